Background: an optimization exercise with open tools, aiming at small area and a short achievable clock period. Do not read the settings as production practice.
RTL that was checked went through simulation tests only; none was proved equivalent to the original.
The runs stand in the order in which they began. Some may have run side by side, so a run need not build on the results above it, and the first need not be the original design.
The series may have gaps, and a smaller design here may also do less where the tests do not look.
The RTL of runs 3 to 7, 10, 12, 15, 17 and 20 to 22 was laid out without a check of its function.
Power figures rest on the tool's default switching activity, not on a simulated workload.

==> design/flow/design.v <==
module rec_calc(
    input [16:0] valA,
    input [3:0] op,
    input clk,
    input reset,
    output [16:0] result
);
    logic [16:0] valB;
    logic [16:0] out;
    always @(posedge clk) begin
        if (reset) begin
            valB <= 'b0;
            out <= 'b0;
        end
        else begin
            valB <= out;
            out <= op == 3 ? (valB == 17'b0 ? 17'h1ffff : valA / valB) : op == 2 ? valA * valB : op == 1 ? valA - valB : valA + valB;
        end
    end
    assign result = out;
endmodule
==> design/flow/run.sh <==
#!/bin/bash
# synth_recipe.tcl (not shown) runs the flow's synth.tcl, then flattens the netlist and writes it again
# the make line also repeats each setting of config.mk as NAME=value (left out here)
make -C /OpenROAD-flow-scripts/flow DESIGN_CONFIG=/design/flow/config.mk WORK_HOME=/design/flow/orfs CLKGATE_MAP_FILE= SYNTH_SCRIPT=/design/flow/synth_recipe.tcl finish
==> design/flow/config.mk <==
export PLATFORM = sky130hd
export DESIGN_NAME = rec_calc
export DESIGN_NICKNAME = rec_calc
export VERILOG_FILES = /design/flow/design.v
export SDC_FILE = /design/flow/constraint.sdc
export NUM_CORES = 4
export LEC_CHECK = 0
export CAP_MARGIN = 20
export CORE_MARGIN = 2
export CORE_UTILIZATION = 40
export SLEW_MARGIN = 20
==> design/flow/constraint.sdc <==
create_clock -name core_clock -period 33.0 [get_ports {clk}]
set_input_delay 6.6000 -clock core_clock [delete_from_list [all_inputs] [get_ports {clk}]]
set_output_delay 6.6000 -clock core_clock [all_outputs]
set_load 0.01 [all_outputs]
==> results.sh, run 1 <==
export IMPL_achievable_frequency_mhz=30.9
export IMPL_clock_sink_count=34
export IMPL_share_of_final_layout_standard_cells_stronger_than_drive_strength_1_pct=33.5
export IMPL_insertion_delay_ps=280
export IMPL_syn_inst=1923
export IMPL_worst_endpoint_required_ps=33170
export IMPL_globalRoute_totalOverflow=0
export IMPL_syn_to_final_growth_pct=46.6
export IMPL_yosys_top_cells_count="ha_1, nand2_1, inv_1"
export IMPL_cts_inserted_buffers=5
export IMPL_timing_worst_slew_pin_value_ps=1030
export IMPL_global_route_usage_total_pct=29.1
export IMPL_worst_setup_sp="valA[16]"
export IMPL_place_port_buffers=39
export IMPL_worstSetupEndpointType="register"
export IMPL_boundaryPins=40
export IMPL_post_synth_num_cell_types=80
export IMPL_dp_hpwl_um=42600
export IMPL_drt_iter0_drc=1213
export IMPL_worstRegToRegCells=138
export IMPL_r2r_slack_ps=5740
export IMPL_post_synth_instance_area_um2=14300
export IMPL_hold_violations=0
export IMPL_hold_path_end="valB[11]$_SDFF_PP0_"
export IMPL_totalWireLength_um=56300
export IMPL_dieArea_um2=37200
export IMPL_synth_enable_flop_cells=0
export IMPL_post_synth_main_area_contributors="ha_1, fa_1, xnor2_1, nand2_1, inv_1"
export IMPL_drc=0
export IMPL_pin_count_of_the_biggest_net_entering_global_routing=35
export IMPL_route_vias_total=16500
export IMPL_timing_worst_setup_path_type="primary input to register"
export IMPL_num_nets_final=2771
export IMPL_drv_cap=0
export IMPL_worstReg2RegEnd="out[0]$_SDFF_PP0_"
export IMPL_postSynth_asyncResetShare_pct=0
export IMPL_slew_violations=0
export IMPL_critPathMaxStageDelay_ps=460
export IMPL_fin_skew_ps=6.31
export IMPL_critPathBufInv=22
export IMPL_yosysWarnings=1
export IMPL_final_antenna_net_count=0
export IMPL_critical_path_startpoint_type="primary input"
export IMPL_fp_dieW_um=193
export IMPL_max_slew_margin_pct=30.9
export IMPL_setup_viol=0
export IMPL_worst_hold_path_num_cells=1
export IMPL_holdCritPathClass="register to register"
export IMPL_die_h_um=193
export IMPL_fin_crit_share_pct=98.2
export IMPL_min_from="out[11]$_SDFF_PP0_"
export IMPL_grt_setup_unrepaired="true"
export IMPL_synth_most_common_cell="ha_1"
export IMPL_outcome="no timing/DRC/antenna violations"
export IMPL_placement_cell_area_um2=18500
export IMPL_largest_area_contributor_in_the_netlist="ha_1"
export IMPL_path_delay_family="compound AO/OA/AOI/OAI gates"
export IMPL_grt_antenna_before_repair=1
export IMPL_placement_rows=69
export IMPL_synth_top_cell_area_share_pct=19.9
export IMPL_crit_slowest_cell="or4_1"
export IMPL_worst_endpoint_arrival_ps=32570
export IMPL_routabilityCongestion=0.952
export IMPL_worst_r2r_startpoint="valB[7]$_SDFF_PP0_"
export IMPL_clock_tree_root_cell="clkbuf_16"
export IMPL_cp_max_fo=8
export IMPL_wl_per_cell_um=19.5
export IMPL_synth_seq_area_share_pct=4.78
export IMPL_first_global_vias=15900
export IMPL_yosys_register_bits=34
export IMPL_period_minus_slack_ps=32390
export IMPL_grt_first_pass_wirelength_um=84600
export IMPL_tritoncts="yes"
export IMPL_cts_htree_levels=2
export IMPL_final_util_pct=59.2
export IMPL_ctsLongestPathBuffers=2
export IMPL_synth_flop_cell="dfxtp_1"
export IMPL_clkSlewWorstSetupHoldPaths_ps=50
export IMPL_initial_util_pct=40.4
export IMPL_postSynthAreaPerCell_um2=7.41
export IMPL_core_region_area_um2=35300
export IMPL_first_pass_iters=5
export IMPL_post_route_cell_area_um2=20900
export IMPL_post_drt_via_cell_ratio=5.71
final cells by class:
cell class              count  area [µm²]
inverters                 190         713
fillers                  3137       14400
diodes                      1        2.50
repair buffers            569        4480
multi-input cells        1626       14300
flip-flops and latches     34         681
clock buffers               7         143
well taps                 461         577
clock inverters             1        5.00
layer usage:
layer | global-route usage (%) | vias up | share of wire, %
li1 | - | 7770 | -
met1 | 38.6 | 7954 | 43
met2 | 48.9 | 622 | 47
met3 | 3.00 | 162 | 6.8
met4 | 10.2 | 0 | 4.1
met5 | 0 | - | 0
stage by stage:
stage | setup slack [ps] | cells | hold WS, ps | setup TNS [ps]
floorplan | 38.9 | 1923 | 492 | 0
global placement | -1260 | 2802 | 487 | -1500
detailed placement | -1850 | 2802 | 489 | -2600
CTS | 11.3 | 2832 | 501 | 0
global route | -620 | 2889 | 502 | -620
finish | 607 | 2889 | 498 | 0
cell families after synthesis:
family / count (synthesis) / synth area share, %
AND/OR/NAND/NOR: 672 / 22.2
AO/OA/AOI/OAI: 464 / 21.9
adder cells (fa/ha/maj): 322 / 33.3
buffers and inverters: 263 / 7.08
XOR/XNOR: 137 / 8.42
flip-flops: 34 / 4.78
multiplexers: 31 / 2.36
worst max path at each step:
| stage | slack (ps) | end | depth (start not counted) |
|---|---|---|---|
| 5_1_grt | -620 | out[0]$_SDFF_PP0_ | 141 |
| 4_1_cts | 10 | out[0]$_SDFF_PP0_ | 137 |
| 6_report | 610 | out[0]$_SDFF_PP0_ | 139 |
| 3_5_place_dp | -1850 | out[0]$_SDFF_PP0_ | 127 |
| 2_1_floorplan | 40 | out[0]$_SDFF_PP0_ | 137 |
| 3_3_place_gp | -1260 | out[0]$_SDFF_PP0_ | 129 |
worst register-to-register path: cells and delay by family (launching register included):
| family | cells | cell delay [ps] |
|---|---|---|
| adders and majority gates | 16 | 4390 |
| muxes | 3 | 1060 |
| DFF | 1 | 580 |
| AOI/OAI and AO/OA | 64 | 12080 |
| and+or+nand+nor | 34 | 6070 |
| buffers and inverters | 21 | 2970 |
state kept, by name, indices dropped and copies added, names as in the netlist:
register	count
out	17
valB	17
placed cells by master (no fill, tap or decap), drive strengths merged, types with 18 or more instances in the layout:
master and instances:
mux2 21, nor2 164, or2 19, ha 227
dfxtp 34, fa 95, xor2 36, a21o 37
o211ai 21, o21a 42, o21ai 78, nand2 220
a21oi 111, xnor2 101, o31ai 18, a31oi 25
and2 36, nor3 65, buf 531, inv 189
clkdlybuf4s50 38, nand3 47, nand2b 21, a211oi 23
or3 19, nor2b 28
what timing repair did:
action,CTS,global route
setup endpoints to repair,2,2
hold buffers,0,0
buffers inserted,22,57
pin swaps,31,139
gates resized for setup,63,266
Power of run 1 is left out: the tool's default activity adds up to more than one toggle a clock period on the data nets, which glitch-free logic cannot reach.
==> run 2, diff against run 1 <==
==> design/flow/design.v (replaced) <==
module rec_calc(
    input [16:0] valA,
    input [3:0] op,
    input clk,
    input reset,
    output [16:0] result
);
    logic [16:0] valB;
    logic [16:0] out;
    logic [16:0] quot;
    logic [16:0] x;
    logic [16:0] nxt;
    logic [18:0] m [1:3];
    logic isdiv, ismul, issub, inv;
    assign isdiv = (op == 4'd3);
    assign ismul = (op == 4'd2);
    assign issub = (op == 4'd1);
    assign inv = isdiv | issub;
    assign m[1] = {2'b0, valB};
    assign m[2] = {1'b0, valB, 1'b0};
    assign m[3] = {2'b0, valB} + {1'b0, valB, 1'b0};
    always_comb begin
        x = ismul ? 17'd0 : valA;
        quot = 17'd0;
        if (isdiv) quot[16] = (valB[16:1] == 16'd0) & (x[16] >= valB[0]);
        else quot[16] = ismul & valA[16];
        if (quot[16]) x[16] = x[16] ^ valB[0];
        for (int j = 7; j >= 0; j--) begin
            logic [17:0] t [1:3];
            logic g [1:3];
            logic [3:0] s;
            logic [16:0] mk;
            for (int k = 1; k <= 3; k++) begin
                mk = m[k][16:0] & ((17'h1 << (17 - 2*j)) - 17'h1);
                t[k] = {1'b0, x >> (2*j)} + {1'b0, inv ? ~mk & ((17'h1 << (17 - 2*j)) - 17'h1) : mk} + inv;
                g[k] = ((m[k] >> (17 - 2*j)) == 19'd0) & t[k][17 - 2*j];
            end
            if (isdiv) begin
                s[3] = g[3];
                s[2] = g[2] & ~g[3];
                s[1] = g[1] & ~g[2];
            end else if (ismul) begin
                s[3] = valA[2*j+1] & valA[2*j];
                s[2] = valA[2*j+1] & ~valA[2*j];
                s[1] = ~valA[2*j+1] & valA[2*j];
            end else begin
                s[3] = 1'b0;
                s[2] = 1'b0;
                s[1] = (j == 0);
            end
            quot[2*j+1] = s[3] | s[2];
            quot[2*j] = s[3] | s[1];
            for (int k = 1; k <= 3; k++)
                if (s[k]) x = (x & ((17'h1 << (2*j)) - 17'h1)) | (t[k][16:0] << (2*j));
        end
    end
    assign nxt = isdiv ? quot : x;
    always @(posedge clk) begin
        if (reset) begin
            valB <= 'b0;
            out <= 'b0;
        end else begin
            valB <= out;
            out <= nxt;
        end
    end
    assign result = out;
endmodule
--- a/design/flow/config.mk
+++ b/design/flow/config.mk
@@ -6,4 +6,5 @@
 export NUM_CORES = 4
 export LEC_CHECK = 0
+export ABC_AREA = 1
 export CAP_MARGIN = 20
 export CORE_MARGIN = 2
==> run 2 against run 1 <==
Compared with the run above: maximum frequency up 6.9%; sequential share of layout area rose by 1.0 points; die area increased by 3.3%; worst hold slack got worse by 73 ps; area after synthesis grew 3.4%; register-to-register slack improved by 2600 ps; clock skew grew 0.87 ps; cell count fell by 0.35%; routed wire length rose by 2.9%; first-iteration DRC count rose by 25%; utilization shrank 16 points; largest cell class unchanged.
==> results.sh, run 2 <==
export IMPL_clock_sink_count=34
export IMPL_clockPowerShare_pct=4.2
export IMPL_power_density_cell_area_nw_per_um2=81.4
export IMPL_setup_viol=0
export IMPL_finalWorstSetupSlack_ps=2700
export IMPL_cts_inserted_buffers=5
export IMPL_final_tns_setup_ps=0
export IMPL_period_minus_slack_ps=30300
export IMPL_timing_worst_setup_path_type="primary input to register"
export IMPL_critPathBufInv=15
export IMPL_global_route_usage_total_pct=29.8
export IMPL_postCtsResizedCells=0
export IMPL_postSynthAreaPerCell_um2=6.19
export IMPL_initial_util_pct=40.4
export IMPL_post_synth_main_area_contributors="ha_1, nand2_1, a21oi_1, inv_1, xor2_1"
export IMPL_fillCellCount=3935
export IMPL_core_region_area_um2=36400
export IMPL_dieArea_um2=38400
export IMPL_grt_setup_unrepaired="false"
export IMPL_grt_first_pass_wirelength_um=89000
export IMPL_worst_endpoint_arrival_ps=30480
export IMPL_timing_worst_slew_pin_value_ps=1060
export IMPL_sw_frac_of_total_pct=59.4
export IMPL_insertion_delay_ps=280
export IMPL_critical_path_top_cell_by_count="nand2_1"
export IMPL_drt_iter0_drc=1518
export IMPL_post_drt_via_cell_ratio=5.65
export IMPL_post_synth_instance_area_um2=14700
export IMPL_post_cts_hold_buffer_count=0
export IMPL_yosys_top_cells_count="nand2_1, inv_1, ha_1"
export IMPL_postSynth_asyncResetShare_pct=0
export IMPL_placement_rows=70
export IMPL_syn_inst=2382
export IMPL_hold_violations=0
export IMPL_p_comb_share_pct=90.8
export IMPL_worstSetupEndpointType="register"
export IMPL_boundaryPins=40
export IMPL_slew_violations=0
export IMPL_syn_to_final_growth_pct=7.62
export IMPL_achievable_frequency_mhz=33.0
export IMPL_holdCritPathClass="register to register"
export IMPL_die_h_um=196
export IMPL_clkSlewWorstSetupHoldPaths_ps=60
export IMPL_largest_area_contributor_in_the_netlist="ha_1"
export IMPL_yosys_register_bits=34
export IMPL_route_vias_total=16300
export IMPL_drv_cap=0
export IMPL_layout_common_cells="nand2_1, inv_1, ha_1"
export IMPL_share_of_final_layout_standard_cells_stronger_than_drive_strength_1_pct=8.13
export IMPL_pin_count_of_the_biggest_net_entering_global_routing=41
export IMPL_fin_skew_ps=7.19
export IMPL_worst_hold_path_num_cells=2
export IMPL_clock_tree_root_cell="clkbuf_16"
export IMPL_crit_slowest_cell="clkdlybuf4s50_1"
export IMPL_cp_max_fo=27
export IMPL_outcome="no timing/DRC/antenna violations"
export IMPL_ctsLongestPathBuffers=2
export IMPL_grt_antenna_before_repair=0
export IMPL_power_frac_seq_pct=4.9
export IMPL_totalWireLength_um=57900
export IMPL_synth_most_common_cell="nand2_1"
export IMPL_placed_cells_incl_taps=2871
export IMPL_synth_seq_area_share_pct=4.62
export IMPL_yosysWarnings=18
export IMPL_place_port_buffers=39
export IMPL_cts_htree_levels=2
export IMPL_routabilityCongestion=1.00
export IMPL_fin_crit_share_pct=91.8
export IMPL_intPower_uw=523
export IMPL_final_cells=2879
export IMPL_wl_per_cell_um=20.1
export IMPL_critPathMaxStageDelay_ps=560
export IMPL_drc=0
export IMPL_irDropWorstVdd_mv=0.0251
export IMPL_first_global_vias=15500
export IMPL_final_antenna_net_count=0
export IMPL_worstRegToRegCells=136
export IMPL_first_pass_iters=6
export IMPL_fp_dieW_um=196
export IMPL_worst_endpoint_required_ps=33170
export IMPL_post_synth_num_cell_types=62
export IMPL_synth_top_cell_area_share_pct=21.2
export IMPL_critical_path_startpoint_type="primary input"
export IMPL_worst_path_stages=130
export IMPL_globalRoute_totalOverflow=0
export IMPL_path_delay_family="compound AO/OA/AOI/OAI gates"
export IMPL_layout_commonest_cell="nand2_1"
export IMPL_num_nets_final=2700
export IMPL_power_leakage_uw=0.00842
export IMPL_synth_enable_flop_cells=0
export IMPL_power_net_switching_uw=767
export IMPL_biggestRegsByFlops="out: 17 flops, valB: 17 flops"
export IMPL_synth_flop_cell="dfxtp_1"
export IMPL_dp_hpwl_um=46000
export IMPL_max_slew_margin_pct=29.5
export IMPL_post_cts_setup_buffers=0
export IMPL_tritoncts="yes"
export IMPL_place_ws_ps=3190
-- run 2: area by class of cell --
type | instances | area (µm²) | share of cell area [%]
diodes | 1 | 2.50 | 0.0158
clock buffers | 6 | 139 | 0.876
clock inverters | 1 | 30.0 | 0.189
inverters | 309 | 1160 | 7.33
multi-input cells | 1999 | 12700 | 80.1
flip-flops and latches | 34 | 681 | 4.29
well taps | 468 | 586 | 3.69
repair buffers | 61 | 556 | 3.50
-- run 2: logic make-up after synthesis --
| logic type | synth area share, % |
|---|---|
| AOI/OAI and AO/OA | 20.8 |
| xor gates and xnor gates | 10.8 |
| adders and majority gates | 23.5 |
| buffers and inverters | 9.48 |
| DFF | 4.62 |
| and+or+nand+nor | 30.8 |
-- run 2: through the flow --
step	utilization (%)	hold WS (ps)	total power, µW	area, µm²
after floorplan	-	447	896	14700
after global placement	43.1	411	1200	15700
after detailed placement	43.1	423	1210	15700
after CTS	43.5	433	1270	15900
after global routing	43.5	444	1420	15900
final	43.5	425	1290	15900
-- run 2: final timing paths --
check / start / slack, ps / endpoint
setup / recovery: op[0] / 2700 / out[2]$_SDFF_PP0_
hold / removal: out[12]$_SDFF_PP0_ / 430 / valB[12]$_SDFF_PP0_
setup reg to reg: valB[16]$_SDFF_PP0_ / 8330 / out[2]$_SDFF_PP0_
hold reg to reg: out[12]$_SDFF_PP0_ / 430 / valB[12]$_SDFF_PP0_
-- run 2: routing by layer --
layer / GRT usage [%] / vias up / wire (µm)
met5: 0 / - / 0
met2: 48.1 / 678 / 24900
met3: 5.02 / 131 / 4830
li1: - / 8007 / -
met1: 39.8 / 7450 / 25800
met4: 10.9 / 0 / 2420
-- run 2: power groups by stage --
stage / clock network (µW) / registers (µW) / logic, µW
after detailed placement: 0 / 64.6 / 1140
after global placement: 0 / 64.5 / 1140
after CTS: 54.6 / 64.0 / 1150
after global routing: 56.0 / 65.2 / 1300
final: 54.8 / 63.6 / 1170
after floorplan: 0 / 64.7 / 831
-- run 2: worst reg2reg max path: cells and delay by family (launching register included) --
kind                       cells  cell delay (ps)
AOI/OAI and AO/OA             52             9680
and+or+nand+nor               62             8360
adders and majority gates      9             3390
buffers and inverters         13             2770
DFF                            1              360
==> run 3, diff against run 2 <==
==> design/flow/design.v (replaced) <==
module rec_calc(
    input [16:0] valA,
    input [3:0] op,
    input clk,
    input reset,
    output [16:0] result
);
    logic [16:0] valB;
    logic [16:0] out;
    logic [16:0] quot;
    logic [16:0] x;
    logic [16:0] nxt;
    logic [18:0] m [1:3];
    logic isdiv, ismul, issub, isadd;
    assign isdiv = (op == 4'd3);
    assign ismul = (op == 4'd2);
    assign issub = (op == 4'd1);
    assign isadd = ~isdiv & ~ismul & ~issub;
    assign m[1] = {2'b0, valB};
    assign m[2] = {1'b0, valB, 1'b0};
    assign m[3] = {2'b0, valB} + {1'b0, valB, 1'b0};
    always_comb begin
        x = (isdiv | issub) ? valA : ismul ? 17'h1ffff : ~valA;
        quot = 17'd0;
        quot[16] = (isdiv & (valB[16:1] == 16'd0) & (x[16] | ~valB[0])) | (ismul & valA[16]);
        if (quot[16]) x[16] = x[16] ^ valB[0];
        for (int j = 7; j >= 0; j--) begin
            logic [17:0] t [1:3];
            logic g [1:4];
            logic [3:0] s;
            logic [16:0] mk;
            g[4] = 1'b0;
            for (int k = 1; k <= 3; k++) begin
                mk = m[k][16:0] & ((17'h1 << (17 - 2*j)) - 17'h1);
                t[k] = {1'b0, x >> (2*j)} + {1'b0, ~mk & ((17'h1 << (17 - 2*j)) - 17'h1)} + 18'd1;
                g[k] = (isdiv & ((m[k] >> (17 - 2*j)) == 19'd0) & t[k][17 - 2*j])
                     | (ismul & ({valA[2*j+1], valA[2*j]} >= k))
                     | ((issub | isadd) & (j == 0) & (k == 1));
            end
            for (int k = 1; k <= 3; k++) s[k] = g[k] & ~g[k+1];
            quot[2*j+1] = g[2];
            quot[2*j] = s[3] | s[1];
            for (int k = 1; k <= 3; k++)
                if (s[k]) x = (x & ((17'h1 << (2*j)) - 17'h1)) | (t[k][16:0] << (2*j));
        end
    end
    assign nxt = isdiv ? quot : issub ? x : ~x;
    always @(posedge clk) begin
        if (reset) begin
            valB <= 'b0;
            out <= 'b0;
        end else begin
            valB <= out;
            out <= nxt;
        end
    end
    assign result = out;
endmodule
--- a/design/flow/config.mk
+++ b/design/flow/config.mk
@@ -9,4 +9,5 @@
 export CAP_MARGIN = 20
 export CORE_MARGIN = 2
-export CORE_UTILIZATION = 40
+export CORE_UTILIZATION = 65
+export SETUP_SLACK_MARGIN = 5
 export SLEW_MARGIN = 20
==> run 3 against run 2 <==
Compared with the run above: utilization increased by 33 points; die area shrank 39%; sequential share of layout area down 0.23 points; worst hold slack worse by 5.0 ps; sequential cell count stayed put; non-clock buffer count is 96 higher; still clean.
==> results.sh, run 3 <==
export IMPL_max_slew_margin_pct=4.01
export IMPL_drc=0
export IMPL_fin_crit_share_pct=81.7
export IMPL_worst_hold_path_num_cells=2
export IMPL_grt_antenna_before_repair=0
export IMPL_core_region_area_um2=21800
export IMPL_n_antenna_cell=0
export IMPL_worstRegToRegCells=139
export IMPL_crit_slowest_cell="clkdlybuf4s50_1"
export IMPL_boundaryPins=40
export IMPL_cts_inserted_buffers=5
export IMPL_final_tns_setup_ps=0
export IMPL_achievable_frequency_mhz=37.1
export IMPL_die_h_um=152
export IMPL_fp_dieW_um=152
export IMPL_final_antenna_net_count=0
export IMPL_cts_htree_levels=2
export IMPL_postSynth_asyncResetShare_pct=0
export IMPL_globalRoute_totalOverflow=0
export IMPL_grt_setup_unrepaired="false"
export IMPL_setup_viol=0
export IMPL_biggestRegsByFlops="out: 17 flops, valB: 17 flops"
export IMPL_hold_violations=0
export IMPL_layout_commonest_cell="nand2_1"
export IMPL_largest_area_contributor_in_the_netlist="ha_1"
export IMPL_insertion_delay_ps=290
export IMPL_yosys_top_cells_count="nand2_1, inv_1, ha_1"
export IMPL_slew_violations=0
export IMPL_dp_hpwl_um=37800
export IMPL_holdCritPathClass="register to register"
export IMPL_cp_max_fo=32
export IMPL_first_pass_iters=6
export IMPL_post_synth_instance_area_um2=14300
export IMPL_route_vias_total=16600
export IMPL_fillCellCount=1785
export IMPL_outcome="no timing/DRC/antenna violations"
export IMPL_synth_most_common_cell="nand2_1"
export IMPL_syn_inst=2307
export IMPL_routabilityCongestion=1.04
export IMPL_drt_iter0_drc=1614
export IMPL_worst_endpoint_required_ps=33150
export IMPL_drv_cap=0
export IMPL_clock_tree_root_cell="clkbuf_16"
export IMPL_post_synth_num_cell_types=54
export IMPL_placement_cell_area_um2=14900
export IMPL_dieArea_um2=23200
export IMPL_critical_path_startpoint_type="primary input"
export IMPL_synth_enable_flop_cells=0
export IMPL_placed_cells_incl_taps=2615
export IMPL_clock_sink_count=34
export IMPL_share_of_final_layout_standard_cells_stronger_than_drive_strength_1_pct=15.5
export IMPL_timing_worst_slew_pin_value_ps=1440
export IMPL_num_nets_final=2748
export IMPL_grt_first_pass_wirelength_um=77300
export IMPL_tritoncts="yes"
export IMPL_synth_seq_area_share_pct=4.75
export IMPL_placement_rows=54
export IMPL_period_minus_slack_ps=26960
export IMPL_synth_flop_cell="dfxtp_1"
export IMPL_critical_path_top_cell_by_count="nand2_1"
export IMPL_totalWireLength_um=51600
export IMPL_postSynthAreaPerCell_um2=6.21
export IMPL_critPathMaxStageDelay_ps=470
export IMPL_final_cells=2724
export IMPL_post_route_cell_area_um2=16800
export IMPL_worst_endpoint_arrival_ps=27110
export IMPL_fin_skew_ps=4.27
export IMPL_layout_area_seq_um2=681
export IMPL_multiInputGateArea_um2=12800
export IMPL_pin_count_of_the_biggest_net_entering_global_routing=33
export IMPL_post_synth_main_area_contributors="ha_1, nand2_1, inv_1, a21oi_1, xor2_1"
export IMPL_ctsLongestPathBuffers=2
export IMPL_timing_worst_setup_path_type="primary input to register"
export IMPL_post_cts_hold_buffer_count=0
export IMPL_layout_common_cells="nand2_1, inv_1, ha_1"
export IMPL_first_global_vias=15200
export IMPL_initial_util_pct=65.8
export IMPL_worstSetupEndpointType="register"
export IMPL_place_port_buffers=39
export IMPL_clkSlewWorstSetupHoldPaths_ps=60
export IMPL_syn_to_final_growth_pct=17.0
export IMPL_synth_top_cell_area_share_pct=22.5
export IMPL_yosys_register_bits=34
export IMPL_wl_per_cell_um=19.0
export IMPL_yosysWarnings=18
export IMPL_post_drt_via_cell_ratio=6.09
export IMPL_global_route_usage_total_pct=40.9
-- run 3: cell types whose count changed in the layout (fill, tap and decap cells not counted), moves of 18 or more --
cell / delta
nand3_1: -19
a21oi_1: -19
buf_4: +90
o21bai_1: +22
xor2_1: -32
o21ai_0: +20
a21oi_2: +18
ha_4: +22
inv_1: +64
o21ai_1: -21
nand2_1: -85
-- run 3: per-stage QoR --
stage	hold WS, ps	utilization [%]	worst slack (ps)
after detailed placement	410	68.5	890
after global placement	408	68.5	1200
after global routing	436	77.0	4460
after floorplan	447	-	8070
after CTS	421	71.3	5010
final	420	77.0	6040
-- run 3: worst paths after layout --
path,start,endpoint,slack (ps)
max,op[2],out[3]$_SDFF_PP0_,6040
min reg2reg,out[15]$_SDFF_PP0_,valB[15]$_SDFF_PP0_,420
max reg2reg,valB[2]$_SDFF_PP0_,out[3]$_SDFF_PP0_,11680
min,out[15]$_SDFF_PP0_,valB[15]$_SDFF_PP0_,420
-- run 3: per-layer routing --
layer	vias up	global-route usage, %	wire [µm]
li1	7881	-	-
met1	7492	53.7	19700
met2	970	65.9	22400
met3	246	5.29	5910
met4	0	21.0	3570
met5	-	0	0
-- run 3: what timing repair did --
item / 4_1_cts / 5_1_grt
setup endpoints to repair: 17 / 17
buffers inserted: 26 / 71
pin swaps: 6 / 53
resized for setup: 63 / 142
gates cloned: 1 / 3
-- run 3: cell families (layout without fill, tap and decap cells) --
| kind of cell | count (synthesis) | count (layout) | synth area share (%) |
|---|---|---|---|
| adder cells (fa/ha/maj) | 282 | 282 | 26.0 |
| AND/OR/NAND/NOR | 936 | 939 | 28.7 |
| buffers and inverters | 401 | 535 | 11.9 |
| AO/OA/AOI/OAI | 515 | 515 | 20.2 |
| flip-flops | 34 | 34 | 4.75 |
| multiplexers | 2 | 2 | 0.140 |
| XOR/XNOR | 137 | 137 | 8.38 |
-- run 3: cell type report --
| class | count | share of cell area (%) |
|---|---|---|
| Inverter | 370 | 8.48 |
| Clock inverter | 2 | 0.224 |
| Sequential cell | 34 | 4.06 |
| Clock buffer | 6 | 0.769 |
| Tap cell | 280 | 2.09 |
| Multi-Input combinational cell | 1875 | 76.4 |
| Timing Repair Buffer | 157 | 7.94 |
-- run 3: worst max-delay path, delay by kind of cell --
kind	cells	cell delay, ps
buf+inv	21	3150
simple gates	48	4370
compound gates	70	10210
fa+ha+maj	9	2650
Power of run 3 is not shown: the default activity estimate is doubtful for this run.
==> run 4, diff against run 3 <==
--- a/design/flow/config.mk
+++ b/design/flow/config.mk
@@ -9,5 +9,4 @@
 export CAP_MARGIN = 20
 export CORE_MARGIN = 2
-export CORE_UTILIZATION = 65
-export SETUP_SLACK_MARGIN = 5
+export CORE_UTILIZATION = 40
 export SLEW_MARGIN = 20
==> run 4 against run 3 <==
Compared with the run above: non-clock buffer count is 92 lower; clock skew up 11 ps; routed wire length down 1.4%; setup slack worse by 3700 ps; die area grew 61%; global-route usage down 14 points; critical endpoint is now out[9]$_SDFF_PP0_.
==> results.sh, run 4 <==
export IMPL_boundaryPins=40
export IMPL_final_tns_setup_ps=0
export IMPL_drt_iter0_drc=1197
export IMPL_timing_worst_slew_pin_value_ps=845
export IMPL_hold_violations=0
export IMPL_synth_top_cell_area_share_pct=22.5
export IMPL_r2r_slack_ps=8320
export IMPL_critical_path_startpoint_type="primary input"
export IMPL_post_drt_via_cell_ratio=5.48
export IMPL_clock_sink_count=34
export IMPL_synth_enable_flop_cells=0
export IMPL_fp_dieW_um=193
export IMPL_first_global_vias=14800
export IMPL_post_synth_instance_area_um2=14300
export IMPL_period_minus_slack_ps=30640
export IMPL_grt_first_pass_wirelength_um=80100
export IMPL_num_nets_final=2653
export IMPL_synth_seq_area_share_pct=4.75
export IMPL_wl_per_cell_um=18.1
export IMPL_clock_tree_root_cell="clkbuf_16"
export IMPL_cp_max_fo=26
export IMPL_outcome="no timing/DRC/antenna violations"
export IMPL_place_port_buffers=39
export IMPL_slew_violations=0
export IMPL_critPathCapture="out[9]$_SDFF_PP0_"
export IMPL_worstRegToRegCells=156
export IMPL_final_hold_worst_slack_ps=421
export IMPL_route_vias_total=15400
export IMPL_routabilityCongestion=0.977
export IMPL_biggestRegsByFlops="out: 17 flops, valB: 17 flops"
export IMPL_share_of_final_layout_standard_cells_stronger_than_drive_strength_1_pct=6.98
export IMPL_crit_slowest_cell="ha_1"
export IMPL_globalRoute_totalOverflow=0
export IMPL_synth_most_common_cell="nand2_1"
export IMPL_holdCritPathClass="register to register"
export IMPL_initial_util_pct=40.5
export IMPL_worst_r2r_startpoint="valB[11]$_SDFF_PP0_"
export IMPL_syn_to_final_growth_pct=7.58
export IMPL_cts_inserted_buffers=5
export IMPL_post_synth_main_area_contributors="ha_1, nand2_1, inv_1, a21oi_1, xor2_1"
export IMPL_n_antenna_cell=0
export IMPL_tritoncts="yes"
export IMPL_clkSlewWorstSetupHoldPaths_ps=70
export IMPL_core_region_area_um2=35400
export IMPL_yosys_top_cells_count="nand2_1, inv_1, ha_1"
export IMPL_worst_endpoint_arrival_ps=30800
export IMPL_achievable_frequency_mhz=32.6
export IMPL_fin_skew_ps=15.3
export IMPL_worst_hold_path_num_cells=2
export IMPL_synth_flop_cell="dfxtp_1"
export IMPL_critPathMaxStageDelay_ps=410
export IMPL_final_cells=2810
export IMPL_post_synth_num_cell_types=54
export IMPL_die_h_um=193
export IMPL_fillCellCount=3728
export IMPL_layout_commonest_cell="nand2_1"
export IMPL_ctsLongestPathBuffers=2
export IMPL_final_util_pct=43.5
export IMPL_max_slew_margin_pct=43.1
export IMPL_first_pass_iters=6
export IMPL_dieArea_um2=37300
export IMPL_worstSetupEndpointType="register"
export IMPL_yosys_register_bits=34
export IMPL_syn_inst=2307
export IMPL_totalWireLength_um=50900
export IMPL_fin_crit_share_pct=92.8
export IMPL_grt_antenna_before_repair=0
export IMPL_worst_endpoint_required_ps=33170
export IMPL_drc=0
export IMPL_placement_rows=69
export IMPL_dp_hpwl_um=39800
export IMPL_placed_cells_incl_taps=2800
export IMPL_worst_setup_sp="op[3]"
export IMPL_pin_count_of_the_biggest_net_entering_global_routing=35
export IMPL_drv_cap=0
export IMPL_postSynthAreaPerCell_um2=6.21
export IMPL_critical_path_top_cell_by_count="nand2_1"
export IMPL_setup_viol=0
export IMPL_final_antenna_net_count=0
export IMPL_insertion_delay_ps=290
export IMPL_worstReg2RegEnd="out[9]$_SDFF_PP0_"
export IMPL_global_route_usage_total_pct=26.7
export IMPL_layout_common_cells="nand2_1, inv_1, ha_1"
export IMPL_cts_htree_levels=2
export IMPL_grt_setup_unrepaired="false"
export IMPL_postSynth_asyncResetShare_pct=0
export IMPL_timing_worst_setup_path_type="primary input to register"
export IMPL_largest_area_contributor_in_the_netlist="ha_1"
export IMPL_yosysWarnings=18
-- run 4: cell type report --
| type | count | area [µm²] | area share, % |
|---|---|---|---|
| Inverter | 370 | 1390 | 9.02 |
| Clock buffer | 7 | 143 | 0.926 |
| Tap cell | 461 | 577 | 3.74 |
| Clock inverter | 1 | 5.00 | 0.0325 |
| Timing Repair Buffer | 65 | 586 | 3.80 |
| Multi-Input combinational cell | 1872 | 12000 | 78.1 |
| Sequential cell | 34 | 681 | 4.42 |
-- run 4: cell families (layout without fill, tap and decap cells) --
logic type | Yosys count | after routing | synth area share [%]
and+or+nand+nor | 936 | 936 | 28.7
AOI/OAI and AO/OA | 515 | 515 | 20.2
buffers and inverters | 401 | 443 | 11.9
adders and majority gates | 282 | 282 | 26.0
xor gates and xnor gates | 137 | 137 | 8.38
DFF | 34 | 34 | 4.75
muxes | 2 | 2 | 0.140
-- run 4: layer usage --
metal,wire (µm),up-vias,global-route usage [%]
met4,2530,0,11.4
met3,3560,130,2.48
met1,22500,7009,35.7
met5,0,-,0
met2,22300,584,43.9
li1,-,7664,-
-- run 4: worst min-delay path by stage --
stage	start	end	slack, ps
after global placement	out[14]$_SDFF_PP0_	valB[14]$_SDFF_PP0_	420
after CTS	out[13]$_SDFF_PP0_	valB[13]$_SDFF_PP0_	430
after global routing	out[14]$_SDFF_PP0_	valB[14]$_SDFF_PP0_	450
final	out[14]$_SDFF_PP0_	valB[14]$_SDFF_PP0_	420
after detailed placement	out[14]$_SDFF_PP0_	valB[14]$_SDFF_PP0_	420
after floorplan	out[0]$_SDFF_PP0_	valB[0]$_SDFF_PP0_	450
-- run 4: per-stage QoR --
stage | instance area (µm²) | setup slack, ps
3_5_place_dp | 15200 | 764
4_1_cts | 15300 | 994
5_1_grt | 15400 | 49.7
6_report | 15400 | 2360
3_3_place_gp | 15200 | 1180
2_1_floorplan | 14300 | 8070
-- run 4: critical path: cells and delay by family --
kind | cells | cell delay (ps)
AOI/OAI and AO/OA | 59 | 10000
and+or+nand+nor | 69 | 7570
buffers and inverters | 23 | 3510
adders and majority gates | 9 | 3090
-- run 4: timing repair --
item	in CTS	in global routing
setup endpoints to repair	0	17
resized for setup	0	20
endpoints found under the hold margin	0	0
hold buffers	0	0
buffers inserted	0	2
Power of run 4 is not shown: the default activity estimate is doubtful for this run.
==> run 5, diff against run 4 <==
==> design/flow/flow/run.sh (new file) <==
#!/bin/bash
# Standard synthesis and layout; the layout's timing repair aims for a setup
# slack of SETUP_MARGIN ns at the design's clock period, so that it sizes and
# buffers the critical paths harder than the default margin of 0 would.
set -euo pipefail
SETUP_MARGIN=$(cat flow/setup_margin.txt)
bash standard.sh synth > synth.log 2>&1
bash standard.sh SETUP_SLACK_MARGIN=$SETUP_MARGIN finish > layout.log 2>&1
==> design/flow/flow/setup_margin.txt (new file) <==
12
==> design/flow/standard.sh (new file) <==
#!/bin/bash
# synth_recipe.tcl (not shown) runs the flow's synth.tcl, then flattens the netlist and writes it again
# the make line also repeats each setting of config.mk as NAME=value (left out here)
make -C /OpenROAD-flow-scripts/flow DESIGN_CONFIG=/design/flow/config.mk WORK_HOME=/design/flow/orfs CLKGATE_MAP_FILE= SYNTH_SCRIPT=/design/flow/synth_recipe.tcl "${@:-finish}"
removed: design/flow/run.sh
==> run 5 against run 4 <==
Compared with the run above: global-route usage up 2.4 points; die area did not move; design area up 29%; largest cell class unchanged; area after synthesis stayed put; maximum frequency is 22% higher; worst hold slack lost 1.8 ps; setup slack better by 5500 ps; sequential cell count unchanged; first-iteration DRC count increased by 1.1%; count of clock-buffer cells in the layout down 2; via count up 11%; cell count up 9.8%; critical endpoint unchanged.
==> results.sh, run 5 <==
export IMPL_clkSlewWorstSetupHoldPaths_ps=70
export IMPL_grt_setup_unrepaired="true"
export IMPL_worstRegToRegCells=151
export IMPL_slew_violations=0
export IMPL_synth_flop_cell="dfxtp_1"
export IMPL_synth_area_mux_share_pct=0.140
export IMPL_outcome="no timing/DRC/antenna violations"
export IMPL_yosysWarnings=18
export IMPL_fin_crit_share_pct=76.2
export IMPL_worst_endpoint_required_ps=33150
export IMPL_timing_worst_setup_path_type="primary input to register"
export IMPL_die_h_um=193
export IMPL_drv_cap=0
export IMPL_synth_enable_flop_cells=0
export IMPL_met1_demand_to_capacity_share_in_global_routing_pct=37.9
export IMPL_final_tns_setup_ps=0
export IMPL_drt_iter0_drc=1210
export IMPL_clock_sink_count=34
export IMPL_grt_util_met2_pct=48.2
export IMPL_routabilityCongestion=0.980
export IMPL_grt_first_pass_wirelength_um=87100
export IMPL_post_synth_num_cell_types=54
export IMPL_cts_inserted_buffers=5
export IMPL_post_synth_instance_area_um2=14300
export IMPL_drc=0
export IMPL_syn_to_final_growth_pct=39.0
export IMPL_critical_path_startpoint_type="primary input"
export IMPL_initial_util_pct=40.5
export IMPL_critical_path_top_cell_by_count="nand2_2"
export IMPL_final_antenna_net_count=0
export IMPL_hold_violations=0
export IMPL_achievable_frequency_mhz=39.8
export IMPL_fin_skew_ps=12.5
export IMPL_first_pass_iters=5
export IMPL_clock_tree_root_cell="clkbuf_16"
export IMPL_boundaryPins=40
export IMPL_post_cts_hold_buffer_count=0
export IMPL_place_port_buffers=39
export IMPL_crit_slowest_cell="o211ai_1"
export IMPL_insertion_delay_ps=300
export IMPL_yosys_area_share_adder_pct=26.0
export IMPL_worst_hold_path_num_cells=2
export IMPL_biggestRegsByFlops="out: 17 flops, valB: 17 flops"
export IMPL_totalWireLength_um=58200
export IMPL_post_drt_via_cell_ratio=5.52
export IMPL_yosys_register_bits=34
export IMPL_worst_endpoint_arrival_ps=25280
export IMPL_postSynth_asyncResetShare_pct=0
export IMPL_synth_seq_area_share_pct=4.75
export IMPL_layout_common_cells="nand2_1, inv_1, buf_4"
export IMPL_n_antenna_cell=0
export IMPL_first_global_vias=16500
export IMPL_synth_xor_xnor_area_share_pct=8.38
export IMPL_syn_inst=2307
export IMPL_gr_max_usage_layer="met2"
export IMPL_largest_area_contributor_in_the_netlist="ha_1"
export IMPL_num_nets_final=2928
export IMPL_timing_worst_slew_pin_value_ps=939
export IMPL_critPathMaxStageDelay_ps=370
export IMPL_dp_hpwl_um=40500
export IMPL_synth_top_cell_area_share_pct=22.5
export IMPL_pin_count_of_the_biggest_net_entering_global_routing=33
export IMPL_wl_per_cell_um=18.9
export IMPL_synth_simple_gate_area_share_pct=28.7
export IMPL_share_of_final_layout_standard_cells_stronger_than_drive_strength_1_pct=28.9
export IMPL_grt_antenna_before_repair=0
export IMPL_post_synth_main_area_contributors="ha_1, nand2_1, inv_1, a21oi_1, xor2_1"
export IMPL_period_minus_slack_ps=25130
export IMPL_largest_family_of_logic_cells_by_synthesized_area="simple AND/OR/NAND/NOR gates"
export IMPL_globalRoute_totalOverflow=0
export IMPL_worstSetupEndpointType="register"
export IMPL_holdCritPathClass="register to register"
export IMPL_route_vias_total=17000
export IMPL_dieArea_um2=37300
export IMPL_layout_commonest_cell="nand2_1"
export IMPL_yosys_top_cells_count="nand2_1, inv_1, ha_1"
export IMPL_max_slew_margin_pct=37.4
export IMPL_global_route_usage_total_pct=29.1
export IMPL_postSynthAreaPerCell_um2=6.21
export IMPL_setup_viol=0
export IMPL_tritoncts="yes"
export IMPL_core_region_area_um2=35400
export IMPL_synth_compound_area_share_pct=20.2
export IMPL_ctsLongestPathBuffers=2
export IMPL_cp_max_fo=13
export IMPL_grt_use_met3_pct=2.42
export IMPL_placement_rows=69
export IMPL_cts_htree_levels=2
export IMPL_fp_dieW_um=193
export IMPL_synth_most_common_cell="nand2_1"
-- run 5: path summary, 6_finish.rpt --
check / startpoint / end / slack [ps]
setup / recovery: op[3] / out[9]$_SDFF_PP0_ / 7870
hold / removal: out[4]$_SDFF_PP0_ / valB[4]$_SDFF_PP0_ / 420
setup reg to reg: valB[11]$_SDFF_PP0_ / out[9]$_SDFF_PP0_ / 13210
hold reg to reg: out[4]$_SDFF_PP0_ / valB[4]$_SDFF_PP0_ / 420
-- run 5: what timing repair did --
item                                    CTS  global route
gates resized for setup                 209           214
endpoints found under the setup margin   17            17
pin swaps                               134           197
cloned                                    6             1
buffers inserted                        196            79
-- run 5: worst max-delay path: cells and delay by family --
kind | cells | cell delay [ps]
AO/OA/AOI/OAI | 50 | 6810
XOR/XNOR | 1 | 110
adder cells (fa/ha/maj) | 9 | 2300
buffers and inverters | 33 | 3540
AND/OR/NAND/NOR | 61 | 5830
-- run 5: cell type report --
cell class / count / area, µm²
Tap cell: 461 / 577
Multi-Input combinational cell: 1879 / 14200
Inverter: 370 / 1470
Sequential cell: 34 / 681
Timing Repair Buffer: 333 / 2810
Clock buffer: 5 / 125
Fill cell: 3352 / 15500
Clock inverter: 3 / 45.0
-- run 5: layer usage --
layer / share of wire, % / routed length (µm)
met5: 0 / 0
met4: 5.7 / 3330
met3: 6.8 / 3970
met2: 45 / 26400
met1: 42 / 24600
-- run 5: cells by family after synthesis --
family,Yosys count
AOI/OAI and AO/OA,515
xor gates and xnor gates,137
adders and majority gates,282
buffers and inverters,401
DFF,34
muxes,2
and+or+nand+nor,936
-- run 5: through the flow --
step | instance area [µm²] | std cells | hold slack [ps] | utilization, % | worst slack, ps
after global routing | 19900 | 3085 | 439 | 56.2 | 6760
final | 19900 | 3085 | 420 | 56.2 | 7870
after detailed placement | 15700 | 2795 | 413 | 44.3 | 3090
after global placement | 15700 | 2795 | 410 | 44.3 | 3480
after floorplan | 14900 | 2307 | 447 | - | 9730
after CTS | 18400 | 3005 | 423 | 51.9 | 8000
Power of run 5 is not shown: the default activity estimate is doubtful for this run.
==> run 6, diff against run 5 <==
==> design/flow/run.sh (new file) <==
#!/bin/bash
# synth_recipe.tcl (not shown) runs the flow's synth.tcl, then flattens the netlist and writes it again
# the make line also repeats each setting of config.mk as NAME=value (left out here)
make -C /OpenROAD-flow-scripts/flow DESIGN_CONFIG=/design/flow/config.mk WORK_HOME=/design/flow/orfs CLKGATE_MAP_FILE= SYNTH_SCRIPT=/design/flow/synth_recipe.tcl finish
--- a/design/flow/config.mk
+++ b/design/flow/config.mk
@@ -6,7 +6,8 @@
 export NUM_CORES = 4
 export LEC_CHECK = 0
-export ABC_AREA = 1
+export ABC_AREA = 0
 export CAP_MARGIN = 20
 export CORE_MARGIN = 2
-export CORE_UTILIZATION = 40
+export CORE_UTILIZATION = 65
+export SETUP_SLACK_MARGIN = 5
 export SLEW_MARGIN = 20
removed: design/flow/flow/run.sh
removed: design/flow/flow/setup_margin.txt
removed: design/flow/standard.sh
==> run 6 against run 5 <==
Compared with the run above: sequential cell count did not move; via count rose by 3.0%; routed wire length rose by 4.3%; non-clock buffer count fell by 199; critical path type unchanged; highest routed layer unchanged.
==> results.sh, run 6 <==
export IMPL_outcome="no timing/DRC/antenna violations"
export IMPL_synth_enable_flop_cells=0
export IMPL_place_port_buffers=39
export IMPL_worstSetupEndpointType="register"
export IMPL_yosys_top_cells_count="ha_1, a21oi_1, nor2_1"
export IMPL_top_signal_layer_used="met4"
export IMPL_worst_endpoint_arrival_ps=27960
export IMPL_synth_most_common_cell="ha_1"
export IMPL_drt_iter0_drc=2309
export IMPL_route_layer_met1_wl_um=22700
export IMPL_post_synth_main_area_contributors="ha_1, xnor2_1, a21oi_1, nor2_1, dfxtp_1"
export IMPL_met3RoutedLength_um=8020
export IMPL_core_region_area_um2=22700
export IMPL_final_tns_setup_ps=0
export IMPL_period_minus_slack_ps=27790
export IMPL_hold_violations=0
export IMPL_drv_cap=0
export IMPL_syn_inst=2075
export IMPL_place_ws_ps=1230
export IMPL_post_cts_hold_buffer_count=0
export IMPL_placement_cell_area_um2=15800
export IMPL_route_vias_total=17500
export IMPL_fin_crit_share_pct=84.2
export IMPL_wl_per_cell_um=24.8
export IMPL_achievable_frequency_mhz=36.0
export IMPL_num_nets_final=2470
export IMPL_timing_worst_setup_path_type="primary input to register"
export IMPL_worst_endpoint_required_ps=33170
export IMPL_drc=0
export IMPL_post_synth_num_cell_types=101
export IMPL_critPathCapture="out[7]$_SDFF_PP0_"
export IMPL_share_of_final_layout_standard_cells_stronger_than_drive_strength_1_pct=13.6
export IMPL_cp_max_fo=18
export IMPL_synth_top_cell_area_share_pct=21.3
export IMPL_critical_path_startpoint_type="primary input"
export IMPL_critical_path_top_cell_by_count="buf_4"
export IMPL_syn_to_final_growth_pct=15.4
export IMPL_yosys_register_bits=34
export IMPL_critPathMaxStageDelay_ps=580
export IMPL_tritoncts="yes"
export IMPL_placement_rows=55
export IMPL_largest_area_contributor_in_the_netlist="ha_1"
export IMPL_fin_skew_ps=4.97
export IMPL_layout_commonest_cell="ha_1"
export IMPL_worst_r2r_startpoint="valB[6]$_SDFF_PP0_"
export IMPL_clock_tree_root_cell="clkbuf_16"
export IMPL_post_route_cell_area_um2=17400
export IMPL_postSynth_asyncResetShare_pct=0
export IMPL_slew_violations=0
export IMPL_grt_antenna_before_repair=1
export IMPL_r2r_slack_ps=10380
export IMPL_worstReg2RegEnd="out[7]$_SDFF_PP0_"
export IMPL_worstRegToRegCells=93
export IMPL_biggestRegsByFlops="out: 17 flops, valB: 17 flops"
export IMPL_first_pass_iters=9
export IMPL_holdCritPathClass="register to register"
export IMPL_route_met2_wl_um=25300
export IMPL_max_slew_margin_pct=20.2
export IMPL_post_synth_instance_area_um2=15100
export IMPL_worst_setup_sp="op[2]"
export IMPL_final_antenna_net_count=0
export IMPL_first_global_vias=16100
export IMPL_initial_util_pct=66.4
export IMPL_synth_seq_area_share_pct=4.51
export IMPL_setup_viol=0
export IMPL_clock_sink_count=34
export IMPL_globalRoute_totalOverflow=0
export IMPL_timing_worst_slew_pin_value_ps=1200
export IMPL_post_drt_via_cell_ratio=7.15
export IMPL_crit_slowest_cell="or4_4"
export IMPL_ctsLongestPathBuffers=2
export IMPL_global_route_usage_total_pct=46.5
export IMPL_grt_first_pass_wirelength_um=88300
export IMPL_insertion_delay_ps=280
export IMPL_die_h_um=156
export IMPL_layout_common_cells="ha_1, nor2_1, a21oi_1"
export IMPL_dp_hpwl_um=44700
export IMPL_dieArea_um2=24400
export IMPL_cts_htree_levels=2
export IMPL_finalWorstSetupSlack_ps=5210
export IMPL_synth_flop_cell="dfxtp_1"
export IMPL_boundaryPins=40
export IMPL_clkSlewWorstSetupHoldPaths_ps=60
export IMPL_totalWireLength_um=60700
export IMPL_pin_count_of_the_biggest_net_entering_global_routing=39
export IMPL_fp_dieW_um=156
export IMPL_grt_setup_unrepaired="true"
export IMPL_postSynthAreaPerCell_um2=7.27
export IMPL_yosysWarnings=18
export IMPL_cts_inserted_buffers=5
export IMPL_routabilityCongestion=1.10
run 6: final cells by class:
class / instances / area (µm²)
multi-input combinational: 1898 / 14700
fill: 1769 / 5310
timing repair buffer: 134 / 1200
sequential: 34 / 681
tap: 285 / 357
inverter: 92 / 345
clock buffer: 7 / 143
clock inverter: 1 / 5.00
antenna: 1 / 2.50
run 6: kinds of logic (layout without fill, tap and decap cells):
logic type,after synthesis,count (layout),share of synthesized area [%]
simple gates,713,713,23.6
compound gates,694,695,30.6
fa+ha+maj,282,282,24.6
xor+xnor,169,169,9.91
buf+inv,144,234,3.94
mux,39,39,2.79
flops,34,34,4.51
other cells,0,1,0
run 6: per-layer routing:
| layer | vias up | global-route usage, % |
|---|---|---|
| met3 | 335 | 10.5 |
| met2 | 1246 | 70.9 |
| met1 | 8067 | 58.4 |
| met5 | - | 0 |
| met4 | 0 | 31.4 |
| li1 | 7884 | - |
run 6: timing repair:
action | CTS | global route
setup buffers | 13 | 54
endpoints found under the setup margin | 17 | 17
gates resized for setup | 75 | 121
cloned | 0 | 3
pin swaps | 10 | 34
run 6: how the worst min path moves through the flow:
| stage | from | endpoint | slack, ps | depth (start not counted) |
|---|---|---|---|---|
| after floorplan | out[0]$_SDFF_PP0_ | valB[0]$_SDFF_PP0_ | 490 | 1 |
| after global placement | out[8]$_SDFF_PP0_ | valB[8]$_SDFF_PP0_ | 440 | 1 |
| after detailed placement | out[0]$_SDFF_PP0_ | valB[0]$_SDFF_PP0_ | 450 | 1 |
| after CTS | out[8]$_SDFF_PP0_ | valB[8]$_SDFF_PP0_ | 460 | 1 |
| after global routing | out[1]$_SDFF_PP0_ | valB[1]$_SDFF_PP0_ | 470 | 1 |
| final | out[8]$_SDFF_PP0_ | valB[8]$_SDFF_PP0_ | 460 | 1 |
run 6: through the flow:
stage                     hold slack (ps)  util [%]  std cells
final                                 460      76.6       2452
after global routing                  474      76.6       2451
after global placement                444      69.6       2373
after floorplan                       492         -       2075
after CTS                             461      72.1       2394
after detailed placement              455      69.6       2373
run 6: worst max-delay path: cells and delay by family:
family / cells / cell delay, ps
AOI/OAI and AO/OA: 44 / 8550
adders and majority gates: 9 / 2690
buffers and inverters: 14 / 2740
muxes: 4 / 960
and+or+nand+nor: 26 / 6400
Power of run 6 is not shown: the default activity estimate is doubtful for this run.
==> run 7, diff against run 6 <==
--- a/design/flow/config.mk
+++ b/design/flow/config.mk
@@ -6,8 +6,7 @@
 export NUM_CORES = 4
 export LEC_CHECK = 0
-export ABC_AREA = 0
+export ABC_AREA = 1
 export CAP_MARGIN = 20
 export CORE_MARGIN = 2
 export CORE_UTILIZATION = 65
-export SETUP_SLACK_MARGIN = 5
 export SLEW_MARGIN = 20
==> run 7 against run 6 <==
Compared with the run above: first-iteration DRC count fell by 36%; cell count grew 7.1%; setup slack got worse by 3100 ps; design area shrank 13%; non-clock buffer count down 74; via count fell by 9.5%; area after synthesis is 5.1% lower; critical path type unchanged; largest cell class unchanged.
==> results.sh, run 7 <==
export IMPL_outcome="no timing/DRC/antenna violations"
export IMPL_synth_seq_area_share_pct=4.75
export IMPL_num_nets_final=2648
export IMPL_synth_top_cell_area_share_pct=22.5
export IMPL_drt_iter0_drc=1477
export IMPL_tritoncts="yes"
export IMPL_ctsLongestPathBuffers=2
export IMPL_final_tns_setup_ps=0
export IMPL_clock_sink_count=34
export IMPL_grt_setup_unrepaired="false"
export IMPL_holdCritPathClass="register to register"
export IMPL_setup_viol=0
export IMPL_core_region_area_um2=21800
export IMPL_worst_setup_sp="op[3]"
export IMPL_routabilityCongestion=1.04
export IMPL_fin_skew_ps=3.73
export IMPL_pin_count_of_the_biggest_net_entering_global_routing=33
export IMPL_post_synth_instance_area_um2=14300
export IMPL_first_global_vias=14900
export IMPL_drc=0
export IMPL_post_drt_via_cell_ratio=6.04
export IMPL_largest_area_contributor_in_the_netlist="ha_1"
export IMPL_grt_antenna_before_repair=2
export IMPL_post_synth_main_area_contributors="ha_1, nand2_1, inv_1, a21oi_1, xor2_1"
export IMPL_synth_most_common_cell="nand2_1"
export IMPL_post_synth_num_cell_types=54
export IMPL_yosys_top_cells_count="nand2_1, inv_1, ha_1"
export IMPL_postSynth_asyncResetShare_pct=0
export IMPL_critical_path_top_cell_by_count="nand2_1"
export IMPL_dp_hpwl_um=37800
export IMPL_final_antenna_net_count=0
export IMPL_worst_endpoint_arrival_ps=31070
export IMPL_fp_dieW_um=152
export IMPL_max_slew_margin_pct=27.2
export IMPL_yosys_register_bits=34
export IMPL_fillCellCount=2055
export IMPL_syn_to_final_growth_pct=5.69
export IMPL_critical_path_startpoint_type="primary input"
export IMPL_die_h_um=152
export IMPL_yosysWarnings=18
export IMPL_grt_first_pass_wirelength_um=76200
export IMPL_drv_cap=0
export IMPL_timing_worst_slew_pin_value_ps=1090
export IMPL_synth_flop_cell="dfxtp_1"
export IMPL_initial_util_pct=65.8
export IMPL_cp_max_fo=32
export IMPL_layout_commonest_cell="nand2_1"
export IMPL_globalRoute_totalOverflow=0
export IMPL_critPathMaxStageDelay_ps=460
export IMPL_timing_worst_setup_path_type="primary input to register"
export IMPL_dieArea_um2=23200
export IMPL_biggestRegsByFlops="out: 17 flops, valB: 17 flops"
export IMPL_boundaryPins=40
export IMPL_worst_r2r_startpoint="valB[9]$_SDFF_PP0_"
export IMPL_placement_rows=54
export IMPL_crit_slowest_cell="ha_1"
export IMPL_insertion_delay_ps=280
export IMPL_place_port_buffers=39
export IMPL_achievable_frequency_mhz=32.3
export IMPL_period_minus_slack_ps=30910
export IMPL_worstSetupEndpointType="register"
export IMPL_slew_violations=0
export IMPL_route_vias_total=15900
export IMPL_share_of_final_layout_standard_cells_stronger_than_drive_strength_1_pct=6.66
export IMPL_layout_common_cells="nand2_1, inv_1, ha_1"
export IMPL_worst_endpoint_required_ps=33150
export IMPL_min_from="out[15]$_SDFF_PP0_"
export IMPL_clkSlewWorstSetupHoldPaths_ps=60
export IMPL_cts_htree_levels=2
export IMPL_wl_per_cell_um=18.4
export IMPL_cts_inserted_buffers=5
export IMPL_syn_inst=2307
export IMPL_global_route_usage_total_pct=40.3
export IMPL_fin_crit_share_pct=93.7
export IMPL_synth_enable_flop_cells=0
export IMPL_post_cts_hold_buffer_count=0
export IMPL_totalWireLength_um=48300
export IMPL_first_pass_iters=6
export IMPL_postSynthAreaPerCell_um2=6.21
export IMPL_clock_tree_root_cell="clkbuf_16"
export IMPL_hold_violations=0
-- run 7: cell count changes in the layout (fill, tap and decap cells not counted), sizes merged, moves of 54 or more --
cell / before / now
buf: 93 / 21
xnor2: 109 / 53
nor2b: 64 / 0
inv: 92 / 368
nand3: 61 / 134
nor2: 187 / 130
nand2: 165 / 581
a21o: 60 / 5
a21oi: 196 / 250
nor3: 61 / 4
-- run 7: path summary, 6_finish.rpt --
kind,slack [ps],depth (start not counted),end
setup reg to reg,8050,146,out[3]$_SDFF_PP0_
hold reg to reg,420,2,valB[15]$_SDFF_PP0_
setup / recovery,2090,146,out[3]$_SDFF_PP0_
hold / removal,420,2,valB[15]$_SDFF_PP0_
-- run 7: kinds of logic (layout without fill, tap and decap cells) --
group	after synthesis	after routing	share of synthesized area, %
AOI/OAI and AO/OA	515	515	20.2
xor gates and xnor gates	137	137	8.38
adders and majority gates	282	282	26.0
buffers and inverters	401	438	11.9
DFF	34	34	4.75
muxes	2	2	0.140
other	0	2	0
and+or+nand+nor	936	936	28.7
-- run 7: cell type report --
type                            count  area (µm²)  share of cell area (%)
Tap cell                          280         350                    2.31
Multi-Input combinational cell   1872       12000                    79.2
Inverter                          370        1390                    9.18
Clock buffer                        6         129                   0.852
Timing Repair Buffer               60         548                    3.62
Clock inverter                      2        37.5                   0.248
Antenna cell                        2        5.00                  0.0331
Sequential cell                    34         681                    4.50
-- run 7: through the flow --
stage / cells / area (µm²) / hold WS (ps) / setup WS, ps / utilization, %
floorplan: 2307 / 14300 / 447 / 8070 / -
global placement: 2615 / 14900 / 408 / 1200 / 68.5
detailed placement: 2615 / 14900 / 410 / 890 / 68.5
CTS: 2623 / 15100 / 421 / 1080 / 69.3
global route: 2624 / 15100 / 436 / 41.8 / 69.5
finish: 2626 / 15100 / 420 / 2090 / 69.6
-- run 7: repair_timing --
item / in CTS / in global routing
setup buffers: 0 / 1
hold endpoints to repair: 0 / 0
setup endpoints to repair: 0 / 17
resized for setup: 0 / 14
-- run 7: metal layers --
metal  wire length [µm]  part of all wire, %  global-route usage [%]
met4               2750                  5.7                    19.4
met1              19900                   41                    53.5
met3               4890                   10                    5.09
met2              20800                   43                    65.0
met5                  0                    0                       0
-- run 7: worst max-delay path, delay by kind of cell --
family          cells  cell delay [ps]
compound gates     59            10970
simple gates       59             7310
fa+ha+maj           9             3130
buf+inv            19             2990
Power of run 7 is not shown: the default activity estimate is doubtful for this run.
==> run 8, diff against run 7 <==
==> design/flow/design.v (replaced) <==
module calc_row #(parameter int W = 17, parameter int K = 3) (
    input  logic [W-1:0]   x,
    input  logic [K*W-1:0] mk,      
    input  logic [K-1:0]   hz,      
    input  logic [K-1:0]   en,      
    output logic [W-1:0]   xn,
    output logic [K-1:0]   g
);
    logic [W:0] t [1:K];
    always_comb begin
        for (int k = 1; k <= K; k++) begin
            t[k] = {1'b0, x} - {1'b0, mk[(k-1)*W +: W]};
            g[k-1] = (hz[k-1] & ~t[k][W]) | en[k-1];
        end
        xn = x & {W{~g[0]}};
        for (int k = 1; k <= K; k++)
            xn = xn | (t[k][W-1:0] & {W{g[k-1] & (k == K || !g[k])}});
    end
endmodule
module rec_calc(
    input [16:0] valA,
    input [3:0] op,
    input clk,
    input reset,
    output [16:0] result
);
    logic [16:0] valB;
    logic [16:0] out;
    logic [16:0] quot;
    logic [16:0] nxt;
    logic [18:0] m [1:3];
    logic isdiv, ismul, issub, isadd;
    logic [16:0] x [0:7];
    assign isdiv = (op == 4'd3);
    assign ismul = (op == 4'd2);
    assign issub = (op == 4'd1);
    assign isadd = ~isdiv & ~ismul & ~issub;
    always_comb
        for (int k = 1; k <= 3; k++) m[k] = valB * k;
    logic [16:0] x0;
    assign x0 = (isdiv | issub) ? valA : ismul ? 17'h1ffff : ~valA;
    logic [20:0] mk0;
    logic [6:0] hz0, en0, g0;
    always_comb
        for (int k = 1; k <= 7; k++) begin
            logic [2:0] lo;
            lo = valB[2:0] * k;
            mk0[(k-1)*3 +: 3] = lo;
            hz0[k-1] = isdiv & (valB <= 17'd7 / k);
            en0[k-1] = ismul & (valA[16:14] >= k);
        end
    calc_row #(.W(3), .K(7)) row_top (.x(x0[16:14]), .mk(mk0), .hz(hz0), .en(en0), .xn(x[7][16:14]), .g(g0));
    assign x[7][13:0] = x0[13:0];
    assign quot[16] = g0[3];
    assign quot[15] = (g0[1] & ~g0[3]) | g0[5];
    assign quot[14] = (g0[0] & ~g0[1]) | (g0[2] & ~g0[3]) | (g0[4] & ~g0[5]) | g0[6];
    for (genvar j = 6; j >= 0; j--) begin : rows
        localparam int W = 17 - 2 * j;
        logic [3*W-1:0] mk;
        logic [2:0] hz, en, g;
        always_comb
            for (int k = 1; k <= 3; k++) begin
                mk[(k-1)*W +: W] = m[k][W-1:0];
                hz[k-1] = isdiv & ((m[k] >> W) == 19'd0);
                en[k-1] = (ismul & ({valA[2*j+1], valA[2*j]} >= k))
                        | ((issub | isadd) & (j == 0) & (k == 1));
            end
        calc_row #(.W(W), .K(3)) row (.x(x[j+1][16:2*j]), .mk(mk), .hz(hz), .en(en), .xn(x[j][16:2*j]), .g(g));
        if (j > 0) begin : low
            assign x[j][2*j-1:0] = x[j+1][2*j-1:0];
        end
        assign quot[2*j+1] = g[1];
        assign quot[2*j] = (g[0] & ~g[1]) | g[2];
    end
    assign nxt = isdiv ? quot : issub ? x[0] : ~x[0];
    always @(posedge clk) begin
        if (reset) begin
            valB <= 'b0;
            out <= 'b0;
        end else begin
            valB <= out;
            out <= nxt;
        end
    end
    assign result = out;
endmodule
--- a/design/flow/config.mk
+++ b/design/flow/config.mk
@@ -10,3 +10,6 @@
 export CORE_MARGIN = 2
 export CORE_UTILIZATION = 65
+export SETUP_SLACK_MARGIN = 5
 export SLEW_MARGIN = 20
+export SYNTH_HIERARCHICAL = 1
+export SYNTH_MINIMUM_KEEP_SIZE = 0
==> run 8 against run 7 <==
Compared with the run above: register-to-register slack better by 8200 ps; utilization is 1.1 points lower; setup slack better by 8300 ps.
==> results.sh, run 8 <==
export IMPL_grt_setup_unrepaired="false"
export IMPL_share_of_final_layout_standard_cells_stronger_than_drive_strength_1_pct=6.39
export IMPL_drc=0
export IMPL_post_synth_instance_area_um2=20600
export IMPL_syn_to_final_growth_pct=4.48
export IMPL_post_cts_hold_buffer_count=0
export IMPL_crit_slowest_cell="fa_1"
export IMPL_slew_violations=0
export IMPL_period_minus_slack_ps=22600
export IMPL_pin_count_of_the_biggest_net_entering_global_routing=41
export IMPL_initial_util_pct=65.6
export IMPL_yosys_register_bits=34
export IMPL_layout_common_cells="nand2_1, inv_1, nand3_1"
export IMPL_clock_tree_root_cell="clkbuf_16"
export IMPL_post_cts_setup_buffers=0
export IMPL_min_from="out[5]$_SDFF_PP0_"
export IMPL_synth_seq_area_share_pct=3.31
export IMPL_placement_cell_area_um2=21400
export IMPL_cts_inserted_buffers=5
export IMPL_synth_top_cell_area_share_pct=20.3
export IMPL_cts_htree_levels=2
export IMPL_post_synth_main_area_contributors="nand2_1, ha_1, inv_1, nand3_1, a21oi_1"
export IMPL_worstReg2RegEnd="out[15]$_SDFF_PP0_"
export IMPL_dieArea_um2=33100
export IMPL_clkSlewWorstSetupHoldPaths_ps=50
export IMPL_timing_worst_slew_pin_value_ps=1020
export IMPL_yosys_top_cells_count="nand2_1, inv_1, nand3_1"
export IMPL_n_antenna_cell=0
export IMPL_layout_commonest_cell="nand2_1"
export IMPL_achievable_frequency_mhz=44.3
export IMPL_largest_area_contributor_in_the_netlist="nand2_1"
export IMPL_worstRegToRegCells=87
export IMPL_critical_path_startpoint_type="primary input"
export IMPL_syn_inst=3684
export IMPL_place_port_buffers=39
export IMPL_postSynthAreaPerCell_um2=5.59
export IMPL_insertion_delay_ps=280
export IMPL_yosysWarnings=35
export IMPL_clock_sink_count=34
export IMPL_route_vias_total=23900
export IMPL_totalWireLength_um=70800
export IMPL_fin_skew_ps=4.21
export IMPL_synth_flop_cell="dfxtp_1"
export IMPL_hold_path_end="valB[5]$_SDFF_PP0_"
export IMPL_global_route_usage_total_pct=42.3
export IMPL_worstSetupEndpointType="register"
export IMPL_cp_max_fo=33
export IMPL_boundaryPins=40
export IMPL_worst_endpoint_arrival_ps=22720
export IMPL_max_slew_margin_pct=31.2
export IMPL_worst_r2r_startpoint="valB[10]$_SDFF_PP0_"
export IMPL_routabilityCongestion=1.06
export IMPL_worst_endpoint_required_ps=33120
export IMPL_final_antenna_net_count=0
export IMPL_post_drt_via_cell_ratio=5.78
export IMPL_biggestRegsByFlops="out: 17 flops, valB: 17 flops"
export IMPL_core_region_area_um2=31400
export IMPL_postCtsResizedCells=0
export IMPL_grt_antenna_before_repair=2
export IMPL_critPathMaxStageDelay_ps=620
export IMPL_setup_viol=0
export IMPL_final_tns_setup_ps=0
export IMPL_wl_per_cell_um=17.2
export IMPL_die_h_um=182
export IMPL_synth_most_common_cell="nand2_1"
export IMPL_fp_dieW_um=182
export IMPL_worst_hold_path_num_cells=2
export IMPL_fin_crit_share_pct=68.5
export IMPL_placement_rows=65
export IMPL_outcome="no timing/DRC/antenna violations"
export IMPL_first_pass_iters=8
export IMPL_drv_cap=0
export IMPL_num_nets_final=4070
export IMPL_post_route_cell_area_um2=21500
export IMPL_ctsLongestPathBuffers=2
export IMPL_r2r_slack_ps=16270
export IMPL_synth_enable_flop_cells=0
export IMPL_tritoncts="yes"
export IMPL_globalRoute_totalOverflow=0
export IMPL_first_global_vias=22400
export IMPL_grt_first_pass_wirelength_um=113000
export IMPL_postSynth_asyncResetShare_pct=0
export IMPL_timing_worst_setup_path_type="primary input to register"
export IMPL_critical_path_top_cell_by_count="nand2_1"
export IMPL_drt_iter0_drc=2513
export IMPL_post_synth_num_cell_types=49
export IMPL_hold_violations=0
export IMPL_dp_hpwl_um=57100
export IMPL_holdCritPathClass="register to register"
run 8: cell types whose count changed after synthesis, sizes merged, moves of 61 or more:
cell,change
nand2,+610
nand4,+61
inv,+433
o21ai,-101
nand3,+253
nor2,+109
run 8: how the worst max path moves through the flow:
| stage | from | to | slack (ps) |
|---|---|---|---|
| 4_1_cts | op[0] | out[15]$_SDFF_PP0_ | 10850 |
| 3_3_place_gp | op[3] | out[10]$_SDFF_PP0_ | 10650 |
| 6_report | op[0] | out[15]$_SDFF_PP0_ | 10400 |
| 2_1_floorplan | op[3] | out[2]$_SDFF_PP0_ | 14810 |
| 5_1_grt | op[3] | out[10]$_SDFF_PP0_ | 9390 |
| 3_5_place_dp | op[0] | out[15]$_SDFF_PP0_ | 10650 |
run 8: cell type report:
type                            count  area, µm²
Sequential cell                    34        682
Multi-Input combinational cell   2819      16600
Inverter                          804       3020
Timing Repair Buffer               60        543
Clock buffer                        6        139
Fill cell                        2976       9890
Clock inverter                      2       12.5
Tap cell                          402        503
run 8: routing by layer:
metal,global-route usage [%],vias up,wire length (µm)
li1,-,11700,-
met3,7.70,270,7950
met1,54.1,10700,28500
met4,21.1,4,4370
met5,0,-,29
met2,68.2,1215,30000
run 8: kinds of logic after synthesis:
family / after synthesis / share of synthesized area [%]
AND/OR/NAND/NOR: 2026 / 44.8
buffers and inverters: 842 / 16.2
AO/OA/AOI/OAI: 332 / 9.67
adder cells (fa/ha/maj): 323 / 20.7
XOR/XNOR: 126 / 5.36
flip-flops: 34 / 3.31
other: 1 / 0.0182
run 8: stage by stage:
step	utilization [%]	hold WS, ps	setup slack [ps]	cells
after global routing	68.5	461	9390	4127
after CTS	68.5	432	10850	4127
after floorplan	-	447	14810	3695
after detailed placement	68.0	419	10650	4119
final	68.5	429	10400	4127
after global placement	68.0	410	10650	4119
run 8: critical path, delay by kind of cell:
| kind | cells | cell delay [ps] |
|---|---|---|
| AO/OA/AOI/OAI | 13 | 3010 |
| AND/OR/NAND/NOR | 56 | 6950 |
| adder cells (fa/ha/maj) | 8 | 3910 |
| buffers and inverters | 12 | 2190 |
Power of run 8 is not shown: the default activity estimate is doubtful for this run.
==> run 9, diff against run 8 <==
--- a/design/flow/config.mk
+++ b/design/flow/config.mk
@@ -12,4 +12,2 @@
 export SETUP_SLACK_MARGIN = 5
 export SLEW_MARGIN = 20
-export SYNTH_HIERARCHICAL = 1
-export SYNTH_MINIMUM_KEEP_SIZE = 0
==> run 9 against run 8 <==
Compared with the run above: still clean; utilization grew 2.2 points; register-to-register slack lost 3900 ps; synthesized cell count shrank 32%; global-route usage increased by 0.79 points; sequential share of layout area is 1.1 points higher; clock skew fell by 1.8 ps; critical path depth grew 34; sequential cell count unchanged; area after synthesis decreased by 27%; design area down 25%; critical path type unchanged; critical endpoint is now out[16]$_SDFF_PP0_.
==> results.sh, run 9 <==
export IMPL_num_nets_final=2846
export IMPL_dp_hpwl_um=41800
export IMPL_finalWorstSetupSlack_ps=6780
export IMPL_largest_area_contributor_in_the_netlist="ha_1"
export IMPL_initial_util_pct=66.5
export IMPL_final_antenna_net_count=0
export IMPL_achievable_frequency_mhz=38.1
export IMPL_layout_common_cells="nand2_1, inv_1, ha_1"
export IMPL_routabilityCongestion=1.08
export IMPL_first_pass_iters=8
export IMPL_insertion_delay_ps=280
export IMPL_route_vias_total=17700
export IMPL_post_synth_instance_area_um2=15100
export IMPL_timing_worst_slew_pin_value_ps=1140
export IMPL_synth_flop_cell="dfxtp_1"
export IMPL_setup_viol=0
export IMPL_dieArea_um2=24500
export IMPL_critical_path_startpoint_type="primary input"
export IMPL_worstSetupEndpointType="register"
export IMPL_postSynth_asyncResetShare_pct=0
export IMPL_boundaryPins=40
export IMPL_drv_cap=0
export IMPL_drc=0
export IMPL_slew_violations=0
export IMPL_synth_seq_area_share_pct=4.51
export IMPL_tritoncts="yes"
export IMPL_clkSlewWorstSetupHoldPaths_ps=50
export IMPL_globalRoute_totalOverflow=0
export IMPL_holdCritPathClass="register to register"
export IMPL_outcome="no timing/DRC/antenna violations"
export IMPL_final_cells=2816
export IMPL_cts_htree_levels=2
export IMPL_hold_violations=0
export IMPL_path_delay_family="simple AND/OR/NAND/NOR gates"
export IMPL_layout_commonest_cell="nand2_1"
export IMPL_worst_path_stages=123
export IMPL_max_slew_margin_pct=24.2
export IMPL_worst_hold_path_num_cells=2
export IMPL_yosys_top_cells_count="nand2_1, inv_1, ha_1"
export IMPL_ctsLongestPathBuffers=2
export IMPL_critPathBufInv=16
export IMPL_clock_sink_count=34
export IMPL_drt_iter0_drc=2037
export IMPL_pin_count_of_the_biggest_net_entering_global_routing=38
export IMPL_worst_endpoint_arrival_ps=26370
export IMPL_cts_inserted_buffers=5
export IMPL_first_global_vias=16600
export IMPL_grt_first_pass_wirelength_um=83800
export IMPL_post_synth_num_cell_types=66
export IMPL_clock_tree_root_cell="clkbuf_16"
export IMPL_worstRegToRegCells=118
export IMPL_postSynthAreaPerCell_um2=6.07
export IMPL_final_tns_setup_ps=0
export IMPL_post_synth_main_area_contributors="ha_1, nand2_1, inv_1, a21oi_1, nor2_1"
export IMPL_synth_most_common_cell="nand2_1"
export IMPL_synth_enable_flop_cells=0
export IMPL_grt_setup_unrepaired="false"
export IMPL_place_ws_ps=5700
export IMPL_share_of_final_layout_standard_cells_stronger_than_drive_strength_1_pct=5.97
export IMPL_placed_cells_incl_taps=2807
export IMPL_fin_skew_ps=2.44
export IMPL_fp_dieW_um=156
export IMPL_worst_endpoint_required_ps=33150
export IMPL_wl_per_cell_um=19.1
export IMPL_fin_crit_share_pct=79.5
export IMPL_period_minus_slack_ps=26220
export IMPL_die_h_um=156
export IMPL_core_region_area_um2=22700
export IMPL_totalWireLength_um=53700
export IMPL_post_cts_hold_buffer_count=0
export IMPL_yosysWarnings=29
export IMPL_biggestRegsByFlops="out: 17 flops, valB: 17 flops"
export IMPL_global_route_usage_total_pct=43.1
export IMPL_timing_worst_setup_path_type="primary input to register"
export IMPL_placement_rows=55
export IMPL_syn_inst=2488
export IMPL_place_port_buffers=39
export IMPL_syn_to_final_growth_pct=6.34
export IMPL_yosys_register_bits=34
export IMPL_post_drt_via_cell_ratio=6.27
export IMPL_crit_slowest_cell="o221ai_1"
export IMPL_synth_top_cell_area_share_pct=22.2
export IMPL_critPathMaxStageDelay_ps=500
export IMPL_grt_antenna_before_repair=1
export IMPL_critical_path_top_cell_by_count="nand2_1"
export IMPL_cp_max_fo=37
-- run 9: changes by cell type after synthesis, moves of 22 or more --
cell and delta:
o21ai_0 +77, nand4_1 -55, ha_1 -27, inv_2 -22
o22ai_1 +36, nand3b_1 -55, inv_1 -391, a21oi_1 +49
nand2_1 -574, nand3_1 -220, nand3_2 -28
-- run 9: layout make-up --
| cell class | instances | area (µm²) |
|---|---|---|
| Sequential cell | 34 | 682 |
| Fill cell | 2055 | 6650 |
| Timing Repair Buffer | 55 | 514 |
| Clock inverter | 1 | 5.00 |
| Tap cell | 285 | 357 |
| Clock buffer | 7 | 143 |
| Antenna cell | 1 | 2.50 |
| Multi-Input combinational cell | 2043 | 12900 |
| Inverter | 390 | 1470 |
-- run 9: worst paths after layout --
kind	startpoint	to	slack [ps]
setup / recovery	op[3]	out[16]$_SDFF_PP0_	6780
hold / removal	out[14]$_SDFF_PP0_	valB[14]$_SDFF_PP0_	420
setup reg to reg	valB[1]$_SDFF_PP0_	out[16]$_SDFF_PP0_	12380
hold reg to reg	out[14]$_SDFF_PP0_	valB[14]$_SDFF_PP0_	420
-- run 9: logic make-up after synthesis --
logic type / synth area share [%]
adder cells (fa/ha/maj): 25.6
buffers and inverters: 10.4
AO/OA/AOI/OAI: 20.4
AND/OR/NAND/NOR: 31.8
XOR/XNOR: 7.24
flip-flops: 4.51
-- run 9: worst register-to-register path, delay by kind of cell, from the launching register on --
family / cells / cell delay (ps)
adders and majority gates: 10 / 4450
AOI/OAI and AO/OA: 37 / 6750
DFF: 1 / 310
and+or+nand+nor: 57 / 7100
xor gates and xnor gates: 1 / 160
buffers and inverters: 13 / 1730
-- run 9: routing by layer --
metal	routed length (µm)	vias up	global-route usage, %	part of all wire, %
li1	-	8416	-	-
met2	22500	1101	67.9	42
met3	6460	266	8.36	12
met4	3790	0	25.3	7.1
met1	21000	7881	54.6	39
met5	0	-	0	0
-- run 9: repair_timing --
item	CTS	global route
gates resized for setup	0	16
buffers inserted	0	0
setup endpoints to repair	0	17
-- run 9: stage by stage --
| stage | area, µm² | hold slack [ps] | utilization [%] |
|---|---|---|---|
| CTS | 16000 | 423 | 70.5 |
| floorplan | 15100 | 447 | - |
| detailed placement | 15900 | 409 | 69.9 |
| finish | 16100 | 422 | 70.7 |
| global placement | 15900 | 409 | 69.9 |
| global route | 16100 | 446 | 70.7 |
Power of run 9 is not shown: the default activity estimate is doubtful for this run.
==> run 10, diff against run 9 <==
--- a/design/flow/design.v
+++ b/design/flow/design.v
@@ -41,5 +41,6 @@
     assign x0 = (isdiv | issub) ? valA : ismul ? 17'h1ffff : ~valA;
     logic [20:0] mk0;
-    logic [6:0] hz0, en0, g0;
+    logic [6:0] hz0, g0;
+    logic [2:0] xt, xm;
     always_comb
         for (int k = 1; k <= 7; k++) begin
@@ -47,8 +48,9 @@
             lo = valB[2:0] * k;
             mk0[(k-1)*3 +: 3] = lo;
-            hz0[k-1] = isdiv & (valB <= 17'd7 / k);
-            en0[k-1] = ismul & (valA[16:14] >= k);
+            hz0[k-1] = (valB <= 17'd7 / k);
         end
-    calc_row #(.W(3), .K(7)) row_top (.x(x0[16:14]), .mk(mk0), .hz(hz0), .en(en0), .xn(x[7][16:14]), .g(g0));
+    calc_row #(.W(3), .K(7)) row_top (.x(valA[16:14]), .mk(mk0), .hz(hz0), .en(7'd0), .xn(xt), .g(g0));
+    assign xm = ~(valA[16:14] * valB[2:0]);
+    assign x[7][16:14] = (isdiv | issub) ? (isdiv ? xt : valA[16:14]) : ismul ? xm : ~valA[16:14];
     assign x[7][13:0] = x0[13:0];
     assign quot[16] = g0[3];
==> run 10 against run 9 <==
Compared with the run above: register-to-register slack got worse by 1100 ps; critical path depth is 8 lower; area after synthesis is 0.71% higher; via count is 2.3% higher; utilization increased by 0.59 points; setup slack worse by 310 ps; die area grew 0.69%; non-clock buffer count up 5; cell count is 2.5% higher; global-route usage increased by 0.78 points; design area rose by 1.1%; worst hold slack improved by 5.2 ps; still clean on timing, DRC and antenna.
==> results.sh, run 10 <==
export IMPL_cts_inserted_buffers=5
export IMPL_dp_hpwl_um=43600
export IMPL_dieArea_um2=24600
export IMPL_synth_simple_gate_area_share_pct=33.3
export IMPL_power_leakage_uw=0.00822
export IMPL_holdCritPathClass="register to register"
export IMPL_sw_frac_of_total_pct=61.4
export IMPL_fp_dieW_um=157
export IMPL_post_synth_main_area_contributors="ha_1, nand2_1, inv_1, a21oi_1, nor2_1"
export IMPL_post_cts_hold_buffer_count=0
export IMPL_power_frac_seq_pct=4.2
export IMPL_clkSlewWorstSetupHoldPaths_ps=50
export IMPL_grt_setup_unrepaired="false"
export IMPL_grt_first_pass_wirelength_um=85100
export IMPL_drv_cap=0
export IMPL_setup_viol=0
export IMPL_share_of_final_layout_standard_cells_stronger_than_drive_strength_1_pct=6.49
export IMPL_synth_enable_flop_cells=0
export IMPL_num_nets_final=2894
export IMPL_global_route_usage_total_pct=43.8
export IMPL_route_vias_total=18100
export IMPL_slew_violations=0
export IMPL_cts_htree_levels=2
export IMPL_post_synth_num_cell_types=56
export IMPL_biggestRegsByFlops="out: 17 flops, valB: 17 flops"
export IMPL_yosysWarnings=29
export IMPL_postSynth_asyncResetShare_pct=0
export IMPL_grt_antenna_before_repair=1
export IMPL_placement_rows=55
export IMPL_largest_family_of_logic_cells_by_synthesized_area="simple AND/OR/NAND/NOR gates"
export IMPL_achievable_frequency_mhz=37.7
export IMPL_post_synth_instance_area_um2=15200
export IMPL_ctsLongestPathBuffers=2
export IMPL_place_port_buffers=39
export IMPL_yosys_area_share_adder_pct=25.9
export IMPL_tritoncts="yes"
export IMPL_n_antenna_cell=0
export IMPL_max_slew_margin_pct=32.8
export IMPL_drc=0
export IMPL_layout_commonest_cell="nand2_1"
export IMPL_cp_max_fo=13
export IMPL_hold_violations=0
export IMPL_critical_path_startpoint_type="primary input"
export IMPL_worstSetupEndpointType="register"
export IMPL_post_drt_via_cell_ratio=6.26
export IMPL_totalWireLength_um=55100
export IMPL_p_comb_share_pct=91.8
export IMPL_irDropWorstVdd_mv=0.0900
export IMPL_die_h_um=157
export IMPL_worst_endpoint_arrival_ps=26690
export IMPL_synth_flop_cell="dfxtp_1"
export IMPL_period_minus_slack_ps=26530
export IMPL_globalRoute_totalOverflow=0
export IMPL_critical_path_top_cell_by_count="nand2_1"
export IMPL_drt_iter0_drc=2315
export IMPL_fin_skew_ps=2.35
export IMPL_multiInputGateArea_um2=13000
export IMPL_critPathMaxStageDelay_ps=670
export IMPL_outcome="no timing/DRC/antenna violations"
export IMPL_boundaryPins=40
export IMPL_initial_util_pct=66.8
export IMPL_fin_crit_share_pct=80.4
export IMPL_intPower_uw=598
export IMPL_clock_sink_count=34
export IMPL_synth_seq_area_share_pct=4.47
export IMPL_layout_common_cells="nand2_1, inv_1, ha_1"
export IMPL_post_route_cell_area_um2=16200
export IMPL_final_antenna_net_count=0
export IMPL_timing_worst_slew_pin_value_ps=1010
export IMPL_first_global_vias=16600
export IMPL_synth_xor_xnor_area_share_pct=5.35
export IMPL_clock_tree_root_cell="clkbuf_16"
export IMPL_synth_top_cell_area_share_pct=22.5
export IMPL_syn_to_final_growth_pct=6.79
export IMPL_insertion_delay_ps=280
export IMPL_power_net_switching_uw=953
export IMPL_power_density_cell_area_nw_per_um2=95.5
export IMPL_fillCellCount=1975
export IMPL_worst_endpoint_required_ps=33160
export IMPL_placement_cell_area_um2=16000
export IMPL_core_region_area_um2=22800
export IMPL_crit_slowest_cell="o21ai_0"
export IMPL_final_tns_setup_ps=0
export IMPL_layout_area_seq_um2=682
export IMPL_wl_per_cell_um=19.1
export IMPL_routabilityCongestion=1.06
export IMPL_synth_most_common_cell="nand2_1"
export IMPL_clockPowerShare_pct=4.0
export IMPL_postSynthAreaPerCell_um2=6.02
export IMPL_timing_worst_setup_path_type="primary input to register"
export IMPL_syn_inst=2527
export IMPL_yosys_top_cells_count="nand2_1, inv_1, ha_1"
export IMPL_synth_compound_area_share_pct=20.8
export IMPL_first_pass_iters=8
export IMPL_largest_area_contributor_in_the_netlist="ha_1"
export IMPL_yosys_register_bits=34
export IMPL_pin_count_of_the_biggest_net_entering_global_routing=32
export IMPL_synth_area_mux_share_pct=0
## run 10: cell type report
type	instances	area share, %
inverter	386	8.95
tap	313	2.41
clock inverter	3	0.424
clock buffer	5	0.770
multi-input combinational	2085	79.9
sequential	34	4.20
timing repair buffer	60	3.37
## run 10: worst max-delay path: cells and delay by family
family                     cells  cell delay, ps
and+or+nand+nor               60            7860
adders and majority gates      9            3230
AOI/OAI and AO/OA             36            6410
buffers and inverters         10            2610
## run 10: timing repair
item | 4_1_cts | 5_1_grt
setup endpoints to repair | 0 | 14
resized for setup | 0 | 3
setup buffers | 0 | 0
## run 10: cell families after synthesis
kind of cell             Yosys count
AO/OA/AOI/OAI                    561
adder cells (fa/ha/maj)          299
flip-flops                        34
buffers and inverters            408
XOR/XNOR                          93
AND/OR/NAND/NOR                 1132
## run 10: metrics by stage
stage	hold WS [ps]	setup slack [ps]	util [%]	std cells	power [µW]
3_3_place_gp	409	6940	70.4	2878	1400
5_1_grt	442	5030	71.3	2886	1690
4_1_cts	426	6900	71.3	2886	1500
2_1_floorplan	447	12270	-	2527	1080
6_report	427	6470	71.3	2886	1550
3_5_place_dp	415	6670	70.4	2878	1430
## run 10: power by group through the flow
stage	clock, µW	combinational [µW]	sequential [µW]
after global placement	0	1330	65.5
after detailed placement	0	1360	65.6
final	61.7	1420	65.7
after global routing	63.3	1560	66.4
after floorplan	0	1010	67.3
after CTS	61.5	1370	65.2
## run 10: path summary, 6_finish.rpt
check        cells after the start  slack [ps]                  to          startpoint
max reg2reg                    117       11300   out[4]$_SDFF_PP0_  valB[1]$_SDFF_PP0_
min reg2reg                      2         430  valB[1]$_SDFF_PP0_   out[1]$_SDFF_PP0_
max                            115        6470   out[4]$_SDFF_PP0_            valA[15]
min                              2         430  valB[1]$_SDFF_PP0_   out[1]$_SDFF_PP0_
## run 10: layer usage
metal	wire length [µm]	part of all wire, %	track usage, %
met1	21900	40	57.5
met2	22500	41	67.0
met3	7200	13	9.22
met4	3590	6.5	23.8
met5	17	0.031	0
==> run 11, diff against run 10 <==
--- a/design/flow/design.v
+++ b/design/flow/design.v
@@ -41,6 +41,5 @@
     assign x0 = (isdiv | issub) ? valA : ismul ? 17'h1ffff : ~valA;
     logic [20:0] mk0;
-    logic [6:0] hz0, g0;
-    logic [2:0] xt, xm;
+    logic [6:0] hz0, en0, g0;
     always_comb
         for (int k = 1; k <= 7; k++) begin
@@ -48,9 +47,8 @@
             lo = valB[2:0] * k;
             mk0[(k-1)*3 +: 3] = lo;
-            hz0[k-1] = (valB <= 17'd7 / k);
+            hz0[k-1] = isdiv & (valB <= 17'd7 / k);
+            en0[k-1] = ismul & (valA[16:14] >= k);
         end
-    calc_row #(.W(3), .K(7)) row_top (.x(valA[16:14]), .mk(mk0), .hz(hz0), .en(7'd0), .xn(xt), .g(g0));
-    assign xm = ~(valA[16:14] * valB[2:0]);
-    assign x[7][16:14] = (isdiv | issub) ? (isdiv ? xt : valA[16:14]) : ismul ? xm : ~valA[16:14];
+    calc_row #(.W(3), .K(7)) row_top (.x(x0[16:14]), .mk(mk0), .hz(hz0), .en(en0), .xn(x[7][16:14]), .g(g0));
     assign x[7][13:0] = x0[13:0];
     assign quot[16] = g0[3];
==> design/flow/flow/run.sh (new file) <==
#!/bin/bash
# Standard synthesis and layout; the layout's timing repair aims for a setup
# slack of SETUP_MARGIN ns at the design's clock period.
set -euo pipefail
SETUP_MARGIN=$(cat flow/setup_margin.txt)
bash standard.sh synth > synth.log 2>&1
bash standard.sh SETUP_SLACK_MARGIN=$SETUP_MARGIN finish > layout.log 2>&1
==> design/flow/flow/setup_margin.txt (new file) <==
8
==> design/flow/standard.sh (new file) <==
#!/bin/bash
# synth_recipe.tcl (not shown) runs the flow's synth.tcl, then flattens the netlist and writes it again
# the make line also repeats each setting of config.mk as NAME=value (left out here)
make -C /OpenROAD-flow-scripts/flow DESIGN_CONFIG=/design/flow/config.mk WORK_HOME=/design/flow/orfs CLKGATE_MAP_FILE= SYNTH_SCRIPT=/design/flow/synth_recipe.tcl "${@:-finish}"
--- a/design/flow/config.mk
+++ b/design/flow/config.mk
@@ -10,4 +10,3 @@
 export CORE_MARGIN = 2
 export CORE_UTILIZATION = 65
-export SETUP_SLACK_MARGIN = 5
 export SLEW_MARGIN = 20
removed: design/flow/run.sh
==> run 11 against run 10 <==
Compared with the run above: still clean; critical endpoint is now out[16]$_SDFF_PP0_; via count down 1.3%; highest routed layer unchanged; critical path depth increased by 8; routed wire length increased by 0.32%; count of clock-buffer cells in the layout is 2 higher.
==> results.sh, run 11 <==
export IMPL_largest_area_contributor_in_the_netlist="ha_1"
export IMPL_fin_skew_ps=3.52
export IMPL_post_drt_via_cell_ratio=6.25
export IMPL_timing_worst_slew_pin_value_ps=1180
export IMPL_layout_common_cells="nand2_1, inv_1, ha_1"
export IMPL_drt_iter0_drc=2218
export IMPL_die_h_um=156
export IMPL_min_from="out[14]$_SDFF_PP0_"
export IMPL_worst_r2r_startpoint="valB[1]$_SDFF_PP0_"
export IMPL_critical_path_top_cell_by_count="nand2_1"
export IMPL_worst_endpoint_arrival_ps=24210
export IMPL_cp_max_fo=19
export IMPL_post_synth_main_area_contributors="ha_1, nand2_1, inv_1, a21oi_1, nor2_1"
export IMPL_pin_count_of_the_biggest_net_entering_global_routing=38
export IMPL_first_pass_iters=13
export IMPL_wl_per_cell_um=19.4
export IMPL_worstReg2RegEnd="out[16]$_SDFF_PP0_"
export IMPL_global_route_usage_total_pct=43.3
export IMPL_initial_util_pct=66.5
export IMPL_cts_htree_levels=2
export IMPL_postSynthAreaPerCell_um2=6.07
export IMPL_syn_inst=2488
export IMPL_synth_top_cell_area_share_pct=22.2
export IMPL_outcome="no timing/DRC/antenna violations"
export IMPL_clock_sink_count=34
export IMPL_place_port_buffers=39
export IMPL_setup_viol=0
export IMPL_post_synth_num_cell_types=66
export IMPL_tritoncts="yes"
export IMPL_fin_crit_share_pct=72.9
export IMPL_max_slew_margin_pct=21.2
export IMPL_worstSetupEndpointType="register"
export IMPL_layout_commonest_cell="nand2_1"
export IMPL_num_nets_final=2884
export IMPL_totalWireLength_um=55300
export IMPL_yosys_top_cells_count="nand2_1, inv_1, ha_1"
export IMPL_drc=0
export IMPL_ctsLongestPathBuffers=2
export IMPL_worstRegToRegCells=116
export IMPL_boundaryPins=40
export IMPL_grt_setup_unrepaired="false"
export IMPL_grt_antenna_before_repair=2
export IMPL_yosys_register_bits=34
export IMPL_timing_worst_setup_path_type="primary input to register"
export IMPL_biggestRegsByFlops="out: 17 flops, valB: 17 flops"
export IMPL_hold_violations=0
export IMPL_placement_rows=55
export IMPL_fp_dieW_um=156
export IMPL_synth_most_common_cell="nand2_1"
export IMPL_routabilityCongestion=1.08
export IMPL_first_global_vias=16600
export IMPL_share_of_final_layout_standard_cells_stronger_than_drive_strength_1_pct=10.4
export IMPL_final_tns_setup_ps=0
export IMPL_r2r_slack_ps=14220
export IMPL_worst_hold_path_num_cells=2
export IMPL_synth_seq_area_share_pct=4.51
export IMPL_critPathMaxStageDelay_ps=500
export IMPL_final_antenna_net_count=0
export IMPL_grt_first_pass_wirelength_um=84200
export IMPL_route_vias_total=17900
export IMPL_postSynth_asyncResetShare_pct=0
export IMPL_dp_hpwl_um=41800
export IMPL_insertion_delay_ps=280
export IMPL_clock_tree_root_cell="clkbuf_16"
export IMPL_syn_to_final_growth_pct=11.8
export IMPL_globalRoute_totalOverflow=0
export IMPL_period_minus_slack_ps=24060
export IMPL_synth_flop_cell="dfxtp_1"
export IMPL_holdCritPathClass="register to register"
export IMPL_dieArea_um2=24500
export IMPL_core_region_area_um2=22700
export IMPL_worst_endpoint_required_ps=33150
export IMPL_post_cts_hold_buffer_count=0
export IMPL_post_synth_instance_area_um2=15100
export IMPL_achievable_frequency_mhz=41.6
export IMPL_slew_violations=0
export IMPL_yosysWarnings=29
export IMPL_cts_inserted_buffers=5
export IMPL_clkSlewWorstSetupHoldPaths_ps=50
export IMPL_critical_path_startpoint_type="primary input"
export IMPL_crit_slowest_cell="ha_1"
export IMPL_hold_path_end="valB[14]$_SDFF_PP0_"
export IMPL_synth_enable_flop_cells=0
export IMPL_drv_cap=0
run 11: cell count changes after synthesis, sizes merged, moves of 6 or more:
| cell | delta |
|---|---|
| nor3 | -6 |
| nand2 | -6 |
| o22ai | +7 |
| o221ai | -6 |
| nand3 | +6 |
| o31ai | +8 |
| nor2 | -23 |
| a31oi | +10 |
| o21bai | -7 |
| xor2 | +34 |
| o21ai | -24 |
| a21oi | -27 |
| nand4 | -11 |
run 11: per-layer routing:
metal | vias to the layer above | part of all wire [%] | global-route usage [%]
met5 | - | 0.090 | 0
met4 | 2 | 6.9 | 25.0
met3 | 286 | 12 | 8.67
met2 | 1128 | 43 | 68.6
met1 | 7938 | 39 | 54.5
li1 | 8496 | - | -
run 11: cells by family after synthesis:
| logic type | after synthesis | synth area share (%) |
|---|---|---|
| flops | 34 | 4.51 |
| simple gates | 1088 | 31.8 |
| compound gates | 537 | 20.4 |
| fa+ha+maj | 294 | 25.6 |
| buf+inv | 411 | 10.4 |
| xor+xnor | 124 | 7.24 |
run 11: worst max-delay path by stage:
stage                      from                  to  depth (start not counted)
after global placement    op[0]   out[6]$_SDFF_PP0_                        119
after global routing      op[3]  out[16]$_SDFF_PP0_                        122
after floorplan           op[3]   out[2]$_SDFF_PP0_                        120
after CTS                 op[2]  out[12]$_SDFF_PP0_                        123
after detailed placement  op[0]   out[6]$_SDFF_PP0_                        119
final                     op[3]  out[16]$_SDFF_PP0_                        123
run 11: what timing repair did:
action                                  4_1_cts  5_1_grt
resized for setup                            25      111
hold endpoints to repair                      0        0
pin swaps                                     4       23
cloned                                        0        1
endpoints found under the setup margin       17       17
buffers inserted                              6       31
run 11: final cells by class:
| class | count | area [µm²] |
|---|---|---|
| multi-input combinational | 2043 | 13400 |
| fill | 1934 | 5830 |
| inverter | 390 | 1490 |
| timing repair buffer | 93 | 838 |
| sequential | 34 | 682 |
| tap | 285 | 357 |
| clock buffer | 7 | 143 |
| clock inverter | 1 | 5.00 |
| antenna | 1 | 2.50 |
run 11: critical path, delay by kind of cell:
family          cells  cell delay, ps
compound gates     37            5700
buf+inv            19            2430
xor+xnor            1             200
simple gates       58            6510
fa+ha+maj           8            2670
run 11: through the flow:
stage / util (%) / worst slack, ps / std cells / hold slack (ps) / instance area [µm²]
2_1_floorplan: - / 10800 / 2488 / 447 / 15100
3_3_place_gp: 69.9 / 6440 / 2807 / 409 / 15900
3_5_place_dp: 69.9 / 5700 / 2807 / 409 / 15900
4_1_cts: 71.1 / 8020 / 2821 / 423 / 16100
5_1_grt: 74.3 / 7810 / 2853 / 446 / 16900
6_report: 74.3 / 8940 / 2854 / 422 / 16900
Power of run 11 is not shown: the default activity estimate is doubtful for this run.
==> run 12, diff against run 11 <==
==> design/flow/design.v (replaced) <==
module calc_row #(parameter int W = 17, parameter int K = 3) (
    input  logic [W-1:0]   x,
    input  logic [K*W-1:0] mk,      
    input  logic [K-1:0]   hz,      
    input  logic [K-1:0]   en,      
    output logic [W-1:0]   xn,
    output logic [K-1:0]   g
);
    logic [W:0] t [1:K];
    always_comb begin
        for (int k = 1; k <= K; k++) begin
            t[k] = {1'b0, x} - {1'b0, mk[(k-1)*W +: W]};
            g[k-1] = (hz[k-1] & ~t[k][W]) | en[k-1];
        end
        xn = x & {W{~g[0]}};
        for (int k = 1; k <= K; k++)
            xn = xn | (t[k][W-1:0] & {W{g[k-1] & (k == K || !g[k])}});
    end
endmodule
module calc_row4 #(parameter int J = 0) (
    input  logic [16:0] x,
    input  logic [16:0] b,
    input  logic [18:0] b3,         
    input  logic        div,
    input  logic [2:0]  en,
    output logic [16:0] xn,
    output logic [1:0]  q
);
    localparam int W = 17 - 2 * J;
    logic [18:0] m [1:3];
    logic [3*W-1:0] mk;
    logic [2:0] hz, g;
    assign m[1] = {2'b0, b};
    assign m[2] = {1'b0, b, 1'b0};
    assign m[3] = b3;
    always_comb
        for (int k = 1; k <= 3; k++) begin
            mk[(k-1)*W +: W] = m[k][W-1:0];
            hz[k-1] = div & ((m[k] >> W) == 19'd0);
        end
    calc_row #(.W(W), .K(3)) row (.x(x[16:2*J]), .mk(mk), .hz(hz), .en(en), .xn(xn[16:2*J]), .g(g));
    if (J > 0) begin : low
        assign xn[2*J-1:0] = x[2*J-1:0];
    end
    assign q[1] = g[1];
    assign q[0] = (g[0] & ~g[1]) | g[2];
endmodule
module rec_calc(
    input [16:0] valA,
    input [3:0] op,
    input clk,
    input reset,
    output [16:0] result
);
    localparam int JS = 4;           
    logic [16:0] valB;               
    logic [16:0] sx;                 
    logic [16:2*JS] sq;              
    logic [16:0] sb;                 
    logic [2*JS-1:0] sa;             
    logic sdiv, ssub, smul;
    logic isdiv, ismul, issub, isadd;
    assign isdiv = (op == 4'd3);
    assign ismul = (op == 4'd2);
    assign issub = (op == 4'd1);
    assign isadd = ~isdiv & ~ismul & ~issub;
    logic [18:0] b3a;
    assign b3a = {2'b0, valB} + {1'b0, valB, 1'b0};
    logic [16:0] xa [JS:7];
    logic [16:0] qa;
    assign xa[7][13:0] = (isdiv | issub) ? valA[13:0] : ismul ? 14'h3fff : ~valA[13:0];
    logic [20:0] mk0;
    logic [6:0] hz0, en0, g0;
    always_comb
        for (int k = 1; k <= 7; k++) begin
            logic [2:0] lo;
            lo = valB[2:0] * k;
            mk0[(k-1)*3 +: 3] = lo;
            hz0[k-1] = isdiv & (valB <= 17'd7 / k);
            en0[k-1] = ismul & (valA[16:14] >= k);
        end
    calc_row #(.W(3), .K(7)) row_top (
        .x((isdiv | issub) ? valA[16:14] : ismul ? 3'h7 : ~valA[16:14]),
        .mk(mk0), .hz(hz0), .en(en0), .xn(xa[7][16:14]), .g(g0));
    assign qa[16] = g0[3];
    assign qa[15] = (g0[1] & ~g0[3]) | g0[5];
    assign qa[14] = (g0[0] & ~g0[1]) | (g0[2] & ~g0[3]) | (g0[4] & ~g0[5]) | g0[6];
    for (genvar j = 6; j >= JS; j--) begin : rows_a
        logic [2:0] en;
        always_comb
            for (int k = 1; k <= 3; k++)
                en[k-1] = ismul & ({valA[2*j+1], valA[2*j]} >= k);
        calc_row4 #(.J(j)) row (.x(xa[j+1]), .b(valB), .b3(b3a), .div(isdiv), .en(en),
                                .xn(xa[j]), .q(qa[2*j+1:2*j]));
    end
    always @(posedge clk) begin
        if (reset) begin
            sx <= 17'h1ffff;
            sq <= '0;
            sb <= '0;
            sa <= '0;
            sdiv <= 1'b0;
            ssub <= 1'b0;
            smul <= 1'b1;
            valB <= 17'd0;
        end else begin
            sx <= xa[JS];
            sq <= qa[16:2*JS];
            sb <= valB;
            sa <= valA[2*JS-1:0];
            sdiv <= isdiv;
            ssub <= issub;
            smul <= ismul;
            valB <= result;
        end
    end
    logic [18:0] b3b;
    assign b3b = {2'b0, sb} + {1'b0, sb, 1'b0};
    logic [16:0] xb [0:JS];
    logic [2*JS-1:0] qb;
    assign xb[JS] = sx;
    for (genvar j = JS - 1; j >= 0; j--) begin : rows_b
        logic [2:0] en;
        always_comb
            for (int k = 1; k <= 3; k++)
                en[k-1] = (smul & ({sa[2*j+1], sa[2*j]} >= k))
                        | (~sdiv & ~smul & (j == 0) & (k == 1));
        calc_row4 #(.J(j)) row (.x(xb[j+1]), .b(sb), .b3(b3b), .div(sdiv), .en(en),
                                .xn(xb[j]), .q(qb[2*j+1:2*j]));
    end
    assign result = sdiv ? {sq, qb} : ssub ? xb[0] : ~xb[0];
endmodule
==> design/flow/run.sh (new file) <==
#!/bin/bash
# synth_recipe.tcl (not shown) runs the flow's synth.tcl, then flattens the netlist and writes it again
# the make line also repeats each setting of config.mk as NAME=value (left out here)
make -C /OpenROAD-flow-scripts/flow DESIGN_CONFIG=/design/flow/config.mk WORK_HOME=/design/flow/orfs CLKGATE_MAP_FILE= SYNTH_SCRIPT=/design/flow/synth_recipe.tcl finish
removed: design/flow/flow/run.sh
removed: design/flow/flow/setup_margin.txt
removed: design/flow/standard.sh
==> run 12 against run 11 <==
Compared with the run above: sequential share of layout area up 3.9 points; maximum frequency up 19%; clock skew up 2.8 ps; cell count up 7.4%; critical path depth down 60; utilization down 5.0 points; count of clock-buffer cells in the layout up 3; first-iteration DRC count down 12%; design area up 6.2%; critical path type is now register to output port; critical endpoint is now result[1]; largest cell class unchanged; highest routed layer is now met4.
==> results.sh, run 12 <==
export IMPL_outcome="no timing/DRC/antenna violations"
export IMPL_tritoncts="yes"
export IMPL_synth_flop_cell="dfxtp_1"
export IMPL_worstReg2RegEnd="valB[1]$_SDFF_PP0_"
export IMPL_worst_endpoint_required_ps=26400
export IMPL_dieArea_um2=27400
export IMPL_dp_hpwl_um=47400
export IMPL_post_drt_via_cell_ratio=6.14
export IMPL_synth_enable_flop_cells=0
export IMPL_globalRoute_totalOverflow=0
export IMPL_grt_antenna_before_repair=0
export IMPL_worst_hold_path_num_cells=2
export IMPL_critical_path_top_cell_by_count="nand2_1"
export IMPL_holdCritPathClass="register to register"
export IMPL_clock_tree_root_cell="clkbuf_16"
export IMPL_syn_to_final_growth_pct=5.84
export IMPL_n_antenna_cell=0
export IMPL_placement_rows=59
export IMPL_postSynth_asyncResetShare_pct=0
export IMPL_synth_most_common_cell="nand2_1"
export IMPL_syn_inst=2700
export IMPL_grt_first_pass_wirelength_um=90400
export IMPL_timing_worst_slew_pin_value_ps=1080
export IMPL_drt_iter0_drc=1941
export IMPL_yosys_top_cells_count="nand2_1, inv_1, ha_1"
export IMPL_worst_path_stages=63
export IMPL_irDropWorstVdd_mv=0.0791
export IMPL_synth_seq_area_share_pct=8.39
export IMPL_layout_common_cells="nand2_1, inv_1, ha_1"
export IMPL_place_ws_ps=13640
export IMPL_clkSlewWorstSetupHoldPaths_ps=60
export IMPL_critical_path_startpoint_type="register"
export IMPL_power_leakage_uw=0.00899
export IMPL_timing_worst_setup_path_type="register to output port"
export IMPL_first_global_vias=17600
export IMPL_boundaryPins=40
export IMPL_grt_setup_unrepaired="false"
export IMPL_achievable_frequency_mhz=49.6
export IMPL_power_density_cell_area_nw_per_um2=94.4
export IMPL_cts_htree_levels=3
export IMPL_route_vias_total=18800
export IMPL_r2r_slack_ps=20120
export IMPL_period_minus_slack_ps=20160
export IMPL_synth_top_cell_area_share_pct=21.4
export IMPL_hold_violations=0
export IMPL_post_synth_instance_area_um2=16900
export IMPL_hold_path_end="sb[12]$_SDFF_PP0_"
export IMPL_worst_r2r_startpoint="sb[0]$_SDFF_PP0_"
export IMPL_fin_skew_ps=6.29
export IMPL_fin_crit_share_pct=61.1
export IMPL_worst_endpoint_arrival_ps=13560
export IMPL_post_synth_num_cell_types=58
export IMPL_post_cts_hold_buffer_count=0
export IMPL_max_slew_margin_pct=27.5
export IMPL_critPathMaxStageDelay_ps=850
export IMPL_postSynthAreaPerCell_um2=6.27
export IMPL_path_delay_family="simple AND/OR/NAND/NOR gates"
export IMPL_die_h_um=165
export IMPL_crit_slowest_cell="xnor2_1"
export IMPL_critPathBufInv=8
export IMPL_setup_viol=0
export IMPL_routabilityCongestion=1.06
export IMPL_postCtsResizedCells=0
export IMPL_final_tns_setup_ps=0
export IMPL_post_synth_main_area_contributors="ha_1, nand2_1, dfxtp_1, inv_1, a21oi_1"
export IMPL_clock_sink_count=71
export IMPL_place_port_buffers=39
export IMPL_share_of_final_layout_standard_cells_stronger_than_drive_strength_1_pct=5.31
export IMPL_drc=0
export IMPL_yosysWarnings=43
export IMPL_final_antenna_net_count=0
export IMPL_wl_per_cell_um=19.2
export IMPL_worstRegToRegCells=62
export IMPL_cp_max_fo=17
export IMPL_finalWorstSetupSlack_ps=12840
export IMPL_post_cts_setup_buffers=0
export IMPL_core_region_area_um2=25800
export IMPL_pin_count_of_the_biggest_net_entering_global_routing=60
export IMPL_biggestRegsByFlops="sb: 17 flops, sx: 17 flops, valB: 17 flops"
export IMPL_min_from="valB[12]$_SDFF_PP0_"
export IMPL_global_route_usage_total_pct=42.7
export IMPL_design_power_total_uw=1690
export IMPL_totalWireLength_um=58900
export IMPL_initial_util_pct=65.6
export IMPL_cts_inserted_buffers=9
export IMPL_drv_cap=0
export IMPL_insertion_delay_ps=350
export IMPL_num_nets_final=3066
export IMPL_fp_dieW_um=165
export IMPL_largest_area_contributor_in_the_netlist="ha_1"
export IMPL_ctsLongestPathBuffers=2
export IMPL_worstSetupEndpointType="output port"
export IMPL_layout_commonest_cell="nand2_1"
export IMPL_yosys_register_bits=71
export IMPL_first_pass_iters=6
export IMPL_slew_violations=0
==> run 12: changes by cell type after synthesis, sizes merged, moves of 26 or more <==
cell / delta
nand3: +38
xnor2: +33
nor2: +38
or2: +26
a21oi: +28
dfxtp: +37
==> run 12: report_power, final <==
group          leakage [µW]  internal [µW]  switching, µW
Clock              0.000135           58.9           41.0
Sequential         0.000587            101           19.0
Combinational       0.00827            543            930
==> run 12: worst reg2reg max path, delay by kind of cell (launching register included) <==
kind / cells / cell delay, ps
adder cells (fa/ha/maj): 6 / 2310
XOR/XNOR: 1 / 850
flip-flops: 1 / 480
buffers and inverters: 7 / 1190
AO/OA/AOI/OAI: 17 / 3660
AND/OR/NAND/NOR: 31 / 4260
==> run 12: stage by stage <==
stage               hold slack, ps  cell area, µm²  util, %  cells
global route                   579           17900     69.4   3066
finish                         551           17900     69.4   3066
global placement               519           17600     68.2   3050
detailed placement             534           17600     68.2   3050
CTS                            542           17900     69.4   3066
floorplan                      473           16900        -   2700
==> run 12: layout make-up <==
class	count	area, µm²
Clock inverter	6	70.1
Sequential cell	71	1420
Tap cell	335	419
Fill cell	2316	7910
Clock buffer	10	229
Inverter	387	1450
Timing Repair Buffer	49	460
Multi-Input combinational cell	2208	13900
==> run 12: worst max path at each step <==
stage,slack [ps],start,end
2_1_floorplan,17910,sb[1]$_SDFF_PP0_,result[16]
3_3_place_gp,14170,sb[0]$_SDFF_PP0_,result[1]
3_5_place_dp,13640,sb[0]$_SDFF_PP0_,result[1]
4_1_cts,13220,sb[0]$_SDFF_PP0_,result[1]
5_1_grt,11950,sb[1]$_SDFF_PP0_,result[1]
6_report,12840,sb[0]$_SDFF_PP0_,result[1]
==> run 12: cells by family (layout without fill, tap and decap cells) <==
| family | Yosys count | in the layout | share of synthesized area [%] |
|---|---|---|---|
| fa+ha+maj | 317 | 317 | 24.6 |
| buf+inv | 421 | 452 | 9.69 |
| compound gates | 544 | 544 | 18.1 |
| flops | 71 | 71 | 8.39 |
| xor+xnor | 163 | 163 | 8.43 |
| simple gates | 1184 | 1184 | 30.8 |
==> run 12: layer usage <==
layer	track usage, %	up-vias	routed length, µm	part of all wire, %
met5	0	-	0	0
met4	28.9	0	4350	7.4
met3	9.24	251	5860	9.9
met2	68.6	1029	25700	44
met1	51.1	8530	23000	39
li1	-	9014	-	-
==> run 13, diff against run 12 <==
--- a/design/flow/design.v
+++ b/design/flow/design.v
@@ -58,4 +58,5 @@
     logic [16:2*JS] sq;              
     logic [16:0] sb;                 
+    logic [18:0] sb3;                
     logic [2*JS-1:0] sa;             
     logic sdiv, ssub, smul;
@@ -99,4 +100,5 @@
             sq <= '0;
             sb <= '0;
+            sb3 <= '0;
             sa <= '0;
             sdiv <= 1'b0;
@@ -108,4 +110,5 @@
             sq <= qa[16:2*JS];
             sb <= valB;
+            sb3 <= b3a;
             sa <= valA[2*JS-1:0];
             sdiv <= isdiv;
@@ -115,6 +118,4 @@
         end
     end
-    logic [18:0] b3b;
-    assign b3b = {2'b0, sb} + {1'b0, sb, 1'b0};
     logic [16:0] xb [0:JS];
     logic [2*JS-1:0] qb;
@@ -126,5 +127,5 @@
                 en[k-1] = (smul & ({sa[2*j+1], sa[2*j]} >= k))
                         | (~sdiv & ~smul & (j == 0) & (k == 1));
-        calc_row4 #(.J(j)) row (.x(xb[j+1]), .b(sb), .b3(b3b), .div(sdiv), .en(en),
+        calc_row4 #(.J(j)) row (.x(xb[j+1]), .b(sb), .b3(sb3), .div(sdiv), .en(en),
                                 .xn(xb[j]), .q(qb[2*j+1:2*j]));
     end
==> design/flow/flow/run.sh (new file) <==
#!/bin/bash
# Standard synthesis and layout; the layout's timing repair aims for a setup
# slack of SETUP_MARGIN ns at the design's clock period.
set -euo pipefail
SETUP_MARGIN=$(cat flow/setup_margin.txt)
bash standard.sh synth > synth.log 2>&1
bash standard.sh SETUP_SLACK_MARGIN=$SETUP_MARGIN finish > layout.log 2>&1
==> design/flow/flow/setup_margin.txt (new file) <==
15
==> design/flow/standard.sh (new file) <==
#!/bin/bash
# synth_recipe.tcl (not shown) runs the flow's synth.tcl, then flattens the netlist and writes it again
# the make line also repeats each setting of config.mk as NAME=value (left out here)
make -C /OpenROAD-flow-scripts/flow DESIGN_CONFIG=/design/flow/config.mk WORK_HOME=/design/flow/orfs CLKGATE_MAP_FILE= SYNTH_SCRIPT=/design/flow/synth_recipe.tcl "${@:-finish}"
removed: design/flow/run.sh
==> run 13 against run 12 <==
Compared with the run above: sequential share of layout area up 1.9 points; clock power up 6%; area after synthesis up 0.81%; sequential cell count up 18; global-route usage down 1.0 points; via count up 2.5%; critical endpoint is now result[2]; design area up 0.94%; still clean on timing, DRC and antenna; total power about the same.
==> results.sh, run 13 <==
export IMPL_cp_max_fo=17
export IMPL_grt_antenna_before_repair=1
export IMPL_share_of_final_layout_standard_cells_stronger_than_drive_strength_1_pct=4.77
export IMPL_postSynthAreaPerCell_um2=6.15
export IMPL_cts_inserted_buffers=9
export IMPL_yosys_register_bits=89
export IMPL_layout_commonest_cell="nand2_1"
export IMPL_routabilityCongestion=1.05
export IMPL_power_density_cell_area_nw_per_um2=93.5
export IMPL_global_route_usage_total_pct=41.7
export IMPL_place_port_buffers=39
export IMPL_drv_cap=0
export IMPL_max_slew_margin_pct=35.4
export IMPL_post_route_cell_area_um2=18100
export IMPL_fp_dieW_um=166
export IMPL_grt_setup_unrepaired="false"
export IMPL_post_cts_hold_buffer_count=0
export IMPL_wl_per_cell_um=18.9
export IMPL_boundaryPins=40
export IMPL_place_ws_ps=16340
export IMPL_synth_flop_cell="dfxtp_1"
export IMPL_period_minus_slack_ps=17270
export IMPL_worstRegToRegCells=59
export IMPL_timing_worst_setup_path_type="register to output port"
export IMPL_dp_hpwl_um=47900
export IMPL_totalWireLength_um=59500
export IMPL_worstSetupEndpointType="output port"
export IMPL_final_util_pct=69.8
export IMPL_clkSlewWorstSetupHoldPaths_ps=70
export IMPL_outcome="no timing/DRC/antenna violations"
export IMPL_first_global_vias=18200
export IMPL_ctsLongestPathBuffers=2
export IMPL_critPathMaxStageDelay_ps=610
export IMPL_insertion_delay_ps=350
export IMPL_postSynth_asyncResetShare_pct=0
export IMPL_syn_to_final_growth_pct=5.98
export IMPL_synth_most_common_cell="nand2_1"
export IMPL_worst_endpoint_required_ps=26400
export IMPL_achievable_frequency_mhz=57.9
export IMPL_n_antenna_cell=0
export IMPL_route_vias_total=19300
export IMPL_largest_area_contributor_in_the_netlist="ha_1"
export IMPL_initial_util_pct=65.9
export IMPL_synth_top_cell_area_share_pct=19.6
export IMPL_holdCritPathClass="register to register"
export IMPL_fillCellCount=2347
export IMPL_slew_violations=0
export IMPL_final_hold_worst_slack_ps=530
export IMPL_layout_common_cells="nand2_1, inv_1, nor2_1"
export IMPL_globalRoute_totalOverflow=0
export IMPL_drc=0
export IMPL_pin_count_of_the_biggest_net_entering_global_routing=45
export IMPL_post_synth_main_area_contributors="ha_1, nand2_1, dfxtp_1, inv_1, a21oi_1"
export IMPL_critical_path_top_cell_by_count="nand2_1"
export IMPL_critical_path_startpoint_type="register"
export IMPL_post_synth_num_cell_types=58
export IMPL_placement_cell_area_um2=17800
export IMPL_placement_rows=59
export IMPL_crit_slowest_cell="fa_1"
export IMPL_core_region_area_um2=25900
export IMPL_power_leakage_uw=0.00906
export IMPL_post_drt_via_cell_ratio=6.14
export IMPL_drt_iter0_drc=2196
export IMPL_cts_htree_levels=3
export IMPL_timing_worst_slew_pin_value_ps=968
export IMPL_hold_violations=0
export IMPL_synth_enable_flop_cells=0
export IMPL_finalWorstSetupSlack_ps=15730
export IMPL_yosys_top_cells_count="nand2_1, inv_1, nor2_1"
export IMPL_final_antenna_net_count=0
export IMPL_irDropWorstVdd_mv=0.0753
export IMPL_grt_first_pass_wirelength_um=92700
export IMPL_synth_seq_area_share_pct=10.4
export IMPL_setup_viol=0
export IMPL_largest_reg_flops=19
export IMPL_tritoncts="yes"
export IMPL_die_h_um=166
export IMPL_largest_register="sb3"
export IMPL_fin_crit_share_pct=52.3
export IMPL_biggestRegsByFlops="sb3: 19 flops, sx: 17 flops, valB: 17 flops"
export IMPL_clock_tree_root_cell="clkbuf_16"
export IMPL_fin_skew_ps=16.1
export IMPL_num_nets_final=3120
export IMPL_yosysWarnings=43
export IMPL_dieArea_um2=27600
export IMPL_syn_inst=2775
export IMPL_first_pass_iters=6
export IMPL_worst_hold_path_num_cells=2
export IMPL_post_synth_instance_area_um2=17100
export IMPL_worst_endpoint_arrival_ps=10670
export IMPL_final_tns_setup_ps=0
export IMPL_clock_sink_count=89
export IMPL_post_cts_setup_buffers=0
[run 13: what timing repair did]
item,in CTS,in global routing
endpoints found under the setup margin,0,4
resized for setup,0,1
hold endpoints to repair,0,0
[run 13: cells by family after synthesis]
| kind of cell | synth area share, % |
|---|---|
| buf+inv | 8.80 |
| fa+ha+maj | 22.7 |
| flops | 10.4 |
| xor+xnor | 7.02 |
| compound gates | 16.9 |
| simple gates | 34.2 |
[run 13: metal layers]
metal  GRT usage, %  vias up  routed length (µm)
li1               -     9206                   -
met1           52.8     8693               23300
met2           67.8     1143               25800
met3           6.63      253                6760
met4           22.9        0                3710
met5              0        -                   0
[run 13: worst max-delay path, delay by kind of cell (launching register included)]
kind | cells | cell delay, ps
buffers and inverters | 9 | 1690
AND/OR/NAND/NOR | 27 | 3690
XOR/XNOR | 1 | 210
adder cells (fa/ha/maj) | 4 | 2010
AO/OA/AOI/OAI | 9 | 2180
flip-flops | 1 | 500
[run 13: path summary, 6_finish.rpt]
check / start / endpoint / slack [ps]
worst max-delay path: sb[1]$_SDFF_PP0_ / result[2] / 15730
worst min-delay path: valB[9]$_SDFF_PP0_ / sb[9]$_SDFF_PP0_ / 530
worst max register to register: valB[0]$_SDFF_PP0_ / sx[15]$_SDFF_PP1_ / 22210
worst min register to register: valB[9]$_SDFF_PP0_ / sb[9]$_SDFF_PP0_ / 530
[run 13: through the flow]
stage               power (µW)  instances
floorplan                 1170       2775
global placement          1500       3127
detailed placement        1530       3127
CTS                       1640       3142
global route              1840       3142
finish                    1690       3142
[run 13: cell type report]
cell class                 instances  area (µm²)  area share [%]
tap                              335         419            2.32
sequential                        89        1780            9.85
clock buffer                      10         239            1.32
clock inverter                     5        62.6           0.346
multi-input combinational       2294       13800            76.3
timing repair buffer              44         423            2.34
inverter                         365        1370            7.58
[run 13: power breakdown]
| group | internal (µW) | total (µW) | switching (µW) |
|---|---|---|---|
| clock network | 60.9 | 106 | 45.2 |
| registers | 131 | 152 | 21.1 |
| logic | 514 | 1430 | 920 |
| total | 705 | 1690 | 986 |
==> run 14, diff against run 13 <==
==> design/flow/run.sh (new file) <==
#!/bin/bash
# synth_recipe.tcl (not shown) runs the flow's synth.tcl, then flattens the netlist and writes it again
# the make line also repeats each setting of config.mk as NAME=value (left out here)
make -C /OpenROAD-flow-scripts/flow DESIGN_CONFIG=/design/flow/config.mk WORK_HOME=/design/flow/orfs CLKGATE_MAP_FILE= SYNTH_SCRIPT=/design/flow/synth_recipe.tcl finish
removed: design/flow/flow/run.sh
removed: design/flow/flow/setup_margin.txt
removed: design/flow/standard.sh
==> run 14 against run 13 <==
Compared with the run above: setup slack lost 130 ps; critical path type unchanged; sequential cell count did not move; largest power group unchanged; first-iteration DRC count rose by 6.1%; clock skew shrank 1.0 ps; still clean; total power down 0.14%; routed wire length is essentially flat; worst hold slack got worse by 2.4 ps; largest cell class unchanged.
==> results.sh, run 14 <==
export IMPL_outcome="no timing/DRC/antenna violations"
export IMPL_totalWireLength_um=59500
export IMPL_period_minus_slack_ps=17400
export IMPL_die_h_um=166
export IMPL_post_cts_setup_buffers=0
export IMPL_clock_tree_root_cell="clkbuf_16"
export IMPL_critical_path_top_cell_by_count="nand2_1"
export IMPL_layout_commonest_cell="nand2_1"
export IMPL_setup_viol=0
export IMPL_final_antenna_net_count=0
export IMPL_fin_crit_share_pct=52.7
export IMPL_slew_violations=0
export IMPL_postCtsResizedCells=0
export IMPL_clkSlewWorstSetupHoldPaths_ps=70
export IMPL_synth_enable_flop_cells=0
export IMPL_route_layer_met1_wl_um=23600
export IMPL_design_power_total_uw=1690
export IMPL_syn_to_final_growth_pct=5.95
export IMPL_postSynth_asyncResetShare_pct=0
export IMPL_fin_skew_ps=15.1
export IMPL_cts_inserted_buffers=9
export IMPL_grt_setup_unrepaired="false"
export IMPL_largest_reg_flops=19
export IMPL_route_vias_total=19300
export IMPL_place_port_buffers=39
export IMPL_wl_per_cell_um=18.9
export IMPL_global_route_usage_total_pct=41.7
export IMPL_post_synth_instance_area_um2=17100
export IMPL_insertion_delay_ps=360
export IMPL_ctsLongestPathBuffers=2
export IMPL_initial_util_pct=65.9
export IMPL_final_tns_setup_ps=0
export IMPL_layout_common_cells="nand2_1, inv_1, nor2_1"
export IMPL_biggestRegsByFlops="sb3: 19 flops, sx: 17 flops, valB: 17 flops"
export IMPL_post_drt_via_cell_ratio=6.16
export IMPL_crit_slowest_cell="fa_1"
export IMPL_boundaryPins=40
export IMPL_largest_area_contributor_in_the_netlist="ha_1"
export IMPL_drv_cap=0
export IMPL_synth_top_cell_area_share_pct=19.6
export IMPL_power_leakage_uw=0.00906
export IMPL_top_signal_layer_used="met5"
export IMPL_r2r_slack_ps=22240
export IMPL_worstSetupEndpointType="output port"
export IMPL_drc=0
export IMPL_fp_dieW_um=166
export IMPL_placement_rows=59
export IMPL_holdCritPathClass="register to register"
export IMPL_grt_antenna_before_repair=1
export IMPL_critPathMaxStageDelay_ps=610
export IMPL_tritoncts="yes"
export IMPL_post_synth_num_cell_types=58
export IMPL_power_density_cell_area_nw_per_um2=93.3
export IMPL_grt_first_pass_wirelength_um=92700
export IMPL_timing_worst_slew_pin_value_ps=972
export IMPL_route_met2_wl_um=25800
export IMPL_dp_hpwl_um=47900
export IMPL_timing_worst_setup_path_type="register to output port"
export IMPL_post_cts_hold_buffer_count=0
export IMPL_core_region_area_um2=25900
export IMPL_postSynthAreaPerCell_um2=6.15
export IMPL_cp_max_fo=17
export IMPL_path_delay_family="simple AND/OR/NAND/NOR gates"
export IMPL_critPathBufInv=8
export IMPL_cts_htree_levels=3
export IMPL_synth_most_common_cell="nand2_1"
export IMPL_max_slew_margin_pct=35.2
export IMPL_yosysWarnings=43
export IMPL_critical_path_startpoint_type="register"
export IMPL_first_global_vias=18200
export IMPL_clock_sink_count=89
export IMPL_irDropWorstVdd_mv=0.0757
export IMPL_post_synth_main_area_contributors="ha_1, nand2_1, dfxtp_1, inv_1, a21oi_1"
export IMPL_largest_register="sb3"
export IMPL_yosys_register_bits=89
export IMPL_yosys_top_cells_count="nand2_1, inv_1, nor2_1"
export IMPL_dieArea_um2=27600
export IMPL_globalRoute_totalOverflow=0
export IMPL_synth_seq_area_share_pct=10.4
export IMPL_first_pass_iters=6
export IMPL_pin_count_of_the_biggest_net_entering_global_routing=45
export IMPL_worst_endpoint_required_ps=26400
export IMPL_routabilityCongestion=1.05
export IMPL_syn_inst=2775
export IMPL_met3RoutedLength_um=6350
export IMPL_synth_flop_cell="dfxtp_1"
export IMPL_num_nets_final=3120
export IMPL_share_of_final_layout_standard_cells_stronger_than_drive_strength_1_pct=4.77
export IMPL_achievable_frequency_mhz=57.5
export IMPL_drt_iter0_drc=2331
export IMPL_worst_endpoint_arrival_ps=10800
export IMPL_hold_violations=0
-- run 14: cell counts after synthesis --
No cell type changed its count.
-- run 14: cells by family after synthesis --
family / Yosys count / share of synthesized area (%)
AND/OR/NAND/NOR: 1359 / 34.2
AO/OA/AOI/OAI: 505 / 16.9
buffers and inverters: 392 / 8.80
adder cells (fa/ha/maj): 294 / 22.7
XOR/XNOR: 136 / 7.02
flip-flops: 89 / 10.4
-- run 14: worst paths after layout --
path	from	end	depth (start not counted)
worst min-delay path	valB[9]$_SDFF_PP0_	sb[9]$_SDFF_PP0_	2
worst max-delay path	sb[1]$_SDFF_PP0_	result[2]	50
worst max register to register	valB[0]$_SDFF_PP0_	sx[15]$_SDFF_PP1_	59
worst min register to register	valB[9]$_SDFF_PP0_	sb[9]$_SDFF_PP0_	2
-- run 14: per-stage QoR --
stage	utilization [%]	setup slack (ps)	std cells	instance area [µm²]	hold slack [ps]
after floorplan	-	19030	2775	17100	473
after global placement	68.7	16400	3127	17800	531
after detailed placement	68.7	16340	3127	17800	526
after CTS	69.8	15920	3142	18100	530
after global routing	69.8	14930	3142	18100	570
final	69.8	15600	3143	18100	528
-- run 14: layout make-up --
class                      count  area (µm²)
timing repair buffer          44         423
clock inverter                 5        62.6
antenna                        1        2.50
inverter                     365        1370
sequential                    89        1780
clock buffer                  10         239
multi-input combinational   2294       13800
fill                        2348        7820
tap                          335         419
-- run 14: worst reg2reg max path, delay by kind of cell (launching register included) --
family,cells,cell delay (ps)
adder cells (fa/ha/maj),5,1910
flip-flops,1,910
AO/OA/AOI/OAI,15,2730
buffers and inverters,8,1500
AND/OR/NAND/NOR,31,3580
-- run 14: report_power, final --
part / leakage (µW) / internal [µW] / switching, µW
Sequential: 0.000736 / 131 / 21.1
Clock: 0.000142 / 60.9 / 45.0
Combinational: 0.00818 / 514 / 918
Total: 0.00906 / 705 / 984
-- run 14: routing by layer --
metal | vias to the layer above | track usage, %
li1 | 9212 | -
met1 | 8793 | 52.8
met2 | 1107 | 67.8
met3 | 234 | 6.63
met4 | 2 | 22.9
met5 | - | 0
==> run 15, diff against run 14 <==
--- a/design/flow/design.v
+++ b/design/flow/design.v
@@ -98,7 +98,4 @@
         if (reset) begin
             sx <= 17'h1ffff;
-            sq <= '0;
-            sb <= '0;
-            sb3 <= '0;
             sa <= '0;
             sdiv <= 1'b0;
@@ -108,7 +105,4 @@
         end else begin
             sx <= xa[JS];
-            sq <= qa[16:2*JS];
-            sb <= valB;
-            sb3 <= b3a;
             sa <= valA[2*JS-1:0];
             sdiv <= isdiv;
@@ -117,4 +111,9 @@
             valB <= result;
         end
+    end
+    always @(posedge clk) begin
+        sq <= qa[16:2*JS];
+        sb <= valB;
+        sb3 <= b3a;
     end
     logic [16:0] xb [0:JS];
==> design/flow/flow/run.sh (new file) <==
#!/bin/bash
# Standard synthesis and layout; the layout's timing repair aims for a setup
# slack of SETUP_MARGIN ns at the design's clock period.
set -euo pipefail
SETUP_MARGIN=$(cat flow/setup_margin.txt)
bash standard.sh synth > synth.log 2>&1
bash standard.sh SETUP_SLACK_MARGIN=$SETUP_MARGIN finish > layout.log 2>&1
==> design/flow/flow/setup_margin.txt (new file) <==
18
==> design/flow/standard.sh (new file) <==
#!/bin/bash
# synth_recipe.tcl (not shown) runs the flow's synth.tcl, then flattens the netlist and writes it again
# the make line also repeats each setting of config.mk as NAME=value (left out here)
make -C /OpenROAD-flow-scripts/flow DESIGN_CONFIG=/design/flow/config.mk WORK_HOME=/design/flow/orfs CLKGATE_MAP_FILE= SYNTH_SCRIPT=/design/flow/synth_recipe.tcl "${@:-finish}"
removed: design/flow/run.sh
==> run 15 against run 14 <==
Compared with the run above: the flow now stops in global routing; area after synthesis barely moved; synthesized cell count fell by 2.7%.
==> results.sh, run 15 <==
export IMPL_outcome="aborted with a tool error"
export IMPL_failing_step="global routing"
export IMPL_error_line="[ERROR GRT-0232] Routing congestion too high. Check the congestion heatmap in the GUI."
export IMPL_synth_flop_cell="dfxtp_1"
export IMPL_placement_cell_area_um2=17700
export IMPL_synth_top_cell_area_share_pct=19.6
export IMPL_postSynth_asyncResetShare_pct=0
export IMPL_post_cts_hold_buffer_count=0
export IMPL_fp_dieW_um=166
export IMPL_place_port_buffers=39
export IMPL_largest_area_contributor_in_the_netlist="ha_1"
export IMPL_clock_sink_count=89
export IMPL_dp_hpwl_um=46100
export IMPL_synth_most_common_cell="nand2_1"
export IMPL_worst_endpoint="result[6]"
export IMPL_synth_enable_flop_cells=0
export IMPL_synth_seq_area_share_pct=10.4
export IMPL_worst_ep_kind="top-level output"
export IMPL_postSynthAreaPerCell_um2=6.33
export IMPL_post_synth_instance_area_um2=17100
export IMPL_post_synth_num_cell_types=58
export IMPL_routabilityCongestion=1.05
export IMPL_yosys_top_cells_count="nand2_1, inv_1, ha_1"
export IMPL_placement_rows=59
export IMPL_initial_util_pct=66.0
export IMPL_ctsLongestPathBuffers=2
export IMPL_cts_inserted_buffers=9
export IMPL_syn_inst=2699
export IMPL_post_synth_main_area_contributors="ha_1, nand2_1, dfxtp_1, inv_1, nand3_1"
export IMPL_die_h_um=166
export IMPL_globalRoute_totalOverflow=18
export IMPL_global_route_usage_total_pct=78.0
export IMPL_boundaryPins=40
export IMPL_clock_tree_root_cell="clkbuf_16"
export IMPL_cts_htree_levels=3
export IMPL_yosysWarnings=43
export IMPL_yosys_register_bits=89
export IMPL_pin_count_of_the_biggest_net_entering_global_routing=38
[run 15: how the worst max path moves through the flow]
stage / slack (ps) / cells after the start / startpoint / end
4_1_cts: 17890 / 54 / sb[9]$_DFF_P_ / result[1]
3_5_place_dp: 15790 / 42 / sb[1]$_DFF_P_ / result[1]
3_3_place_gp: 16010 / 40 / sb[1]$_DFF_P_ / result[6]
2_1_floorplan: 18960 / 68 / op[3] / sx[15]$_SDFF_PP1_
[run 15: metal layers]
metal  GRT overflow  track usage (%)
met5              0             45.6
met4              5             73.5
met3              0             65.7
met2             10             92.7
met1              3             78.2
[run 15: cells by family after synthesis]
kind of cell / Yosys count / synth area share, %
compound gates: 468 / 15.7
xor+xnor: 136 / 7.06
fa+ha+maj: 294 / 22.7
buf+inv: 400 / 9.23
flops: 89 / 10.4
simple gates: 1312 / 34.9
[run 15: metrics by stage]
step | cells | setup WS [ps]
floorplan | 2699 | 18960
CTS | 3207 | 17890
detailed placement | 3047 | 15790
global placement | 3047 | 16010
[run 15: repair_timing]
| action | CTS |
|---|---|
| endpoints found under the setup margin | 28 |
| setup buffers | 138 |
| endpoints found under the hold margin | 0 |
| pin swaps | 75 |
| resized for setup | 285 |
| gates cloned | 7 |
==> run 16, diff against run 15 <==
--- a/design/flow/design.v
+++ b/design/flow/design.v
@@ -72,5 +72,6 @@
     assign xa[7][13:0] = (isdiv | issub) ? valA[13:0] : ismul ? 14'h3fff : ~valA[13:0];
     logic [20:0] mk0;
-    logic [6:0] hz0, en0, g0;
+    logic [6:0] hz0, g0;
+    logic [2:0] xt;
     always_comb
         for (int k = 1; k <= 7; k++) begin
@@ -78,10 +79,9 @@
             lo = valB[2:0] * k;
             mk0[(k-1)*3 +: 3] = lo;
-            hz0[k-1] = isdiv & (valB <= 17'd7 / k);
-            en0[k-1] = ismul & (valA[16:14] >= k);
+            hz0[k-1] = (valB <= 17'd7 / k);
         end
-    calc_row #(.W(3), .K(7)) row_top (
-        .x((isdiv | issub) ? valA[16:14] : ismul ? 3'h7 : ~valA[16:14]),
-        .mk(mk0), .hz(hz0), .en(en0), .xn(xa[7][16:14]), .g(g0));
+    calc_row #(.W(3), .K(7)) row_top (.x(valA[16:14]), .mk(mk0), .hz(hz0), .en(7'd0), .xn(xt), .g(g0));
+    assign xa[7][16:14] = isdiv ? xt : issub ? valA[16:14]
+                        : ismul ? ~(valA[16:14] * valB[2:0]) : ~valA[16:14];
     assign qa[16] = g0[3];
     assign qa[15] = (g0[1] & ~g0[3]) | g0[5];
==> design/flow/run.sh (new file) <==
#!/bin/bash
# synth_recipe.tcl (not shown) runs the flow's synth.tcl, then flattens the netlist and writes it again
# the make line also repeats each setting of config.mk as NAME=value (left out here)
make -C /OpenROAD-flow-scripts/flow DESIGN_CONFIG=/design/flow/config.mk WORK_HOME=/design/flow/orfs CLKGATE_MAP_FILE= SYNTH_SCRIPT=/design/flow/synth_recipe.tcl finish
removed: design/flow/flow/run.sh
removed: design/flow/flow/setup_margin.txt
removed: design/flow/standard.sh
==> run 16 against run 15 <==
Compared with the run above: the run now finishes clean; synthesized cell count down 2.7%; area after synthesis decreased by 1.1%.
==> results.sh, run 16 <==
export IMPL_outcome="no timing/DRC/antenna violations"
export IMPL_globalRoute_totalOverflow=0
export IMPL_cts_htree_levels=3
export IMPL_drt_iter0_drc=2066
export IMPL_min_from="valB[8]$_SDFF_PP0_"
export IMPL_critical_path_startpoint_type="register"
export IMPL_postCtsResizedCells=0
export IMPL_critical_path_top_cell_by_count="nand2_1"
export IMPL_slew_violations=0
export IMPL_global_route_usage_total_pct=42.0
export IMPL_worst_r2r_startpoint="valB[1]$_SDFF_PP0_"
export IMPL_synth_seq_area_share_pct=10.5
export IMPL_post_route_cell_area_um2=17800
export IMPL_totalWireLength_um=58200
export IMPL_core_region_area_um2=25800
export IMPL_n_antenna_cell=0
export IMPL_clock_sink_count=89
export IMPL_post_drt_via_cell_ratio=6.19
export IMPL_hold_violations=0
export IMPL_cp_max_fo=17
export IMPL_worst_endpoint_required_ps=26400
export IMPL_first_pass_iters=6
export IMPL_post_synth_instance_area_um2=16900
export IMPL_final_antenna_net_count=0
export IMPL_synth_top_cell_area_share_pct=20.2
export IMPL_timing_worst_slew_pin_value_ps=911
export IMPL_biggestRegsByFlops="sb3: 19 flops, sx: 17 flops, valB: 17 flops"
export IMPL_clkSlewWorstSetupHoldPaths_ps=60
export IMPL_layout_commonest_cell="nand2_1"
export IMPL_worst_setup_sp="sb[1]$_DFF_P_"
export IMPL_first_global_vias=17000
export IMPL_syn_to_final_growth_pct=5.63
export IMPL_die_h_um=165
export IMPL_cts_inserted_buffers=9
export IMPL_period_minus_slack_ps=17560
export IMPL_fin_skew_ps=13.2
export IMPL_clock_tree_root_cell="clkbuf_16"
export IMPL_yosysWarnings=43
export IMPL_dp_hpwl_um=47100
export IMPL_routabilityCongestion=1.05
export IMPL_largest_register="sb3"
export IMPL_postSynthAreaPerCell_um2=6.43
export IMPL_critPathMaxStageDelay_ps=750
export IMPL_tritoncts="yes"
export IMPL_achievable_frequency_mhz=56.9
export IMPL_fp_dieW_um=165
export IMPL_grt_first_pass_wirelength_um=88600
export IMPL_synth_most_common_cell="nand2_1"
export IMPL_setup_viol=0
export IMPL_yosys_top_cells_count="nand2_1, inv_1, ha_1"
export IMPL_largest_reg_flops=19
export IMPL_drv_cap=0
export IMPL_ctsLongestPathBuffers=2
export IMPL_layout_common_cells="nand2_1, inv_1, ha_1"
export IMPL_post_synth_main_area_contributors="ha_1, nand2_1, dfxtp_1, inv_1, a21oi_1"
export IMPL_timing_worst_setup_path_type="register to output port"
export IMPL_placement_rows=59
export IMPL_synth_flop_cell="dfxtp_1"
export IMPL_crit_slowest_cell="a21boi_2"
export IMPL_yosys_register_bits=89
export IMPL_grt_setup_unrepaired="false"
export IMPL_synth_enable_flop_cells=0
export IMPL_largest_area_contributor_in_the_netlist="ha_1"
export IMPL_worst_endpoint_arrival_ps=10960
export IMPL_max_slew_margin_pct=38.9
export IMPL_route_vias_total=18500
export IMPL_dieArea_um2=27300
export IMPL_post_cts_setup_buffers=0
export IMPL_final_tns_setup_ps=0
export IMPL_wl_per_cell_um=19.4
export IMPL_placement_cell_area_um2=17600
export IMPL_postSynth_asyncResetShare_pct=0
export IMPL_post_cts_hold_buffer_count=0
export IMPL_insertion_delay_ps=350
export IMPL_num_nets_final=2978
export IMPL_drc=0
export IMPL_boundaryPins=40
export IMPL_syn_inst=2627
export IMPL_worstSetupEndpointType="output port"
export IMPL_share_of_final_layout_standard_cells_stronger_than_drive_strength_1_pct=6.13
export IMPL_holdCritPathClass="register to register"
export IMPL_place_port_buffers=39
export IMPL_fin_crit_share_pct=53.2
export IMPL_initial_util_pct=65.6
export IMPL_post_synth_num_cell_types=64
export IMPL_pin_count_of_the_biggest_net_entering_global_routing=38
export IMPL_grt_antenna_before_repair=1
run 16: path summary, 6_finish.rpt:
check,cells after the start,to,slack [ps]
max,47,result[7],15440
min,0,sb[8]$_DFF_P_,400
max reg2reg,61,sx[13]$_SDFF_PP1_,22740
min reg2reg,0,sb[8]$_DFF_P_,400
run 16: cell type report:
cell class              instances  area, µm²
multi-input cells            2163      13600
fillers                      2304       7920
flip-flops and latches         89       1780
inverters                     351       1320
well taps                     335        419
repair buffers                 42        413
clock buffers                  11        233
clock inverters                 4       53.8
run 16: worst max-delay path: cells and delay by family (launching register included):
family	cells	cell delay, ps
AO/OA/AOI/OAI	11	2610
buffers and inverters	7	1820
flip-flops	1	560
adder cells (fa/ha/maj)	4	1740
AND/OR/NAND/NOR	25	3870
run 16: metrics by stage:
| stage | setup slack, ps | std cells | util [%] | hold WS (ps) |
|---|---|---|---|---|
| 3_3_place_gp | 16300 | 2980 | 68.2 | 381 |
| 5_1_grt | 14720 | 2995 | 69.3 | 416 |
| 2_1_floorplan | 19320 | 2627 | - | 371 |
| 4_1_cts | 15680 | 2995 | 69.3 | 395 |
| 6_report | 15440 | 2995 | 69.3 | 396 |
| 3_5_place_dp | 16140 | 2980 | 68.2 | 386 |
run 16: layer usage:
| layer | track usage, % | wire (µm) | vias up |
|---|---|---|---|
| li1 | - | - | 8826 |
| met1 | 53.2 | 23000 | 8412 |
| met2 | 67.4 | 25200 | 1061 |
| met3 | 6.82 | 6080 | 235 |
| met4 | 24.3 | 3900 | 2 |
| met5 | 0 | 11 | - |
run 16: cells by family (layout without fill, tap and decap cells):
logic type,Yosys count,count (layout),share of synthesized area (%)
and+or+nand+nor,1228,1228,32.6
adders and majority gates,299,299,23.3
AOI/OAI and AO/OA,496,496,17.3
DFF,89,89,10.5
xor gates and xnor gates,140,140,7.35
buffers and inverters,375,408,8.82
Power of run 16 is not shown: the default activity estimate is doubtful for this run.
==> run 17, diff against run 16 <==
--- a/design/flow/design.v
+++ b/design/flow/design.v
@@ -7,9 +7,27 @@
     output logic [K-1:0]   g
 );
+    function automatic logic [W:0] sub(input logic [W-1:0] a, input logic [W-1:0] y);
+        logic [W-1:0] gg, pp, p;
+        logic [W:0] c;
+        integer i, d;
+        p = a ^ ~y;
+        pp = p;
+        gg = a & ~y;
+        gg[0] = gg[0] | pp[0];       
+        for (d = 1; d < W; d = d * 2)
+            for (i = 0; i < W; i = i + 1)
+                if (i & d) begin
+                    gg[i] = gg[i] | (pp[i] & gg[(i & ~(d - 1)) - 1]);
+                    pp[i] = pp[i] & pp[(i & ~(d - 1)) - 1];
+                end
+        c[0] = 1'b1;
+        c[W:1] = gg;
+        sub = {c[W], p ^ c[W-1:0]};
+    endfunction
     logic [W:0] t [1:K];
     always_comb begin
         for (int k = 1; k <= K; k++) begin
-            t[k] = {1'b0, x} - {1'b0, mk[(k-1)*W +: W]};
-            g[k-1] = (hz[k-1] & ~t[k][W]) | en[k-1];
+            t[k] = sub(x, mk[(k-1)*W +: W]);
+            g[k-1] = (hz[k-1] & t[k][W]) | en[k-1];
         end
         xn = x & {W{~g[0]}};
==> run 17 against run 16 <==
Compared with the run above: still clean; design area decreased by 8.0%; non-clock buffer count increased by 4; sequential cell count unchanged; maximum frequency decreased by 8.7%; area after synthesis decreased by 8.7%; setup slack got worse by 1700 ps; largest cell class unchanged.
==> results.sh, run 17 <==
export IMPL_outcome="no timing/DRC/antenna violations"
export IMPL_route_vias_total=15200
export IMPL_final_antenna_net_count=0
export IMPL_dp_hpwl_um=40500
export IMPL_slew_violations=0
export IMPL_fillCellCount=2102
export IMPL_drv_cap=0
export IMPL_fin_skew_ps=23.9
export IMPL_period_minus_slack_ps=19240
export IMPL_post_cts_setup_buffers=0
export IMPL_largest_register="sb3"
export IMPL_grt_setup_unrepaired="false"
export IMPL_final_cells=2581
export IMPL_placement_rows=56
export IMPL_hold_path_end="sb[5]$_DFF_P_"
export IMPL_pin_count_of_the_biggest_net_entering_global_routing=38
export IMPL_synth_flop_cell="dfxtp_1"
export IMPL_post_synth_num_cell_types=61
export IMPL_critical_path_startpoint_type="register"
export IMPL_grt_antenna_before_repair=0
export IMPL_dieArea_um2=25000
export IMPL_ctsLongestPathBuffers=2
export IMPL_synth_enable_flop_cells=0
export IMPL_postSynthAreaPerCell_um2=6.94
export IMPL_global_route_usage_total_pct=40.5
export IMPL_post_cts_hold_buffer_count=0
export IMPL_post_drt_via_cell_ratio=5.90
export IMPL_layout_common_cells="nand2_1, inv_1, ha_1"
export IMPL_yosys_top_cells_count="nand2_1, inv_1, ha_1"
export IMPL_final_tns_setup_ps=0
export IMPL_globalRoute_totalOverflow=0
export IMPL_worst_endpoint_arrival_ps=12640
export IMPL_largest_reg_flops=19
export IMPL_max_slew_margin_pct=28.7
export IMPL_worstRegToRegCells=61
export IMPL_drc=0
export IMPL_synth_top_cell_area_share_pct=19.9
export IMPL_fp_dieW_um=158
export IMPL_cts_inserted_buffers=9
export IMPL_timing_worst_slew_pin_value_ps=1060
export IMPL_worst_r2r_startpoint="sb[1]$_DFF_P_"
export IMPL_biggestRegsByFlops="sb3: 19 flops, sx: 17 flops, valB: 17 flops"
export IMPL_largest_area_contributor_in_the_netlist="ha_1"
export IMPL_tritoncts="yes"
export IMPL_drt_iter0_drc=1430
export IMPL_placed_cells_incl_taps=2565
export IMPL_postCtsResizedCells=0
export IMPL_num_nets_final=2608
export IMPL_initial_util_pct=65.9
export IMPL_worst_hold_path_num_cells=0
export IMPL_hold_violations=0
export IMPL_clkSlewWorstSetupHoldPaths_ps=70
export IMPL_yosysWarnings=43
export IMPL_first_global_vias=14600
export IMPL_wl_per_cell_um=19.3
export IMPL_achievable_frequency_mhz=52.0
export IMPL_cp_max_fo=17
export IMPL_grt_first_pass_wirelength_um=77600
export IMPL_synth_seq_area_share_pct=11.5
export IMPL_holdCritPathClass="register to register"
export IMPL_syn_to_final_growth_pct=6.49
export IMPL_layout_commonest_cell="nand2_1"
export IMPL_n_antenna_cell=0
export IMPL_boundaryPins=40
export IMPL_crit_slowest_cell="nor2_1"
export IMPL_postSynth_asyncResetShare_pct=0
export IMPL_post_synth_instance_area_um2=15400
export IMPL_critical_path_top_cell_by_count="nand2_1"
export IMPL_min_from="valB[5]$_SDFF_PP0_"
export IMPL_yosys_register_bits=89
export IMPL_worst_endpoint_required_ps=26400
export IMPL_setup_viol=0
export IMPL_post_synth_main_area_contributors="ha_1, nand2_1, dfxtp_1, fa_1, inv_1"
export IMPL_die_h_um=158
export IMPL_core_region_area_um2=23400
export IMPL_cts_htree_levels=3
export IMPL_routabilityCongestion=1.10
export IMPL_timing_worst_setup_path_type="register to output port"
export IMPL_synth_most_common_cell="nand2_1"
export IMPL_syn_inst=2223
export IMPL_worstSetupEndpointType="output port"
export IMPL_critPathMaxStageDelay_ps=740
export IMPL_share_of_final_layout_standard_cells_stronger_than_drive_strength_1_pct=7.21
export IMPL_insertion_delay_ps=360
export IMPL_totalWireLength_um=49900
export IMPL_fin_crit_share_pct=58.3
export IMPL_worstReg2RegEnd="valB[14]$_SDFF_PP0_"
export IMPL_r2r_slack_ps=21060
export IMPL_clock_tree_root_cell="clkbuf_16"
export IMPL_first_pass_iters=9
export IMPL_final_hold_worst_slack_ps=412
export IMPL_place_port_buffers=39
export IMPL_clock_sink_count=89
run 17: cell types whose count changed after synthesis, moves of 28 or more:
cell,change
a21oi_1,-75
fa_1,+57
ha_1,-28
nand2_1,-112
nand3_1,-74
nor2_1,-34
xor2_1,-34
run 17: area by class of cell:
cell class / count / area (µm²) / area share, %
repair buffers: 46 / 443 / 2.70
well taps: 319 / 399 / 2.43
inverters: 335 / 1260 / 7.70
clock inverters: 7 / 71.3 / 0.434
clock buffers: 9 / 225 / 1.37
flip-flops and latches: 89 / 1780 / 10.8
multi-input cells: 1776 / 12200 / 74.5
run 17: per-stage QoR:
step | util (%) | worst slack, ps | cell area, µm²
6_report | 70.2 | 13760 | 16400
5_1_grt | 70.2 | 12840 | 16400
4_1_cts | 70.2 | 14100 | 16400
3_5_place_dp | 68.9 | 14480 | 16100
3_3_place_gp | 68.9 | 14880 | 16100
2_1_floorplan | - | 18190 | 15400
run 17: worst max-delay path by stage:
stage | to | depth (start not counted) | from | slack (ps)
6_report | result[14] | 63 | sb[1]$_DFF_P_ | 13760
3_5_place_dp | result[14] | 60 | sb3[0]$_DFF_P_ | 14480
4_1_cts | result[14] | 60 | sb3[0]$_DFF_P_ | 14100
5_1_grt | result[13] | 66 | sb3[0]$_DFF_P_ | 12840
3_3_place_gp | result[14] | 60 | sb[1]$_DFF_P_ | 14880
2_1_floorplan | result[2] | 54 | sb3[0]$_DFF_P_ | 18190
run 17: worst max-delay path: cells and delay by family (launching register included):
kind / cells / cell delay [ps]
buffers and inverters: 8 / 2500
adder cells (fa/ha/maj): 5 / 2200
AND/OR/NAND/NOR: 37 / 4750
AO/OA/AOI/OAI: 13 / 2310
flip-flops: 1 / 510
run 17: cell families after synthesis:
kind of cell / share of synthesized area (%)
and+or+nand+nor: 30.1
buffers and inverters: 9.13
AOI/OAI and AO/OA: 13.0
adders and majority gates: 30.6
xor gates and xnor gates: 5.56
DFF: 11.5
run 17: per-layer routing:
| metal | part of all wire [%] | global-route usage [%] |
|---|---|---|
| met5 | 0 | 0 |
| met4 | 7.9 | 28.7 |
| met3 | 10 | 6.79 |
| met2 | 43 | 63.3 |
| met1 | 39 | 50.9 |
Power of run 17 is not shown: the default activity estimate is doubtful for this run.
==> run 18, diff against run 17 <==
--- a/design/flow/design.v
+++ b/design/flow/design.v
@@ -7,27 +7,9 @@
     output logic [K-1:0]   g
 );
-    function automatic logic [W:0] sub(input logic [W-1:0] a, input logic [W-1:0] y);
-        logic [W-1:0] gg, pp, p;
-        logic [W:0] c;
-        integer i, d;
-        p = a ^ ~y;
-        pp = p;
-        gg = a & ~y;
-        gg[0] = gg[0] | pp[0];       
-        for (d = 1; d < W; d = d * 2)
-            for (i = 0; i < W; i = i + 1)
-                if (i & d) begin
-                    gg[i] = gg[i] | (pp[i] & gg[(i & ~(d - 1)) - 1]);
-                    pp[i] = pp[i] & pp[(i & ~(d - 1)) - 1];
-                end
-        c[0] = 1'b1;
-        c[W:1] = gg;
-        sub = {c[W], p ^ c[W-1:0]};
-    endfunction
     logic [W:0] t [1:K];
     always_comb begin
         for (int k = 1; k <= K; k++) begin
-            t[k] = sub(x, mk[(k-1)*W +: W]);
-            g[k-1] = (hz[k-1] & t[k][W]) | en[k-1];
+            t[k] = {1'b0, x} - {1'b0, mk[(k-1)*W +: W]};
+            g[k-1] = (hz[k-1] & ~t[k][W]) | en[k-1];
         end
         xn = x & {W{~g[0]}};
==> design/flow/flow/run.sh (new file) <==
#!/bin/bash
# Standard synthesis and layout; the layout's timing repair aims for a setup
# slack of SETUP_MARGIN ns at the design's clock period.
set -euo pipefail
SETUP_MARGIN=$(cat flow/setup_margin.txt)
bash standard.sh synth > synth.log 2>&1
bash standard.sh SETUP_SLACK_MARGIN=$SETUP_MARGIN finish > layout.log 2>&1
==> design/flow/flow/setup_margin.txt (new file) <==
16.5
==> design/flow/standard.sh (new file) <==
#!/bin/bash
# synth_recipe.tcl (not shown) runs the flow's synth.tcl, then flattens the netlist and writes it again
# the make line also repeats each setting of config.mk as NAME=value (left out here)
make -C /OpenROAD-flow-scripts/flow DESIGN_CONFIG=/design/flow/config.mk WORK_HOME=/design/flow/orfs CLKGATE_MAP_FILE= SYNTH_SCRIPT=/design/flow/synth_recipe.tcl "${@:-finish}"
removed: design/flow/run.sh
==> run 18 against run 17 <==
Compared with the run above: maximum frequency grew 19%; worst hold slack got worse by 17 ps; largest cell class unchanged; critical endpoint is now result[6]; via count grew 25%; utilization is 4.3 points higher; highest routed layer unchanged; sequential share of layout area is 1.5 points lower; design area rose by 17%; first-iteration DRC count increased by 42%.
==> results.sh, run 18 <==
export IMPL_outcome="no timing/DRC/antenna violations"
export IMPL_cts_htree_levels=3
export IMPL_globalRoute_totalOverflow=0
export IMPL_fp_dieW_um=165
export IMPL_worst_endpoint_arrival_ps=9590
export IMPL_tritoncts="yes"
export IMPL_critPathMaxStageDelay_ps=550
export IMPL_worst_endpoint_required_ps=26400
export IMPL_synth_top_cell_area_share_pct=20.2
export IMPL_largest_register="sb3"
export IMPL_totalWireLength_um=60600
export IMPL_holdCritPathClass="register to register"
export IMPL_clock_sink_count=89
export IMPL_achievable_frequency_mhz=61.8
export IMPL_worst_hold_path_num_cells=0
export IMPL_post_synth_main_area_contributors="ha_1, nand2_1, dfxtp_1, inv_1, a21oi_1"
export IMPL_post_synth_instance_area_um2=16900
export IMPL_clock_tree_root_cell="clkbuf_16"
export IMPL_dieArea_um2=27300
export IMPL_global_route_usage_total_pct=42.2
export IMPL_syn_to_final_growth_pct=13.5
export IMPL_cts_inserted_buffers=9
export IMPL_worstReg2RegEnd="sx[13]$_SDFF_PP1_"
export IMPL_postSynth_asyncResetShare_pct=0
export IMPL_drc=0
export IMPL_worstSetupEndpointType="output port"
export IMPL_layout_commonest_cell="nand2_1"
export IMPL_num_nets_final=3052
export IMPL_route_vias_total=19000
export IMPL_fin_crit_share_pct=49.1
export IMPL_yosys_top_cells_count="nand2_1, inv_1, ha_1"
export IMPL_yosysWarnings=43
export IMPL_core_region_area_um2=25800
export IMPL_final_tns_setup_ps=0
export IMPL_final_antenna_net_count=0
export IMPL_synth_enable_flop_cells=0
export IMPL_layout_common_cells="nand2_1, inv_1, ha_1"
export IMPL_grt_first_pass_wirelength_um=89100
export IMPL_pin_count_of_the_biggest_net_entering_global_routing=38
export IMPL_largest_reg_flops=19
export IMPL_yosys_register_bits=89
export IMPL_grt_antenna_before_repair=1
export IMPL_first_pass_iters=8
export IMPL_worstRegToRegCells=61
export IMPL_insertion_delay_ps=350
export IMPL_period_minus_slack_ps=16190
export IMPL_worst_r2r_startpoint="valB[1]$_SDFF_PP0_"
export IMPL_boundaryPins=40
export IMPL_place_port_buffers=39
export IMPL_critical_path_top_cell_by_count="nand2_1"
export IMPL_post_synth_num_cell_types=64
export IMPL_biggestRegsByFlops="sb3: 19 flops, sx: 17 flops, valB: 17 flops"
export IMPL_synth_most_common_cell="nand2_1"
export IMPL_drt_iter0_drc=2037
export IMPL_die_h_um=165
export IMPL_cp_max_fo=11
export IMPL_dp_hpwl_um=47100
export IMPL_crit_slowest_cell="clkdlybuf4s50_1"
export IMPL_r2r_slack_ps=22720
export IMPL_hold_path_end="sb[8]$_DFF_P_"
export IMPL_timing_worst_slew_pin_value_ps=769
export IMPL_synth_seq_area_share_pct=10.5
export IMPL_max_slew_margin_pct=48.7
export IMPL_ctsLongestPathBuffers=2
export IMPL_clkSlewWorstSetupHoldPaths_ps=70
export IMPL_placement_rows=59
export IMPL_critPathBufInv=9
export IMPL_postSynthAreaPerCell_um2=6.43
export IMPL_path_delay_family="simple AND/OR/NAND/NOR gates"
export IMPL_post_cts_hold_buffer_count=0
export IMPL_first_global_vias=17100
export IMPL_largest_area_contributor_in_the_netlist="ha_1"
export IMPL_min_from="valB[8]$_SDFF_PP0_"
export IMPL_initial_util_pct=65.6
export IMPL_hold_violations=0
export IMPL_fin_skew_ps=13.6
export IMPL_grt_setup_unrepaired="false"
export IMPL_post_drt_via_cell_ratio=6.20
export IMPL_drv_cap=0
export IMPL_share_of_final_layout_standard_cells_stronger_than_drive_strength_1_pct=11.8
export IMPL_critical_path_startpoint_type="register"
export IMPL_setup_viol=0
export IMPL_timing_worst_setup_path_type="register to output port"
export IMPL_syn_inst=2627
export IMPL_slew_violations=0
export IMPL_routabilityCongestion=1.05
export IMPL_synth_flop_cell="dfxtp_1"
export IMPL_wl_per_cell_um=19.7
==> run 18: cell count changes in the layout (fill, tap and decap cells not counted), sizes merged, moves of 9 or more <==
cell / delta
o21ai: +35
buf: +70
fa: -57
o21bai: +13
nor2: +31
clkinvlp: +20
nand3: +76
a21oi: +78
xnor2: +9
ha: +28
xor2: +34
a31oi: +12
nand2: +96
==> run 18: timing repair <==
action                                  4_1_cts  5_1_grt
pin swaps                                     2       18
endpoints found under the setup margin       17       17
setup buffers                                 9       65
resized for setup                            14      106
endpoints found under the hold margin         0        0
==> run 18: final cells by class <==
cell class              count  area [µm²]
flip-flops and latches     89        1790
inverters                 351        1410
repair buffers            116        1010
fillers                  2120        6580
clock buffers              11         233
multi-input cells        2163       14300
clock inverters             4        53.8
diodes                      1        2.50
well taps                 335         419
==> run 18: kinds of logic (layout without fill, tap and decap cells) <==
family | count (synthesis) | after routing | synth area share [%]
simple gates | 1228 | 1228 | 32.6
compound gates | 496 | 496 | 17.3
buf+inv | 375 | 482 | 8.82
fa+ha+maj | 299 | 299 | 23.3
xor+xnor | 140 | 140 | 7.35
flops | 89 | 89 | 10.5
other cells | 0 | 1 | 0
==> run 18: routing by layer <==
metal  share of wire (%)  global-route usage [%]  vias up
li1                    -                       -     8971
met3                  11                    7.59      257
met4                 7.3                    25.3        0
met5                   0                       0        -
met2                  43                    67.8     1116
met1                  38                    52.6     8679
==> run 18: how the worst max path moves through the flow <==
stage	from	to	slack (ps)	cells after the start
3_5_place_dp	sb[1]$_DFF_P_	result[6]	16140	47
3_3_place_gp	sb[1]$_DFF_P_	result[6]	16300	47
5_1_grt	sb[1]$_DFF_P_	result[14]	16370	57
6_report	sb3[10]$_DFF_P_	result[6]	16810	52
4_1_cts	sb3[2]$_DFF_P_	result[7]	16510	53
2_1_floorplan	sb3[0]$_DFF_P_	result[1]	19320	49
==> run 18: per-stage QoR <==
step	hold slack [ps]	cells	setup WS (ps)	util (%)	instance area, µm²
finish	395	3070	16810	74.5	19200
global route	416	3069	16370	74.4	19200
global placement	381	2980	16300	68.2	17600
detailed placement	386	2980	16140	68.2	17600
floorplan	371	2627	19320	-	16900
CTS	395	3004	16510	69.7	18000
Power of run 18 is not shown: the default activity estimate is doubtful for this run.
==> run 19, diff against run 18 <==
==> design/flow/flow/run.sh (replaced) <==
#!/bin/bash
# Standard synthesis and layout. The layout's timing repair aims for a setup
# slack of SETUP_MARGIN ns at the design's clock period and only resizes or
# swaps cells (no buffering or cloning), so that it sizes the critical paths.
set -euo pipefail
SETUP_MARGIN=$(cat flow/setup_margin.txt)
bash standard.sh synth > synth.log 2>&1
bash standard.sh SETUP_SLACK_MARGIN=$SETUP_MARGIN SETUP_MOVE_SEQUENCE=sizeup,swap finish > layout.log 2>&1
==> design/flow/flow/setup_margin.txt (replaced) <==
17
==> run 19 against run 18 <==
Compared with the run above: maximum frequency shrank 1.1%; via count shrank 1.9%; register-to-register slack gained 280 ps; die area is the same; clock skew grew 0.96 ps; cell count shrank 2.4%; critical path depth shrank 3; largest cell class unchanged; sequential cell count is the same.
==> results.sh, run 19 <==
export IMPL_route_met2_wl_um=26500
export IMPL_worst_endpoint_required_ps=26400
export IMPL_layout_common_cells="nand2_1, inv_1, ha_1"
export IMPL_r2r_slack_ps=23000
export IMPL_route_layer_met1_wl_um=23200
export IMPL_period_minus_slack_ps=16370
export IMPL_pin_count_of_the_biggest_net_entering_global_routing=38
export IMPL_final_tns_setup_ps=0
export IMPL_core_region_area_um2=25800
export IMPL_layout_commonest_cell="nand2_1"
export IMPL_post_synth_main_area_contributors="ha_1, nand2_1, dfxtp_1, inv_1, a21oi_1"
export IMPL_wl_per_cell_um=20.0
export IMPL_syn_inst=2627
export IMPL_worst_endpoint_arrival_ps=9770
export IMPL_fin_skew_ps=14.6
export IMPL_top_signal_layer_used="met4"
export IMPL_critPathMaxStageDelay_ps=530
export IMPL_final_hold_worst_slack_ps=388
export IMPL_critPathCapture="result[12]"
export IMPL_crit_slowest_cell="a21boi_4"
export IMPL_post_synth_instance_area_um2=16900
export IMPL_routabilityCongestion=1.05
export IMPL_cts_htree_levels=3
export IMPL_yosys_area_share_adder_pct=23.3
export IMPL_worst_r2r_startpoint="valB[1]$_SDFF_PP0_"
export IMPL_slew_violations=0
export IMPL_synth_enable_flop_cells=0
export IMPL_route_vias_total=18700
export IMPL_clock_tree_root_cell="clkbuf_16"
export IMPL_post_drt_via_cell_ratio=6.23
export IMPL_synth_seq_area_share_pct=10.5
export IMPL_worst_setup_sp="sb[9]$_DFF_P_"
export IMPL_synth_most_common_cell="nand2_1"
export IMPL_yosys_register_bits=89
export IMPL_timing_worst_setup_path_type="register to output port"
export IMPL_syn_to_final_growth_pct=12.2
export IMPL_largest_register="sb3"
export IMPL_global_route_usage_total_pct=42.6
export IMPL_final_antenna_net_count=0
export IMPL_first_global_vias=17200
export IMPL_max_slew_margin_pct=45.6
export IMPL_fillCellCount=2127
export IMPL_multiInputGateArea_um2=14700
export IMPL_worstReg2RegEnd="sx[15]$_SDFF_PP1_"
export IMPL_layout_area_seq_um2=1790
export IMPL_insertion_delay_ps=350
export IMPL_synth_flop_cell="dfxtp_1"
export IMPL_dieArea_um2=27300
export IMPL_worstRegToRegCells=61
export IMPL_globalRoute_totalOverflow=0
export IMPL_achievable_frequency_mhz=61.1
export IMPL_fp_dieW_um=165
export IMPL_synth_area_mux_share_pct=0
export IMPL_largest_reg_flops=19
export IMPL_grt_setup_unrepaired="true"
export IMPL_totalWireLength_um=59900
export IMPL_placement_rows=59
export IMPL_timing_worst_slew_pin_value_ps=815
export IMPL_biggestRegsByFlops="sb3: 19 flops, sx: 17 flops, valB: 17 flops"
export IMPL_share_of_final_layout_standard_cells_stronger_than_drive_strength_1_pct=12.5
export IMPL_critical_path_top_cell_by_count="nand2_1"
export IMPL_cp_max_fo=17
export IMPL_dp_hpwl_um=47100
export IMPL_synth_simple_gate_area_share_pct=32.6
export IMPL_boundaryPins=40
export IMPL_met3RoutedLength_um=6300
export IMPL_clock_sink_count=89
export IMPL_critical_path_startpoint_type="register"
export IMPL_largest_area_contributor_in_the_netlist="ha_1"
export IMPL_hold_violations=0
export IMPL_num_nets_final=2978
export IMPL_initial_util_pct=65.6
export IMPL_n_antenna_cell=0
export IMPL_yosysWarnings=43
export IMPL_drv_cap=0
export IMPL_outcome="no timing/DRC/antenna violations"
export IMPL_post_synth_num_cell_types=64
export IMPL_synth_compound_area_share_pct=17.3
export IMPL_ctsLongestPathBuffers=2
export IMPL_first_pass_iters=8
export IMPL_drt_iter0_drc=1876
export IMPL_postSynthAreaPerCell_um2=6.43
export IMPL_fin_crit_share_pct=49.6
export IMPL_drc=0
export IMPL_grt_antenna_before_repair=1
export IMPL_tritoncts="yes"
export IMPL_cts_inserted_buffers=9
export IMPL_synth_xor_xnor_area_share_pct=7.35
export IMPL_holdCritPathClass="register to register"
export IMPL_largest_family_of_logic_cells_by_synthesized_area="simple AND/OR/NAND/NOR gates"
export IMPL_clkSlewWorstSetupHoldPaths_ps=70
export IMPL_grt_first_pass_wirelength_um=90200
export IMPL_place_port_buffers=39
export IMPL_synth_top_cell_area_share_pct=20.2
export IMPL_yosys_top_cells_count="nand2_1, inv_1, ha_1"
export IMPL_worstSetupEndpointType="output port"
export IMPL_die_h_um=165
export IMPL_setup_viol=0
export IMPL_postSynth_asyncResetShare_pct=0
## run 19: what timing repair did
| action | in CTS | in global routing |
|---|---|---|
| endpoints found under the setup margin | 17 | 26 |
| gates cloned | 0 | 0 |
| resized for setup | 108 | 138 |
| setup buffers | 0 | 0 |
| hold buffers | 0 | 0 |
| pin swaps | 47 | 59 |
## run 19: through the flow
stage / worst slack (ps) / instances / instance area, µm² / utilization (%)
6_report: 16630 / 2995 / 19000 / 73.6
3_5_place_dp: 16140 / 2980 / 17600 / 68.2
3_3_place_gp: 16300 / 2980 / 17600 / 68.2
2_1_floorplan: 19320 / 2627 / 16900 / -
5_1_grt: 16200 / 2995 / 19000 / 73.6
4_1_cts: 17000 / 2995 / 18300 / 71.2
## run 19: layer usage
layer,track usage (%),vias up
met2,69.7,1077
met5,0,-
li1,-,8825
met1,53.0,8522
met3,8.57,230
met4,22.2,0
## run 19: layout make-up
type / count / share of cell area [%]
inverter: 351 / 7.29
timing repair buffer: 42 / 1.98
sequential: 89 / 9.47
tap: 335 / 2.21
multi-input combinational: 2163 / 77.5
clock inverter: 4 / 0.284
clock buffer: 11 / 1.23
## run 19: kinds of logic after synthesis
| group | after synthesis |
|---|---|
| flip-flops | 89 |
| adder cells (fa/ha/maj) | 299 |
| XOR/XNOR | 140 |
| buffers and inverters | 375 |
| AND/OR/NAND/NOR | 1228 |
| AO/OA/AOI/OAI | 496 |
## run 19: worst min-delay path by stage
| stage | start | to | slack (ps) | cells past startpoint |
|---|---|---|---|---|
| after floorplan | valB[10]$_SDFF_PP0_ | sb[10]$_DFF_P_ | 370 | 0 |
| after global placement | valB[8]$_SDFF_PP0_ | sb[8]$_DFF_P_ | 380 | 0 |
| after detailed placement | valB[8]$_SDFF_PP0_ | sb[8]$_DFF_P_ | 390 | 0 |
| after CTS | valB[8]$_SDFF_PP0_ | sb[8]$_DFF_P_ | 400 | 0 |
| after global routing | valB[8]$_SDFF_PP0_ | sb[8]$_DFF_P_ | 410 | 0 |
| final | valB[8]$_SDFF_PP0_ | sb[8]$_DFF_P_ | 390 | 0 |
## run 19: critical path: cells and delay by family, from the launching register on
| kind | cells | cell delay, ps |
|---|---|---|
| simple gates | 27 | 3620 |
| flops | 1 | 340 |
| compound gates | 12 | 2440 |
| fa+ha+maj | 4 | 1660 |
| buf+inv | 6 | 1320 |
Power of run 19 is not shown: the default activity estimate is doubtful for this run.
==> run 20, diff against run 19 <==
--- a/design/flow/design.v
+++ b/design/flow/design.v
@@ -68,24 +68,11 @@
     logic [18:0] b3a;
     assign b3a = {2'b0, valB} + {1'b0, valB, 1'b0};
-    logic [16:0] xa [JS:7];
+    logic [16:0] xa [JS:8];
     logic [16:0] qa;
-    assign xa[7][13:0] = (isdiv | issub) ? valA[13:0] : ismul ? 14'h3fff : ~valA[13:0];
-    logic [20:0] mk0;
-    logic [6:0] hz0, g0;
-    logic [2:0] xt;
-    always_comb
-        for (int k = 1; k <= 7; k++) begin
-            logic [2:0] lo;
-            lo = valB[2:0] * k;
-            mk0[(k-1)*3 +: 3] = lo;
-            hz0[k-1] = (valB <= 17'd7 / k);
-        end
-    calc_row #(.W(3), .K(7)) row_top (.x(valA[16:14]), .mk(mk0), .hz(hz0), .en(7'd0), .xn(xt), .g(g0));
-    assign xa[7][16:14] = isdiv ? xt : issub ? valA[16:14]
-                        : ismul ? ~(valA[16:14] * valB[2:0]) : ~valA[16:14];
-    assign qa[16] = g0[3];
-    assign qa[15] = (g0[1] & ~g0[3]) | g0[5];
-    assign qa[14] = (g0[0] & ~g0[1]) | (g0[2] & ~g0[3]) | (g0[4] & ~g0[5]) | g0[6];
-    for (genvar j = 6; j >= JS; j--) begin : rows_a
+    assign xa[8][15:0] = (isdiv | issub) ? valA[15:0] : ismul ? 16'hffff : ~valA[15:0];
+    assign qa[16] = (valB[16:1] == 16'd0) & (valA[16] | ~valB[0]);
+    assign xa[8][16] = isdiv ? valA[16] ^ (qa[16] & valB[0]) : issub ? valA[16]
+                     : ismul ? ~(valA[16] & valB[0]) : ~valA[16];
+    for (genvar j = 7; j >= JS; j--) begin : rows_a
         logic [2:0] en;
         always_comb
==> design/flow/run.sh (new file) <==
#!/bin/bash
# synth_recipe.tcl (not shown) runs the flow's synth.tcl, then flattens the netlist and writes it again
# the make line also repeats each setting of config.mk as NAME=value (left out here)
make -C /OpenROAD-flow-scripts/flow DESIGN_CONFIG=/design/flow/config.mk WORK_HOME=/design/flow/orfs CLKGATE_MAP_FILE= SYNTH_SCRIPT=/design/flow/synth_recipe.tcl finish
--- a/design/flow/config.mk
+++ b/design/flow/config.mk
@@ -9,4 +9,5 @@
 export CAP_MARGIN = 20
 export CORE_MARGIN = 2
-export CORE_UTILIZATION = 65
+export CORE_UTILIZATION = 75
+export PLACE_DENSITY = 0.8
 export SLEW_MARGIN = 20
removed: design/flow/flow/run.sh
removed: design/flow/flow/setup_margin.txt
removed: design/flow/standard.sh
==> run 20 against run 19 <==
Compared with the run above: still clean; cell count is 2.2% lower; first-iteration DRC count is 25% higher; synthesized cell count is 0.34% lower; sequential cell count stayed put; critical path depth is 1 lower; routed wire length is 8.3% lower; setup slack worse by 2000 ps; register-to-register slack worse by 1100 ps; via count is 0.46% lower.
==> results.sh, run 20 <==
export IMPL_outcome="no timing/DRC/antenna violations"
export IMPL_setup_viol=0
export IMPL_worst_setup_sp="sb[1]$_DFF_P_"
export IMPL_place_port_buffers=39
export IMPL_critical_path_startpoint_type="register"
export IMPL_critPathMaxStageDelay_ps=720
export IMPL_post_synth_main_area_contributors="ha_1, nand2_1, dfxtp_1, inv_1, nand3_1"
export IMPL_routabilityCongestion=1.16
export IMPL_n_antenna_cell=0
export IMPL_clock_tree_root_cell="clkbuf_16"
export IMPL_grt_antenna_before_repair=0
export IMPL_crit_slowest_cell="a21boi_2"
export IMPL_critPathBufInv=7
export IMPL_final_cells=2930
export IMPL_post_synth_instance_area_um2=16600
export IMPL_largest_register="sb3"
export IMPL_syn_to_final_growth_pct=5.14
export IMPL_postCtsResizedCells=0
export IMPL_post_drt_via_cell_ratio=6.34
export IMPL_drt_iter0_drc=2343
export IMPL_fin_crit_share_pct=55.5
export IMPL_drv_cap=0
export IMPL_worstSetupEndpointType="output port"
export IMPL_synth_most_common_cell="nand2_1"
export IMPL_tritoncts="yes"
export IMPL_layout_common_cells="nand2_1, inv_1, ha_1"
export IMPL_synth_flop_cell="dfxtp_1"
export IMPL_final_tns_setup_ps=0
export IMPL_initial_util_pct=76.1
export IMPL_post_cts_setup_buffers=0
export IMPL_global_route_usage_total_pct=45.9
export IMPL_wl_per_cell_um=18.8
export IMPL_r2r_slack_ps=21940
export IMPL_insertion_delay_ps=350
export IMPL_cts_htree_levels=3
export IMPL_largest_reg_flops=19
export IMPL_worst_endpoint_arrival_ps=11720
export IMPL_postSynthAreaPerCell_um2=6.32
export IMPL_biggestRegsByFlops="sb3: 19 flops, sx: 17 flops, valB: 17 flops"
export IMPL_hold_violations=0
export IMPL_cp_max_fo=17
export IMPL_clock_sink_count=89
export IMPL_worst_endpoint_required_ps=26400
export IMPL_final_hold_worst_slack_ps=393
export IMPL_totalWireLength_um=54900
export IMPL_worstReg2RegEnd="valB[7]$_SDFF_PP0_"
export IMPL_post_synth_num_cell_types=61
export IMPL_max_slew_margin_pct=37.7
export IMPL_dp_hpwl_um=43500
export IMPL_slew_violations=0
export IMPL_synth_seq_area_share_pct=10.8
export IMPL_syn_inst=2618
export IMPL_synth_enable_flop_cells=0
export IMPL_yosys_register_bits=89
export IMPL_largest_area_contributor_in_the_netlist="ha_1"
export IMPL_holdCritPathClass="register to register"
export IMPL_worst_path_stages=48
export IMPL_dieArea_um2=23300
export IMPL_final_antenna_net_count=0
export IMPL_grt_setup_unrepaired="false"
export IMPL_placement_rows=54
export IMPL_cts_inserted_buffers=9
export IMPL_drc=0
export IMPL_yosysWarnings=45
export IMPL_placed_cells_incl_taps=2915
export IMPL_route_vias_total=18600
export IMPL_pin_count_of_the_biggest_net_entering_global_routing=37
export IMPL_layout_commonest_cell="nand2_1"
export IMPL_yosys_top_cells_count="nand2_1, inv_1, ha_1"
export IMPL_num_nets_final=2950
export IMPL_worstRegToRegCells=47
export IMPL_worst_r2r_startpoint="sb[1]$_DFF_P_"
export IMPL_timing_worst_setup_path_type="register to output port"
export IMPL_first_global_vias=17500
export IMPL_critPathCapture="result[7]"
export IMPL_post_cts_hold_buffer_count=0
export IMPL_clkSlewWorstSetupHoldPaths_ps=70
export IMPL_globalRoute_totalOverflow=0
export IMPL_synth_top_cell_area_share_pct=19.4
export IMPL_achievable_frequency_mhz=54.6
export IMPL_fp_dieW_um=153
export IMPL_first_pass_iters=6
export IMPL_die_h_um=153
export IMPL_ctsLongestPathBuffers=2
export IMPL_fin_skew_ps=11.9
export IMPL_grt_first_pass_wirelength_um=87200
export IMPL_critical_path_top_cell_by_count="nand2_1"
export IMPL_core_region_area_um2=21800
export IMPL_period_minus_slack_ps=18320
export IMPL_timing_worst_slew_pin_value_ps=928
export IMPL_share_of_final_layout_standard_cells_stronger_than_drive_strength_1_pct=5.51
export IMPL_path_delay_family="simple AND/OR/NAND/NOR gates"
export IMPL_boundaryPins=40
export IMPL_postSynth_asyncResetShare_pct=0
run 20: cell count changes in the layout (fill, tap and decap cells not counted), moves of 15 or more:
cell,before,now
nand2_4,16,1
inv_1,318,361
ha_1,223,256
o21ai_0,99,117
nand2_1,594,648
ha_4,47,0
nand2_2,42,14
nand3_1,189,211
clkdlybuf4s50_1,22,39
run 20: worst min-delay path by stage:
| stage | startpoint | to | slack, ps | cells after the start |
|---|---|---|---|---|
| 2_1_floorplan | valB[10]$_SDFF_PP0_ | sb[10]$_DFF_P_ | 370 | 0 |
| 3_3_place_gp | valB[7]$_SDFF_PP0_ | sb[7]$_DFF_P_ | 380 | 0 |
| 3_5_place_dp | valB[3]$_SDFF_PP0_ | sb[3]$_DFF_P_ | 380 | 0 |
| 4_1_cts | valB[3]$_SDFF_PP0_ | sb[3]$_DFF_P_ | 390 | 0 |
| 5_1_grt | valB[3]$_SDFF_PP0_ | sb[3]$_DFF_P_ | 400 | 0 |
| 6_report | valB[3]$_SDFF_PP0_ | sb[3]$_DFF_P_ | 390 | 0 |
run 20: cell families after synthesis:
kind of cell	count (synthesis)	synth area share, %
AOI/OAI and AO/OA	455	15.7
xor gates and xnor gates	134	7.18
adders and majority gates	281	22.4
buffers and inverters	403	10.1
DFF	89	10.8
and+or+nand+nor	1256	33.8
run 20: layer usage:
layer | vias up | wire (µm) | track usage, %
met5 | - | 0 | 0
met4 | 0 | 3570 | 25.3
met3 | 299 | 7270 | 9.87
met2 | 1311 | 23600 | 73.3
met1 | 8247 | 20500 | 57.8
li1 | 8712 | - | -
run 20: through the flow:
step                setup slack (ps)  cell area, µm²  utilization, %
floorplan                      18970           16600               -
finish                         14680           17400            80.0
global route                   14360           17400            80.0
CTS                            15240           17400            80.0
detailed placement             15780           17100            78.5
global placement               15870           17100            78.5
run 20: worst reg2reg max path, delay by kind of cell, from the launching register on:
kind / cells / cell delay [ps]
flops: 1 / 490
fa+ha+maj: 4 / 1670
compound gates: 13 / 3610
simple gates: 25 / 3720
buf+inv: 5 / 1430
run 20: layout make-up:
type	instances	area, µm²
fill	1657	4350
inverter	375	1410
clock inverter	5	88.8
clock buffer	10	239
tap	280	350
multi-input combinational	2126	13100
sequential	89	1780
timing repair buffer	45	435
Power of run 20 is not shown: the default activity estimate is doubtful for this run.
==> run 21, diff against run 20 <==
--- a/design/flow/config.mk
+++ b/design/flow/config.mk
@@ -9,5 +9,4 @@
 export CAP_MARGIN = 20
 export CORE_MARGIN = 2
-export CORE_UTILIZATION = 75
-export PLACE_DENSITY = 0.8
+export CORE_UTILIZATION = 65
 export SLEW_MARGIN = 20
==> run 21 against run 20 <==
Compared with the run above: register-to-register slack got worse by 140 ps; still clean; non-clock buffer count down 1; sequential share of layout area about the same; highest routed layer unchanged; largest cell class unchanged; sequential cell count stayed put; utilization shrank 11 points.
==> results.sh, run 21 <==
export IMPL_outcome="no timing/DRC/antenna violations"
export IMPL_clock_tree_root_cell="clkbuf_16"
export IMPL_worstSetupEndpointType="output port"
export IMPL_place_port_buffers=39
export IMPL_drv_cap=0
export IMPL_grt_antenna_before_repair=0
export IMPL_hold_path_end="sb[5]$_DFF_P_"
export IMPL_dieArea_um2=26800
export IMPL_timing_worst_slew_pin_value_ps=892
export IMPL_route_vias_total=18200
export IMPL_crit_slowest_cell="fa_1"
export IMPL_num_nets_final=2949
export IMPL_first_pass_iters=6
export IMPL_postSynthAreaPerCell_um2=6.32
export IMPL_n_antenna_cell=0
export IMPL_synth_seq_area_share_pct=10.8
export IMPL_setup_viol=0
export IMPL_post_drt_via_cell_ratio=6.10
export IMPL_worstReg2RegEnd="valB[7]$_SDFF_PP0_"
export IMPL_yosys_top_cells_count="nand2_1, inv_1, ha_1"
export IMPL_drt_iter0_drc=2230
export IMPL_cts_inserted_buffers=9
export IMPL_dp_hpwl_um=45200
export IMPL_yosys_register_bits=89
export IMPL_postCtsResizedCells=0
export IMPL_post_synth_instance_area_um2=16600
export IMPL_holdCritPathClass="register to register"
export IMPL_post_cts_setup_buffers=0
export IMPL_worst_setup_sp="sb[1]$_DFF_P_"
export IMPL_critPathBufInv=5
export IMPL_postSynth_asyncResetShare_pct=0
export IMPL_fin_skew_ps=16.3
export IMPL_synth_enable_flop_cells=0
export IMPL_synth_flop_cell="dfxtp_1"
export IMPL_critical_path_top_cell_by_count="nand2_1"
export IMPL_post_cts_hold_buffer_count=0
export IMPL_timing_worst_setup_path_type="register to output port"
export IMPL_largest_area_contributor_in_the_netlist="ha_1"
export IMPL_placed_cells_incl_taps=2964
export IMPL_hold_violations=0
export IMPL_post_synth_main_area_contributors="ha_1, nand2_1, dfxtp_1, inv_1, nand3_1"
export IMPL_drc=0
export IMPL_critical_path_startpoint_type="register"
export IMPL_worst_endpoint_arrival_ps=12010
export IMPL_tritoncts="yes"
export IMPL_first_global_vias=16800
export IMPL_path_delay_family="simple AND/OR/NAND/NOR gates"
export IMPL_biggestRegsByFlops="sb3: 19 flops, sx: 17 flops, valB: 17 flops"
export IMPL_yosysWarnings=45
export IMPL_cp_max_fo=17
export IMPL_worst_r2r_startpoint="sb[1]$_DFF_P_"
export IMPL_boundaryPins=40
export IMPL_worst_endpoint_required_ps=26400
export IMPL_largest_reg_flops=19
export IMPL_final_antenna_net_count=0
export IMPL_insertion_delay_ps=360
export IMPL_routabilityCongestion=1.05
export IMPL_globalRoute_totalOverflow=0
export IMPL_synth_top_cell_area_share_pct=19.4
export IMPL_initial_util_pct=65.9
export IMPL_totalWireLength_um=56300
export IMPL_placement_rows=58
export IMPL_critPathMaxStageDelay_ps=610
export IMPL_slew_violations=0
export IMPL_achievable_frequency_mhz=53.7
export IMPL_syn_to_final_growth_pct=5.25
export IMPL_syn_inst=2618
export IMPL_min_from="valB[5]$_SDFF_PP0_"
export IMPL_worst_path_stages=48
export IMPL_cts_htree_levels=3
export IMPL_ctsLongestPathBuffers=2
export IMPL_wl_per_cell_um=18.9
export IMPL_layout_common_cells="nand2_1, inv_1, ha_1"
export IMPL_core_region_area_um2=25100
export IMPL_max_slew_margin_pct=40.2
export IMPL_fp_dieW_um=164
export IMPL_worstRegToRegCells=45
export IMPL_period_minus_slack_ps=18610
export IMPL_clock_sink_count=89
export IMPL_clkSlewWorstSetupHoldPaths_ps=70
export IMPL_layout_commonest_cell="nand2_1"
export IMPL_die_h_um=164
export IMPL_fin_crit_share_pct=56.4
export IMPL_fillCellCount=2328
export IMPL_pin_count_of_the_biggest_net_entering_global_routing=37
export IMPL_share_of_final_layout_standard_cells_stronger_than_drive_strength_1_pct=5.51
export IMPL_r2r_slack_ps=21800
export IMPL_post_synth_num_cell_types=61
export IMPL_synth_most_common_cell="nand2_1"
export IMPL_grt_first_pass_wirelength_um=87000
export IMPL_final_cells=2980
export IMPL_final_tns_setup_ps=0
export IMPL_global_route_usage_total_pct=41.5
export IMPL_grt_setup_unrepaired="false"
export IMPL_worst_hold_path_num_cells=0
export IMPL_largest_register="sb3"
==> run 21: cell counts after synthesis <==
No cell type changed its count.
==> run 21: area by class of cell <==
type / count / area (µm²) / share of cell area (%)
multi-input combinational: 2126 / 13100 / 75.2
timing repair buffer: 44 / 428 / 2.46
clock inverter: 5 / 38.8 / 0.223
tap: 330 / 413 / 2.37
sequential: 89 / 1780 / 10.2
clock buffer: 11 / 253 / 1.45
inverter: 375 / 1410 / 8.09
==> run 21: stage by stage <==
step                hold slack (ps)  instance area, µm²  worst slack, ps  utilization (%)
detailed placement              388               17100            15210             68.2
CTS                             395               17400            14820             69.4
global placement                381               17100            15190             68.2
finish                          389               17400            14390             69.4
floorplan                       371               16600            18970                -
global route                    402               17400            13800             69.4
==> run 21: worst max-delay path by stage <==
stage | endpoint
after global routing | result[3]
after detailed placement | result[7]
after floorplan | result[1]
after CTS | result[3]
final | result[3]
after global placement | result[7]
==> run 21: per-layer routing <==
metal	track usage [%]	up-vias	part of all wire, %
li1	-	8714	-
met1	54.3	8163	41
met2	65.2	1063	42
met3	7.85	226	11
met4	21.3	0	6.2
met5	0	-	0
==> run 21: logic make-up (layout without fill, tap and decap cells) <==
kind of cell             Yosys count  count (layout)  share of synthesized area (%)
flip-flops                        89              89                           10.8
adder cells (fa/ha/maj)          281             281                           22.4
XOR/XNOR                         134             134                           7.18
buffers and inverters            403             435                           10.1
AND/OR/NAND/NOR                 1256            1256                           33.8
AO/OA/AOI/OAI                    455             455                           15.7
Power of run 21 is not shown: the default activity estimate is doubtful for this run.
==> run 22, diff against run 21 <==
--- a/design/flow/design.v
+++ b/design/flow/design.v
@@ -1,3 +1,3 @@
-module calc_row #(parameter int W = 17, parameter int K = 3) (
+module calc_row #(parameter int W = 17, parameter int K = 3, parameter bit SK = 0) (
     input  logic [W-1:0]   x,
     input  logic [K*W-1:0] mk,      
@@ -7,9 +7,31 @@
     output logic [K-1:0]   g
 );
+    function automatic logic [W:0] sub_sk(input logic [W-1:0] a, input logic [W-1:0] y);
+        logic [W-1:0] gg, pp, p;
+        logic [W:0] c;
+        integer i, d;
+        p = a ^ ~y;
+        pp = p;
+        gg = a & ~y;
+        gg[0] = gg[0] | pp[0];       
+        for (d = 1; d < W; d = d * 2)
+            for (i = 0; i < W; i = i + 1)
+                if (i & d) begin
+                    gg[i] = gg[i] | (pp[i] & gg[(i & ~(d - 1)) - 1]);
+                    pp[i] = pp[i] & pp[(i & ~(d - 1)) - 1];
+                end
+        c[0] = 1'b1;
+        c[W:1] = gg;
+        sub_sk = {c[W], p ^ c[W-1:0]};
+    endfunction
     logic [W:0] t [1:K];
     always_comb begin
         for (int k = 1; k <= K; k++) begin
-            t[k] = {1'b0, x} - {1'b0, mk[(k-1)*W +: W]};
-            g[k-1] = (hz[k-1] & ~t[k][W]) | en[k-1];
+            if (SK) t[k] = sub_sk(x, mk[(k-1)*W +: W]);
+            else begin
+                t[k] = {1'b0, x} - {1'b0, mk[(k-1)*W +: W]};
+                t[k][W] = ~t[k][W];
+            end
+            g[k-1] = (hz[k-1] & t[k][W]) | en[k-1];
         end
         xn = x & {W{~g[0]}};
@@ -18,5 +40,5 @@
     end
 endmodule
-module calc_row4 #(parameter int J = 0) (
+module calc_row4 #(parameter int J = 0, parameter bit SK = 0) (
     input  logic [16:0] x,
     input  logic [16:0] b,
@@ -39,5 +61,5 @@
             hz[k-1] = div & ((m[k] >> W) == 19'd0);
         end
-    calc_row #(.W(W), .K(3)) row (.x(x[16:2*J]), .mk(mk), .hz(hz), .en(en), .xn(xn[16:2*J]), .g(g));
+    calc_row #(.W(W), .K(3), .SK(SK)) row (.x(x[16:2*J]), .mk(mk), .hz(hz), .en(en), .xn(xn[16:2*J]), .g(g));
     if (J > 0) begin : low
         assign xn[2*J-1:0] = x[2*J-1:0];
@@ -79,5 +101,5 @@
             for (int k = 1; k <= 3; k++)
                 en[k-1] = ismul & ({valA[2*j+1], valA[2*j]} >= k);
-        calc_row4 #(.J(j)) row (.x(xa[j+1]), .b(valB), .b3(b3a), .div(isdiv), .en(en),
+        calc_row4 #(.J(j), .SK(1)) row (.x(xa[j+1]), .b(valB), .b3(b3a), .div(isdiv), .en(en),
                                 .xn(xa[j]), .q(qa[2*j+1:2*j]));
     end
==> run 22 against run 21 <==
Compared with the run above: still clean; non-clock buffer count increased by 1; maximum frequency increased by 5.0%; sequential cell count unchanged; count of clock-buffer cells in the layout decreased by 1; global-route usage increased by 0.80 points; setup slack improved by 890 ps; largest cell class unchanged.
==> results.sh, run 22 <==
export IMPL_yosysWarnings=45
export IMPL_grt_antenna_before_repair=0
export IMPL_wl_per_cell_um=19.6
export IMPL_layout_commonest_cell="nand2_1"
export IMPL_clock_sink_count=89
export IMPL_boundaryPins=40
export IMPL_grt_first_pass_wirelength_um=87500
export IMPL_critical_path_startpoint_type="primary input"
export IMPL_clock_tree_root_cell="clkbuf_16"
export IMPL_num_nets_final=2867
export IMPL_timing_worst_setup_path_type="primary input to register"
export IMPL_min_from="valB[10]$_SDFF_PP0_"
export IMPL_crit_slowest_cell="o31ai_1"
export IMPL_yosys_register_bits=89
export IMPL_final_cells=2888
export IMPL_worst_r2r_startpoint="valB[2]$_SDFF_PP0_"
export IMPL_fin_crit_share_pct=53.7
export IMPL_drt_iter0_drc=2176
export IMPL_timing_worst_slew_pin_value_ps=986
export IMPL_fp_dieW_um=162
export IMPL_largest_area_contributor_in_the_netlist="ha_1"
export IMPL_postCtsResizedCells=0
export IMPL_first_pass_iters=9
export IMPL_insertion_delay_ps=360
export IMPL_outcome="no timing/DRC/antenna violations"
export IMPL_global_route_usage_total_pct=42.3
export IMPL_n_antenna_cell=0
export IMPL_fin_skew_ps=10.2
export IMPL_drc=0
export IMPL_achievable_frequency_mhz=56.4
export IMPL_post_cts_hold_buffer_count=0
export IMPL_synth_seq_area_share_pct=11.0
export IMPL_final_tns_setup_ps=0
export IMPL_die_h_um=162
export IMPL_postSynthAreaPerCell_um2=6.40
export IMPL_initial_util_pct=66.4
export IMPL_clkSlewWorstSetupHoldPaths_ps=70
export IMPL_placed_cells_incl_taps=2872
export IMPL_grt_setup_unrepaired="false"
export IMPL_worst_endpoint_arrival_ps=18020
export IMPL_largest_reg_flops=19
export IMPL_setup_viol=0
export IMPL_holdCritPathClass="register to register"
export IMPL_post_synth_instance_area_um2=16200
export IMPL_critPathCapture="sx[15]$_SDFF_PP1_"
export IMPL_yosys_top_cells_count="nand2_1, inv_1, ha_1"
export IMPL_worstRegToRegCells=56
export IMPL_core_region_area_um2=24400
export IMPL_period_minus_slack_ps=17720
export IMPL_post_cts_setup_buffers=0
export IMPL_synth_top_cell_area_share_pct=18.5
export IMPL_syn_to_final_growth_pct=6.15
export IMPL_route_vias_total=18000
export IMPL_largest_register="sb3"
export IMPL_final_antenna_net_count=0
export IMPL_r2r_slack_ps=21800
export IMPL_first_global_vias=17000
export IMPL_worst_setup_sp="op[3]"
export IMPL_post_drt_via_cell_ratio=6.25
export IMPL_cts_inserted_buffers=9
export IMPL_routabilityCongestion=1.05
export IMPL_synth_enable_flop_cells=0
export IMPL_cp_max_fo=13
export IMPL_place_port_buffers=39
export IMPL_slew_violations=0
export IMPL_pin_count_of_the_biggest_net_entering_global_routing=38
export IMPL_worstSetupEndpointType="register"
export IMPL_hold_violations=0
export IMPL_globalRoute_totalOverflow=0
export IMPL_post_synth_num_cell_types=57
export IMPL_max_slew_margin_pct=33.9
export IMPL_synth_most_common_cell="nand2_1"
export IMPL_biggestRegsByFlops="sb3: 19 flops, sx: 17 flops, valB: 17 flops"
export IMPL_placement_rows=57
export IMPL_worstReg2RegEnd="sx[15]$_SDFF_PP1_"
export IMPL_ctsLongestPathBuffers=2
export IMPL_post_synth_main_area_contributors="ha_1, nand2_1, dfxtp_1, inv_1, nand3_1"
export IMPL_synth_flop_cell="dfxtp_1"
export IMPL_dieArea_um2=26200
export IMPL_tritoncts="yes"
export IMPL_critPathMaxStageDelay_ps=570
export IMPL_dp_hpwl_um=45500
export IMPL_drv_cap=0
export IMPL_cts_htree_levels=3
export IMPL_layout_common_cells="nand2_1, inv_1, ha_1"
export IMPL_postSynth_asyncResetShare_pct=0
export IMPL_worst_endpoint_required_ps=33300
export IMPL_syn_inst=2529
export IMPL_totalWireLength_um=56500
export IMPL_share_of_final_layout_standard_cells_stronger_than_drive_strength_1_pct=6.40
run 22: cell types whose count changed in the layout (fill, tap and decap cells not counted), sizes merged, moves of 5 or more:
cell   previous run  this run
a31oi            14         9
fa               25        45
ha              256       240
inv             374       336
nand2           663       650
nand3           221       211
nand4            47        60
nor2            223       231
o21ai           146       137
xnor2            42        37
xor2             92        81
run 22: through the flow:
step	setup slack [ps]	hold WS (ps)	utilization (%)	instance area [µm²]
after global placement	15140	389	69.2	16900
after floorplan	17980	371	-	16200
final	15280	400	70.5	17200
after detailed placement	15170	397	69.2	16900
after CTS	15480	404	70.5	17200
after global routing	14210	413	70.5	17200
run 22: how the worst min path moves through the flow:
stage / to / slack, ps / cells past startpoint
2_1_floorplan: sb[10]$_DFF_P_ / 370 / 0
3_3_place_gp: sb[10]$_DFF_P_ / 390 / 0
3_5_place_dp: sb[10]$_DFF_P_ / 400 / 0
4_1_cts: sb[10]$_DFF_P_ / 400 / 0
5_1_grt: sb[10]$_DFF_P_ / 410 / 0
6_report: sb[10]$_DFF_P_ / 400 / 0
run 22: cell families (layout without fill, tap and decap cells):
family / after synthesis / count (layout) / share of synthesized area (%)
buffers and inverters: 360 / 395 / 8.66
AOI/OAI and AO/OA: 435 / 435 / 15.6
xor gates and xnor gates: 118 / 118 / 6.38
adders and majority gates: 285 / 285 / 24.1
DFF: 89 / 89 / 11.0
and+or+nand+nor: 1242 / 1242 / 34.3
run 22: final cells by class:
cell class,count,area (µm²)
repair buffers,45,435
clock buffers,10,229
clock inverters,6,72.6
flip-flops and latches,89,1780
multi-input cells,2080,13000
fillers,2173,7200
inverters,334,1250
well taps,324,405
run 22: per-layer routing:
layer	routed length [µm]	GRT usage (%)
met1	21500	51.1
met2	24200	67.7
met3	6920	11.7
met4	3810	24.5
met5	0	0
run 22: worst max-delay path, delay by kind of cell:
family                   cells  cell delay (ps)
AO/OA/AOI/OAI               20             4140
adder cells (fa/ha/maj)      6             2380
buffers and inverters       13             2150
AND/OR/NAND/NOR             22             2740
Power of run 22 is not shown: the default activity estimate is doubtful for this run.
==> run 23, diff against run 22 <==
==> design/flow/design.v: back to that of run 16 <==
==> design/flow/flow/run.sh (new file) <==
#!/bin/bash
set -euo pipefail
SETUP_MARGIN=$(cat flow/setup_margin.txt)
bash standard.sh synth > synth.log 2>&1
bash standard.sh "BUFFER_PORTS_ARGS=-buffer_cell sky130_fd_sc_hd__buf_4" \
    SETUP_SLACK_MARGIN=$SETUP_MARGIN SETUP_MOVE_SEQUENCE=sizeup,swap finish > layout.log 2>&1
==> design/flow/flow/setup_margin.txt (new file) <==
17
==> design/flow/standard.sh (new file) <==
#!/bin/bash
# synth_recipe.tcl (not shown) runs the flow's synth.tcl, then flattens the netlist and writes it again
# the make line also repeats each setting of config.mk as NAME=value (left out here)
make -C /OpenROAD-flow-scripts/flow DESIGN_CONFIG=/design/flow/config.mk WORK_HOME=/design/flow/orfs CLKGATE_MAP_FILE= SYNTH_SCRIPT=/design/flow/synth_recipe.tcl "${@:-finish}"
removed: design/flow/run.sh
==> run 23 against run 22 <==
Compared with the run above: routed wire length is 2.3% higher; worst hold slack worse by 17 ps; register-to-register slack better by 1100 ps; critical path depth is 10 lower; design area is 8.9% higher; die area is 4.2% higher; first-iteration DRC count is 14% lower; synthesized cell count is 3.9% higher; global-route usage is 1.6 points lower; clock skew hardly changed; critical path type is now register to output port.
==> results.sh, run 23 <==
export IMPL_drt_iter0_drc=1871
export IMPL_postSynthAreaPerCell_um2=6.43
export IMPL_initial_util_pct=65.6
export IMPL_postSynth_asyncResetShare_pct=0
export IMPL_share_of_final_layout_standard_cells_stronger_than_drive_strength_1_pct=13.0
export IMPL_worst_endpoint_required_ps=26400
export IMPL_dp_hpwl_um=45600
export IMPL_yosys_top_cells_count="nand2_1, inv_1, ha_1"
export IMPL_place_port_buffers=39
export IMPL_fin_crit_share_pct=49.5
export IMPL_global_route_usage_total_pct=40.7
export IMPL_synth_flop_cell="dfxtp_1"
export IMPL_route_vias_total=18400
export IMPL_syn_to_final_growth_pct=10.8
export IMPL_dieArea_um2=27300
export IMPL_biggestRegsByFlops="sb3: 19 flops, sx: 17 flops, valB: 17 flops"
export IMPL_worst_endpoint_arrival_ps=9720
export IMPL_final_tns_setup_ps=0
export IMPL_holdCritPathClass="register to register"
export IMPL_critPathMaxStageDelay_ps=500
export IMPL_synth_seq_area_share_pct=10.5
export IMPL_largest_family_of_logic_cells_by_synthesized_area="simple AND/OR/NAND/NOR gates"
export IMPL_n_antenna_cell=0
export IMPL_layout_common_cells="nand2_1, inv_1, ha_1"
export IMPL_synth_simple_gate_area_share_pct=32.6
export IMPL_timing_worst_slew_pin_value_ps=809
export IMPL_layout_commonest_cell="nand2_1"
export IMPL_max_slew_margin_pct=45.9
export IMPL_worstSetupEndpointType="output port"
export IMPL_totalWireLength_um=57800
export IMPL_tritoncts="yes"
export IMPL_globalRoute_totalOverflow=0
export IMPL_place_ws_ps=16690
export IMPL_core_region_area_um2=25800
export IMPL_post_drt_via_cell_ratio=6.14
export IMPL_cts_htree_levels=3
export IMPL_crit_slowest_cell="ha_4"
export IMPL_die_h_um=165
export IMPL_final_hold_worst_slack_ps=383
export IMPL_pin_count_of_the_biggest_net_entering_global_routing=38
export IMPL_drc=0
export IMPL_ctsLongestPathBuffers=2
export IMPL_wl_per_cell_um=19.3
export IMPL_num_nets_final=2979
export IMPL_clkSlewWorstSetupHoldPaths_ps=60
export IMPL_boundaryPins=40
export IMPL_yosys_area_share_adder_pct=23.3
export IMPL_outcome="no timing/DRC/antenna violations"
export IMPL_synth_xor_xnor_area_share_pct=7.35
export IMPL_first_pass_iters=6
export IMPL_grt_antenna_before_repair=0
export IMPL_fillCellCount=2140
export IMPL_yosysWarnings=43
export IMPL_cts_inserted_buffers=9
export IMPL_drv_cap=0
export IMPL_critPathBufInv=5
export IMPL_cp_max_fo=17
export IMPL_post_cts_hold_buffer_count=0
export IMPL_fin_skew_ps=10.1
export IMPL_finalWorstSetupSlack_ps=16680
export IMPL_path_delay_family="simple AND/OR/NAND/NOR gates"
export IMPL_routabilityCongestion=1.07
export IMPL_insertion_delay_ps=340
export IMPL_clock_sink_count=89
export IMPL_synth_top_cell_area_share_pct=20.2
export IMPL_synth_enable_flop_cells=0
export IMPL_largest_register="sb3"
export IMPL_synth_most_common_cell="nand2_1"
export IMPL_timing_worst_setup_path_type="register to output port"
export IMPL_post_synth_instance_area_um2=16900
export IMPL_largest_reg_flops=19
export IMPL_slew_violations=0
export IMPL_clock_tree_root_cell="clkbuf_16"
export IMPL_post_synth_main_area_contributors="ha_1, nand2_1, dfxtp_1, inv_1, a21oi_1"
export IMPL_syn_inst=2627
export IMPL_post_synth_num_cell_types=64
export IMPL_final_antenna_net_count=0
export IMPL_synth_compound_area_share_pct=17.3
export IMPL_synth_area_mux_share_pct=0
export IMPL_placement_rows=59
export IMPL_period_minus_slack_ps=16320
export IMPL_setup_viol=0
export IMPL_hold_violations=0
export IMPL_fp_dieW_um=165
export IMPL_first_global_vias=16800
export IMPL_critical_path_startpoint_type="register"
export IMPL_grt_setup_unrepaired="true"
export IMPL_post_cts_setup_buffers=0
export IMPL_yosys_register_bits=89
export IMPL_grt_first_pass_wirelength_um=86700
export IMPL_achievable_frequency_mhz=61.3
export IMPL_largest_area_contributor_in_the_netlist="ha_1"
[run 23: changes by cell type after synthesis, moves of 10 or more]
cell	delta
xor2_1	+11
nand4_1	-16
ha_1	+33
a21o_1	+10
nand3b_1	+10
inv_1	+20
fa_1	-19
a21oi_1	+27
[run 23: cell type report]
| cell class | count | area (µm²) | share of cell area [%] |
|---|---|---|---|
| clock buffers | 11 | 243 | 1.30 |
| clock inverters | 5 | 38.8 | 0.207 |
| inverters | 351 | 1390 | 7.40 |
| multi-input cells | 2163 | 14500 | 77.5 |
| flip-flops and latches | 89 | 1800 | 9.59 |
| well taps | 335 | 419 | 2.24 |
| repair buffers | 43 | 334 | 1.78 |
[run 23: layer usage]
metal  vias to the layer above  track usage (%)  share of wire, %
li1                       8828                -                 -
met1                      8420             52.2                40
met2                       971             65.5                44
met3                       195             5.99               9.9
met4                         0             22.5               6.2
met5                         -                0                 0
[run 23: final timing paths]
check,slack (ps),from,end,depth (start not counted)
hold reg to reg,380,valB[8]$_SDFF_PP0_,sb[8]$_DFF_P_,0
setup reg to reg,22850,valB[1]$_SDFF_PP0_,sx[15]$_SDFF_PP1_,58
setup / recovery,16680,sb[8]$_DFF_P_,result[2],51
hold / removal,380,valB[8]$_SDFF_PP0_,sb[8]$_DFF_P_,0
[run 23: cells by family after synthesis]
kind of cell             Yosys count
AO/OA/AOI/OAI                    496
XOR/XNOR                         140
flip-flops                        89
AND/OR/NAND/NOR                 1228
buffers and inverters            375
adder cells (fa/ha/maj)          299
[run 23: what timing repair did]
action / 4_1_cts / 5_1_grt
gates cloned: 0 / 0
gates resized for setup: 27 / 166
setup endpoints to repair: 17 / 17
pin swaps: 8 / 63
hold endpoints to repair: 0 / 0
[run 23: stage by stage]
stage,utilization [%],std cells,area (µm²)
after global placement,67.8,2981,17500
after detailed placement,67.8,2981,17500
after floorplan,-,2627,16900
after global routing,72.6,2997,18700
final,72.6,2997,18700
after CTS,69.4,2997,17900
Power of run 23 is not shown: the default activity estimate is doubtful for this run.
==> run 24, diff against run 23 <==
--- a/design/flow/design.v
+++ b/design/flow/design.v
@@ -7,9 +7,26 @@
     output logic [K-1:0]   g
 );
+    function automatic logic [W:0] sub(input logic [W-1:0] a, input logic [W-1:0] y);
+        logic [W-1:0] gg, tt;
+        logic [W:0] c;
+        integer i, d;
+        gg = a & ~y;
+        tt = a | ~y;
+        gg[0] = tt[0];               
+        for (d = 1; d < W; d = d * 2)
+            for (i = 0; i < W; i = i + 1)
+                if (i & d) begin
+                    gg[i] = gg[i] | (tt[i] & gg[(i & ~(d - 1)) - 1]);
+                    tt[i] = tt[i] & tt[(i & ~(d - 1)) - 1];
+                end
+        c[0] = 1'b1;
+        c[W:1] = gg;
+        sub = {c[W], a ^ (~y ^ c[W-1:0])};
+    endfunction
     logic [W:0] t [1:K];
     always_comb begin
         for (int k = 1; k <= K; k++) begin
-            t[k] = {1'b0, x} - {1'b0, mk[(k-1)*W +: W]};
-            g[k-1] = (hz[k-1] & ~t[k][W]) | en[k-1];
+            t[k] = sub(x, mk[(k-1)*W +: W]);
+            g[k-1] = (hz[k-1] & t[k][W]) | en[k-1];
         end
         xn = x & {W{~g[0]}};
--- a/design/flow/config.mk
+++ b/design/flow/config.mk
@@ -9,4 +9,5 @@
 export CAP_MARGIN = 20
 export CORE_MARGIN = 2
-export CORE_UTILIZATION = 65
+export CORE_UTILIZATION = 75
+export PLACE_DENSITY = 0.8
 export SLEW_MARGIN = 20
==> run 24 against run 23 <==
Compared with the run above: largest cell class unchanged; routed wire length is 4.5% higher; highest routed layer is now met5; critical path depth up 3; synthesized cell count is 3.0% higher; design area is 7.2% lower; critical path type unchanged; via count is 4.6% higher.
==> results.sh, run 24 <==
export IMPL_yosys_top_cells_count="nand2_1, inv_1, nand3_1"
export IMPL_post_synth_main_area_contributors="nand2_1, dfxtp_1, fa_1, inv_1, nand3_1"
export IMPL_worst_hold_path_num_cells=0
export IMPL_setup_viol=0
export IMPL_achievable_frequency_mhz=61.1
export IMPL_share_of_final_layout_standard_cells_stronger_than_drive_strength_1_pct=12.8
export IMPL_layout_common_cells="nand2_1, inv_1, nand3_1"
export IMPL_slew_violations=0
export IMPL_route_vias_total=19300
export IMPL_drc=0
export IMPL_postSynth_asyncResetShare_pct=0
export IMPL_synth_seq_area_share_pct=11.2
export IMPL_largest_reg_flops=19
export IMPL_crit_slowest_cell="dfxtp_1"
export IMPL_power_leakage_uw=0.00935
export IMPL_cts_inserted_buffers=9
export IMPL_final_cells=2995
export IMPL_placement_rows=53
export IMPL_initial_util_pct=76.1
export IMPL_globalRoute_totalOverflow=0
export IMPL_syn_to_final_growth_pct=9.31
export IMPL_timing_worst_slew_pin_value_ps=1290
export IMPL_fp_dieW_um=150
export IMPL_first_global_vias=17400
export IMPL_yosys_register_bits=89
export IMPL_final_antenna_net_count=0
export IMPL_tritoncts="yes"
export IMPL_yosysWarnings=43
export IMPL_die_h_um=150
export IMPL_synth_most_common_cell="nand2_1"
export IMPL_post_synth_num_cell_types=61
export IMPL_largest_register="sb3"
export IMPL_worstReg2RegEnd="sx[9]$_SDFF_PP1_"
export IMPL_n_antenna_cell=0
export IMPL_min_from="valB[8]$_SDFF_PP0_"
export IMPL_critical_path_startpoint_type="register"
export IMPL_ctsLongestPathBuffers=2
export IMPL_irDropWorstVdd_mv=0.0369
export IMPL_grt_first_pass_wirelength_um=89100
export IMPL_dieArea_um2=22400
export IMPL_post_cts_setup_buffers=0
export IMPL_biggestRegsByFlops="sb3: 19 flops, sx: 17 flops, valB: 17 flops"
export IMPL_place_port_buffers=39
export IMPL_first_pass_iters=19
export IMPL_cp_max_fo=16
export IMPL_fin_skew_ps=13.4
export IMPL_period_minus_slack_ps=16360
export IMPL_routabilityCongestion=1.12
export IMPL_grt_setup_unrepaired="true"
export IMPL_final_hold_worst_slack_ps=402
export IMPL_hold_path_end="sb[8]$_DFF_P_"
export IMPL_layout_commonest_cell="nand2_1"
export IMPL_global_route_usage_total_pct=51.2
export IMPL_grt_antenna_before_repair=0
export IMPL_clock_tree_root_cell="clkbuf_16"
export IMPL_core_region_area_um2=20900
export IMPL_power_density_cell_area_nw_per_um2=84.6
export IMPL_layout_area_seq_um2=1790
export IMPL_outcome="no timing/DRC/antenna violations"
export IMPL_syn_inst=2706
export IMPL_synth_top_cell_area_share_pct=21.6
export IMPL_clock_sink_count=89
export IMPL_postSynthAreaPerCell_um2=5.87
export IMPL_place_ws_ps=16420
export IMPL_pin_count_of_the_biggest_net_entering_global_routing=42
export IMPL_multiInputGateArea_um2=12900
export IMPL_largest_area_contributor_in_the_netlist="nand2_1"
export IMPL_timing_worst_setup_path_type="register to output port"
export IMPL_critical_path_top_cell_by_count="nand2_2"
export IMPL_worst_endpoint_arrival_ps=9760
export IMPL_final_util_pct=83.2
export IMPL_fin_crit_share_pct=49.6
export IMPL_fillCellCount=1467
export IMPL_boundaryPins=40
export IMPL_wl_per_cell_um=20.2
export IMPL_worst_r2r_startpoint="valB[2]$_SDFF_PP0_"
export IMPL_num_nets_final=2884
export IMPL_hold_violations=0
export IMPL_totalWireLength_um=60400
export IMPL_post_synth_instance_area_um2=15900
export IMPL_post_cts_hold_buffer_count=0
export IMPL_finalWorstSetupSlack_ps=16640
export IMPL_final_tns_setup_ps=0
export IMPL_critPathMaxStageDelay_ps=650
export IMPL_drt_iter0_drc=2343
export IMPL_insertion_delay_ps=350
export IMPL_holdCritPathClass="register to register"
export IMPL_worstRegToRegCells=53
export IMPL_worstSetupEndpointType="output port"
export IMPL_clkSlewWorstSetupHoldPaths_ps=70
export IMPL_placed_cells_incl_taps=2978
export IMPL_worst_endpoint_required_ps=26400
export IMPL_post_drt_via_cell_ratio=6.43
export IMPL_dp_hpwl_um=42800
export IMPL_synth_enable_flop_cells=0
export IMPL_synth_flop_cell="dfxtp_1"
export IMPL_cts_htree_levels=3
export IMPL_max_slew_margin_pct=13.3
export IMPL_r2r_slack_ps=22160
export IMPL_drv_cap=0
## run 24: cell count changes in the layout (fill, tap and decap cells not counted), sizes merged, moves of 19 or more
cell / delta
inv: +85
nand4: +22
nand3: +38
ha: -210
o21bai: -20
a21o: -28
o21ai: -19
nand2: +294
a21oi: -101
fa: +57
## run 24: through the flow
step / power [µW] / instance area (µm²)
detailed placement: 1210 / 16300
finish: 1470 / 17400
floorplan: 936 / 15900
global placement: 1170 / 16300
global route: 1560 / 17400
CTS: 1340 / 16800
## run 24: power breakdown
group	switching (µW)	internal (µW)	total [µW]	leakage [µW]
clock network	46.2	67.2	113	0.000161
logic	770	371	1140	0.00844
registers	77.2	138	215	0.000744
## run 24: logic make-up after synthesis
group | Yosys count | share of synthesized area [%]
AOI/OAI and AO/OA | 305 | 11.0
buffers and inverters | 476 | 11.8
DFF | 89 | 11.2
xor gates and xnor gates | 124 | 6.83
adders and majority gates | 146 | 15.4
and+or+nand+nor | 1566 | 43.6
## run 24: area by class of cell
| class | count | share of cell area (%) |
|---|---|---|
| multi-input combinational | 2141 | 74.2 |
| clock buffer | 9 | 1.30 |
| sequential | 89 | 10.3 |
| inverter | 427 | 9.36 |
| timing repair buffer | 47 | 2.22 |
| tap | 275 | 1.98 |
| clock inverter | 7 | 0.576 |
## run 24: worst max-delay path by stage
stage	startpoint	slack, ps	cells past startpoint	to
global placement	sb3[0]$_DFF_P_	16730	62	result[5]
floorplan	sb3[0]$_DFF_P_	18830	59	result[5]
global route	sb3[1]$_DFF_P_	16400	60	result[5]
detailed placement	sb3[0]$_DFF_P_	16420	62	result[5]
CTS	sb[1]$_DFF_P_	16960	63	result[5]
finish	sb[2]$_DFF_P_	16640	54	result[5]
## run 24: timing repair
| action | CTS | global route |
|---|---|---|
| cloned | 0 | 0 |
| endpoints found under the setup margin | 17 | 27 |
| gates resized for setup | 42 | 156 |
| pin swaps | 8 | 72 |
## run 24: critical path, delay by kind of cell, from the launching register on
kind	cells	cell delay, ps
simple gates	35	4970
compound gates	10	1710
buf+inv	7	1460
flops	1	650
xor+xnor	1	340
fa+ha+maj	1	230
## run 24: per-layer routing
metal,vias up,wire (µm),track usage (%)
met5,-,61,0
met4,2,6250,39.6
met3,555,9220,15.8
met2,1612,25000,77.3
met1,8513,19900,60.5
li1,8575,-,-
==> run 25, diff against run 24 <==
--- a/design/flow/config.mk
+++ b/design/flow/config.mk
@@ -9,5 +9,4 @@
 export CAP_MARGIN = 20
 export CORE_MARGIN = 2
-export CORE_UTILIZATION = 75
-export PLACE_DENSITY = 0.8
+export CORE_UTILIZATION = 65
 export SLEW_MARGIN = 20
==> run 25 against run 24 <==
Compared with the run above: clock power fell by 6%; cell count rose by 1.7%; total power fell by 3.0%; die area rose by 15%; worst hold slack got worse by 8.6 ps; critical endpoint unchanged; first-iteration DRC count fell by 13%.
==> results.sh, run 25 <==
export IMPL_yosysWarnings=43
export IMPL_largest_reg_flops=19
export IMPL_crit_slowest_cell="dfxtp_1"
export IMPL_holdCritPathClass="register to register"
export IMPL_synth_most_common_cell="nand2_1"
export IMPL_synth_top_cell_area_share_pct=21.6
export IMPL_global_route_usage_total_pct=42.6
export IMPL_period_minus_slack_ps=15840
export IMPL_fin_crit_share_pct=48.0
export IMPL_pin_count_of_the_biggest_net_entering_global_routing=42
export IMPL_postSynth_asyncResetShare_pct=0
export IMPL_critPathBufInv=5
export IMPL_place_port_buffers=39
export IMPL_synth_flop_cell="dfxtp_1"
export IMPL_drt_iter0_drc=2042
export IMPL_route_vias_total=18300
export IMPL_fillCellCount=2186
export IMPL_syn_inst=2706
export IMPL_postSynthAreaPerCell_um2=5.87
export IMPL_achievable_frequency_mhz=63.1
export IMPL_first_pass_iters=8
export IMPL_insertion_delay_ps=340
export IMPL_hold_violations=0
export IMPL_path_delay_family="simple AND/OR/NAND/NOR gates"
export IMPL_slew_violations=0
export IMPL_num_nets_final=2886
export IMPL_n_antenna_cell=0
export IMPL_dieArea_um2=25700
export IMPL_power_density_cell_area_nw_per_um2=81.2
export IMPL_final_tns_setup_ps=0
export IMPL_irDropWorstVdd_mv=0.0401
export IMPL_grt_util_met2_pct=69.3
export IMPL_post_cts_hold_buffer_count=0
export IMPL_yosys_register_bits=89
export IMPL_core_region_area_um2=24200
export IMPL_routabilityCongestion=1.03
export IMPL_met1_demand_to_capacity_share_in_global_routing_pct=52.0
export IMPL_ctsLongestPathBuffers=2
export IMPL_first_global_vias=17200
export IMPL_share_of_final_layout_standard_cells_stronger_than_drive_strength_1_pct=13.3
export IMPL_grt_first_pass_wirelength_um=87400
export IMPL_worst_endpoint_arrival_ps=9240
export IMPL_die_h_um=160
export IMPL_post_drt_via_cell_ratio=6.02
export IMPL_timing_worst_slew_pin_value_ps=1070
export IMPL_grt_setup_unrepaired="true"
export IMPL_placement_rows=57
export IMPL_globalRoute_totalOverflow=0
export IMPL_fin_skew_ps=6.29
export IMPL_fp_dieW_um=160
export IMPL_clkSlewWorstSetupHoldPaths_ps=60
export IMPL_outcome="no timing/DRC/antenna violations"
export IMPL_largest_register="sb3"
export IMPL_biggestRegsByFlops="sb3: 19 flops, sx: 17 flops, valB: 17 flops"
export IMPL_drc=0
export IMPL_final_cells=3046
export IMPL_clock_sink_count=89
export IMPL_post_synth_num_cell_types=61
export IMPL_grt_antenna_before_repair=0
export IMPL_post_cts_setup_buffers=0
export IMPL_cp_max_fo=20
export IMPL_initial_util_pct=65.7
export IMPL_max_slew_margin_pct=27.6
export IMPL_timing_worst_setup_path_type="register to output port"
export IMPL_drv_cap=0
export IMPL_boundaryPins=40
export IMPL_post_synth_main_area_contributors="nand2_1, dfxtp_1, fa_1, inv_1, nand3_1"
export IMPL_largest_area_contributor_in_the_netlist="nand2_1"
export IMPL_synth_seq_area_share_pct=11.2
export IMPL_cts_htree_levels=3
export IMPL_critPathMaxStageDelay_ps=810
export IMPL_post_synth_instance_area_um2=15900
export IMPL_yosys_top_cells_count="nand2_1, inv_1, nand3_1"
export IMPL_clock_tree_root_cell="clkbuf_16"
export IMPL_gr_max_usage_layer="met2"
export IMPL_syn_to_final_growth_pct=10.4
export IMPL_layout_commonest_cell="nand2_1"
export IMPL_setup_viol=0
export IMPL_totalWireLength_um=56300
export IMPL_worstSetupEndpointType="output port"
export IMPL_cts_inserted_buffers=9
export IMPL_final_antenna_net_count=0
export IMPL_worst_endpoint_required_ps=26400
export IMPL_grt_use_met3_pct=7.52
export IMPL_power_leakage_uw=0.00936
export IMPL_wl_per_cell_um=18.5
export IMPL_tritoncts="yes"
export IMPL_synth_enable_flop_cells=0
export IMPL_placed_cells_incl_taps=3030
export IMPL_dp_hpwl_um=43800
export IMPL_layout_common_cells="nand2_1, inv_1, nand3_1"
export IMPL_critical_path_startpoint_type="register"
[run 25: cell counts after synthesis]
No cell type changed its count.
[run 25: repair_timing]
action	4_1_cts	5_1_grt
pin swaps	13	88
endpoints found under the setup margin	17	27
resized for setup	47	168
[run 25: logic make-up (layout without fill, tap and decap cells)]
family                     count (synthesis)  after routing  share of synthesized area, %
and+or+nand+nor                         1566           1566                          43.6
buffers and inverters                    476            492                          11.8
AOI/OAI and AO/OA                        305            305                          11.0
adders and majority gates                146            146                          15.4
xor gates and xnor gates                 124            124                          6.83
DFF                                       89             89                          11.2
[run 25: path summary, 6_finish.rpt]
| path | cells past startpoint | slack (ps) | from | endpoint |
|---|---|---|---|---|
| worst max-delay path | 51 | 17160 | sb[6]$_DFF_P_ | result[5] |
| worst min-delay path | 0 | 390 | valB[8]$_SDFF_PP0_ | sb[8]$_DFF_P_ |
| worst max register to register | 51 | 22400 | valB[2]$_SDFF_PP0_ | sx[9]$_SDFF_PP1_ |
| worst min register to register | 0 | 390 | valB[8]$_SDFF_PP0_ | sb[8]$_DFF_P_ |
[run 25: metal layers]
layer	vias to the layer above	wire, µm
li1	8565	-
met3	273	6100
met4	0	4000
met5	-	0
met2	1123	25500
met1	8368	20700
[run 25: worst reg2reg max path: cells and delay by family (launching register included)]
kind	cells	cell delay (ps)
AOI/OAI and AO/OA	18	2960
adders and majority gates	3	1120
buffers and inverters	9	2190
DFF	1	870
and+or+nand+nor	21	3370
[run 25: layout make-up]
| type | count | area [µm²] | share of cell area, % |
|---|---|---|---|
| clock buffer | 11 | 253 | 1.44 |
| inverter | 427 | 1630 | 9.32 |
| timing repair buffer | 49 | 397 | 2.26 |
| sequential | 89 | 1800 | 10.3 |
| tap | 324 | 405 | 2.31 |
| clock inverter | 5 | 62.6 | 0.357 |
| multi-input combinational | 2141 | 13000 | 74.0 |
[run 25: power breakdown]
part	total, µW	internal [µW]	switching, µW
Clock	106	63.2	42.9
Combinational	1120	374	743
Sequential	202	138	63.7
[run 25: metrics by stage]
step | hold WS [ps] | util [%] | area, µm² | total power (µW) | setup WS, ps
floorplan | 371 | - | 15900 | 936 | 18830
global placement | 381 | 67.8 | 16400 | 1190 | 16550
detailed placement | 382 | 67.8 | 16400 | 1210 | 16280
CTS | 391 | 69.8 | 16900 | 1330 | 17000
global route | 399 | 72.5 | 17500 | 1540 | 16770
finish | 394 | 72.5 | 17500 | 1420 | 17160
==> run 26, diff against run 25 <==
--- a/design/flow/design.v
+++ b/design/flow/design.v
@@ -1,2 +1,26 @@
+module calc_sub #(parameter int W = 17) (
+    input  logic [W-1:0] a,
+    input  logic [W-1:0] y,
+    output logic [W:0]   r
+);
+    localparam int L = W > 16 ? 5 : W > 8 ? 4 : W > 4 ? 3 : W > 2 ? 2 : 1;    
+    logic [W-1:0] gp [0:L];
+    logic [W-1:0] tp [0:L];
+    assign gp[0] = (a & ~y) | {{(W - 1){1'b0}}, ~y[0] | a[0]};    
+    assign tp[0] = a | ~y;
+    for (genvar l = 0; l < L; l++) begin : lvl
+        for (genvar i = 0; i < W; i++) begin : bitx
+            if ((i >> l) & 1) begin : comb
+                localparam int J = ((i >> l) << l) - 1;
+                assign gp[l+1][i] = gp[l][i] | (tp[l][i] & gp[l][J]);
+                assign tp[l+1][i] = tp[l][i] & tp[l][J];
+            end else begin : pass
+                assign gp[l+1][i] = gp[l][i];
+                assign tp[l+1][i] = tp[l][i];
+            end
+        end
+    end
+    assign r = {gp[L][W-1], a ^ (~y ^ {gp[L][W-2:0], 1'b1})};
+endmodule
 module calc_row #(parameter int W = 17, parameter int K = 3) (
     input  logic [W-1:0]   x,
@@ -7,31 +31,19 @@
     output logic [K-1:0]   g
 );
-    function automatic logic [W:0] sub(input logic [W-1:0] a, input logic [W-1:0] y);
-        logic [W-1:0] gg, tt;
-        logic [W:0] c;
-        integer i, d;
-        gg = a & ~y;
-        tt = a | ~y;
-        gg[0] = tt[0];               
-        for (d = 1; d < W; d = d * 2)
-            for (i = 0; i < W; i = i + 1)
-                if (i & d) begin
-                    gg[i] = gg[i] | (tt[i] & gg[(i & ~(d - 1)) - 1]);
-                    tt[i] = tt[i] & tt[(i & ~(d - 1)) - 1];
-                end
-        c[0] = 1'b1;
-        c[W:1] = gg;
-        sub = {c[W], a ^ (~y ^ c[W-1:0])};
-    endfunction
     logic [W:0] t [1:K];
-    always_comb begin
-        for (int k = 1; k <= K; k++) begin
-            t[k] = sub(x, mk[(k-1)*W +: W]);
-            g[k-1] = (hz[k-1] & t[k][W]) | en[k-1];
+    logic [W-1:0] sel [0:K];
+    for (genvar k = 1; k <= K; k++) begin : subs
+        calc_sub #(.W(W)) sub (.a(x), .y(mk[(k-1)*W +: W]), .r(t[k]));
+        assign g[k-1] = (hz[k-1] & t[k][W]) | en[k-1];
+    end
+    assign sel[0] = x & {W{~g[0]}};
+    for (genvar k = 1; k <= K; k++) begin : mux
+        if (k == K) begin : last
+            assign sel[k] = sel[k-1] | (t[k][W-1:0] & {W{g[k-1]}});
+        end else begin : mid
+            assign sel[k] = sel[k-1] | (t[k][W-1:0] & {W{g[k-1] & ~g[k]}});
         end
-        xn = x & {W{~g[0]}};
-        for (int k = 1; k <= K; k++)
-            xn = xn | (t[k][W-1:0] & {W{g[k-1] & (k == K || !g[k])}});
     end
+    assign xn = sel[K];
 endmodule
 module calc_row4 #(parameter int J = 0) (
==> run 26 against run 25 <==
Compared with the run above: still clean on timing, DRC and antenna; die area grew 1.2%; design area grew 0.81%; setup slack gained 66 ps; clock skew grew 2.1 ps; non-clock buffer count is the same; synthesized cell count grew 0.89%; count of clock-buffer cells in the layout shrank 2; sequential cell count is the same; sequential share of layout area shrank 0.10 points; critical path type unchanged; critical endpoint is now result[3]; highest routed layer unchanged.
==> results.sh, run 26 <==
export IMPL_power_density_cell_area_nw_per_um2=81.0
export IMPL_largest_reg_flops=19
export IMPL_wl_per_cell_um=18.7
export IMPL_slew_violations=0
export IMPL_worstReg2RegEnd="sx[9]$_SDFF_PP1_"
export IMPL_power_leakage_uw=0.00950
export IMPL_ctsLongestPathBuffers=2
export IMPL_power_net_switching_uw=864
export IMPL_num_nets_final=2915
export IMPL_first_global_vias=16900
export IMPL_yosysWarnings=75
export IMPL_drt_iter0_drc=2112
export IMPL_place_port_buffers=39
export IMPL_synth_most_common_cell="nand2_1"
export IMPL_holdCritPathClass="register to register"
export IMPL_synth_seq_area_share_pct=11.1
export IMPL_fin_skew_ps=8.39
export IMPL_die_h_um=161
export IMPL_sw_frac_of_total_pct=60.3
export IMPL_placed_cells_incl_taps=3059
export IMPL_worstSetupEndpointType="output port"
export IMPL_core_region_area_um2=24300
export IMPL_max_slew_margin_pct=35.2
export IMPL_setup_viol=0
export IMPL_final_cells=3076
export IMPL_place_ws_ps=15910
export IMPL_postSynth_asyncResetShare_pct=0
export IMPL_share_of_final_layout_standard_cells_stronger_than_drive_strength_1_pct=13.3
export IMPL_grt_antenna_before_repair=1
export IMPL_drv_cap=0
export IMPL_intPower_uw=569
export IMPL_biggestRegsByFlops="sb3: 19 flops, sx: 17 flops, valB: 17 flops"
export IMPL_syn_to_final_growth_pct=9.95
export IMPL_timing_worst_setup_path_type="register to output port"
export IMPL_largest_area_contributor_in_the_netlist="nand2_1"
export IMPL_finalWorstSetupSlack_ps=17230
export IMPL_clkSlewWorstSetupHoldPaths_ps=70
export IMPL_power_frac_seq_pct=13.9
export IMPL_synth_top_cell_area_share_pct=21.5
export IMPL_grt_setup_unrepaired="true"
export IMPL_routabilityCongestion=1.04
export IMPL_post_cts_hold_buffer_count=0
export IMPL_largest_register="sb3"
export IMPL_worst_endpoint_required_ps=26400
export IMPL_r2r_slack_ps=22550
export IMPL_clock_tree_root_cell="clkbuf_16"
export IMPL_worstRegToRegCells=46
export IMPL_irDropWorstVdd_mv=0.0362
export IMPL_clock_sink_count=89
export IMPL_period_minus_slack_ps=15770
export IMPL_grt_first_pass_wirelength_um=87800
export IMPL_critPathCapture="result[3]"
export IMPL_insertion_delay_ps=350
export IMPL_global_route_usage_total_pct=42.9
export IMPL_final_antenna_net_count=0
export IMPL_synth_flop_cell="dfxtp_1"
export IMPL_worst_endpoint_arrival_ps=9170
export IMPL_syn_inst=2730
export IMPL_pin_count_of_the_biggest_net_entering_global_routing=42
export IMPL_yosys_top_cells_count="nand2_1, inv_1, nand3_1"
export IMPL_worst_r2r_startpoint="valB[1]$_SDFF_PP0_"
export IMPL_tritoncts="yes"
export IMPL_placement_rows=57
export IMPL_post_synth_main_area_contributors="nand2_1, dfxtp_1, fa_1, inv_1, nand3_1"
export IMPL_yosys_register_bits=89
export IMPL_globalRoute_totalOverflow=0
export IMPL_critical_path_startpoint_type="register"
export IMPL_crit_slowest_cell="fa_1"
export IMPL_cts_inserted_buffers=9
export IMPL_post_synth_num_cell_types=58
export IMPL_achievable_frequency_mhz=63.4
export IMPL_post_drt_via_cell_ratio=5.97
export IMPL_critical_path_top_cell_by_count="nand2_1"
export IMPL_synth_enable_flop_cells=0
export IMPL_critPathMaxStageDelay_ps=450
export IMPL_route_vias_total=18400
export IMPL_totalWireLength_um=57500
export IMPL_layout_common_cells="nand2_1, inv_1, nand3_1"
export IMPL_outcome="no timing/DRC/antenna violations"
export IMPL_p_comb_share_pct=79.1
export IMPL_final_tns_setup_ps=0
export IMPL_timing_worst_slew_pin_value_ps=970
export IMPL_cts_htree_levels=3
export IMPL_post_synth_instance_area_um2=16100
export IMPL_dp_hpwl_um=44300
export IMPL_final_util_pct=72.7
export IMPL_drc=0
export IMPL_first_pass_iters=6
export IMPL_worst_setup_sp="sdiv$_SDFF_PP0_"
export IMPL_fp_dieW_um=161
export IMPL_dieArea_um2=26000
export IMPL_initial_util_pct=66.1
export IMPL_fin_crit_share_pct=47.8
export IMPL_layout_commonest_cell="nand2_1"
export IMPL_hold_violations=0
export IMPL_cp_max_fo=17
export IMPL_postSynthAreaPerCell_um2=5.89
export IMPL_boundaryPins=40
export IMPL_design_power_total_uw=1430
export IMPL_clockPowerShare_pct=7.0
[run 26: changes by cell type in the layout (fill, tap and decap cells not counted), sizes merged, moves of 4 or more]
cell    previous run  this run
a31oi              4        11
o21a               0         4
or2               30        24
nand3            248       260
nor3              18         9
a21oi            121       111
nand2            948       957
xor2              87        82
nand4             66        78
clkinv             7        15
nand3b            16        22
nor2             230       238
a21boi             7        16
[run 26: worst min path at each step]
stage	startpoint	endpoint	slack [ps]	depth (start not counted)
floorplan	valB[10]$_SDFF_PP0_	sb[10]$_DFF_P_	370	0
global placement	valB[8]$_SDFF_PP0_	sb[8]$_DFF_P_	380	0
detailed placement	valB[8]$_SDFF_PP0_	sb[8]$_DFF_P_	390	0
CTS	valB[8]$_SDFF_PP0_	sb[8]$_DFF_P_	400	0
global route	valB[10]$_SDFF_PP0_	sb[10]$_DFF_P_	420	0
finish	valB[8]$_SDFF_PP0_	sb[8]$_DFF_P_	400	0
[run 26: power groups by stage]
stage	Clock (µW)	Sequential (µW)	Combinational [µW]
after CTS	99.5	192	1040
after detailed placement	0	194	1030
after floorplan	0	158	786
after global routing	104	198	1250
final	100	199	1130
after global placement	0	193	1000
[run 26: area by class of cell]
| class | count | area [µm²] |
|---|---|---|
| fillers | 2160 | 6640 |
| multi-input cells | 2167 | 13200 |
| inverters | 430 | 1640 |
| flip-flops and latches | 89 | 1800 |
| clock inverters | 7 | 66.3 |
| repair buffers | 49 | 388 |
| clock buffers | 9 | 225 |
| diodes | 1 | 2.50 |
| well taps | 324 | 405 |
[run 26: what timing repair did]
item,CTS,global route
setup endpoints to repair,17,18
buffers inserted,0,0
gates resized for setup,29,187
pin swaps,7,103
[run 26: logic make-up after synthesis]
group	synth area share [%]
compound gates	11.2
xor+xnor	6.54
fa+ha+maj	15.2
buf+inv	11.7
flops	11.1
simple gates	44.2
[run 26: metal layers]
| metal | GRT usage [%] | part of all wire, % | vias up |
|---|---|---|---|
| met5 | 0 | 0 | - |
| met4 | 25.5 | 6.8 | 0 |
| met3 | 8.53 | 11 | 261 |
| met2 | 69.0 | 44 | 1097 |
| met1 | 53.5 | 38 | 8316 |
| li1 | - | - | 8683 |
[run 26: worst max-delay path, delay by kind of cell, from the launching register on]
family	cells	cell delay, ps
buf+inv	6	1090
xor+xnor	1	300
compound gates	6	1010
simple gates	38	5380
fa+ha+maj	2	680
flops	1	320
[run 26: stage by stage]
stage | area, µm² | hold WS, ps
floorplan | 16100 | 371
global placement | 16600 | 384
detailed placement | 16600 | 389
CTS | 17000 | 399
global route | 17700 | 418
finish | 17700 | 400
==> run 27, diff against run 26 <==
==> design/flow/flow/setup_margin.txt (replaced) <==
18
==> run 27 against run 26 <==
Compared with the run above: maximum frequency rose by 0.93%; first-iteration DRC count barely moved; non-clock buffer count did not move; routed wire length shrank 0.17%; area after synthesis unchanged; count of clock-buffer cells in the layout did not move; critical path depth grew 4; critical path type unchanged; critical endpoint unchanged; largest cell class unchanged.
==> results.sh, run 27 <==
export IMPL_largest_reg_flops=19
export IMPL_critical_path_startpoint_type="register"
export IMPL_pin_count_of_the_biggest_net_entering_global_routing=42
export IMPL_crit_slowest_cell="fa_2"
export IMPL_synth_flop_cell="dfxtp_1"
export IMPL_synth_top_cell_area_share_pct=21.5
export IMPL_final_antenna_net_count=0
export IMPL_drv_cap=0
export IMPL_synth_enable_flop_cells=0
export IMPL_outcome="no timing/DRC/antenna violations"
export IMPL_route_vias_total=18400
export IMPL_ctsLongestPathBuffers=2
export IMPL_timing_worst_setup_path_type="register to output port"
export IMPL_worst_endpoint_required_ps=26400
export IMPL_final_hold_worst_slack_ps=401
export IMPL_layout_area_seq_um2=1800
export IMPL_hold_violations=0
export IMPL_multiInputGateArea_um2=13300
export IMPL_placement_cell_area_um2=16600
export IMPL_layout_common_cells="nand2_1, inv_1, nand3_1"
export IMPL_slew_violations=0
export IMPL_dieArea_um2=26000
export IMPL_yosys_top_cells_count="nand2_1, inv_1, nand3_1"
export IMPL_wl_per_cell_um=18.7
export IMPL_first_pass_iters=9
export IMPL_synth_most_common_cell="nand2_1"
export IMPL_globalRoute_totalOverflow=0
export IMPL_critPathMaxStageDelay_ps=530
export IMPL_holdCritPathClass="register to register"
export IMPL_fin_skew_ps=8.19
export IMPL_final_util_pct=73.1
export IMPL_achievable_frequency_mhz=64.0
export IMPL_drc=0
export IMPL_power_leakage_uw=0.00951
export IMPL_share_of_final_layout_standard_cells_stronger_than_drive_strength_1_pct=13.7
export IMPL_final_tns_setup_ps=0
export IMPL_syn_to_final_growth_pct=10.6
export IMPL_cts_htree_levels=3
export IMPL_totalWireLength_um=57400
export IMPL_core_region_area_um2=24300
export IMPL_yosys_register_bits=89
export IMPL_setup_viol=0
export IMPL_grt_setup_unrepaired="true"
export IMPL_post_cts_setup_buffers=0
export IMPL_dp_hpwl_um=44300
export IMPL_biggestRegsByFlops="sb3: 19 flops, sx: 17 flops, valB: 17 flops"
export IMPL_routabilityCongestion=1.04
export IMPL_synth_seq_area_share_pct=11.1
export IMPL_post_synth_main_area_contributors="nand2_1, dfxtp_1, fa_1, inv_1, nand3_1"
export IMPL_period_minus_slack_ps=15630
export IMPL_max_slew_margin_pct=36.1
export IMPL_timing_worst_slew_pin_value_ps=958
export IMPL_die_h_um=161
export IMPL_post_synth_num_cell_types=58
export IMPL_initial_util_pct=66.1
export IMPL_clkSlewWorstSetupHoldPaths_ps=70
export IMPL_boundaryPins=40
export IMPL_tritoncts="yes"
export IMPL_grt_first_pass_wirelength_um=89000
export IMPL_placement_rows=57
export IMPL_worstSetupEndpointType="output port"
export IMPL_postSynth_asyncResetShare_pct=0
export IMPL_insertion_delay_ps=350
export IMPL_finalWorstSetupSlack_ps=17370
export IMPL_critical_path_top_cell_by_count="nand2_1"
export IMPL_postSynthAreaPerCell_um2=5.89
export IMPL_largest_area_contributor_in_the_netlist="nand2_1"
export IMPL_largest_register="sb3"
export IMPL_worst_endpoint_arrival_ps=9030
export IMPL_place_ws_ps=15910
export IMPL_clock_tree_root_cell="clkbuf_16"
export IMPL_layout_commonest_cell="nand2_1"
export IMPL_fillCellCount=2135
export IMPL_power_density_cell_area_nw_per_um2=81.0
export IMPL_post_route_cell_area_um2=17800
export IMPL_clock_sink_count=89
export IMPL_irDropWorstVdd_mv=0.0364
export IMPL_fin_crit_share_pct=47.4
export IMPL_num_nets_final=2915
export IMPL_cp_max_fo=17
export IMPL_cts_inserted_buffers=9
export IMPL_post_drt_via_cell_ratio=5.98
export IMPL_n_antenna_cell=0
export IMPL_syn_inst=2730
export IMPL_place_port_buffers=39
export IMPL_global_route_usage_total_pct=43.5
export IMPL_grt_antenna_before_repair=0
export IMPL_first_global_vias=17100
export IMPL_yosysWarnings=75
export IMPL_fp_dieW_um=161
export IMPL_post_synth_instance_area_um2=16100
export IMPL_drt_iter0_drc=2114
[run 27: path summary, 6_finish.rpt]
kind	from	endpoint	slack (ps)	cells after the start
worst max-delay path	sb[1]$_DFF_P_	result[3]	17370	57
worst min-delay path	valB[8]$_SDFF_PP0_	sb[8]$_DFF_P_	400	0
worst max register to register	valB[1]$_SDFF_PP0_	sx[9]$_SDFF_PP1_	23500	50
worst min register to register	valB[8]$_SDFF_PP0_	sb[8]$_DFF_P_	400	0
[run 27: cell type report]
| class | count | share of cell area [%] |
|---|---|---|
| sequential | 89 | 10.1 |
| clock buffer | 9 | 1.27 |
| multi-input combinational | 2167 | 74.5 |
| inverter | 430 | 9.21 |
| timing repair buffer | 49 | 2.24 |
| tap | 324 | 2.28 |
| clock inverter | 7 | 0.373 |
[run 27: power by group]
group | switching (µW) | leakage (µW) | total (µW) | internal, µW
Sequential | 60.5 | 0.000744 | 198 | 138
Combinational | 760 | 0.00862 | 1140 | 382
Clock | 47.4 | 0.000141 | 100 | 52.6
[run 27: per-stage QoR]
stage,power (µW),instances
floorplan,944,2730
global placement,1200,3059
detailed placement,1220,3059
CTS,1370,3075
global route,1560,3075
finish,1440,3075
[run 27: layer usage]
| layer | vias to the layer above | global-route usage [%] | routed length (µm) |
|---|---|---|---|
| met5 | - | 0 | 0 |
| met4 | 0 | 27.3 | 4200 |
| met3 | 254 | 8.55 | 6730 |
| met2 | 1135 | 69.8 | 25300 |
| met1 | 8307 | 53.7 | 21200 |
| li1 | 8687 | - | - |
[run 27: cell families after synthesis]
group                      count (synthesis)  share of synthesized area (%)
buffers and inverters                    474                           11.7
xor gates and xnor gates                 120                           6.54
DFF                                       89                           11.1
and+or+nand+nor                         1591                           44.2
adders and majority gates                146                           15.2
AOI/OAI and AO/OA                        310                           11.2
[run 27: critical path: cells and delay by family (launching register included)]
family          cells  cell delay [ps]
compound gates      7             1190
xor+xnor            1              130
fa+ha+maj           3             1170
buf+inv             8             1310
flops               1              370
simple gates       38             4460
[run 27: repair_timing]
| item | 4_1_cts | 5_1_grt |
|---|---|---|
| pin swaps | 91 | 76 |
| setup endpoints to repair | 20 | 27 |
| hold endpoints to repair | 0 | 0 |
| resized for setup | 171 | 70 |
| hold buffers | 0 | 0 |
==> run 28, diff against run 27 <==
--- a/design/flow/design.v
+++ b/design/flow/design.v
@@ -88,5 +88,4 @@
     logic [16:0] sb;                 
     logic [18:0] sb3;                
-    logic [2*JS-1:0] sa;             
     logic sdiv, ssub, smul;
     logic isdiv, ismul, issub, isadd;
@@ -100,4 +99,6 @@
     logic [16:0] qa;
     assign xa[7][13:0] = (isdiv | issub) ? valA[13:0] : ismul ? 14'h3fff : ~valA[13:0];
+    logic [2*JS-1:0] xlo;
+    assign xlo = isadd ? ~valA[2*JS-1:0] : valA[2*JS-1:0];
     logic [20:0] mk0;
     logic [6:0] hz0, g0;
@@ -126,6 +127,5 @@
     always @(posedge clk) begin
         if (reset) begin
-            sx <= 17'h1ffff;
-            sa <= '0;
+            sx <= {{(17 - 2*JS){1'b1}}, {(2*JS){1'b0}}};
             sdiv <= 1'b0;
             ssub <= 1'b0;
@@ -133,6 +133,5 @@
             valB <= 17'd0;
         end else begin
-            sx <= xa[JS];
-            sa <= valA[2*JS-1:0];
+            sx <= {xa[JS][16:2*JS], xlo};
             sdiv <= isdiv;
             ssub <= issub;
@@ -148,10 +147,10 @@
     logic [16:0] xb [0:JS];
     logic [2*JS-1:0] qb;
-    assign xb[JS] = sx;
+    assign xb[JS] = {sx[16:2*JS], sx[2*JS-1:0] | {(2*JS){smul}}};
     for (genvar j = JS - 1; j >= 0; j--) begin : rows_b
         logic [2:0] en;
         always_comb
             for (int k = 1; k <= 3; k++)
-                en[k-1] = (smul & ({sa[2*j+1], sa[2*j]} >= k))
+                en[k-1] = (smul & ({sx[2*j+1], sx[2*j]} >= k))
                         | (~sdiv & ~smul & (j == 0) & (k == 1));
         calc_row4 #(.J(j)) row (.x(xb[j+1]), .b(sb), .b3(sb3), .div(sdiv), .en(en),
==> design/flow/flow/setup_margin.txt (replaced) <==
17
==> run 28 against run 27 <==
Compared with the run above: largest cell class unchanged; register-to-register slack worse by 790 ps; highest routed layer unchanged; non-clock buffer count increased by 3; critical path type unchanged; sequential cell count down 8; design area fell by 2.2%; cell count decreased by 0.36%; via count increased by 1.1%; die area is 0.85% higher; critical endpoint is now result[5].
==> results.sh, run 28 <==
export IMPL_synth_flop_cell="dfxtp_1"
export IMPL_period_minus_slack_ps=15670
export IMPL_wl_per_cell_um=19.0
export IMPL_totalWireLength_um=58200
export IMPL_first_pass_iters=7
export IMPL_drv_cap=0
export IMPL_n_antenna_cell=0
export IMPL_critical_path_top_cell_by_count="nand2_1"
export IMPL_grt_first_pass_wirelength_um=90500
export IMPL_post_synth_num_cell_types=61
export IMPL_synth_top_cell_area_share_pct=20.0
export IMPL_worst_endpoint_required_ps=26400
export IMPL_routabilityCongestion=1.10
export IMPL_yosysWarnings=75
export IMPL_yosys_register_bits=81
export IMPL_synth_seq_area_share_pct=10.0
export IMPL_power_density_cell_area_nw_per_um2=94.5
export IMPL_global_route_usage_total_pct=43.6
export IMPL_biggestRegsByFlops="sb3: 19 flops, sx: 17 flops, valB: 17 flops"
export IMPL_worst_endpoint_arrival_ps=9070
export IMPL_synth_most_common_cell="nand2_1"
export IMPL_holdCritPathClass="register to register"
export IMPL_globalRoute_totalOverflow=0
export IMPL_grt_setup_unrepaired="false"
export IMPL_critPathMaxStageDelay_ps=630
export IMPL_fp_dieW_um=162
export IMPL_slew_violations=0
export IMPL_first_global_vias=17600
export IMPL_largest_register="sb3"
export IMPL_max_slew_margin_pct=18.6
export IMPL_syn_inst=2718
export IMPL_core_region_area_um2=24400
export IMPL_place_port_buffers=39
export IMPL_final_antenna_net_count=0
export IMPL_outcome="no timing/DRC/antenna violations"
export IMPL_fin_crit_share_pct=47.5
export IMPL_clock_sink_count=81
export IMPL_dp_hpwl_um=46000
export IMPL_clock_tree_root_cell="clkbuf_16"
export IMPL_synth_enable_flop_cells=0
export IMPL_achievable_frequency_mhz=63.8
export IMPL_r2r_slack_ps=22710
export IMPL_critPathBufInv=10
export IMPL_boundaryPins=40
export IMPL_grt_antenna_before_repair=0
export IMPL_ctsLongestPathBuffers=2
export IMPL_largest_reg_flops=19
export IMPL_drc=0
export IMPL_dieArea_um2=26200
export IMPL_post_drt_via_cell_ratio=6.07
export IMPL_worstSetupEndpointType="output port"
export IMPL_post_cts_hold_buffer_count=0
export IMPL_die_h_um=162
export IMPL_drt_iter0_drc=2276
export IMPL_cts_inserted_buffers=9
export IMPL_irDropWorstVdd_mv=0.0449
export IMPL_setup_viol=0
export IMPL_layout_common_cells="nand2_1, inv_1, nand3_1"
export IMPL_layout_commonest_cell="nand2_1"
export IMPL_yosys_top_cells_count="nand2_1, inv_1, nand3_1"
export IMPL_post_cts_setup_buffers=0
export IMPL_placement_rows=57
export IMPL_share_of_final_layout_standard_cells_stronger_than_drive_strength_1_pct=12.6
export IMPL_design_power_total_uw=1640
export IMPL_post_synth_instance_area_um2=16200
export IMPL_final_tns_setup_ps=0
export IMPL_timing_worst_setup_path_type="register to output port"
export IMPL_clkSlewWorstSetupHoldPaths_ps=70
export IMPL_route_vias_total=18600
export IMPL_fin_skew_ps=16.2
export IMPL_num_nets_final=2900
export IMPL_cp_max_fo=17
export IMPL_pin_count_of_the_biggest_net_entering_global_routing=28
export IMPL_cts_htree_levels=3
export IMPL_tritoncts="yes"
export IMPL_power_leakage_uw=0.00932
export IMPL_timing_worst_slew_pin_value_ps=1210
export IMPL_postSynthAreaPerCell_um2=5.97
export IMPL_postSynth_asyncResetShare_pct=0
export IMPL_syn_to_final_growth_pct=7.18
export IMPL_post_synth_main_area_contributors="nand2_1, dfxtp_1, fa_1, inv_1, nand3_1"
export IMPL_crit_slowest_cell="dfxtp_1"
export IMPL_critical_path_startpoint_type="register"
export IMPL_largest_area_contributor_in_the_netlist="nand2_1"
export IMPL_initial_util_pct=66.5
export IMPL_path_delay_family="simple AND/OR/NAND/NOR gates"
export IMPL_insertion_delay_ps=350
export IMPL_hold_violations=0
[run 28: changes by cell type after synthesis, moves of 8 or more]
cell | previous run | this run
clkbuf_1 | 19 | 9
nand2_2 | 30 | 47
nor2_1 | 219 | 210
inv_2 | 20 | 32
nand2_1 | 921 | 864
xnor2_1 | 38 | 48
dfxtp_1 | 89 | 81
nand3_1 | 226 | 235
a21oi_1 | 105 | 97
inv_1 | 397 | 408
[run 28: cell families after synthesis]
logic type	share of synthesized area, %
AO/OA/AOI/OAI	11.0
XOR/XNOR	6.80
adder cells (fa/ha/maj)	14.7
buffers and inverters	12.6
flip-flops	10.0
AND/OR/NAND/NOR	44.9
[run 28: through the flow]
stage	setup WS, ps	hold WS [ps]	instances	util, %	instance area, µm²
2_1_floorplan	19220	371	2718	-	16200
3_3_place_gp	16630	389	3048	68.3	16700
3_5_place_dp	16510	393	3048	68.3	16700
4_1_cts	17020	407	3064	69.7	17000
5_1_grt	16980	417	3064	71.3	17400
6_report	17330	413	3064	71.3	17400
[run 28: timing repair]
action	in CTS	in global routing
resized for setup	16	105
pin swaps	0	35
endpoints found under the setup margin	17	18
endpoints found under the hold margin	0	0
[run 28: final cells by class]
cell class / instances / area, µm²
multi-input cells: 2141 / 12900
flip-flops and latches: 81 / 1640
fillers: 2166 / 7010
well taps: 324 / 405
clock inverters: 6 / 48.8
clock buffers: 10 / 239
repair buffers: 52 / 402
inverters: 450 / 1710
[run 28: layer usage]
layer,track usage [%],share of wire [%],up-vias
met5,0,0,-
met2,70.7,45,1208
li1,-,-,8665
met3,8.02,11,320
met4,30.7,8.0,0
met1,52.3,36,8401
[run 28: power breakdown]
| part | leakage, µW | switching, µW | total (µW) | internal [µW] |
|---|---|---|---|---|
| Sequential | 0.000678 | 70.0 | 202 | 132 |
| Combinational | 0.00850 | 899 | 1340 | 444 |
| Clock | 0.000137 | 43.2 | 97.2 | 53.9 |
| Total | 0.00932 | 1010 | 1640 | 630 |
[run 28: final timing paths]
kind                       startpoint           endpoint  cells after the start
hold / removal    valB[11]$_SDFF_PP0_     sb[11]$_DFF_P_                      0
hold reg to reg   valB[11]$_SDFF_PP0_     sb[11]$_DFF_P_                      0
setup / recovery        sb[7]$_DFF_P_          result[5]                     57
setup reg to reg   valB[3]$_SDFF_PP0_  sx[12]$_SDFF_PP1_                     44
[run 28: worst register-to-register path, delay by kind of cell (launching register included)]
family | cells | cell delay [ps]
and+or+nand+nor | 21 | 3360
DFF | 1 | 600
adders and majority gates | 2 | 1010
xor gates and xnor gates | 1 | 230
AOI/OAI and AO/OA | 13 | 3470
buffers and inverters | 7 | 1450
==> run 29, diff against run 28 <==
--- a/design/flow/config.mk
+++ b/design/flow/config.mk
@@ -10,3 +10,4 @@
 export CORE_MARGIN = 2
 export CORE_UTILIZATION = 65
+export GPL_ROUTABILITY_DRIVEN = 0
 export SLEW_MARGIN = 20
==> run 29 against run 28 <==
Compared with the run above: critical path depth is 8 lower; area after synthesis stayed put; critical path type unchanged; count of clock-buffer cells in the layout is 1 lower; design area is 0.78% lower; clock power is 2% lower; global-route usage is 1.5 points lower; worst hold slack worse by 5.4 ps; critical endpoint is now result[9].
==> results.sh, run 29 <==
export IMPL_largest_register="sb3"
export IMPL_grt_antenna_before_repair=0
export IMPL_worst_r2r_startpoint="valB[1]$_SDFF_PP0_"
export IMPL_grt_first_pass_wirelength_um=87200
export IMPL_gr_max_usage_layer="met2"
export IMPL_synth_xor_xnor_area_share_pct=6.80
export IMPL_largest_reg_flops=19
export IMPL_worstSetupEndpointType="output port"
export IMPL_tritoncts="yes"
export IMPL_power_leakage_uw=0.00925
export IMPL_layout_commonest_cell="nand2_1"
export IMPL_final_antenna_net_count=0
export IMPL_irDropWorstVdd_mv=0.0501
export IMPL_post_drt_via_cell_ratio=5.99
export IMPL_share_of_final_layout_standard_cells_stronger_than_drive_strength_1_pct=12.1
export IMPL_syn_to_final_growth_pct=6.34
export IMPL_globalRoute_totalOverflow=0
export IMPL_final_tns_setup_ps=0
export IMPL_synth_most_common_cell="nand2_1"
export IMPL_insertion_delay_ps=340
export IMPL_largest_family_of_logic_cells_by_synthesized_area="simple AND/OR/NAND/NOR gates"
export IMPL_totalWireLength_um=56100
export IMPL_syn_inst=2718
export IMPL_grt_use_met3_pct=7.35
export IMPL_crit_slowest_cell="dfxtp_1"
export IMPL_ctsLongestPathBuffers=2
export IMPL_dieArea_um2=26200
export IMPL_pin_count_of_the_biggest_net_entering_global_routing=28
export IMPL_drc=0
export IMPL_timing_worst_slew_pin_value_ps=1060
export IMPL_synth_top_cell_area_share_pct=20.0
export IMPL_fin_skew_ps=11.1
export IMPL_postSynth_asyncResetShare_pct=0
export IMPL_power_density_cell_area_nw_per_um2=93.5
export IMPL_worst_hold_path_num_cells=0
export IMPL_initial_util_pct=66.5
export IMPL_core_region_area_um2=24400
export IMPL_global_route_usage_total_pct=42.2
export IMPL_num_nets_final=2897
export IMPL_slew_violations=0
export IMPL_synth_simple_gate_area_share_pct=44.9
export IMPL_die_h_um=162
export IMPL_layout_area_seq_um2=1640
export IMPL_synth_compound_area_share_pct=11.0
export IMPL_worstRegToRegCells=50
export IMPL_final_util_pct=70.7
export IMPL_dp_hpwl_um=44300
export IMPL_yosysWarnings=75
export IMPL_placement_rows=57
export IMPL_met1_demand_to_capacity_share_in_global_routing_pct=52.1
export IMPL_place_port_buffers=39
export IMPL_period_minus_slack_ps=15460
export IMPL_synth_seq_area_share_pct=10.0
export IMPL_route_vias_total=18300
export IMPL_largest_area_contributor_in_the_netlist="nand2_1"
export IMPL_cts_inserted_buffers=9
export IMPL_drv_cap=0
export IMPL_fin_crit_share_pct=46.8
export IMPL_fillCellCount=2221
export IMPL_clkSlewWorstSetupHoldPaths_ps=60
export IMPL_yosys_top_cells_count="nand2_1, inv_1, nand3_1"
export IMPL_biggestRegsByFlops="sb3: 19 flops, sx: 17 flops, valB: 17 flops"
export IMPL_post_synth_main_area_contributors="nand2_1, dfxtp_1, fa_1, inv_1, nand3_1"
export IMPL_clock_tree_root_cell="clkbuf_16"
export IMPL_post_cts_setup_buffers=0
export IMPL_synth_flop_cell="dfxtp_1"
export IMPL_min_from="valB[7]$_SDFF_PP0_"
export IMPL_critPathMaxStageDelay_ps=620
export IMPL_post_synth_instance_area_um2=16200
export IMPL_outcome="no timing/DRC/antenna violations"
export IMPL_wl_per_cell_um=18.3
export IMPL_layout_common_cells="nand2_1, inv_1, nand3_1"
export IMPL_fp_dieW_um=162
export IMPL_timing_worst_setup_path_type="register to output port"
export IMPL_first_global_vias=16800
export IMPL_boundaryPins=40
export IMPL_achievable_frequency_mhz=64.7
export IMPL_yosys_area_share_adder_pct=14.7
export IMPL_synth_area_mux_share_pct=0
export IMPL_first_pass_iters=8
export IMPL_cts_htree_levels=3
export IMPL_worstReg2RegEnd="sx[9]$_SDFF_PP1_"
export IMPL_critical_path_startpoint_type="register"
export IMPL_critical_path_top_cell_by_count="nand2_1"
export IMPL_synth_enable_flop_cells=0
export IMPL_drt_iter0_drc=1791
export IMPL_hold_violations=0
export IMPL_grt_setup_unrepaired="false"
export IMPL_cp_max_fo=17
export IMPL_post_synth_num_cell_types=61
export IMPL_multiInputGateArea_um2=12800
export IMPL_clock_sink_count=81
export IMPL_r2r_slack_ps=23000
export IMPL_worst_endpoint_required_ps=26400
export IMPL_worst_endpoint_arrival_ps=8860
export IMPL_yosys_register_bits=81
export IMPL_hold_path_end="sb[7]$_DFF_P_"
export IMPL_setup_viol=0
export IMPL_grt_util_met2_pct=67.7
export IMPL_holdCritPathClass="register to register"
export IMPL_postSynthAreaPerCell_um2=5.97
export IMPL_max_slew_margin_pct=29.0
export IMPL_post_cts_hold_buffer_count=0
==> run 29: cell counts after synthesis <==
No cell type changed its count.
==> run 29: power breakdown <==
group / internal [µW] / switching (µW) / total, µW
Sequential: 131 / 71.9 / 203
Combinational: 441 / 874 / 1310
Clock: 52.3 / 43.2 / 95.4
==> run 29: kinds of logic after synthesis <==
logic type                 Yosys count
and+or+nand+nor                   1570
DFF                                 81
adders and majority gates          142
AOI/OAI and AO/OA                  303
buffers and inverters              496
xor gates and xnor gates           126
==> run 29: cell type report <==
type,instances,share of cell area (%)
multi-input cells,2141,74.4
inverters,450,9.90
flip-flops and latches,81,9.50
well taps,324,2.35
repair buffers,49,2.15
clock buffers,9,1.31
clock inverters,7,0.355
diodes,1,0.0145
==> run 29: worst max-delay path: cells and delay by family, from the launching register on <==
kind                       cells  cell delay (ps)
DFF                            1              620
buffers and inverters          8             1120
xor gates and xnor gates       4              730
adders and majority gates      3             1100
and+or+nand+nor               27             3990
AOI/OAI and AO/OA              7              920
==> run 29: worst max path at each step <==
stage / startpoint / to / cells after the start
4_1_cts: smul$_SDFF_PP1_ / result[1] / 64
3_5_place_dp: smul$_SDFF_PP1_ / result[1] / 59
6_report: sb[7]$_DFF_P_ / result[9] / 49
3_3_place_gp: smul$_SDFF_PP1_ / result[5] / 57
5_1_grt: smul$_SDFF_PP1_ / result[3] / 61
2_1_floorplan: smul$_SDFF_PP1_ / result[5] / 59
==> run 29: timing repair <==
item	CTS	global route
pin swaps	0	23
resized for setup	10	81
setup endpoints to repair	17	27
==> run 29: stage by stage <==
step,instance area [µm²],setup WS [ps],cells,hold slack [ps],total power (µW)
2_1_floorplan,16200,19220,2718,371,1120
3_3_place_gp,16600,16760,3045,402,1410
3_5_place_dp,16600,16630,3045,399,1440
4_1_cts,16900,17080,3061,407,1540
5_1_grt,17200,16940,3061,414,1750
6_report,17200,17540,3062,408,1610
==> run 29: layer usage <==
layer  vias to the layer above  wire length (µm)
li1                       8651                 -
met1                      8252             20900
met2                      1178             24600
met3                       260              6280
met4                         0              4240
met5                         -                 0
==> run 30, diff against run 29 <==
--- a/design/flow/config.mk
+++ b/design/flow/config.mk
@@ -11,3 +11,4 @@
 export CORE_UTILIZATION = 65
 export GPL_ROUTABILITY_DRIVEN = 0
+export GPL_TIMING_DRIVEN = 0
 export SLEW_MARGIN = 20
==> run 30 against run 29 <==
Compared with the run above: cell count increased by 1.1%; total power down 1.2%; register-to-register slack got worse by 700 ps; via count is 0.19% lower; critical path depth increased by 9; non-clock buffer count grew 35; first-iteration DRC count up 1.7%; die area unchanged; global-route usage shrank 0.19 points; setup slack worse by 60 ps; critical path type unchanged.
==> results.sh, run 30 <==
export IMPL_outcome="no timing/DRC/antenna violations"
export IMPL_syn_inst=2718
export IMPL_synth_simple_gate_area_share_pct=44.9
export IMPL_irDropWorstVdd_mv=0.0433
export IMPL_totalWireLength_um=55600
export IMPL_power_density_cell_area_nw_per_um2=91.8
export IMPL_period_minus_slack_ps=15520
export IMPL_post_drt_via_cell_ratio=5.91
export IMPL_pin_count_of_the_biggest_net_entering_global_routing=20
export IMPL_post_synth_num_cell_types=61
export IMPL_yosys_area_share_adder_pct=14.7
export IMPL_post_route_cell_area_um2=17400
export IMPL_num_nets_final=2932
export IMPL_synth_xor_xnor_area_share_pct=6.80
export IMPL_layout_commonest_cell="nand2_1"
export IMPL_final_tns_setup_ps=0
export IMPL_fp_dieW_um=162
export IMPL_crit_slowest_cell="dfxtp_1"
export IMPL_postSynth_asyncResetShare_pct=0
export IMPL_fin_crit_share_pct=47.0
export IMPL_largest_area_contributor_in_the_netlist="nand2_1"
export IMPL_largest_reg_flops=19
export IMPL_yosys_register_bits=81
export IMPL_clkSlewWorstSetupHoldPaths_ps=70
export IMPL_yosys_top_cells_count="nand2_1, inv_1, nand3_1"
export IMPL_hold_path_end="sb[7]$_DFF_P_"
export IMPL_synth_top_cell_area_share_pct=20.0
export IMPL_fin_skew_ps=11.6
export IMPL_critical_path_top_cell_by_count="nand2_1"
export IMPL_n_antenna_cell=0
export IMPL_cp_max_fo=10
export IMPL_global_route_usage_total_pct=42.0
export IMPL_place_ws_ps=17240
export IMPL_worstRegToRegCells=48
export IMPL_min_from="valB[7]$_SDFF_PP0_"
export IMPL_layout_common_cells="nand2_1, inv_1, nand3_1"
export IMPL_timing_worst_slew_pin_value_ps=1100
export IMPL_yosysWarnings=75
export IMPL_holdCritPathClass="register to register"
export IMPL_insertion_delay_ps=340
export IMPL_initial_util_pct=66.5
export IMPL_worstSetupEndpointType="output port"
export IMPL_boundaryPins=40
export IMPL_globalRoute_totalOverflow=0
export IMPL_tritoncts="yes"
export IMPL_wl_per_cell_um=18.0
export IMPL_clock_tree_root_cell="clkbuf_16"
export IMPL_dieArea_um2=26200
export IMPL_post_cts_hold_buffer_count=0
export IMPL_clock_sink_count=81
export IMPL_dp_hpwl_um=44200
export IMPL_die_h_um=162
export IMPL_worst_r2r_startpoint="valB[2]$_SDFF_PP0_"
export IMPL_post_synth_main_area_contributors="nand2_1, dfxtp_1, fa_1, inv_1, nand3_1"
export IMPL_post_synth_instance_area_um2=16200
export IMPL_synth_flop_cell="dfxtp_1"
export IMPL_synth_compound_area_share_pct=11.0
export IMPL_worst_endpoint_required_ps=26400
export IMPL_grt_first_pass_wirelength_um=86900
export IMPL_core_region_area_um2=24400
export IMPL_worst_hold_path_num_cells=0
export IMPL_drv_cap=0
export IMPL_worstReg2RegEnd="sx[9]$_SDFF_PP1_"
export IMPL_final_antenna_net_count=0
export IMPL_ctsLongestPathBuffers=2
export IMPL_first_global_vias=17000
export IMPL_hold_violations=0
export IMPL_syn_to_final_growth_pct=6.99
export IMPL_largest_register="sb3"
export IMPL_drc=0
export IMPL_synth_seq_area_share_pct=10.0
export IMPL_post_cts_setup_buffers=0
export IMPL_critical_path_startpoint_type="register"
export IMPL_synth_most_common_cell="nand2_1"
export IMPL_finalWorstSetupSlack_ps=17480
export IMPL_route_vias_total=18300
export IMPL_r2r_slack_ps=22300
export IMPL_synth_enable_flop_cells=0
export IMPL_biggestRegsByFlops="sb3: 19 flops, sx: 17 flops, valB: 17 flops"
export IMPL_place_port_buffers=38
export IMPL_placement_cell_area_um2=16900
export IMPL_placement_rows=57
export IMPL_setup_viol=0
export IMPL_grt_antenna_before_repair=0
export IMPL_first_pass_iters=8
export IMPL_grt_setup_unrepaired="true"
export IMPL_worst_endpoint_arrival_ps=8920
export IMPL_drt_iter0_drc=1821
export IMPL_synth_area_mux_share_pct=0
export IMPL_timing_worst_setup_path_type="register to output port"
export IMPL_postSynthAreaPerCell_um2=5.97
export IMPL_cts_htree_levels=3
export IMPL_power_leakage_uw=0.00937
export IMPL_achievable_frequency_mhz=64.4
export IMPL_share_of_final_layout_standard_cells_stronger_than_drive_strength_1_pct=11.6
export IMPL_max_slew_margin_pct=26.4
export IMPL_critPathMaxStageDelay_ps=650
export IMPL_slew_violations=0
export IMPL_cts_inserted_buffers=9
export IMPL_largest_family_of_logic_cells_by_synthesized_area="simple AND/OR/NAND/NOR gates"
[run 30: cell counts after synthesis]
Identical to the previous run, type by type.
[run 30: timing repair]
action | CTS | global route
pin swaps | 0 | 7
setup endpoints to repair | 11 | 24
gates resized for setup | 1 | 43
[run 30: how the worst max path moves through the flow]
| stage | startpoint | to | slack, ps | depth (start not counted) |
|---|---|---|---|---|
| floorplan | smul$_SDFF_PP1_ | result[5] | 19220 | 59 |
| global placement | sb3[0]$_DFF_P_ | result[5] | 17400 | 62 |
| detailed placement | smul$_SDFF_PP1_ | result[5] | 17240 | 64 |
| CTS | smul$_SDFF_PP1_ | result[5] | 17080 | 64 |
| global route | smul$_SDFF_PP1_ | result[10] | 16910 | 67 |
| finish | sb3[7]$_DFF_P_ | result[9] | 17480 | 58 |
[run 30: power breakdown]
part	total [µW]	switching [µW]	leakage, µW	internal (µW)
combinational	1310	868	0.00856	440
clock	95.2	41.5	0.000136	53.8
sequential	190	59.3	0.000675	131
total	1590	968	0.00937	625
[run 30: cell type report]
type / instances / area [µm²]
inverter: 450 / 1690
multi-input combinational: 2141 / 12700
fill: 2282 / 7040
timing repair buffer: 38 / 285
clock inverter: 6 / 50.0
tap: 324 / 405
buffer: 46 / 370
clock buffer: 10 / 239
sequential: 81 / 1620
[run 30: metrics by stage]
step	util, %	hold WS, ps	total power (µW)	std cells
floorplan	-	371	1120	2718
global placement	69.3	390	1400	3080
detailed placement	69.3	392	1440	3080
CTS	70.5	404	1540	3096
global route	71.1	414	1740	3096
finish	71.1	407	1590	3096
[run 30: critical path: cells and delay by family (launching register included)]
kind,cells,cell delay [ps]
xor gates and xnor gates,4,670
DFF,1,650
AOI/OAI and AO/OA,6,1080
adders and majority gates,3,1040
buffers and inverters,12,1360
and+or+nand+nor,33,3710
[run 30: cells by family after synthesis]
kind of cell               count (synthesis)
AOI/OAI and AO/OA                        303
xor gates and xnor gates                 126
adders and majority gates                142
buffers and inverters                    496
DFF                                       81
and+or+nand+nor                         1570
[run 30: layer usage]
metal | up-vias | GRT usage (%) | routed length, µm
met5 | - | 0 | 0
met3 | 258 | 5.95 | 5980
met2 | 1053 | 67.8 | 24900
li1 | 8715 | - | -
met4 | 0 | 28.6 | 4080
met1 | 8281 | 52.0 | 20700
==> run 31, diff against run 30 <==
--- a/design/flow/design.v
+++ b/design/flow/design.v
@@ -86,6 +86,6 @@
     logic [16:0] sx;                 
     logic [16:2*JS] sq;              
-    logic [16:0] sb;                 
-    logic [18:0] sb3;                
+    logic [16:0] sbn;                
+    logic [18:0] sb3n;               
     logic sdiv, ssub, smul;
     logic isdiv, ismul, issub, isadd;
@@ -142,6 +142,6 @@
     always @(posedge clk) begin
         sq <= qa[16:2*JS];
-        sb <= valB;
-        sb3 <= b3a;
+        sbn <= ~valB;
+        sb3n <= ~b3a;
     end
     logic [16:0] xb [0:JS];
@@ -154,5 +154,5 @@
                 en[k-1] = (smul & ({sx[2*j+1], sx[2*j]} >= k))
                         | (~sdiv & ~smul & (j == 0) & (k == 1));
-        calc_row4 #(.J(j)) row (.x(xb[j+1]), .b(sb), .b3(sb3), .div(sdiv), .en(en),
+        calc_row4 #(.J(j)) row (.x(xb[j+1]), .b(~sbn), .b3(~sb3n), .div(sdiv), .en(en),
                                 .xn(xb[j]), .q(qb[2*j+1:2*j]));
     end
--- a/design/flow/config.mk
+++ b/design/flow/config.mk
@@ -11,4 +11,3 @@
 export CORE_UTILIZATION = 65
 export GPL_ROUTABILITY_DRIVEN = 0
-export GPL_TIMING_DRIVEN = 0
 export SLEW_MARGIN = 20
==> run 31 against run 30 <==
Compared with the run above: maximum frequency is 1.5% lower; total power is 5.5% higher; count of clock-buffer cells in the layout is 1 lower; sequential cell count stayed put; critical path type unchanged; design area is 1.4% higher; area after synthesis is 1.8% lower; critical path depth is 12 lower; via count is 1.1% higher; global-route usage is 0.28 points higher; combinational power is 4% higher; clock skew is 1.5 ps higher; highest routed layer is now met5.
==> results.sh, run 31 <==
export IMPL_power_frac_seq_pct=12.4
export IMPL_critPathMaxStageDelay_ps=650
export IMPL_drt_iter0_drc=1929
export IMPL_die_h_um=161
export IMPL_hold_path_end="sbn[12]$_DFF_P_"
export IMPL_r2r_slack_ps=22240
export IMPL_grt_first_pass_wirelength_um=87000
export IMPL_worstRegToRegCells=50
export IMPL_min_from="valB[12]$_SDFF_PP0_"
export IMPL_post_synth_main_area_contributors="nand2_1, inv_1, dfxtp_1, fa_1, nand3_1"
export IMPL_syn_inst=2725
export IMPL_slew_violations=0
export IMPL_final_tns_setup_ps=0
export IMPL_post_drt_via_cell_ratio=6.02
export IMPL_synth_seq_area_share_pct=10.2
export IMPL_clockPowerShare_pct=6.6
export IMPL_critical_path_top_cell_by_count="nand2_2"
export IMPL_worstSetupEndpointType="output port"
export IMPL_max_slew_margin_pct=38.5
export IMPL_final_antenna_net_count=0
export IMPL_place_ws_ps=16400
export IMPL_post_cts_hold_buffer_count=0
export IMPL_timing_worst_slew_pin_value_ps=921
export IMPL_holdCritPathClass="register to register"
export IMPL_power_density_cell_area_nw_per_um2=95.5
export IMPL_largest_register="sb3n"
export IMPL_ctsLongestPathBuffers=2
export IMPL_postSynthAreaPerCell_um2=5.85
export IMPL_intPower_uw=655
export IMPL_worst_endpoint_arrival_ps=9160
export IMPL_layout_common_cells="nand2_1, inv_1, nand3_1"
export IMPL_synth_flop_cell="dfxtp_1"
export IMPL_insertion_delay_ps=340
export IMPL_cts_htree_levels=3
export IMPL_dieArea_um2=25800
export IMPL_yosys_register_bits=81
export IMPL_route_vias_total=18500
export IMPL_hold_violations=0
export IMPL_setup_viol=0
export IMPL_initial_util_pct=65.9
export IMPL_yosysWarnings=75
export IMPL_irDropWorstVdd_mv=0.0433
export IMPL_worstReg2RegEnd="sx[8]$_SDFF_PP1_"
export IMPL_num_nets_final=2911
export IMPL_syn_to_final_growth_pct=10.5
export IMPL_fin_crit_share_pct=47.7
export IMPL_post_cts_setup_buffers=0
export IMPL_largest_area_contributor_in_the_netlist="nand2_1"
export IMPL_post_synth_instance_area_um2=15900
export IMPL_global_route_usage_total_pct=42.2
export IMPL_sw_frac_of_total_pct=61.0
export IMPL_drv_cap=0
export IMPL_place_port_buffers=39
export IMPL_first_pass_iters=8
export IMPL_final_cells=3076
export IMPL_share_of_final_layout_standard_cells_stronger_than_drive_strength_1_pct=15.3
export IMPL_biggestRegsByFlops="sb3n: 19 flops, sx: 17 flops, valB: 17 flops"
export IMPL_power_leakage_uw=0.00988
export IMPL_worst_endpoint_required_ps=26400
export IMPL_period_minus_slack_ps=15760
export IMPL_final_hold_worst_slack_ps=470
export IMPL_layout_commonest_cell="nand2_1"
export IMPL_cp_max_fo=14
export IMPL_yosys_top_cells_count="nand2_1, inv_1, nand3_1"
export IMPL_wl_per_cell_um=18.1
export IMPL_dp_hpwl_um=44700
export IMPL_post_synth_num_cell_types=55
export IMPL_placed_cells_incl_taps=3059
export IMPL_postSynth_asyncResetShare_pct=0
export IMPL_outcome="no timing/DRC/antenna violations"
export IMPL_cts_inserted_buffers=9
export IMPL_clock_sink_count=81
export IMPL_pin_count_of_the_biggest_net_entering_global_routing=29
export IMPL_clkSlewWorstSetupHoldPaths_ps=70
export IMPL_core_region_area_um2=24200
export IMPL_synth_enable_flop_cells=0
export IMPL_fin_skew_ps=13.1
export IMPL_synth_top_cell_area_share_pct=20.5
export IMPL_placement_rows=57
export IMPL_clock_tree_root_cell="clkbuf_16"
export IMPL_achievable_frequency_mhz=63.5
export IMPL_p_comb_share_pct=81.0
export IMPL_critical_path_startpoint_type="register"
export IMPL_largest_reg_flops=19
export IMPL_tritoncts="yes"
export IMPL_boundaryPins=40
export IMPL_globalRoute_totalOverflow=0
export IMPL_power_net_switching_uw=1030
export IMPL_finalWorstSetupSlack_ps=17240
export IMPL_final_util_pct=72.8
export IMPL_first_global_vias=17100
export IMPL_crit_slowest_cell="dfxtp_1"
export IMPL_grt_setup_unrepaired="true"
export IMPL_worst_hold_path_num_cells=1
export IMPL_fp_dieW_um=161
export IMPL_totalWireLength_um=55800
export IMPL_synth_most_common_cell="nand2_1"
export IMPL_timing_worst_setup_path_type="register to output port"
export IMPL_grt_antenna_before_repair=1
export IMPL_worst_r2r_startpoint="valB[1]$_SDFF_PP0_"
export IMPL_drc=0
==> run 31: final cells by class <==
class                      instances  area, µm²
fill                            2143       6580
sequential                        81       1640
timing repair buffer              48        380
tap                              324        405
multi-input combinational       2135      13000
antenna                            1       2.50
clock inverter                     7        105
inverter                         471       1800
clock buffer                       9        225
==> run 31: per-stage QoR <==
stage	cell area, µm²	total power (µW)
floorplan	15900	1100
global placement	16500	1410
detailed placement	16500	1440
CTS	16800	1560
global route	17600	1830
finish	17600	1680
==> run 31: power by group through the flow <==
stage | logic [µW] | clock network [µW] | registers (µW)
5_1_grt | 1510 | 117 | 206
6_report | 1360 | 112 | 208
2_1_floorplan | 945 | 0 | 159
3_5_place_dp | 1240 | 0 | 200
3_3_place_gp | 1210 | 0 | 200
4_1_cts | 1250 | 112 | 198
==> run 31: cells by family after synthesis <==
family,Yosys count,synth area share [%]
buffers and inverters,509,12.5
xor gates and xnor gates,106,5.83
adders and majority gates,142,15.0
and+or+nand+nor,1568,44.5
DFF,81,10.2
AOI/OAI and AO/OA,319,12.0
==> run 31: how the worst max path moves through the flow <==
stage | start | to | slack, ps
finish | sb3n[4]$_DFF_P_ | result[8] | 17240
global route | sb3n[0]$_DFF_P_ | result[3] | 16740
CTS | sbn[4]$_DFF_P_ | result[5] | 16980
detailed placement | smul$_SDFF_PP1_ | result[5] | 16400
global placement | smul$_SDFF_PP1_ | result[5] | 16670
floorplan | valA[14] | sx[8]$_SDFF_PP1_ | 19430
==> run 31: routing by layer <==
layer,GRT usage (%),routed length (µm),vias to the layer above,part of all wire [%]
li1,-,-,8662,-
met1,53.3,21400,8436,38
met2,69.6,24800,1115,44
met3,4.49,5450,295,9.8
met4,26.2,4130,2,7.4
met5,0,10,-,0.018
==> run 31: worst max-delay path: cells and delay by family, from the launching register on <==
kind | cells | cell delay, ps
simple gates | 27 | 3380
buf+inv | 8 | 1010
compound gates | 8 | 2620
fa+ha+maj | 2 | 920
xor+xnor | 1 | 220
flops | 1 | 650
==> run 31: repair_timing <==
| item | 4_1_cts | 5_1_grt |
|---|---|---|
| pin swaps | 2 | 94 |
| setup endpoints to repair | 17 | 27 |
| gates resized for setup | 12 | 210 |
| cloned | 0 | 0 |
==> run 32, diff against run 31 <==
--- a/design/flow/config.mk
+++ b/design/flow/config.mk
@@ -9,5 +9,5 @@
 export CAP_MARGIN = 20
 export CORE_MARGIN = 2
-export CORE_UTILIZATION = 65
+export CORE_UTILIZATION = 70
 export GPL_ROUTABILITY_DRIVEN = 0
 export SLEW_MARGIN = 20
==> run 32 against run 31 <==
Compared with the run above: routed wire length decreased by 0.62%; clock power grew 7%; die area fell by 7.0%; synthesized cell count stayed put; critical endpoint unchanged; largest cell class unchanged.
==> results.sh, run 32 <==
export IMPL_final_antenna_net_count=0
export IMPL_layout_common_cells="nand2_1, inv_1, nand3_1"
export IMPL_biggestRegsByFlops="sb3n: 19 flops, sx: 17 flops, valB: 17 flops"
export IMPL_timing_worst_setup_path_type="register to output port"
export IMPL_cp_max_fo=14
export IMPL_holdCritPathClass="register to register"
export IMPL_drv_cap=0
export IMPL_pin_count_of_the_biggest_net_entering_global_routing=29
export IMPL_worst_endpoint_arrival_ps=9360
export IMPL_die_h_um=155
export IMPL_first_global_vias=17500
export IMPL_post_cts_hold_buffer_count=0
export IMPL_slew_violations=0
export IMPL_max_slew_margin_pct=40.3
export IMPL_synth_enable_flop_cells=0
export IMPL_dp_hpwl_um=44000
export IMPL_largest_area_contributor_in_the_netlist="nand2_1"
export IMPL_post_cts_setup_buffers=0
export IMPL_crit_slowest_cell="dfxtp_1"
export IMPL_path_delay_family="simple AND/OR/NAND/NOR gates"
export IMPL_setup_viol=0
export IMPL_fin_skew_ps=6.76
export IMPL_wl_per_cell_um=18.3
export IMPL_post_drt_via_cell_ratio=6.19
export IMPL_largest_register="sb3n"
export IMPL_grt_util_met2_pct=73.1
export IMPL_final_tns_setup_ps=0
export IMPL_critical_path_startpoint_type="register"
export IMPL_insertion_delay_ps=330
export IMPL_core_region_area_um2=22500
export IMPL_syn_to_final_growth_pct=9.86
export IMPL_hold_violations=0
export IMPL_gr_max_usage_layer="met2"
export IMPL_route_vias_total=18800
export IMPL_layout_commonest_cell="nand2_1"
export IMPL_met1_demand_to_capacity_share_in_global_routing_pct=54.2
export IMPL_final_cells=3032
export IMPL_share_of_final_layout_standard_cells_stronger_than_drive_strength_1_pct=14.4
export IMPL_initial_util_pct=70.8
export IMPL_fin_crit_share_pct=48.4
export IMPL_post_synth_instance_area_um2=15900
export IMPL_tritoncts="yes"
export IMPL_clock_sink_count=81
export IMPL_worst_endpoint_required_ps=26400
export IMPL_boundaryPins=40
export IMPL_irDropWorstVdd_mv=0.0497
export IMPL_critPathBufInv=6
export IMPL_synth_seq_area_share_pct=10.2
export IMPL_syn_inst=2725
export IMPL_drc=0
export IMPL_worstSetupEndpointType="output port"
export IMPL_clkSlewWorstSetupHoldPaths_ps=60
export IMPL_ctsLongestPathBuffers=2
export IMPL_dieArea_um2=24000
export IMPL_postSynthAreaPerCell_um2=5.85
export IMPL_grt_setup_unrepaired="true"
export IMPL_yosys_top_cells_count="nand2_1, inv_1, nand3_1"
export IMPL_period_minus_slack_ps=15960
export IMPL_synth_flop_cell="dfxtp_1"
export IMPL_achievable_frequency_mhz=62.7
export IMPL_power_density_cell_area_nw_per_um2=96.7
export IMPL_global_route_usage_total_pct=45.4
export IMPL_yosys_register_bits=81
export IMPL_synth_top_cell_area_share_pct=20.5
export IMPL_postSynth_asyncResetShare_pct=0
export IMPL_grt_first_pass_wirelength_um=86700
export IMPL_clock_tree_root_cell="clkbuf_16"
export IMPL_placement_rows=55
export IMPL_critPathMaxStageDelay_ps=840
export IMPL_globalRoute_totalOverflow=0
export IMPL_finalWorstSetupSlack_ps=17040
export IMPL_cts_inserted_buffers=9
export IMPL_totalWireLength_um=55400
export IMPL_placed_cells_incl_taps=3016
export IMPL_cts_htree_levels=3
export IMPL_power_leakage_uw=0.00988
export IMPL_post_synth_num_cell_types=55
export IMPL_largest_reg_flops=19
export IMPL_grt_antenna_before_repair=1
export IMPL_place_ws_ps=16070
export IMPL_first_pass_iters=9
export IMPL_fp_dieW_um=155
export IMPL_synth_most_common_cell="nand2_1"
export IMPL_timing_worst_slew_pin_value_ps=895
export IMPL_outcome="no timing/DRC/antenna violations"
export IMPL_drt_iter0_drc=2009
export IMPL_yosysWarnings=75
export IMPL_grt_use_met3_pct=9.53
export IMPL_post_synth_main_area_contributors="nand2_1, inv_1, dfxtp_1, fa_1, nand3_1"
export IMPL_fillCellCount=1783
export IMPL_place_port_buffers=39
export IMPL_num_nets_final=2907
[run 32: routing by layer]
metal  routed length (µm)  up-vias
met5                    0        -
met4                 4630        0
met3                 6910      375
met2                24300     1307
met1                19600     8432
li1                     -     8649
[run 32: cell families (layout without fill, tap and decap cells)]
family,after synthesis,after routing,synth area share [%]
flip-flops,81,81,10.2
other,0,1,0
AND/OR/NAND/NOR,1568,1568,44.5
buffers and inverters,509,530,12.5
adder cells (fa/ha/maj),142,142,15.0
AO/OA/AOI/OAI,319,319,12.0
XOR/XNOR,106,106,5.83
[run 32: what timing repair did]
action,in CTS,in global routing
pin swaps,11,67
setup endpoints to repair,17,27
hold endpoints to repair,0,0
resized for setup,34,169
[run 32: layout make-up]
cell class | count | area (µm²) | area share [%]
Clock inverter | 5 | 129 | 0.737
Multi-Input combinational cell | 2135 | 13000 | 74.2
Tap cell | 285 | 357 | 2.04
Clock buffer | 10 | 229 | 1.31
Inverter | 471 | 1800 | 10.3
Sequential cell | 81 | 1640 | 9.37
Antenna cell | 1 | 2.50 | 0.0143
Timing Repair Buffer | 44 | 349 | 1.99
[run 32: path summary, 6_finish.rpt]
kind	from	end	slack, ps	cells after the start
max	sbn[7]$_DFF_P_	result[8]	17040	45
min	valB[11]$_SDFF_PP0_	sbn[11]$_DFF_P_	470	1
max reg2reg	valB[1]$_SDFF_PP0_	sx[8]$_SDFF_PP1_	22230	47
min reg2reg	valB[11]$_SDFF_PP0_	sbn[11]$_DFF_P_	470	1
[run 32: where the power goes]
group / internal (µW) / switching (µW)
Clock: 81.3 / 38.7
Combinational: 455 / 907
Sequential: 132 / 77.5
[run 32: metrics by stage]
stage | utilization (%) | hold WS, ps | area (µm²) | power [µW]
floorplan | - | 417 | 15900 | 1100
global placement | 72.8 | 450 | 16400 | 1400
detailed placement | 72.8 | 464 | 16400 | 1430
CTS | 75.1 | 474 | 16900 | 1570
global route | 77.7 | 494 | 17500 | 1840
finish | 77.8 | 475 | 17500 | 1690

[afterwards: timing with drivers on the ports]
No port has a modelled driver above. Below, the same layouts with a new extraction and two added sets of constraints.
Step 1: set_driving_cell puts a clkbuf_16 on clk and a buf_2 on each other input, an assumption about the parent block.
Step 2 moves the port delays by t, midway between the first and last clock arrival at a register: inputs arrive t later, outputs are due t later. That takes back most of the time a late clock gives input paths.
a / b / c = no drivers / after step 1 / after step 2; a / b = the first two.
| run | t (ns) | setup slack, ns | hold slack, ns | clock arrival spread, ns |
|---|---|---|---|---|
| run 1 | 0.329 | 0.607 / 0.617 / 0.288 | 0.498 / 0.498 / 0.498 | 0.007 / 0.006 |
| run 2 | 0.310 | 2.697 / 2.710 / 2.399 | 0.425 / 0.425 / 0.425 | 0.007 / 0.007 |
| run 3 | 0.320 | 6.038 / 6.050 / 5.730 | 0.420 / 0.420 / 0.420 | 0.004 / 0.004 |
| run 4 | 0.321 | 2.362 / 2.380 / 2.059 | 0.421 / 0.421 / 0.421 | 0.016 / 0.016 |
| run 5 | 0.330 | 7.866 / 7.867 / 7.537 | 0.420 / 0.420 / 0.420 | 0.012 / 0.012 |
| run 6 | 0.309 | 5.213 / 5.214 / 4.904 | 0.460 / 0.460 / 0.460 | 0.005 / 0.005 |
| run 7 | 0.319 | 2.085 / 2.101 / 1.783 | 0.420 / 0.420 / 0.420 | 0.004 / 0.003 |
| run 8 | 0.305 | 10.404 / 10.409 / 10.104 | 0.429 / 0.429 / 0.429 | 0.004 / 0.004 |
| run 9 | 0.308 | 6.779 / 6.785 / 6.476 | 0.422 / 0.422 / 0.422 | 0.002 / 0.003 |
| run 10 | 0.310 | 6.468 / 6.475 / 6.165 | 0.427 / 0.427 / 0.427 | 0.002 / 0.002 |
| run 11 | 0.310 | 8.941 / 8.952 / 8.642 | 0.422 / 0.422 / 0.422 | 0.004 / 0.004 |
| run 12 | 0.394 | 12.836 / 12.787 / 13.181 | 0.551 / 0.551 / 0.551 | 0.008 / 0.007 |
| run 13 | 0.391 | 15.729 / 15.684 / 16.027 | 0.530 / 0.530 / 0.530 | 0.016 / 0.016 |
| run 14 | 0.398 | 15.597 / 15.550 / 15.948 | 0.528 / 0.528 / 0.528 | 0.015 / 0.015 |
| run 16 | 0.388 | 15.438 / 15.393 / 15.780 | 0.396 / 0.396 / 0.396 | 0.013 / 0.013 |
| run 17 | 0.387 | 13.757 / 13.714 / 14.101 | 0.412 / 0.412 / 0.412 | 0.024 / 0.024 |
| run 18 | 0.396 | 16.807 / 16.759 / 17.154 | 0.395 / 0.395 / 0.395 | 0.014 / 0.013 |
| run 19 | 0.390 | 16.627 / 16.581 / 16.970 | 0.388 / 0.388 / 0.388 | 0.014 / 0.015 |
| run 20 | 0.383 | 14.676 / 14.632 / 15.015 | 0.393 / 0.393 / 0.393 | 0.012 / 0.012 |
| run 21 | 0.394 | 14.390 / 14.344 / 14.738 | 0.389 / 0.389 / 0.389 | 0.016 / 0.016 |
| run 22 | 0.397 | 15.277 / 15.300 / 14.903 | 0.400 / 0.400 / 0.400 | 0.010 / 0.010 |
| run 23 | 0.388 | 16.678 / 16.630 / 17.018 | 0.383 / 0.383 / 0.383 | 0.010 / 0.010 |
| run 24 | 0.392 | 16.642 / 16.598 / 16.990 | 0.402 / 0.402 / 0.402 | 0.013 / 0.014 |
| run 25 | 0.380 | 17.160 / 17.117 / 17.497 | 0.394 / 0.394 / 0.394 | 0.007 / 0.006 |
| run 26 | 0.385 | 17.226 / 17.183 / 17.436 | 0.400 / 0.400 / 0.400 | 0.009 / 0.008 |
| run 27 | 0.387 | 17.371 / 17.328 / 17.715 | 0.401 / 0.401 / 0.401 | 0.008 / 0.008 |
| run 28 | 0.383 | 17.326 / 17.282 / 17.520 | 0.413 / 0.413 / 0.413 | 0.017 / 0.017 |
| run 29 | 0.377 | 17.542 / 17.498 / 17.557 | 0.408 / 0.408 / 0.408 | 0.011 / 0.011 |
| run 30 | 0.377 | 17.482 / 17.439 / 17.428 | 0.407 / 0.407 / 0.407 | 0.012 / 0.012 |
| run 31 | 0.377 | 17.243 / 17.202 / 17.579 | 0.470 / 0.470 / 0.470 | 0.013 / 0.013 |
| run 32 | 0.372 | 17.044 / 17.003 / 17.375 | 0.475 / 0.475 / 0.475 | 0.007 / 0.006 |
After both steps every run listed still meets setup and hold. The setup slack of run 22, which loses most, moves by +0.023 ns with the drivers and by -0.374 ns with both steps.
